Source: an optimization exercise on an open RTL-to-GDS flow (aim: small area, a short achievable clock period and few clock cycles per item). Production flows keep margins and buffers that such runs may drop. Function was checked by simulation only, so behaviour that the tests miss may differ from the original. Runs are listed by start time; runs that overlapped did not see each other's results, and the first one shown may already differ from the original design. The series may have gaps, and a smaller design here may also do less where the tests do not look. Power is estimated from default activity; no workload was simulated.

File: design/flow/run.sh
#!/bin/bash
# synth_recipe.tcl (not shown) runs the flow's synth.tcl, then flattens the netlist and writes it again
# the make line also repeats each setting of config.mk as NAME=value (left out here)
make -C /OpenROAD-flow-scripts/flow DESIGN_CONFIG=/design/flow/config.mk WORK_HOME=/design/flow/orfs CLKGATE_MAP_FILE= SYNTH_SCRIPT=/design/flow/synth_recipe.tcl finish
File: design/flow/config.mk
export PLATFORM = sky130hd
export DESIGN_NAME = M_accelerator_wrapper
export DESIGN_NICKNAME = M_accelerator_wrapper
export VERILOG_FILES = /design/flow/design.v
export SDC_FILE = /design/flow/constraint.sdc
export NUM_CORES = 4
export LEC_CHECK = 0
export CAP_MARGIN = 20
export CORE_MARGIN = 2
export CORE_UTILIZATION = 40
export SLEW_MARGIN = 20
File: design/flow/constraint.sdc
create_clock -name core_clock -period 10.0 [get_ports {clk_i}]
set_input_delay 2.0000 -clock core_clock [delete_from_list [all_inputs] [get_ports {clk_i}]]
set_output_delay 2.0000 -clock core_clock [all_outputs]
set_load 0.01 [all_outputs]
File: design/flow/design.v
module multiplier
(
    input          clk_i,
    input          rst_i,
    input          en_pipe_i,
    input  [15:0]  A_i,
    input  [15:0]  B_i,
    input sigA_i,
    input sigB_i,
    output [32:0]  result_o
);
    wire [3:0] A3_s;
    wire [3:0] A2_s;
    wire [3:0] A1_s;
    wire [3:0] A0_s;
    wire [3:0] B3_s;
    wire [3:0] B2_s;
    wire [3:0] B1_s;
    wire [3:0] B0_s;
    wire [8:0] A3_ext_s;
    wire [8:0] A2_ext_s;
    wire [8:0] A1_ext_s;
    wire [8:0] A0_ext_s;
    wire [8:0] B3_ext_s;
    wire [8:0] B2_ext_s;
    wire [8:0] B1_ext_s;
    wire [8:0] B0_ext_s;
    wire [8:0] A0B0_s;
    wire [8:0] A0B1_s;
    wire [8:0] A0B2_s;
    wire [8:0] A0B3_s;
    wire [8:0] A1B0_s;
    wire [8:0] A1B1_s;
    wire [8:0] A1B2_s;
    wire [8:0] A1B3_s;
    wire [8:0] A2B0_s;
    wire [8:0] A2B1_s;
    wire [8:0] A2B2_s;
    wire [8:0] A2B3_s;
    wire [8:0] A3B0_s;
    wire [8:0] A3B1_s;
    wire [8:0] A3B2_s;
    wire [8:0] A3B3_s;
    wire [32:0] A0B0_ext_s;
    wire [32:0] A0B1_ext_s;
    wire [32:0] A0B2_ext_s;
    wire [32:0] A0B3_ext_s;
    wire [32:0] A1B0_ext_s;
    wire [32:0] A1B1_ext_s;
    wire [32:0] A1B2_ext_s;
    wire [32:0] A1B3_ext_s;
    wire [32:0] A2B0_ext_s;
    wire [32:0] A2B1_ext_s;
    wire [32:0] A2B2_ext_s;
    wire [32:0] A2B3_ext_s;
    wire [32:0] A3B0_ext_s;
    wire [32:0] A3B1_ext_s;
    wire [32:0] A3B2_ext_s;
    wire [32:0] A3B3_ext_s;
    wire [32:0] A0B0_sft_s;
    wire [32:0] A0B1_sft_s;
    wire [32:0] A0B2_sft_s;
    wire [32:0] A0B3_sft_s;
    wire [32:0] A1B0_sft_s;
    wire [32:0] A1B1_sft_s;
    wire [32:0] A1B2_sft_s;
    wire [32:0] A1B3_sft_s;
    wire [32:0] A2B0_sft_s;
    wire [32:0] A2B1_sft_s;
    wire [32:0] A2B2_sft_s;
    wire [32:0] A2B3_sft_s;
    wire [32:0] A3B0_sft_s;
    wire [32:0] A3B1_sft_s;
    wire [32:0] A3B2_sft_s;
    wire [32:0] A3B3_sft_s;
    assign A3_s = A_i[15:12];
    assign A2_s = A_i[11:8];
    assign A1_s = A_i[7:4];
    assign A0_s = A_i[3:0];
    assign B3_s = B_i[15:12];
    assign B2_s = B_i[11:8];
    assign B1_s = B_i[7:4];
    assign B0_s = B_i[3:0];
    assign A3_ext_s = (sigA_i) ? {{5{A3_s[3]}},A3_s} : {5'b00000, A3_s};
    assign A2_ext_s = {5'b00000, A2_s};
    assign A1_ext_s = {5'b00000, A1_s};
    assign A0_ext_s = {5'b00000, A0_s};
    assign B3_ext_s = (sigB_i) ? {{5{B3_s[3]}},B3_s} : {5'b00000, B3_s};
    assign B2_ext_s = {5'b00000, B2_s};
    assign B1_ext_s = {5'b00000, B1_s};
    assign B0_ext_s = {5'b00000, B0_s};
    assign A0B0_s = A0_ext_s*B0_ext_s;
    assign A0B1_s = A0_ext_s*B1_ext_s;
    assign A0B2_s = A0_ext_s*B2_ext_s;
    assign A0B3_s = A0_ext_s*B3_ext_s;
    assign A1B0_s = A1_ext_s*B0_ext_s;
    assign A1B1_s = A1_ext_s*B1_ext_s;
    assign A1B2_s = A1_ext_s*B2_ext_s;
    assign A1B3_s = A1_ext_s*B3_ext_s;
    assign A2B0_s = A2_ext_s*B0_ext_s;
    assign A2B1_s = A2_ext_s*B1_ext_s;
    assign A2B2_s = A2_ext_s*B2_ext_s;
    assign A2B3_s = A2_ext_s*B3_ext_s;
    assign A3B0_s = A3_ext_s*B0_ext_s;
    assign A3B1_s = A3_ext_s*B1_ext_s;
    assign A3B2_s = A3_ext_s*B2_ext_s;
    assign A3B3_s = A3_ext_s*B3_ext_s;
    reg [8:0] reg_pipe_AB_s [15:0];
    always@(posedge clk_i, posedge rst_i) begin
        if (rst_i) begin
            reg_pipe_AB_s[0] <= 9'b000000000;
            reg_pipe_AB_s[1] <= 9'b000000000;
            reg_pipe_AB_s[2] <= 9'b000000000;
            reg_pipe_AB_s[3] <= 9'b000000000;
            reg_pipe_AB_s[4] <= 9'b000000000;
            reg_pipe_AB_s[5] <= 9'b000000000;
            reg_pipe_AB_s[6] <= 9'b000000000;
            reg_pipe_AB_s[7] <= 9'b000000000;
            reg_pipe_AB_s[8] <= 9'b000000000;
            reg_pipe_AB_s[9] <= 9'b000000000;
            reg_pipe_AB_s[10] <= 9'b000000000;
            reg_pipe_AB_s[11] <= 9'b000000000;
            reg_pipe_AB_s[12] <= 9'b000000000;
            reg_pipe_AB_s[13] <= 9'b000000000;
            reg_pipe_AB_s[14] <= 9'b000000000;
            reg_pipe_AB_s[15] <= 9'b000000000;
        end
            else if(en_pipe_i) begin
                reg_pipe_AB_s[0] <= A0B0_s;
                reg_pipe_AB_s[1] <= A0B1_s;
                reg_pipe_AB_s[2] <= A0B2_s;
                reg_pipe_AB_s[3] <= A0B3_s;
                reg_pipe_AB_s[4] <= A1B0_s;
                reg_pipe_AB_s[5] <= A1B1_s;
                reg_pipe_AB_s[6] <= A1B2_s;
                reg_pipe_AB_s[7] <= A1B3_s;
                reg_pipe_AB_s[8] <= A2B0_s;
                reg_pipe_AB_s[9] <= A2B1_s;
                reg_pipe_AB_s[10] <= A2B2_s;
                reg_pipe_AB_s[11] <= A2B3_s;
                reg_pipe_AB_s[12] <= A3B0_s;
                reg_pipe_AB_s[13] <= A3B1_s;
                reg_pipe_AB_s[14] <= A3B2_s;
                reg_pipe_AB_s[15] <= A3B3_s;
            end
        end
    assign A0B0_ext_s = {{24{reg_pipe_AB_s[0][8]}}, reg_pipe_AB_s[0]};
    assign A0B1_ext_s = {{24{reg_pipe_AB_s[1][8]}}, reg_pipe_AB_s[1]};
    assign A0B2_ext_s = {{24{reg_pipe_AB_s[2][8]}}, reg_pipe_AB_s[2]};
    assign A0B3_ext_s = {{24{reg_pipe_AB_s[3][8]}}, reg_pipe_AB_s[3]};
    assign A1B0_ext_s = {{24{reg_pipe_AB_s[4][8]}}, reg_pipe_AB_s[4]};
    assign A1B1_ext_s = {{24{reg_pipe_AB_s[5][8]}}, reg_pipe_AB_s[5]};
    assign A1B2_ext_s = {{24{reg_pipe_AB_s[6][8]}}, reg_pipe_AB_s[6]};
    assign A1B3_ext_s = {{24{reg_pipe_AB_s[7][8]}}, reg_pipe_AB_s[7]};
    assign A2B0_ext_s = {{24{reg_pipe_AB_s[8][8]}}, reg_pipe_AB_s[8]};
    assign A2B1_ext_s = {{24{reg_pipe_AB_s[9][8]}}, reg_pipe_AB_s[9]};
    assign A2B2_ext_s = {{24{reg_pipe_AB_s[10][8]}}, reg_pipe_AB_s[10]};
    assign A2B3_ext_s = {{24{reg_pipe_AB_s[11][8]}}, reg_pipe_AB_s[11]};
    assign A3B0_ext_s = {{24{reg_pipe_AB_s[12][8]}}, reg_pipe_AB_s[12]};
    assign A3B1_ext_s = {{24{reg_pipe_AB_s[13][8]}}, reg_pipe_AB_s[13]};
    assign A3B2_ext_s = {{24{reg_pipe_AB_s[14][8]}}, reg_pipe_AB_s[14]};
    assign A3B3_ext_s = {{24{reg_pipe_AB_s[15][8]}}, reg_pipe_AB_s[15]};
    assign A0B0_sft_s = A0B0_ext_s;
    assign A0B1_sft_s = A0B1_ext_s<<4;
    assign A0B2_sft_s = A0B2_ext_s<<8;
    assign A0B3_sft_s = A0B3_ext_s<<12;
    assign A1B0_sft_s = A1B0_ext_s<<4;
    assign A1B1_sft_s = A1B1_ext_s<<8;
    assign A1B2_sft_s = A1B2_ext_s<<12;
    assign A1B3_sft_s = A1B3_ext_s<<16;
    assign A2B0_sft_s = A2B0_ext_s<<8;
    assign A2B1_sft_s = A2B1_ext_s<<12;
    assign A2B2_sft_s = A2B2_ext_s<<16;
    assign A2B3_sft_s = A2B3_ext_s<<20;
    assign A3B0_sft_s = A3B0_ext_s<<12;
    assign A3B1_sft_s = A3B1_ext_s<<16;
    assign A3B2_sft_s = A3B2_ext_s<<20;
    assign A3B3_sft_s = A3B3_ext_s<<24;
    assign result_o = {A0B0_sft_s[32:4] + A0B1_sft_s[32:4] + A0B2_sft_s[32:4] + A0B3_sft_s[32:4] +
                               A1B0_sft_s[32:4] + A1B1_sft_s[32:4] + A1B2_sft_s[32:4] + A1B3_sft_s[32:4] +
                               A2B0_sft_s[32:4] + A2B1_sft_s[32:4] + A2B2_sft_s[32:4] + A2B3_sft_s[32:4] +
                               A3B0_sft_s[32:4] + A3B1_sft_s[32:4] + A3B2_sft_s[32:4] + A3B3_sft_s[32:4], A0B0_sft_s[3:0]};
endmodule
module multiplier_DP ( 
    input wire        clk_i,
    input wire        rst_i,
    input wire        upper_i,
    input wire        signed_A_i,      
    input wire        signed_B_i,      
    input wire [31:0] op_A_i,
    input wire [31:0] op_B_i,
    input wire       init_i,           
    input wire       reg_B_en_i,       
    input wire       AC_en_i,          
    input wire       en_pipe_i,        
    input wire       rst_AC_i,         
    input wire       shift_amount_i,   
    output wire [31:0] result_o
);
    reg  [31:0] reg_A_s;               
    reg  [31:0] reg_B_s;               
    reg         reg_upper_s;           
    reg         reg_sigA_s;            
    reg  [1:0]  reg_sigB_s;            
    wire [31:0] mux_B_s;               
    wire [3:0]  mux_sigB_s;            
    wire [3:0] B0_s [3:0];            
    wire [3:0] B1_s [3:0];            
    reg  [32:0] pipe_S2_A0xB0_s;      
    reg  [32:0] pipe_S2_A1xB1_s;
    wire [63:0] A0_x_B0_64_s;         
    wire [63:0] A1_x_B1_64_s;         
    reg  [63:0] A0_x_B0_sft_s;         
    reg  [63:0] A1_x_B1_sft_s;         
    wire [47:0] partial_result_1_s;      
    wire [47:0] acumulated_result_s;
    wire rst_AC_s;
    reg  [47:0] pipe_S3_AC_s;                  
    reg  [15:0] pipe_S3_answr_low_s;
    wire [63:0] final_full_answer_s;
    assign mux_sigB_s = (init_i == 1'b1) ? {signed_B_i, 1'b0} : {reg_sigB_s[0], reg_sigB_s[1]};
    assign mux_B_s = (init_i == 1'b1) ? op_B_i : {reg_B_s[15:0], reg_B_s[31:16]};
    always @(posedge clk_i, posedge rst_i) begin
        if (rst_i) begin
            reg_A_s           <= 32'h00000000;
            reg_B_s           <= 32'h00000000;
            reg_upper_s       <= 1'b0;
            reg_sigA_s        <= 1'b0;
            reg_sigB_s        <= 2'b00;
        end
        else begin
            if (init_i) begin
                reg_A_s           <= op_A_i;
                reg_upper_s       <= upper_i;
                reg_sigA_s        <= signed_A_i;
            end
            if (reg_B_en_i) begin
                reg_B_s           <= mux_B_s;
                reg_sigB_s        <= mux_sigB_s; 
            end
        end
    end
    wire [32:0] temp_mult1, temp_mult2;
    multiplier mult1 (
        .clk_i     ( clk_i         ),
        .rst_i     ( rst_i         ),
        .A_i       ( reg_A_s[15:0] ),
        .B_i       ( reg_B_s[15:0] ),
        .en_pipe_i ( en_pipe_i     ),
        .sigA_i    ( 1'b0          ),
        .sigB_i    ( reg_sigB_s[0] ),
        .result_o  ( temp_mult1    )
    );
    multiplier mult2 (
        .clk_i     ( clk_i          ),
        .rst_i     ( rst_i          ),
        .A_i       ( reg_A_s[31:16] ),
        .B_i       ( reg_B_s[31:16] ),
        .en_pipe_i ( en_pipe_i      ),
        .sigA_i    ( reg_sigA_s     ),
        .sigB_i    ( reg_sigB_s[1]  ),
        .result_o  ( temp_mult2     )
    );
    always@(posedge clk_i, posedge rst_i) begin
        if (rst_i) begin
            pipe_S2_A0xB0_s   <= 33'h00000;
            pipe_S2_A1xB1_s   <= 33'h00000;
        end
        else if ( en_pipe_i ) begin
            pipe_S2_A0xB0_s   <= temp_mult1;
            pipe_S2_A1xB1_s   <= temp_mult2;
        end
    end
    assign A0_x_B0_64_s = {{31{pipe_S2_A0xB0_s[32]}}, pipe_S2_A0xB0_s};
    assign A1_x_B1_64_s = {{31{pipe_S2_A1xB1_s[32]}}, pipe_S2_A1xB1_s};
    always@* begin
        case (shift_amount_i)
            1'b1 : begin
                A0_x_B0_sft_s = A0_x_B0_64_s;
                A1_x_B1_sft_s = A1_x_B1_64_s << 32;
            end
            1'b0 : begin
                A0_x_B0_sft_s = A0_x_B0_64_s << 16;
                A1_x_B1_sft_s = A1_x_B1_64_s << 16;
            end
        endcase
    end
    assign partial_result_1_s = A0_x_B0_sft_s[63:16] + A1_x_B1_sft_s[63:16];
    assign acumulated_result_s = partial_result_1_s + pipe_S3_AC_s;
    reg pipe_S3_upper_s;
    assign rst_AC_s = rst_AC_i;
    always@(posedge clk_i, posedge rst_i) begin
        if (rst_i) begin
            pipe_S3_AC_s    <= 48'h000000000000;
            pipe_S3_upper_s <= 1'b0; 
        end
        else if (rst_AC_s) begin
            pipe_S3_AC_s    <= 48'h000000000000;
            pipe_S3_upper_s <= 1'b0; 
        end
        else if (AC_en_i) begin
            pipe_S3_AC_s    <= acumulated_result_s;
            pipe_S3_upper_s <= reg_upper_s;
        end
    end
    always@(posedge clk_i, posedge rst_i) begin
        if (rst_i) begin
            pipe_S3_answr_low_s <= 16'h0000; 
        end
        else if (rst_AC_s) begin
            pipe_S3_answr_low_s <= 16'h0000; 
        end
        else if (shift_amount_i) begin
            pipe_S3_answr_low_s <= A0_x_B0_sft_s[15:0];
        end
    end
    assign final_full_answer_s = {pipe_S3_AC_s, pipe_S3_answr_low_s};
    assign result_o = pipe_S3_upper_s ? final_full_answer_s[63:32] : final_full_answer_s[31:0];
endmodule
module multiplier_CP (
    input wire clk_i,
    input wire rst_i,
    input wire mult_en_i,              
    output reg       init_o,       
    output reg       reg_B_en_o,       
    output reg       AC_en_o,          
    output reg       en_pipe_o,        
    output reg       shift_amount_o,   
    output reg       rst_AC_o,
    output reg       stall_o       
);
    localparam INIT   = 3'b000;
    localparam MULT_1 = 3'b001;
    localparam MULT_2 = 3'b011;
    localparam WAIT   = 3'b010;
    localparam DONE   = 3'b110;
    reg [2:0] Current_State_s;
    reg [2:0] Next_State_s;
    always@* begin
        case(Current_State_s)
            INIT    : begin Next_State_s = (mult_en_i) ? MULT_1 : INIT; end
            MULT_1  : begin Next_State_s = MULT_2; end
            MULT_2  : begin Next_State_s = WAIT; end
            WAIT    : begin Next_State_s = DONE; end
            DONE    : begin Next_State_s = INIT; end
            default : begin Next_State_s = INIT; end
        endcase
    end
    always@(posedge clk_i, posedge rst_i) begin
        if (rst_i) begin
            Current_State_s <= INIT;
        end
        else begin
            Current_State_s <= Next_State_s;
        end
    end
    always@* begin
        case (Current_State_s)
            INIT : begin
                init_o         = 1'b1;
                reg_B_en_o     = 1'b1;
                en_pipe_o      = 1'b0;
                shift_amount_o = 1'b0;
                AC_en_o        = 1'b0;
                rst_AC_o       = 1'b0;
                stall_o        = 1'b0;
            end
            MULT_1 : begin
                init_o         = 1'b0;
                reg_B_en_o     = 1'b1;
                en_pipe_o      = 1'b1;
                shift_amount_o = 1'b0;
                AC_en_o        = 1'b0;
                rst_AC_o       = 1'b1;
                stall_o        = 1'b1;
            end
            MULT_2 : begin
                init_o         = 1'b0;
                reg_B_en_o     = 1'b1;
                en_pipe_o      = 1'b1;
                shift_amount_o = 1'b0;
                AC_en_o        = 1'b0;
                rst_AC_o       = 1'b0;
                stall_o        = 1'b1;
            end
            WAIT : begin
                init_o         = 1'b0;
                reg_B_en_o     = 1'b0;
                en_pipe_o      = 1'b1;
                shift_amount_o = 1'b1;
                AC_en_o        = 1'b1;
                rst_AC_o       = 1'b0;
                stall_o        = 1'b1;
            end
            DONE : begin
                init_o         = 1'b0;
                reg_B_en_o     = 1'b0;
                en_pipe_o      = 1'b1;
                shift_amount_o = 1'b0;
                AC_en_o        = 1'b1;
                rst_AC_o       = 1'b0;
                stall_o        = 1'b1;
            end
            default : begin
                init_o         = 1'b0;
                reg_B_en_o     = 1'b0;
                en_pipe_o      = 1'b0;
                shift_amount_o = 1'b0;
                AC_en_o        = 1'b0;
                rst_AC_o       = 1'b0;
                stall_o        = 1'b0;
            end
        endcase
    end
endmodule
module multiplier_top (
    input wire clk_i,
    input wire rst_i,
    input wire mult_en_i,
    input wire [31:0] op_A_i,
    input wire [31:0] op_B_i,
    input wire signed_A_i,
    input wire signed_B_i,
    input wire upper_i,
    output wire [31:0] result_o,
    output wire stall_o
);
    wire       init_s;
    wire       reg_B_en_s;
    wire       AC_en_s;
    wire       rst_AC_s;
    wire       rst_internal_s;
    wire       en_pipe_s;
    wire       mux_B_sel_s;
    wire       shift_amount_s;
    multiplier_CP MULT_CP_inst(
        .clk_i          ( clk_i          ),
        .rst_i          ( rst_i          ),
        .mult_en_i      ( mult_en_i      ),
        .init_o         ( init_s         ),
        .reg_B_en_o     ( reg_B_en_s     ),
        .AC_en_o        ( AC_en_s        ),
        .rst_AC_o       ( rst_AC_s       ),
        .en_pipe_o      ( en_pipe_s      ),
        .shift_amount_o ( shift_amount_s ),
        .stall_o        ( stall_o        )
    );
    multiplier_DP MULT_DP_inst ( 
        .clk_i          ( clk_i          ),
        .rst_i          ( rst_i          ),
        .signed_A_i     ( signed_A_i     ),
        .signed_B_i     ( signed_B_i     ),
        .upper_i        ( upper_i        ),
        .op_A_i         ( op_A_i         ),
        .op_B_i         ( op_B_i         ),
        .init_i         ( init_s         ),
        .reg_B_en_i     ( reg_B_en_s     ),
        .AC_en_i        ( AC_en_s        ),
        .rst_AC_i       ( rst_AC_s       ),
        .en_pipe_i      ( en_pipe_s      ),
        .shift_amount_i ( shift_amount_s ),
        .result_o       ( result_o       )
    );
endmodule
module divider
(
     input           clk_i
    ,input           rst_i
    ,input           div_on_i        
    ,input           signed_A_i      
    ,input           signed_B_i      
    ,input           upper_rem_i     
    ,input  [ 31:0]  operand_a_i
    ,input  [ 31:0]  operand_b_i  
    ,output          writeback_stall_o
    ,output [ 31:0]  writeback_value_o
    ,output          div_by_zero_o
);
reg          valid_q;
reg  [31:0]  wb_result_q;
reg          div_by_zero_q;
reg [31:0] dividend_q;
reg [62:0] divisor_q;
reg [31:0] quotient_q;
reg [31:0] q_mask_q;
reg        is_quotient_q;
reg        div_busy_q;
reg        invert_res_q;
reg        div_calc_clz_q; 
reg        div_prepare_q;  
reg [5:0]  saved_shift_amt_q;
reg [31:0] saved_op_b_abs_q;
wire div_start_w    =  div_on_i;
wire div_complete_w = (!(|q_mask_q) || !(|dividend_q))
                    & div_busy_q 
                    & !div_prepare_q 
                    & !div_calc_clz_q;
wire [31:0] op_a_abs_w;
wire [31:0] op_b_abs_w;
assign op_a_abs_w = (signed_A_i && operand_a_i[31])
                  ? -operand_a_i
                  : operand_a_i;
assign op_b_abs_w = (signed_B_i && operand_b_i[31])
                  ? -operand_b_i
                  : operand_b_i;
function [5:0] clz;
    input [31:0] data;
    integer i;
    begin
        clz = 32;
        for (i = 31; i >= 0; i = i - 1) begin
            if (data[i] && (clz == 32)) 
                clz = 31 - i;
        end
    end
endfunction
wire [5:0] lz_a_w;
wire [5:0] lz_b_w;
wire [5:0] diff_lz_w;
assign lz_a_w    = clz(dividend_q);       
assign lz_b_w    = clz(saved_op_b_abs_q); 
assign diff_lz_w = (lz_b_w > lz_a_w)
                 ? (lz_b_w - lz_a_w)
                 : 6'b0;
wire [32:0] sub_res_w = {1'b0, dividend_q} - {1'b0, divisor_q[31:0]};
wire divisor_high_is_zero = (divisor_q[62:32] == 31'b0);
wire can_subtract_w = divisor_high_is_zero && !sub_res_w[32];
always @(posedge clk_i or posedge rst_i)
if (rst_i)
begin
    div_busy_q        <= 1'b0;
    div_calc_clz_q    <= 1'b0; 
    div_prepare_q     <= 1'b0;
    dividend_q        <= 32'b0;
    divisor_q         <= 63'b0;
    invert_res_q      <= 1'b0;
    quotient_q        <= 32'b0;
    q_mask_q          <= 32'b0;
    is_quotient_q     <= 1'b0;
    div_by_zero_q     <= 1'b0;
    saved_shift_amt_q <= 6'b0;
    saved_op_b_abs_q  <= 32'b0;
end
else if (div_start_w && !div_busy_q && !div_prepare_q && !div_calc_clz_q)
begin
    is_quotient_q <= !upper_rem_i;
    invert_res_q <= (!upper_rem_i && signed_A_i && signed_B_i && (operand_a_i[31] != operand_b_i[31]) && |operand_b_i) || 
                    ( upper_rem_i && signed_A_i && operand_a_i[31]);
    if (op_b_abs_w == 32'b0)
    begin
        div_by_zero_q  <= 1'b1;
        dividend_q     <= operand_a_i; 
        quotient_q     <= 32'hFFFFFFFF;
        q_mask_q       <= 32'b0; 
        div_calc_clz_q <= 1'b0; 
        div_busy_q     <= 1'b1; 
    end
    else
    begin
        div_by_zero_q    <= 1'b0;
        dividend_q       <= op_a_abs_w;
        saved_op_b_abs_q <= op_b_abs_w;
        quotient_q       <= 32'b0;
        div_calc_clz_q   <= 1'b1; 
        div_busy_q       <= 1'b1; 
    end
end
else if (div_calc_clz_q) 
begin
    saved_shift_amt_q <= diff_lz_w;
    if (saved_op_b_abs_q > dividend_q)
    begin
        q_mask_q <= 32'b0;
    end
    div_calc_clz_q <= 1'b0;
    div_prepare_q  <= 1'b1;
end
else if (div_prepare_q)
begin
    if (q_mask_q != 32'b0 || (saved_op_b_abs_q <= dividend_q)) 
    begin
        q_mask_q      <= 32'h1 << saved_shift_amt_q;
        divisor_q     <= {31'b0, saved_op_b_abs_q} << saved_shift_amt_q;
        if (saved_op_b_abs_q > dividend_q) 
             q_mask_q <= 32'b0;
    end
    else
    begin
        divisor_q     <= {31'b0, saved_op_b_abs_q};
    end
    div_prepare_q <= 1'b0;
end
else if (div_complete_w)
begin
    div_busy_q <= 1'b0;
end
else if (div_busy_q)
begin
    if (can_subtract_w)
    begin
        dividend_q <= sub_res_w[31:0];
        quotient_q <= quotient_q | q_mask_q;
    end
    divisor_q <= {1'b0, divisor_q[62:1]};
    q_mask_q  <= {1'b0, q_mask_q[31:1]};
end
reg [31:0] div_result_r;
always @ *
begin
    div_result_r = 32'b0;
    if (div_by_zero_q)
    begin
        if (is_quotient_q)
            div_result_r = 32'hFFFFFFFF; 
        else
            div_result_r = dividend_q;   
    end
    else
    begin
        if (is_quotient_q)
            div_result_r = invert_res_q ? -quotient_q : quotient_q;
        else
            div_result_r = invert_res_q ? -dividend_q : dividend_q;
    end
end
always @(posedge clk_i or posedge rst_i)
if (rst_i)
    valid_q <= 1'b0;
else
    valid_q <= div_complete_w;
always @(posedge clk_i or posedge rst_i)
if (rst_i)
    wb_result_q <= 32'b0;
else if (div_complete_w)
    wb_result_q <= div_result_r;
assign writeback_stall_o = div_busy_q;
assign writeback_value_o = wb_result_q;
assign div_by_zero_o     = valid_q & div_by_zero_q;
endmodule
module decoder (
    input wire [6:0] opcode_i,
    input wire [2:0] funct3_i,
    input wire [6:0] funct7_i,
    output reg mult_on_o,
    output reg div_on_o,
    output reg signed_A_o,
    output reg signed_B_o,
    output reg upper_rem_o
);
    localparam opcode_M      = 7'b0110011;
    localparam funct7_M      = 7'b0000001;
    localparam funct3_MUL    = 3'b000;
    localparam funct3_MULH   = 3'b001;
    localparam funct3_MULHSU = 3'b010;
    localparam funct3_MULHU  = 3'b011;
    localparam funct3_DIV    = 3'b100;
    localparam funct3_DIVU   = 3'b101;
    localparam funct3_REM    = 3'b110;
    localparam funct3_REMU   = 3'b111;
    reg active_accelerator_s;
    always@* begin
        if (opcode_i == opcode_M && funct7_i == funct7_M) begin
            active_accelerator_s = 1'b1;
        end
        else begin
            active_accelerator_s = 1'b0;
        end
        if (active_accelerator_s == 1'b1 && funct3_i[2] == 1'b0) begin
            mult_on_o = 1'b1;
            div_on_o  = 1'b0;
        end
        else if (active_accelerator_s == 1'b1 && funct3_i[2] == 1'b1) begin
            mult_on_o = 1'b0;
            div_on_o  = 1'b1;
        end
        else begin
            mult_on_o = 1'b0;
            div_on_o  = 1'b0;
        end
        case (funct3_i)
            funct3_MUL : begin
                signed_A_o  = 1'b1;
                signed_B_o  = 1'b1;
                upper_rem_o = 1'b0;
            end
            funct3_MULH : begin
                signed_A_o  = 1'b1;
                signed_B_o  = 1'b1;
                upper_rem_o = 1'b1;
            end
            funct3_MULHU : begin
                signed_A_o  = 1'b0;
                signed_B_o  = 1'b0;
                upper_rem_o = 1'b1;
            end
            funct3_MULHSU : begin
                signed_A_o  = 1'b1;
                signed_B_o  = 1'b0;
                upper_rem_o = 1'b1;
            end
            funct3_DIV : begin
                signed_A_o  = 1'b1;
                signed_B_o  = 1'b1;
                upper_rem_o = 1'b0;
            end
            funct3_DIVU : begin
                signed_A_o  = 1'b0;
                signed_B_o  = 1'b0;
                upper_rem_o = 1'b0;
            end
            funct3_REM : begin
                signed_A_o  = 1'b1;
                signed_B_o  = 1'b1;
                upper_rem_o = 1'b1;
            end
            funct3_REMU : begin
                signed_A_o  = 1'b0;
                signed_B_o  = 1'b0;
                upper_rem_o = 1'b1;
            end
        endcase
    end
endmodule
module M_accelerator_wrapper (
    input  wire clk_i,
    input  wire rst_i,
    input  wire [6:0]  opcode_i,
    input  wire [2:0]  funct3_i,
    input  wire [6:0]  funct7_i,
    input  wire [31:0] op_A_i,
    input  wire [31:0] op_B_i,
    output wire  [31:0] result_o,
    output wire  stall_o,
    output wire  division_by_zero_o
);
    wire mult_on_s;
    wire div_on_s;
    wire signed_A_s;
    wire signed_B_s;
    wire upper_rem_s;
    wire [31:0] mult_result_s;
    wire        mult_stall_s;
    wire [31:0] div_result_s;
    wire        div_stall_s;
    wire mult_clk_s;
    wire div_clk_s;
    wire core_clk_s;
    reg mux_selector_s;
    wire stall_s;
    decoder DECODER_INST (
        .opcode_i    ( opcode_i    ),
        .funct3_i    ( funct3_i    ),
        .funct7_i    ( funct7_i    ),
        .mult_on_o   ( mult_on_s   ),
        .div_on_o    ( div_on_s    ),
        .signed_A_o  ( signed_A_s  ),
        .signed_B_o  ( signed_B_s  ),
        .upper_rem_o ( upper_rem_s )
    );
    multiplier_top MULTIPLIER_INST (
        .clk_i      ( clk_i    ),
        .rst_i      ( rst_i         ),
        .mult_en_i  ( mult_on_s     ),
        .op_A_i     ( op_A_i        ),
        .op_B_i     ( op_B_i        ),
        .signed_A_i ( signed_A_s    ),
        .signed_B_i ( signed_B_s    ),
        .upper_i    ( upper_rem_s   ),
        .result_o   ( mult_result_s ),
        .stall_o    ( mult_stall_s  )
    );
    divider DIVIDER_INST (
        .clk_i       ( clk_i   ),
        .rst_i       ( rst_i       ),
        .div_on_i    ( div_on_s    ),
        .signed_A_i  ( signed_A_s  ),
        .signed_B_i  ( signed_B_s  ),
        .upper_rem_i ( upper_rem_s ),
        .operand_a_i ( op_A_i      ),
        .operand_b_i ( op_B_i      ),
        .writeback_stall_o ( div_stall_s   ),
        .writeback_value_o ( div_result_s  ),
        .div_by_zero_o     ( division_by_zero_o )
    );
    always@(posedge clk_i, posedge rst_i) begin
        if (rst_i)
            mux_selector_s <= 1'b0;
        else if (!stall_s)
            mux_selector_s <= div_on_s;
    end
    assign result_o = (mux_selector_s==1'b1) ? div_result_s : mult_result_s;
    assign stall_s = div_stall_s || mult_stall_s;
    assign stall_o = stall_s;
endmodule
==> flow_metrics.env, run 1 <==
export IMPL_initial_utilization=0.403
export IMPL_end_kind="flop"
export IMPL_ys_async_sr_fraction=1.00
export IMPL_port_buffers=116
export IMPL_start_kind="flop"
export IMPL_fmax_mhz=130
export IMPL_finalSetupViolCount=0
export IMPL_critPathTopFamily="compound AO/OA/AOI/OAI gates"
export IMPL_ctsHoldBuffers=0
export IMPL_die_height_um=412
export IMPL_nets=8813
export IMPL_antenna_found_initial=9
export IMPL_cp_data_arrival_time_ns=8.31
export IMPL_first_global_vias=55078
export IMPL_slew_viol_final=0
export IMPL_status="finished clean"
export IMPL_avgRoutedWirePerCell_um=22.4
export IMPL_drtIter0Drc=5233
export IMPL_drive_above_1_share=0.0555
export IMPL_path_clk_slew_ns=0.06
export IMPL_vias=55853
export IMPL_core_area_mm2=0.165
export IMPL_final_hold_viol_count=0
export IMPL_hold_class="reg2reg"
export IMPL_synthCells=7742
export IMPL_root_buffer="clkbuf_16"
export IMPL_whs_ns=0.463
export IMPL_post_cts_buffers=0
export IMPL_place_hpwl_mm=168
export IMPL_rows=149
export IMPL_cts_tree="done"
export IMPL_rsz0062_at_grt="false"
export IMPL_synth_edf_count=0
export IMPL_first_pass_iters=7
export IMPL_maxCapViolations=0
export IMPL_grt_usage=0.262
export IMPL_finalClockSkew_ns=0.0461
export IMPL_critPathBufInv=4
export IMPL_min_period_ns=7.67
export IMPL_seq_area_frac_synth=0.265
export IMPL_post_route_period_util=0.767
export IMPL_post_cts_resized=0
export IMPL_drc_errors=0
export IMPL_crit_top_cell="buf_4"
export IMPL_synth_flop_cell="dfrtp_1"
export IMPL_grt_pass1_wl_mm=342
export IMPL_grt_overflow_total=0
export IMPL_crit_chain="nor2b_2, buf_4, nand2b_2, buf_4, buf_4, nand2_1, fa_1, inv_1, ha_1, or3_1, a211oi_1, a21boi_0, nor3_1, o21ai_0, a211o_1, a31oi_1, a2111oi_0, nor3_1, a2111oi_0, a31oi_1, or4_1, o2111ai_1"
export IMPL_synth_seq_cells=706
export IMPL_synth_nets=8901
export IMPL_die_area_mm2=0.170
export IMPL_crit_slowest_cell="a2111oi_0"
export IMPL_critPathKind="reg2reg"
export IMPL_worstSkewPairLatency_ns=0.74
export IMPL_cts_buffers=90
export IMPL_crit_path_max_incr_delay_ns=0.75
export IMPL_cts_num_sinks=706
export IMPL_clockBufferDepth=3
export IMPL_syn_avg_cell_area_um2=8.61
export IMPL_yosysUniqueCellTypes=96
export IMPL_r2r_setup_slack_ns=2.33
export IMPL_yosys_warnings=7
export IMPL_slew_headroom=0.216
export IMPL_wirelength_mm=222
export IMPL_required_ns=10.64
export IMPL_drt_antenna_violating_nets=0
export IMPL_ios=117
export IMPL_h_tree_depth=3
export IMPL_crit_fanout=34
export IMPL_routabilityCongestion=0.966
export IMPL_tightest_slew_ns=1.17
export IMPL_setup_slack_ns=2.33
export IMPL_preCtsSetupSlack_ns=2.17
export IMPL_postLayoutCoreUtil=0.443
export IMPL_syn_area_mm2=0.0667
export IMPL_fill_cells=16218
export IMPL_grt_max_degree=218
export IMPL_die_w_um=412
export IMPL_via_per_inst=5.63
export IMPL_synthToLayoutAreaGrowth_pct=9.92
==> stage by stage <==
step / cell area [µm²] / setup TNS (ns) / cells
2_1_floorplan: 66700 / -1176.13 / 7742
3_3_place_gp: 70000 / 0 / 9750
3_5_place_dp: 70000 / 0 / 9750
4_1_cts: 73300 / 0 / 9915
5_1_grt: 73300 / 0 / 9918
6_report: 73300 / 0 / 9920
==> cells in the final DEF (no fill, tap or decap), types with 42 or more instances in the layout <==
master / Yosys / routed
and3_1: 72 / 72
buf_4: 0 / 111
clkbuf_16: 0 / 92
mux2i_1: 124 / 124
or3_1: 44 / 44
nand2_1: 1248 / 1246
inv_1: 785 / 784
nor3_1: 93 / 90
xor2_1: 144 / 144
xnor2_1: 251 / 251
a21o_1: 112 / 112
o21ai_0: 486 / 486
clkdlybuf4s50_1: 0 / 116
mux2_2: 85 / 85
fa_1: 462 / 462
ha_1: 614 / 614
nand3_1: 100 / 100
a31oi_1: 43 / 42
dfrtp_1: 706 / 703
nand4_1: 73 / 73
and2_1: 269 / 269
a21oi_1: 451 / 451
o21bai_1: 59 / 59
nor2_1: 461 / 459
==> synth_stat cells (all sizes together), types with 73 or more instances <==
| cell type | number | area share |
|---|---|---|
| mux2i | 124 | 0.019 |
| ha | 614 | 0.12 |
| mux2 | 85 | 0.014 |
| nand3 | 100 | 0.0075 |
| a21oi | 451 | 0.034 |
| nand4 | 73 | 0.0068 |
| xor2 | 144 | 0.019 |
| inv | 785 | 0.044 |
| a21o | 112 | 0.013 |
| fa | 462 | 0.14 |
| nor2 | 461 | 0.026 |
| o21ai | 489 | 0.037 |
| and2 | 269 | 0.025 |
| nand2 | 1248 | 0.070 |
| nor3 | 93 | 0.0070 |
| and3 | 73 | 0.0069 |
| xnor2 | 251 | 0.033 |
| dfrtp | 706 | 0.26 |
| clkbuf | 369 | 0.021 |
==> worst reg2reg max path, stage by stage (launching register included) <==
cell	delay [ns]
dfrtp_1	0.50
nor2b_2	0.21
buf_4	0.23
nand2b_2	0.69
buf_4	0.55
buf_4	0.21
nand2_1	0.07
fa_1	0.50
inv_1	0.04
ha_1	0.24
or3_1	0.35
a211oi_1	0.20
a21boi_0	0.40
nor3_1	0.13
o21ai_0	0.45
a211o_1	0.22
a31oi_1	0.24
a2111oi_0	0.75
nor3_1	0.13
a2111oi_0	0.73
a31oi_1	0.22
or4_1	0.45
o2111ai_1	0.11
==> cell families after synthesis <==
logic type / after synthesis / share of synthesized area
and+or+nand+nor: 2528 / 0.171
AOI/OAI and AO/OA: 1613 / 0.151
buffers and inverters: 1198 / 0.0681
adders and majority gates: 1076 / 0.254
DFF: 706 / 0.265
xor gates and xnor gates: 395 / 0.0519
muxes: 226 / 0.0387
==> registers in the layout, indices dropped and copies added, names as in the netlist, 2 cells and up <==
register,cells
DIVIDER_INST.dividend_q,32
DIVIDER_INST.divisor_q,63
DIVIDER_INST.q_mask_q,32
DIVIDER_INST.quotient_q,32
DIVIDER_INST.saved_op_b_abs_q,32
DIVIDER_INST.saved_shift_amt_q,6
DIVIDER_INST.wb_result_q,32
MULTIPLIER_INST.MULT_CP_inst.Current_State_s,3
MULTIPLIER_INST.MULT_DP_inst.mult1.reg_pipe_AB_s,132
MULTIPLIER_INST.MULT_DP_inst.mult2.reg_pipe_AB_s,135
MULTIPLIER_INST.MULT_DP_inst.pipe_S2_A0xB0_s,33
MULTIPLIER_INST.MULT_DP_inst.pipe_S2_A1xB1_s,33
MULTIPLIER_INST.MULT_DP_inst.pipe_S3_AC_s,48
MULTIPLIER_INST.MULT_DP_inst.pipe_S3_answr_low_s,16
MULTIPLIER_INST.MULT_DP_inst.reg_A_s,32
MULTIPLIER_INST.MULT_DP_inst.reg_B_s,32
MULTIPLIER_INST.MULT_DP_inst.reg_sigB_s,2
==> cell type report <==
cell class / instances / area, µm² / share of cell area
Multi-Input combinational cell: 5838 / 44600 / 0.608
Sequential cell: 706 / 17700 / 0.241
Antenna cell: 4 / 10.0 / 0.000137
Tap cell: 2189 / 2740 / 0.0374
Inverter: 786 / 2950 / 0.0403
Clock inverter: 38 / 638 / 0.00870
Clock buffer: 127 / 2610 / 0.0357
Timing Repair Buffer: 232 / 2100 / 0.0287
==> layer usage <==
| layer | track usage | part of all wire | up-vias |
|---|---|---|---|
| met5 | 0 | 0 | - |
| met3 | 0.0393 | 0.074 | 321 |
| met4 | 0.0905 | 0.036 | 0 |
| met1 | 0.377 | 0.45 | 27763 |
| li1 | - | - | 25851 |
| met2 | 0.402 | 0.44 | 1918 |
==> worst paths after layout <==
| path | start | endpoint | depth (start not counted) |
|---|---|---|---|
| worst max-delay path | MULTIPLIER_INST.MULT_CP_inst.Current_State_s[1]$_DFF_PP0_ | MULTIPLIER_INST.MULT_DP_inst.pipe_S3_AC_s[46]$_DFFE_PP0P_ | 22 |
| worst min-delay path | flop | MULTIPLIER_INST.MULT_DP_inst.pipe_S2_A1xB1_s[1]$_DFFE_PP0P_ | 2 |
| worst max register to register | MULTIPLIER_INST.MULT_CP_inst.Current_State_s[1]$_DFF_PP0_ | MULTIPLIER_INST.MULT_DP_inst.pipe_S3_AC_s[46]$_DFFE_PP0P_ | 22 |
| worst min register to register | flop | MULTIPLIER_INST.MULT_DP_inst.pipe_S2_A1xB1_s[1]$_DFFE_PP0P_ | 2 |
| max in group asynchronous | rst_i | DIVIDER_INST.divisor_q[45]$_DFFE_PP0P_ | 4 |
| min in group asynchronous | rst_i | MULTIPLIER_INST.MULT_DP_inst.pipe_S2_A0xB0_s[20]$_DFFE_PP0P_ | 2 |
Testbench counts, summed over its fixed seeds: cycles 22,421, ops 3,200.
Power of run 1 is not shown: the default activity estimate is doubtful for this run.
==> run 2, diff against run 1 <==
==> design/flow/design.v (replaced) <==
module M_accelerator_wrapper (
    input  wire        clk_i,
    input  wire        rst_i,
    input  wire [6:0]  opcode_i,
    input  wire [2:0]  funct3_i,
    input  wire [6:0]  funct7_i,
    input  wire [31:0] op_A_i,
    input  wire [31:0] op_B_i,
    output wire [31:0] result_o,
    output wire        stall_o,
    output wire        division_by_zero_o
);
    localparam ST_MUL  = 2'd0;
    localparam ST_PREP = 2'd1;
    localparam ST_STEP = 2'd2;
    localparam ST_FIX  = 2'd3;
    localparam OS_LO = 2'd0;
    localparam OS_HI = 2'd1;
    localparam OS_R  = 2'd2;
    function [5:0] bitlen;
        input [31:0] x;
        integer i;
        begin
            bitlen = 6'd0;
            for (i = 0; i < 32; i = i + 1)
                if (x[i]) bitlen = i + 1;
        end
    endfunction
    reg        busy_q;
    reg [1:0]  st_q;
    reg [3:0]  cnt_q;
    reg        first_q;
    reg        msgn_q;
    reg        frem_q;
    reg        fneg_q;
    reg        dbz_q;
    reg [1:0]  osel_q;
    reg [32:0] a_q;      
    reg [32:0] b_q;      
    reg [63:0] p_q;      
    wire       is_m   = (opcode_i == 7'b0110011) && (funct7_i == 7'b0000001);
    wire       is_mul = ~funct3_i[2];
    wire       s_a    = is_mul ? (funct3_i[1:0] != 2'b11) : ~funct3_i[0];
    wire       s_b    = is_mul ? ~funct3_i[1]             : ~funct3_i[0];
    wire       a_neg  = s_a & op_A_i[31];
    wire       b_neg  = s_b & op_B_i[31];
    wire [31:0] va    = op_A_i ^ {32{a_neg}};
    wire [31:0] vb    = op_B_i ^ {32{b_neg}};
    wire [5:0] bl_a   = bitlen(va);
    wire [5:0] bl_b   = bitlen(vb);
    wire       b_zero = (op_B_i == 32'd0);
    wire [5:0] bl_a_m1 = bl_a - 6'd1;
    wire [5:0] bl_b_m1 = bl_b - 6'd1;
    wire [1:0] dig_a  = s_a ? bl_a[4:3] : ((bl_a == 6'd0) ? 2'd0 : bl_a_m1[4:3]);
    wire [1:0] dig_b  = s_b ? bl_b[4:3] : ((bl_b == 6'd0) ? 2'd0 : bl_b_m1[4:3]);
    wire       swap   = dig_b > dig_a;
    wire [5:0] bl_a_ub = bl_a + {5'd0, a_neg};
    wire       early  = b_zero | (bl_a_ub < bl_b);
    wire       fixing = busy_q & (st_q == ST_FIX);
    wire [31:0] neg_src = fixing ? (frem_q ? a_q[31:0] : p_q[31:0]) : op_A_i;
    wire [31:0] neg_val = -neg_src;
    wire [31:0] abs_a   = a_neg ? neg_val : op_A_i;
    wire [31:0] abs_b   = b_neg ? -op_B_i : op_B_i;
    wire [7:0]  digit   = b_q[cnt_q[1:0]*8 +: 8];
    wire        dtop    = first_q & msgn_q & digit[7];
    wire signed [32:0] mcand = a_q;
    wire signed [8:0]  mdig  = {dtop, digit};
    wire signed [41:0] prod  = mcand * mdig;
    wire [63:0] p_mul   = {p_q[55:0], 8'd0} + {{22{prod[41]}}, prod};
    wire        lt      = a_q[31:0] < b_q[31:0];
    wire [4:0]  dsh     = bitlen(a_q[31:0]) - bitlen(b_q[31:0]);
    wire [4:0]  dsh1    = dsh | 5'd1;
    wire [32:0] b_align = {1'b0, b_q[31:0]} << dsh1;
    wire [33:0] t1 = {2'b00, a_q[31:0]} - {1'b0, b_q};
    wire        q1 = ~t1[33];
    wire [31:0] r1 = q1 ? t1[31:0] : a_q[31:0];
    wire [32:0] t2 = {1'b0, r1} - {1'b0, b_q[32:1]};
    wire        q2 = ~t2[32];
    wire [31:0] r2 = q2 ? t2[31:0] : r1;
    always @(posedge clk_i or posedge rst_i) begin
        if (rst_i) begin
            busy_q <= 1'b0;
        end else if (!busy_q) begin
            busy_q <= is_m & (is_mul | ~early);
        end else begin
            case (st_q)
                ST_MUL:  if (cnt_q[1:0] == 2'd0) busy_q <= 1'b0;
                ST_PREP: if (lt) busy_q <= 1'b0;
                ST_STEP: if (cnt_q == 4'd0 && !fneg_q) busy_q <= 1'b0;
                default: busy_q <= 1'b0;
            endcase
        end
    end
    always @(posedge clk_i) begin
        if (!busy_q) begin
            st_q    <= is_mul ? ST_MUL : ST_PREP;
            first_q <= 1'b1;
            frem_q  <= funct3_i[1];
            fneg_q  <= funct3_i[1] ? a_neg : (a_neg ^ b_neg);
            dbz_q   <= ~is_mul & b_zero;
            if (is_mul) begin
                osel_q <= (funct3_i[1:0] == 2'b00) ? OS_LO : OS_HI;
                a_q    <= swap ? {s_b & op_B_i[31], op_B_i} : {s_a & op_A_i[31], op_A_i};
                b_q    <= {1'b0, swap ? op_A_i : op_B_i};
                msgn_q <= swap ? s_a : s_b;
                cnt_q  <= {2'b00, swap ? dig_a : dig_b};
                p_q    <= 64'd0;
            end else begin
                osel_q <= funct3_i[1] ? OS_HI : OS_LO;
                a_q    <= {1'b0, abs_a};
                b_q    <= {1'b0, abs_b};
                p_q    <= {op_A_i, {32{b_zero}}};
            end
        end else begin
            case (st_q)
                ST_MUL: begin
                    first_q <= 1'b0;
                    cnt_q   <= cnt_q - 4'd1;
                    p_q     <= p_mul;
                end
                ST_PREP: begin
                    if (!lt) begin
                        st_q   <= ST_STEP;
                        b_q    <= b_align;
                        cnt_q  <= dsh1[4:1];
                        osel_q <= frem_q ? OS_R : OS_LO;
                    end
                end
                ST_STEP: begin
                    a_q          <= {1'b0, r2};
                    b_q          <= {2'b00, b_q[32:2]};
                    p_q[31:0]    <= {p_q[29:0], q1, q2};
                    cnt_q        <= cnt_q - 4'd1;
                    if (cnt_q == 4'd0) st_q <= ST_FIX;
                end
                default: begin
                    if (frem_q) a_q[31:0] <= neg_val;
                    else        p_q[31:0] <= neg_val;
                end
            endcase
        end
    end
    assign stall_o            = busy_q;
    assign division_by_zero_o = dbz_q;
    assign result_o           = (osel_q == OS_LO) ? p_q[31:0] :
                                (osel_q == OS_HI) ? p_q[63:32] : a_q[31:0];
endmodule
==> flow_metrics.env, run 2 <==
export IMPL_hold_class="reg2reg"
export IMPL_port_buffers=116
export IMPL_h_tree_depth=4
export IMPL_routabilityCongestion=1.00
export IMPL_synth_xor_area_frac=0.0607
export IMPL_fin_setup_tns_ns=0
export IMPL_first_pass_iters=6
export IMPL_synth_edf_count=142
export IMPL_crit_fanout=14
export IMPL_post_route_period_util=0.962
export IMPL_synth_compound_area_frac=0.227
export IMPL_die_height_um=284
export IMPL_rr_startpoint="cnt_q[1]$_DFFE_PP_"
export IMPL_post_cts_buffers=0
export IMPL_maxCapViolations=0
export IMPL_vias=31086
export IMPL_min_period_ns=9.62
export IMPL_final_cell_mix="nand2_1, a21oi_1, inv_1, o21ai_0, nor2_1"
export IMPL_status="finished clean"
export IMPL_synth_area_leader_cell="fa_1"
export IMPL_synth_most_common_cell="nand2_1"
export IMPL_critPathTopFamily="compound AO/OA/AOI/OAI gates"
export IMPL_ctsHoldBuffers=0
export IMPL_clockBufferDepth=2
export IMPL_critPathBufInv=4
export IMPL_finalClockSkew_ns=0.0103
export IMPL_ys_async_sr_fraction=0.00694
export IMPL_final_common_cell="nand2_1"
export IMPL_largest_reg_flops=64
export IMPL_start_kind="flop"
export IMPL_r2r_end="p_q[62]$_DFFE_PP_"
export IMPL_via_per_inst=6.22
export IMPL_fmax_mhz=104
export IMPL_rows=102
export IMPL_busiest_layer="met2"
export IMPL_seq_area_frac_synth=0.138
export IMPL_met2_usage=0.448
export IMPL_critPathKind="reg2reg"
export IMPL_synthMuxAreaShare=0.0725
export IMPL_antenna_found_initial=0
export IMPL_yosysUniqueCellTypes=102
export IMPL_die_w_um=284
export IMPL_path_clk_slew_ns=0.07
export IMPL_root_buffer="clkbuf_16"
export IMPL_synthCells=3967
export IMPL_yosys_warnings=1
export IMPL_cts_tree="done"
export IMPL_hold_depth=2
export IMPL_required_ns=10.22
export IMPL_whs_endpoint="first_q$_SDFFE_PN1P_"
export IMPL_avgRoutedWirePerCell_um=26.1
export IMPL_first_global_vias=28851
export IMPL_synth_flop_cell="edfxtp_1"
export IMPL_r2r_cells=33
export IMPL_grt_max_degree=66
export IMPL_drive_above_1_share=0.0667
export IMPL_synthTopCellsByCount="nand2_1, a21oi_1, inv_1, o21ai_0, nor2_1"
export IMPL_crit_top_cell="fa_1"
export IMPL_synthAdderAreaFrac=0.243
export IMPL_post_cts_resized=0
export IMPL_finalSetupViolCount=0
export IMPL_tightest_slew_ns=1.16
export IMPL_synthToLayoutAreaGrowth_pct=9.23
export IMPL_synth_top_family_by_area="adder cells"
export IMPL_syn_area_mm2=0.0313
export IMPL_drc_errors=0
export IMPL_end_kind="flop"
export IMPL_nets=4492
export IMPL_reg_top3="p_q: 64 flops, a_q: 33 flops, b_q: 33 flops"
export IMPL_cts_buffers=17
export IMPL_synth_seq_cells=144
export IMPL_syn_avg_cell_area_um2=7.89
export IMPL_slew_headroom=0.215
export IMPL_place_hpwl_mm=103
export IMPL_final_hold_viol_count=0
export IMPL_ios=117
export IMPL_grt_overflow_total=0
export IMPL_worstSkewPairLatency_ns=0.50
export IMPL_r2r_setup_slack_ns=0.38
export IMPL_synth_top_cell_area_share=0.155
export IMPL_crit_path_max_incr_delay_ns=0.59
export IMPL_wirelength_mm=131
export IMPL_drt_antenna_violating_nets=0
export IMPL_initial_utilization=0.404
export IMPL_grt_pass1_wl_mm=192
export IMPL_min_from="first_q$_SDFFE_PN1P_"
export IMPL_rsz0062_at_grt="false"
export IMPL_synth_nets=4512
export IMPL_die_area_mm2=0.0805
export IMPL_slew_viol_final=0
export IMPL_drtIter0Drc=3754
export IMPL_core_area_mm2=0.0775
export IMPL_ys_top_cells_by_area="fa_1, edfxtp_1, ha_1"
export IMPL_met3_usage=0.0594
export IMPL_cp_data_arrival_time_ns=9.84
export IMPL_cts_num_sinks=144
export IMPL_crit_slowest_cell="mux4_2"
export IMPL_top_register="p_q"
export IMPL_use_met1=0.441
export IMPL_grt_usage=0.316
export IMPL_synth_simple_area_share=0.191
==> run 2: changes by cell type in the layout (fill, tap and decap cells not counted), sizes merged, moves of 142 or more <==
cell,before,now
a21oi,451,307
and2,269,118
dfrtp,706,1
edfxtp,0,142
fa,462,242
ha,614,220
inv,786,297
nand2,1248,545
nor2,461,247
o21ai,489,290
==> run 2: per-layer routing <==
| metal | vias to the layer above | share of wire |
|---|---|---|
| met5 | - | 0 |
| met4 | 0 | 0.074 |
| met3 | 295 | 0.10 |
| met2 | 1825 | 0.41 |
| met1 | 14954 | 0.42 |
| li1 | 14012 | - |
==> run 2: area by class of cell <==
type,count,area [µm²]
Sequential cell,144,4310
Multi-Input combinational cell,3278,25000
Inverter,289,1080
Antenna cell,1,2.50
Clock inverter,15,146
Timing Repair Buffer,217,1940
Clock buffer,17,425
Tap cell,1040,1300
Fill cell,7805,43300
==> run 2: how the worst max path moves through the flow <==
| stage | end | startpoint | cells past startpoint |
|---|---|---|---|
| 3_5_place_dp | p_q[62]$_DFFE_PP_ | cnt_q[1]$_DFFE_PP_ | 32 |
| 6_report | p_q[62]$_DFFE_PP_ | cnt_q[1]$_DFFE_PP_ | 33 |
| 4_1_cts | p_q[62]$_DFFE_PP_ | cnt_q[1]$_DFFE_PP_ | 32 |
| 5_1_grt | p_q[62]$_DFFE_PP_ | cnt_q[0]$_DFFE_PP_ | 33 |
| 3_3_place_gp | p_q[62]$_DFFE_PP_ | cnt_q[1]$_DFFE_PP_ | 32 |
| 2_1_floorplan | p_q[63]$_DFFE_PP_ | cnt_q[0]$_DFFE_PP_ | 32 |
==> run 2: cell families (layout without fill, tap and decap cells) <==
kind of cell / Yosys count / after routing
AOI/OAI and AO/OA: 1114 / 1114
xor gates and xnor gates: 217 / 217
adders and majority gates: 462 / 462
buffers and inverters: 545 / 538
DFF: 144 / 144
muxes: 206 / 206
other: 0 / 1
and+or+nand+nor: 1279 / 1279
==> run 2: stage by stage <==
step | hold slack, ns | cell area (µm²) | worst slack (ns) | util | instances
after global placement | 0.471 | 33500 | 0.445 | 0.433 | 4966
after CTS | 0.481 | 34100 | 0.365 | 0.441 | 4999
after detailed placement | 0.469 | 33600 | 0.415 | 0.433 | 4967
after floorplan | 0.440 | 31300 | 0.638 | - | 3967
after global routing | 0.500 | 34200 | 0.000640 | 0.441 | 5000
final | 0.493 | 34200 | 0.381 | 0.441 | 5001
==> run 2: worst register-to-register path, delay by kind of cell (launching register included) <==
kind            cells  cell delay, ns
mux                 2            0.74
simple gates        6            1.10
flops               1            0.54
fa+ha+maj           7            3.01
buf+inv             4            0.64
compound gates     13            3.09
xor+xnor            1            0.19
Testbench counts for the RTL of run 2, summed over its fixed seeds: cycles 11,772, ops 3,200.
Power of run 2 is not shown: the default activity estimate is doubtful for this run.
==> run 3, diff against run 2 <==
==> design/flow/design.v (replaced) <==
module M_accelerator_wrapper (
    input  wire        clk_i,
    input  wire        rst_i,
    input  wire [6:0]  opcode_i,
    input  wire [2:0]  funct3_i,
    input  wire [6:0]  funct7_i,
    input  wire [31:0] op_A_i,
    input  wire [31:0] op_B_i,
    output wire [31:0] result_o,
    output wire        stall_o,
    output wire        division_by_zero_o
);
    localparam ST_MUL  = 2'd0;
    localparam ST_PREP = 2'd1;
    localparam ST_STEP = 2'd2;
    localparam ST_FIX  = 2'd3;
    localparam OS_LO = 2'd0;
    localparam OS_HI = 2'd1;
    localparam OS_R  = 2'd2;
    function [5:0] bitlen;
        input [31:0] x;
        integer i;
        begin
            bitlen = 6'd0;
            for (i = 0; i < 32; i = i + 1)
                if (x[i]) bitlen = i + 1;
        end
    endfunction
    reg        busy_q;
    reg [1:0]  st_q;
    reg [7:0]  oh_q;     
    reg [3:0]  cnt_q;    
    reg [4:0]  dsh_q;    
    reg        first_q;
    reg        msgn_q;
    reg        frem_q;
    reg        fneg_q;
    reg        dbz_q;
    reg [1:0]  osel_q;
    reg [32:0] a_q;      
    reg [33:0] b_q;      
    reg [63:0] p_q;      
    wire       is_m   = (opcode_i == 7'b0110011) && (funct7_i == 7'b0000001);
    wire       is_mul = ~funct3_i[2];
    wire       s_a    = is_mul ? (funct3_i[1:0] != 2'b11) : ~funct3_i[0];
    wire       s_b    = is_mul ? ~funct3_i[1]             : ~funct3_i[0];
    wire       a_neg  = s_a & op_A_i[31];
    wire       b_neg  = s_b & op_B_i[31];
    wire [31:0] va    = op_A_i ^ {32{a_neg}};
    wire [31:0] vb    = op_B_i ^ {32{b_neg}};
    wire [5:0] bl_a   = bitlen(va);
    wire [5:0] bl_b   = bitlen(vb);
    wire       b_zero = (op_B_i == 32'd0);
    wire [5:0] bl_a_m1 = bl_a - 6'd1;
    wire [5:0] bl_b_m1 = bl_b - 6'd1;
    wire [2:0] dig_a  = s_a ? bl_a[4:2] : ((bl_a == 6'd0) ? 3'd0 : bl_a_m1[4:2]);
    wire [2:0] dig_b  = s_b ? bl_b[4:2] : ((bl_b == 6'd0) ? 3'd0 : bl_b_m1[4:2]);
    wire       swap   = dig_b > dig_a;
    wire [2:0] dig_m  = swap ? dig_a : dig_b;
    wire [6:0] ldiff  = {1'b0, bl_a} + {6'd0, a_neg} - {1'b0, bl_b};
    wire       early  = b_zero | ldiff[6];
    wire       fixing = busy_q & (st_q == ST_FIX);
    wire [31:0] neg_src = fixing ? (frem_q ? a_q[31:0] : p_q[31:0]) : op_A_i;
    wire [31:0] neg_val = -neg_src;
    wire [31:0] abs_a   = a_neg ? neg_val : op_A_i;
    wire [31:0] abs_b   = b_neg ? -op_B_i : op_B_i;
    wire [3:0] digit = ({4{oh_q[7]}} & b_q[31:28]) | ({4{oh_q[6]}} & b_q[27:24]) |
                       ({4{oh_q[5]}} & b_q[23:20]) | ({4{oh_q[4]}} & b_q[19:16]) |
                       ({4{oh_q[3]}} & b_q[15:12]) | ({4{oh_q[2]}} & b_q[11:8])  |
                       ({4{oh_q[1]}} & b_q[7:4])   | ({4{oh_q[0]}} & b_q[3:0]);
    wire        nd  = first_q & msgn_q & digit[3];
    wire [31:0] pp0 = {32{digit[0]}} & a_q[31:0];
    wire [31:0] pp1 = {32{digit[1]}} & a_q[31:0];
    wire [31:0] pp2 = {32{digit[2]}} & a_q[31:0];
    wire [31:0] pp3 = ({32{digit[3]}} & a_q[31:0]) ^ {32{nd}};
    wire        sg0 = digit[0] & a_q[32];
    wire        sg1 = digit[1] & a_q[32];
    wire        sg2 = digit[2] & a_q[32];
    wire        sg3 = digit[3] & a_q[32];
    wire [63:0] r0 = {28'hFFFFFFF, 2'b00, ~sg0, sg0, pp0};
    wire [63:0] r1 = {30'd0, ~sg1, pp1, 1'b0};
    wire [63:0] r2 = {29'd0, ~sg2, pp2, 2'b0};
    wire [63:0] r3 = {28'd0, ~sg3 ^ nd, pp3, 3'b0};
    wire [63:0] rp = {p_q[59:0], nd, 3'b0};
    wire [63:0] s1 = r0 ^ r1 ^ r2;
    wire [63:0] c1 = {((r0 & r1) | (r0 & r2) | (r1 & r2)), 1'b0};
    wire [63:0] s2 = s1 ^ c1 ^ r3;
    wire [63:0] c2 = {((s1 & c1) | (s1 & r3) | (c1 & r3)), 1'b0};
    wire [63:0] s3 = s2 ^ c2 ^ rp;
    wire [63:0] c3 = {((s2 & c2) | (s2 & rp) | (c2 & rp)), 1'b0};
    wire [63:0] p_mul = s3 + c3;
    wire [4:0]  dsh1    = dsh_q | 5'd1;
    wire [33:0] b_align = {2'b00, b_q[31:0]} << dsh1;
    wire [34:0] t1 = {3'b000, a_q[31:0]} - {1'b0, b_q};
    wire        q1 = ~t1[34];
    wire [31:0] r1d = q1 ? t1[31:0] : a_q[31:0];
    wire [33:0] t2 = {2'b00, r1d} - {1'b0, b_q[33:1]};
    wire        q2 = ~t2[33];
    wire [31:0] r2d = q2 ? t2[31:0] : r1d;
    always @(posedge clk_i or posedge rst_i) begin
        if (rst_i) begin
            busy_q <= 1'b0;
        end else if (!busy_q) begin
            busy_q <= is_m & (is_mul | ~early);
        end else begin
            case (st_q)
                ST_MUL:  if (oh_q[0]) busy_q <= 1'b0;
                ST_PREP: ;
                ST_STEP: if (cnt_q == 4'd0 && !fneg_q) busy_q <= 1'b0;
                default: busy_q <= 1'b0;
            endcase
        end
    end
    always @(posedge clk_i) begin
        if (!busy_q) begin
            st_q    <= is_mul ? ST_MUL : ST_PREP;
            first_q <= 1'b1;
            frem_q  <= funct3_i[1];
            fneg_q  <= funct3_i[1] ? a_neg : (a_neg ^ b_neg);
            dbz_q   <= ~is_mul & b_zero;
            dsh_q   <= ldiff[4:0] | {5{ldiff[5]}};
            oh_q    <= 8'd1 << dig_m;
            if (is_mul) begin
                osel_q <= (funct3_i[1:0] == 2'b00) ? OS_LO : OS_HI;
                a_q    <= swap ? {s_b & op_B_i[31], op_B_i} : {s_a & op_A_i[31], op_A_i};
                b_q    <= {2'b00, swap ? op_A_i : op_B_i};
                msgn_q <= swap ? s_a : s_b;
                p_q    <= 64'd0;
            end else begin
                osel_q <= funct3_i[1] ? OS_HI : OS_LO;
                a_q    <= {1'b0, abs_a};
                b_q    <= {2'b00, abs_b};
                p_q    <= {op_A_i, {32{b_zero}}};
            end
        end else begin
            case (st_q)
                ST_MUL: begin
                    first_q <= 1'b0;
                    oh_q    <= {1'b0, oh_q[7:1]};
                    p_q     <= p_mul;
                end
                ST_PREP: begin
                    st_q   <= ST_STEP;
                    b_q    <= b_align;
                    cnt_q  <= dsh1[4:1];
                    osel_q <= frem_q ? OS_R : OS_LO;
                end
                ST_STEP: begin
                    a_q       <= {1'b0, r2d};
                    b_q       <= {2'b00, b_q[33:2]};
                    p_q[31:0] <= {p_q[29:0], q1, q2};
                    cnt_q     <= cnt_q - 4'd1;
                    if (cnt_q == 4'd0) st_q <= ST_FIX;
                end
                default: begin
                    if (frem_q) a_q[31:0] <= neg_val;
                    else        p_q[31:0] <= neg_val;
                end
            endcase
        end
    end
    assign stall_o            = busy_q;
    assign division_by_zero_o = dbz_q;
    assign result_o           = (osel_q == OS_LO) ? p_q[31:0] :
                                (osel_q == OS_HI) ? p_q[63:32] : a_q[31:0];
endmodule
--- a/design/flow/config.mk
+++ b/design/flow/config.mk
@@ -7,5 +7,6 @@
 export LEC_CHECK = 0
 export CAP_MARGIN = 20
 export CORE_MARGIN = 2
-export CORE_UTILIZATION = 40
+export CORE_UTILIZATION = 55
+export SETUP_SLACK_MARGIN = 5
 export SLEW_MARGIN = 20
==> flow_metrics.env, run 3 <==
export IMPL_status="finished clean"
export IMPL_critPathBufInv=8
export IMPL_worstSkewPairLatency_ns=0.48
export IMPL_ir_worst_vdd_v=0.000235
export IMPL_die_area_mm2=0.0464
export IMPL_end_kind="flop"
export IMPL_post_route_period_util=0.622
export IMPL_slew_viol_final=0
export IMPL_required_ns=10.22
export IMPL_start_kind="flop"
export IMPL_reg_top3="p_q: 64 flops, b_q: 34 flops, a_q: 33 flops"
export IMPL_drive_above_1_share=0.291
export IMPL_slew_headroom=0.230
export IMPL_crit_slowest_cell="edfxtp_1"
export IMPL_drc_errors=0
export IMPL_drt_antenna_violating_nets=0
export IMPL_grt_usage=0.510
export IMPL_ys_async_sr_fraction=0.00637
export IMPL_min_period_ns=6.22
export IMPL_antenna_found_initial=3
export IMPL_crit_path_max_incr_delay_ns=0.52
export IMPL_seq_power_share=0.137
export IMPL_syn_avg_cell_area_um2=7.86
export IMPL_fin_setup_tns_ns=0
export IMPL_final_cell_mix="nand2_1, buf_4, nor2_1, o21ai_0, a21oi_1"
export IMPL_avgRoutedWirePerCell_um=30.6
export IMPL_yosys_warnings=1
export IMPL_grt_max_degree=65
export IMPL_synth_edf_count=155
export IMPL_place_hpwl_mm=80.0
export IMPL_synth_nets=3461
export IMPL_synthCells=3130
export IMPL_clockBufferDepth=2
export IMPL_wirelength_mm=125
export IMPL_seq_area_frac_synth=0.191
export IMPL_power_internal_mw=3.37
export IMPL_hold_class="reg2reg"
export IMPL_h_tree_depth=4
export IMPL_drtIter0Drc=5492
export IMPL_rr_startpoint="b_q[8]$_DFFE_PP_"
export IMPL_grt_overflow_total=0
export IMPL_routabilityCongestion=1.07
export IMPL_final_cell_area_mm2=0.0333
export IMPL_synthToLayoutAreaGrowth_pct=35.5
export IMPL_yosysUniqueCellTypes=104
export IMPL_via_per_inst=7.24
export IMPL_vias=29595
export IMPL_clkPwrFrac=0.112
export IMPL_cp_data_arrival_time_ns=6.45
export IMPL_setup_slack_ns=3.78
export IMPL_cp_depth=29
export IMPL_place_inst=3683
export IMPL_synth_most_common_cell="nand2_1"
export IMPL_synthAdderAreaFrac=0.157
export IMPL_synth_compound_area_frac=0.253
export IMPL_cts_tree="done"
export IMPL_synth_simple_area_share=0.198
export IMPL_preCtsSetupSlack_ns=1.98
export IMPL_synth_top_cell_area_share=0.189
export IMPL_synthMuxAreaShare=0.0730
export IMPL_synth_flop_cell="edfxtp_1"
export IMPL_critPathKind="reg2reg"
export IMPL_postLayoutCoreUtil=0.754
export IMPL_nets=3807
export IMPL_min_from="first_q$_SDFFE_PN1P_"
export IMPL_final_hold_viol_count=0
export IMPL_switching_share=0.488
export IMPL_synth_xor_area_frac=0.0722
export IMPL_grt_pass1_wl_mm=177
export IMPL_die_height_um=216
export IMPL_syn_area_mm2=0.0246
export IMPL_tightest_slew_ns=1.15
export IMPL_r2r_setup_slack_ns=3.78
export IMPL_cts_buffers=17
export IMPL_r2r_cells=29
export IMPL_path_clk_slew_ns=0.07
export IMPL_root_buffer="clkbuf_16"
export IMPL_critPathTopFamily="compound AO/OA/AOI/OAI gates"
export IMPL_power_leakage_nw=14.1
export IMPL_switchingPower_mw=3.21
export IMPL_synth_seq_cells=157
export IMPL_synth_top_family_by_area="compound AO/OA/AOI/OAI gates"
export IMPL_rows=77
export IMPL_first_global_vias=27788
export IMPL_hold_depth=2
export IMPL_largest_reg_flops=64
export IMPL_fmax_mhz=161
export IMPL_crit_end="a_q[2]$_DFFE_PP_"
export IMPL_placed_area_mm2=0.0266
export IMPL_port_buffers=116
export IMPL_die_w_um=216
export IMPL_r2r_end="a_q[2]$_DFFE_PP_"
export IMPL_final_common_cell="nand2_1"
export IMPL_cts_num_sinks=157
export IMPL_finalClockSkew_ns=0.0174
export IMPL_ios=117
export IMPL_pwr_share_comb=0.750
export IMPL_rsz0062_at_grt="true"
export IMPL_crit_fanout=4
export IMPL_fin_cells=4088
export IMPL_first_pass_iters=14
export IMPL_core_area_mm2=0.0442
export IMPL_synthTopCellsByCount="nand2_1, o21ai_0, nor2_1"
export IMPL_synth_area_leader_cell="edfxtp_1"
export IMPL_finalSetupViolCount=0
export IMPL_top_register="p_q"
export IMPL_ys_top_cells_by_area="edfxtp_1, fa_1, ha_1"
export IMPL_startpoint="b_q[8]$_DFFE_PP_"
export IMPL_initial_utilization=0.556
export IMPL_p_per_area_mw_per_mm2=198
export IMPL_maxCapViolations=0
run 3: cell count changes after synthesis, moves of 26 or more:
cell	change
clkbuf_1	-56
xnor2_1	-26
mux2i_1	-36
fa_1	-141
nand2_1	-134
ha_1	-73
a21oi_1	-79
inv_1	-146
run 3: final cells by class:
| type | count | area (µm²) |
|---|---|---|
| inverter | 144 | 583 |
| clock inverter | 15 | 185 |
| tap | 592 | 741 |
| multi-input combinational | 2625 | 21300 |
| sequential | 157 | 4700 |
| clock buffer | 17 | 425 |
| fill | 3096 | 10900 |
| timing repair buffer | 531 | 5400 |
| antenna | 7 | 17.5 |
run 3: worst min-delay path by stage:
| stage | to | slack, ns |
|---|---|---|
| 3_3_place_gp | first_q$_SDFFE_PN1P_ | 0.48 |
| 2_1_floorplan | first_q$_SDFFE_PN1P_ | 0.44 |
| 4_1_cts | first_q$_SDFFE_PN1P_ | 0.50 |
| 3_5_place_dp | first_q$_SDFFE_PN1P_ | 0.49 |
| 5_1_grt | first_q$_SDFFE_PN1P_ | 0.56 |
| 6_report | first_q$_SDFFE_PN1P_ | 0.50 |
run 3: stage by stage:
stage | total power [mW] | hold slack, ns
2_1_floorplan | 3.33 | 0.444
3_3_place_gp | 4.21 | 0.479
3_5_place_dp | 4.25 | 0.486
4_1_cts | 5.95 | 0.499
5_1_grt | 6.81 | 0.557
6_report | 6.58 | 0.502
run 3: kinds of logic (layout without fill, tap and decap cells):
kind of cell | Yosys count | count (layout)
multiplexers | 167 | 167
AO/OA/AOI/OAI | 955 | 956
buffers and inverters | 352 | 707
adder cells (fa/ha/maj) | 248 | 248
flip-flops | 157 | 157
XOR/XNOR | 202 | 202
other | 0 | 7
AND/OR/NAND/NOR | 1049 | 1052
run 3: power by group through the flow:
stage	Clock [mW]	Sequential, mW	Combinational, mW
floorplan	0	0.846	2.49
global placement	0	0.931	3.27
detailed placement	0	0.932	3.32
CTS	0.714	0.894	4.34
global route	0.743	0.901	5.16
finish	0.740	0.905	4.94
run 3: timing repair:
action,in CTS,in global routing
pin swaps,220,133
setup buffers,258,87
setup endpoints to repair,143,142
gates cloned,21,0
hold buffers,0,0
resized for setup,654,240
run 3: routing by layer:
metal	vias to the layer above	global-route usage	share of wire
met2	2759	0.745	0.41
met4	6	0.372	0.099
met3	921	0.196	0.16
li1	12064	-	-
met1	13845	0.610	0.33
met5	-	0.00729	0.0014
run 3: tightest hold or removal path, stage by stage (launching register included):
cell and delay [ns]:
dfxtp_1 0.32, inv_1 0.06, o21ai_0 0.07
Testbench counts for the RTL of run 3, summed over its fixed seeds: cycles 14,551, ops 3,200.
==> run 4, diff against run 3 <==
==> design/flow/design.v (replaced) <==
module m_booth_enc (
    input  wire [8:0] chunk,
    output wire [3:0] one,
    output wire [3:0] two,
    output wire [3:0] neg
);
    genvar gt;
    generate
        for (gt = 0; gt < 4; gt = gt + 1) begin : g_dig
            wire b0 = chunk[2*gt];
            wire b1 = chunk[2*gt+1];
            wire b2 = chunk[2*gt+2];
            assign one[gt] = b1 ^ b0;
            assign two[gt] = (b2 & ~b1 & ~b0) | (~b2 & b1 & b0);
            assign neg[gt] = b2;
        end
    endgenerate
endmodule
module m_mul_step (
    input  wire [32:0] mc,         
    input  wire [3:0]  one,
    input  wire [3:0]  two,
    input  wire [3:0]  neg,
    input  wire [63:0] p_q,
    output wire [63:0] p_mul
);
    wire [33:0] mc1 = {mc[32], mc};
    wire [33:0] mc2 = {mc, 1'b0};
    wire [33:0] bpp [0:3];
    genvar gt;
    generate
        for (gt = 0; gt < 4; gt = gt + 1) begin : g_pp
            assign bpp[gt] = (({34{one[gt]}} & mc1) | ({34{two[gt]}} & mc2)) ^ {34{neg[gt]}};
        end
    endgenerate
    wire [63:0] r0 = {30'd0, ~bpp[0][33], bpp[0][32:0]};
    wire [63:0] r1 = {28'd0, ~bpp[1][33], bpp[1][32:0], 2'b00};
    wire [63:0] r2 = {26'd0, ~bpp[2][33], bpp[2][32:0], 4'b0000};
    wire [63:0] r3 = {24'd0, ~bpp[3][33], bpp[3][32:0], 6'b000000};
    wire [63:0] rp = {p_q[55:0], 1'b0, neg[3], 1'b0, neg[2], 1'b0, neg[1], 1'b0, neg[0]};
    wire [63:0] rk = 64'hFFFFFF5600000000;
    wire [63:0] s1 = r0 ^ r1 ^ r2;
    wire [63:0] c1 = {((r0[62:0] & r1[62:0]) | (r0[62:0] & r2[62:0]) | (r1[62:0] & r2[62:0])), 1'b0};
    wire [63:0] s2 = r3 ^ rp ^ rk;
    wire [63:0] c2 = {((r3[62:0] & rp[62:0]) | (r3[62:0] & rk[62:0]) | (rp[62:0] & rk[62:0])), 1'b0};
    wire [63:0] s3 = s1 ^ c1 ^ s2;
    wire [63:0] c3 = {((s1[62:0] & c1[62:0]) | (s1[62:0] & s2[62:0]) | (c1[62:0] & s2[62:0])), 1'b0};
    wire [63:0] s4 = s3 ^ c3 ^ c2;
    wire [63:0] c4 = {((s3[62:0] & c3[62:0]) | (s3[62:0] & c2[62:0]) | (c3[62:0] & c2[62:0])), 1'b0};
    assign p_mul = s4 + c4;
endmodule
module m_div_align (
    input  wire [31:0] abs_a,
    input  wire [33:0] b_q,        
    output wire [34:0] d_align,
    output wire [3:0]  cnt         
);
    function [5:0] bitlen;
        input [31:0] x;
        integer i;
        begin
            bitlen = 6'd0;
            for (i = 0; i < 32; i = i + 1)
                if (x[i]) bitlen = i + 1;
        end
    endfunction
    wire [6:0] ldiff = {1'b0, bitlen(abs_a)} - {1'b0, bitlen(b_q[31:0] ^ {32{b_q[32]}})};
    wire [4:0] dsh1  = (ldiff[4:0] | 5'd1 | {5{ldiff[5]}}) & {5{~ldiff[6]}} | {4'd0, ldiff[6]};
    assign d_align = {{3{b_q[32]}}, b_q[31:0]} << dsh1;
    assign cnt     = dsh1[4:1];
endmodule
module m_div_step (
    input  wire [31:0] r,
    input  wire [34:0] d,
    output wire [31:0] r_next,
    output wire        q1,
    output wire        q2
);
    wire        dneg = d[34];
    wire [35:0] d1   = {d[34], d} ^ {36{~dneg}};
    wire [35:0] d2   = {d[34], d[34], d[34:1]} ^ {36{~dneg}};
    wire [35:0] t1   = {4'b0000, r} + d1 + {35'd0, ~dneg};
    assign      q1   = ~t1[35];
    wire [31:0] r1   = q1 ? t1[31:0] : r;
    wire [35:0] t2   = {4'b0000, r1} + d2 + {35'd0, ~dneg};
    assign      q2   = ~t2[35];
    assign r_next    = q2 ? t2[31:0] : r1;
endmodule
module m_issue (
    input  wire [6:0]  opcode_i,
    input  wire [2:0]  funct3_i,
    input  wire [6:0]  funct7_i,
    input  wire [31:0] op_A_i,
    input  wire [31:0] op_B_i,
    output wire        is_m,       
    output wire        is_mul,
    output wire        a_neg,      
    output wire        b_neg,
    output wire        b_zero,
    output wire        early,      
    output wire        swap,       
    output wire [4:0]  top_a,      
    output wire [4:0]  top_b
);
    function [31:0] sfx_or;
        input [31:0] x;
        integer i, k;
        reg [31:0] t;
        begin
            t = x;
            for (k = 1; k < 32; k = k * 2)
                for (i = 0; i + k < 32; i = i + 1)
                    t[i] = t[i] | t[i + k];
            sfx_or = t;
        end
    endfunction
    assign is_m   = (opcode_i == 7'b0110011) && (funct7_i == 7'b0000001);
    assign is_mul = ~funct3_i[2];
    wire   s_a    = is_mul ? (funct3_i[1:0] != 2'b11) : ~funct3_i[0];
    wire   s_b    = is_mul ? ~funct3_i[1]             : ~funct3_i[0];
    assign a_neg  = s_a & op_A_i[31];
    assign b_neg  = s_b & op_B_i[31];
    wire [31:0] va = op_A_i ^ {32{a_neg}};
    wire [31:0] vb = op_B_i ^ {32{b_neg}};
    wire [31:0] ta = sfx_or(va);
    wire [31:0] tb = sfx_or(vb);
    assign b_zero = ~tb[0] & ~b_neg;
    wire [4:0] th_a = {ta[31], ta[23], ta[15], ta[7], 1'b1};
    wire [4:0] th_b = {tb[31], tb[23], tb[15], tb[7], 1'b1};
    assign top_a = th_a & ~{1'b0, th_a[4:1]};
    assign top_b = th_b & ~{1'b0, th_b[4:1]};
    assign swap  = |(th_b & ~th_a);
    wire [31:0] ta_ub = a_neg ? {ta[30:0], 1'b1} : ta;
    assign early = b_zero | (|(tb & ~ta_ub));
endmodule
module M_accelerator_wrapper (
    input  wire        clk_i,
    input  wire        rst_i,
    input  wire [6:0]  opcode_i,
    input  wire [2:0]  funct3_i,
    input  wire [6:0]  funct7_i,
    input  wire [31:0] op_A_i,
    input  wire [31:0] op_B_i,
    output wire [31:0] result_o,
    output wire        stall_o,
    output wire        division_by_zero_o
);
    localparam ST_MUL  = 2'd0;
    localparam ST_PREP = 2'd1;
    localparam ST_STEP = 2'd2;
    localparam ST_FIX  = 2'd3;
    localparam OS_LO = 2'd0;
    localparam OS_HI = 2'd1;
    localparam OS_R  = 2'd2;
    reg        busy_q;
    reg [1:0]  st_q;
    reg [4:0]  oh_q;     
    reg [3:0]  bo_q;     
    reg [3:0]  bt_q;
    reg [3:0]  bn_q;
    reg [3:0]  cnt_q;    
    reg        frem_q;
    reg        fneg_q;
    reg        dbz_q;
    reg [1:0]  osel_q;
    reg [32:0] a_q;      
    reg [34:0] b_q;      
    reg [63:0] p_q;      
    wire       is_m, is_mul, a_neg, b_neg, b_zero, early, swap;
    wire [4:0] top_a, top_b;
    m_issue ISSUE (
        .opcode_i (opcode_i),
        .funct3_i (funct3_i),
        .funct7_i (funct7_i),
        .op_A_i   (op_A_i),
        .op_B_i   (op_B_i),
        .is_m     (is_m),
        .is_mul   (is_mul),
        .a_neg    (a_neg),
        .b_neg    (b_neg),
        .b_zero   (b_zero),
        .early    (early),
        .swap     (swap),
        .top_a    (top_a),
        .top_b    (top_b)
    );
    wire [40:0] ax = {{8{a_neg}}, op_A_i, 1'b0};
    wire [40:0] bx = {{8{b_neg}}, op_B_i, 1'b0};
    wire [40:0] mx = {{8{b_q[32]}}, b_q[31:0], 1'b0};
    wire [8:0]  chunk_issue = swap ?
        (({9{top_a[4]}} & ax[40:32]) | ({9{top_a[3]}} & ax[32:24]) | ({9{top_a[2]}} & ax[24:16]) |
         ({9{top_a[1]}} & ax[16:8])  | ({9{top_a[0]}} & ax[8:0])) :
        (({9{top_b[4]}} & bx[40:32]) | ({9{top_b[3]}} & bx[32:24]) | ({9{top_b[2]}} & bx[24:16]) |
         ({9{top_b[1]}} & bx[16:8])  | ({9{top_b[0]}} & bx[8:0]));
    wire [8:0]  chunk_next = ({9{oh_q[4]}} & mx[32:24]) | ({9{oh_q[3]}} & mx[24:16]) |
                             ({9{oh_q[2]}} & mx[16:8])  | ({9{oh_q[1]}} & mx[8:0]);
    wire [8:0]  chunk = busy_q ? chunk_next : chunk_issue;
    wire [3:0]  one, two, neg;
    m_booth_enc BOOTH (
        .chunk (chunk),
        .one   (one),
        .two   (two),
        .neg   (neg)
    );
    wire [63:0] p_mul;
    m_mul_step MUL (
        .mc    (a_q),
        .one   (bo_q),
        .two   (bt_q),
        .neg   (bn_q),
        .p_q   (p_q),
        .p_mul (p_mul)
    );
    wire        fixing  = busy_q & (st_q == ST_FIX);
    wire [31:0] neg_src = fixing ? (frem_q ? a_q[31:0] : p_q[31:0]) : op_A_i;
    wire [31:0] neg_val = -neg_src;
    wire [31:0] abs_a   = a_neg ? neg_val : op_A_i;
    wire [34:0] d_align;
    wire [3:0]  cnt_init;
    m_div_align ALIGN (
        .abs_a   (a_q[31:0]),
        .b_q     (b_q[33:0]),
        .d_align (d_align),
        .cnt     (cnt_init)
    );
    wire [31:0] r2d;
    wire        q1, q2;
    m_div_step STEP (
        .r      (a_q[31:0]),
        .d      (b_q),
        .r_next (r2d),
        .q1     (q1),
        .q2     (q2)
    );
    always @(posedge clk_i or posedge rst_i) begin
        if (rst_i) begin
            busy_q <= 1'b0;
        end else if (!busy_q) begin
            busy_q <= is_m & (is_mul | ~early);
        end else begin
            case (st_q)
                ST_MUL:  if (oh_q[0]) busy_q <= 1'b0;
                ST_PREP: ;
                ST_STEP: if (cnt_q == 4'd0 && !fneg_q) busy_q <= 1'b0;
                default: busy_q <= 1'b0;
            endcase
        end
    end
    always @(posedge clk_i) begin
        if (!busy_q) begin
            st_q    <= is_mul ? ST_MUL : ST_PREP;
            frem_q  <= funct3_i[1];
            fneg_q  <= funct3_i[1] ? a_neg : (a_neg ^ b_neg);
            dbz_q   <= ~is_mul & b_zero;
            oh_q    <= swap ? top_a : top_b;
            bo_q    <= one;
            bt_q    <= two;
            bn_q    <= neg;
            if (is_mul) begin
                osel_q <= (funct3_i[1:0] == 2'b00) ? OS_LO : OS_HI;
                a_q    <= swap ? {b_neg, op_B_i} : {a_neg, op_A_i};
                b_q    <= swap ? {2'b00, a_neg, op_A_i} : {2'b00, b_neg, op_B_i};
                p_q    <= 64'd0;
            end else begin
                osel_q <= funct3_i[1] ? (early ? OS_HI : OS_R) : OS_LO;
                a_q    <= {1'b0, abs_a};
                b_q    <= {2'b00, b_neg, op_B_i};
                p_q    <= {op_A_i, {32{b_zero}}};
            end
        end else begin
            case (st_q)
                ST_MUL: begin
                    oh_q    <= {1'b0, oh_q[4:1]};
                    bo_q    <= one;
                    bt_q    <= two;
                    bn_q    <= neg;
                    p_q     <= p_mul;
                end
                ST_PREP: begin
                    st_q    <= ST_STEP;
                    b_q     <= d_align;
                    cnt_q   <= cnt_init;
                end
                ST_STEP: begin
                    a_q       <= {1'b0, r2d};
                    b_q       <= {b_q[34], b_q[34], b_q[34:2]};
                    p_q[31:0] <= {p_q[29:0], q1, q2};
                    cnt_q     <= cnt_q - 4'd1;
                    if (cnt_q == 4'd0) st_q <= ST_FIX;
                end
                default: begin
                    if (frem_q) a_q[31:0] <= neg_val;
                    else        p_q[31:0] <= neg_val;
                end
            endcase
        end
    end
    assign stall_o            = busy_q;
    assign division_by_zero_o = dbz_q;
    assign result_o           = (osel_q == OS_LO) ? p_q[31:0] :
                                (osel_q == OS_HI) ? p_q[63:32] : a_q[31:0];
endmodule
--- a/design/flow/config.mk
+++ b/design/flow/config.mk
@@ -7,6 +7,6 @@
 export LEC_CHECK = 0
 export CAP_MARGIN = 20
 export CORE_MARGIN = 2
-export CORE_UTILIZATION = 55
+export CORE_UTILIZATION = 45
 export SETUP_SLACK_MARGIN = 5
 export SLEW_MARGIN = 20
==> flow_metrics.env, run 4 <==
export IMPL_yosysUniqueCellTypes=106
export IMPL_syn_avg_cell_area_um2=7.86
export IMPL_die_w_um=257
export IMPL_rows=92
export IMPL_vias=32343
export IMPL_ctsHoldBuffers=0
export IMPL_busiest_layer="met2"
export IMPL_die_area_mm2=0.0660
export IMPL_crit_path_max_incr_delay_ns=0.46
export IMPL_syn_area_mm2=0.0288
export IMPL_critPathTopFamily="compound AO/OA/AOI/OAI gates"
export IMPL_cp_data_arrival_time_ns=6.36
export IMPL_use_met1=0.519
export IMPL_synth_top_cell_area_share=0.167
export IMPL_critPathKind="reg2reg"
export IMPL_reg_top3="p_q: 64 flops, b_q: 35 flops, a_q: 33 flops"
export IMPL_h_tree_depth=4
export IMPL_synth_flop_cell="edfxtp_1"
export IMPL_drtIter0Drc=4842
export IMPL_drc_errors=0
export IMPL_ys_async_sr_fraction=0.00621
export IMPL_tightest_slew_ns=1.29
export IMPL_final_hold_viol_count=0
export IMPL_path_clk_slew_ns=0.08
export IMPL_postLayoutCoreUtil=0.613
export IMPL_slew_headroom=0.142
export IMPL_ios=117
export IMPL_required_ns=10.23
export IMPL_slew_viol_final=0
export IMPL_finalSetupViolCount=0
export IMPL_place_hpwl_mm=92.6
export IMPL_ys_top_cells_by_area="edfxtp_1, ha_1, xnor2_1"
export IMPL_port_buffers=116
export IMPL_end_kind="flop"
export IMPL_cts_buffers=17
export IMPL_start_kind="flop"
export IMPL_r2r_setup_slack_ns=3.87
export IMPL_post_route_period_util=0.613
export IMPL_first_pass_iters=8
export IMPL_rsz0062_at_grt="true"
export IMPL_met3_usage=0.115
export IMPL_r2r_cells=26
export IMPL_hold_class="reg2reg"
export IMPL_fin_cells=4806
export IMPL_crit_fanout=7
export IMPL_synthTopCellsByCount="nand2_1, inv_1, o21ai_0"
export IMPL_top_register="p_q"
export IMPL_fmax_mhz=163
export IMPL_whs_endpoint="cnt_q[0]$_DFFE_PP_"
export IMPL_maxCapViolations=0
export IMPL_avgRoutedWirePerCell_um=29.3
export IMPL_grt_pass1_wl_mm=200
export IMPL_place_inst=4429
export IMPL_seq_area_frac_synth=0.168
export IMPL_hold_depth=1
export IMPL_antenna_found_initial=6
export IMPL_die_height_um=257
export IMPL_cts_tree="done"
export IMPL_clockBufferDepth=2
export IMPL_yosys_warnings=4
export IMPL_grt_overflow_total=0
export IMPL_nets=4330
export IMPL_synthToLayoutAreaGrowth_pct=34.6
export IMPL_final_common_cell="nand2_1"
export IMPL_grt_usage=0.404
export IMPL_register_area_mm2=0.00483
export IMPL_cp_depth=26
export IMPL_multi_input_comb_area_mm2=0.0258
export IMPL_initial_utilization=0.456
export IMPL_largest_reg_flops=64
export IMPL_min_period_ns=6.13
export IMPL_worstSkewPairLatency_ns=0.48
export IMPL_final_cell_mix="nand2_1, buf_4, inv_1, nor2_1, xnor2_1"
export IMPL_first_global_vias=29799
export IMPL_grt_max_degree=74
export IMPL_critPathBufInv=5
export IMPL_routabilityCongestion=1.02
export IMPL_crit_slowest_cell="edfxtp_1"
export IMPL_r2r_end="a_q[28]$_DFFE_PP_"
export IMPL_min_from="cnt_q[0]$_DFFE_PP_"
export IMPL_root_buffer="clkbuf_16"
export IMPL_fin_setup_tns_ns=0
export IMPL_drive_above_1_share=0.273
export IMPL_synth_nets=4051
export IMPL_met2_usage=0.597
export IMPL_wirelength_mm=141
export IMPL_fill_cells=5432
export IMPL_synth_area_leader_cell="edfxtp_1"
export IMPL_finalClockSkew_ns=0.0186
export IMPL_synthCells=3665
export IMPL_synth_most_common_cell="nand2_1"
export IMPL_status="finished clean"
export IMPL_synth_edf_count=160
export IMPL_drt_antenna_violating_nets=0
export IMPL_cts_num_sinks=161
export IMPL_core_area_mm2=0.0632
export IMPL_via_per_inst=6.73
export IMPL_synth_seq_cells=161
export IMPL_rr_startpoint="b_q[34]$_SDFFCE_PN0P_"
[run 4: cell count changes after synthesis, moves of 43 or more]
cell      delta
ha_1        +60
nand2_1     -64
and2_1      -88
nor2_1      -43
mux2i_1     +65
xnor2_1    +138
inv_1      +123
a22oi_1    +117
clkbuf_1    +55
[run 4: logic make-up after synthesis]
| family | after synthesis | share of synthesized area |
|---|---|---|
| flops | 161 | 0.168 |
| fa+ha+maj | 303 | 0.157 |
| mux | 213 | 0.0753 |
| xor+xnor | 326 | 0.0994 |
| buf+inv | 566 | 0.0775 |
| simple gates | 932 | 0.152 |
| compound gates | 1164 | 0.272 |
[run 4: worst max-delay path by stage]
stage,startpoint,end
after floorplan,b_q[34]$_SDFFCE_PN0P_,a_q[30]$_DFFE_PP_
after global placement,op_A_i[31],a_q[5]$_DFFE_PP_
after detailed placement,op_A_i[31],a_q[5]$_DFFE_PP_
after CTS,b_q[34]$_SDFFCE_PN0P_,a_q[30]$_DFFE_PP_
after global routing,b_q[34]$_SDFFCE_PN0P_,a_q[30]$_DFFE_PP_
final,b_q[34]$_SDFFCE_PN0P_,a_q[28]$_DFFE_PP_
[run 4: area by class of cell]
class                      count  share of cell area
multi-input combinational   2946               0.665
timing repair buffer         548               0.140
sequential                   161               0.125
inverter                     270              0.0273
tap                          846              0.0273
clock buffer                  17              0.0110
clock inverter                15             0.00442
antenna                        3            0.000194
[run 4: what timing repair did]
action | 4_1_cts | 5_1_grt
resized for setup | 590 | 350
setup endpoints to repair | 155 | 141
cloned | 19 | 7
pin swaps | 189 | 201
buffers inserted | 210 | 106
[run 4: per-stage QoR]
step | cell area [µm²] | setup slack [ns] | hold slack, ns
global placement | 31100 | 2.53 | 0.611
detailed placement | 31100 | 2.56 | 0.612
global route | 38800 | 3.62 | 0.668
floorplan | 29600 | 4.33 | 0.531
CTS | 36300 | 3.79 | 0.623
finish | 38800 | 3.87 | 0.615
[run 4: layer usage]
layer	part of all wire	wire, µm	up-vias
met5	0.0014	196	-
met4	0.078	11000	10
met1	0.37	52700	15342
met2	0.42	58900	2429
met3	0.13	18100	615
li1	-	-	13947
Testbench counts for the RTL of run 4, summed over its fixed seeds: cycles 11,867, ops 3,200.
Power of run 4 is not shown: the default activity estimate is doubtful for this run.
==> run 5, diff against run 4 <==
--- a/design/flow/config.mk
+++ b/design/flow/config.mk
@@ -5,8 +5,10 @@
 export SDC_FILE = /design/flow/constraint.sdc
 export NUM_CORES = 4
 export LEC_CHECK = 0
+export ABC_AREA = 1
 export CAP_MARGIN = 20
 export CORE_MARGIN = 2
 export CORE_UTILIZATION = 45
 export SETUP_SLACK_MARGIN = 5
 export SLEW_MARGIN = 20
+export TNS_END_PERCENT = 0
==> flow_metrics.env, run 5 <==
export IMPL_vias=32218
export IMPL_port_buffers=116
export IMPL_hold_class="reg2reg"
export IMPL_seq_area_frac_synth=0.173
export IMPL_synthCells=4103
export IMPL_fin_cells=5050
export IMPL_grt_overflow_total=0
export IMPL_power_leakage_nw=14.6
export IMPL_slew_headroom=0.263
export IMPL_crit_path_max_incr_delay_ns=0.55
export IMPL_final_common_cell="nand2_1"
export IMPL_top_register="p_q"
export IMPL_synthToLayoutAreaGrowth_pct=17.4
export IMPL_clockBufferDepth=2
export IMPL_ys_async_sr_fraction=0.00621
export IMPL_reg_top3="p_q: 64 flops, b_q: 35 flops, a_q: 33 flops"
export IMPL_first_pass_iters=8
export IMPL_end_kind="flop"
export IMPL_h_tree_depth=4
export IMPL_p_per_area_mw_per_mm2=314
export IMPL_root_buffer="clkbuf_16"
export IMPL_synthTopCellsByCount="nand2_1, inv_1, a21oi_1"
export IMPL_nets=4632
export IMPL_drive_above_1_share=0.118
export IMPL_worstSkewPairLatency_ns=0.51
export IMPL_synth_seq_cells=161
export IMPL_synth_nets=4489
export IMPL_cts_num_sinks=161
export IMPL_finalClockSkew_ns=0.0231
export IMPL_grt_max_degree=66
export IMPL_required_ns=10.33
export IMPL_crit_top_cell="nor2_1"
export IMPL_syn_area_mm2=0.0279
export IMPL_grt_usage=0.410
export IMPL_yosys_warnings=4
export IMPL_yosysUniqueCellTypes=67
export IMPL_routabilityCongestion=1.04
export IMPL_die_height_um=253
export IMPL_post_route_period_util=0.617
export IMPL_min_period_ns=6.17
export IMPL_cts_buffers=17
export IMPL_synth_top_cell_area_share=0.172
export IMPL_preCtsSetupSlack_ns=2.33
export IMPL_syn_avg_cell_area_um2=6.81
export IMPL_start_kind="primary input"
export IMPL_crit_slowest_cell="clkdlybuf4s50_1"
export IMPL_drtIter0Drc=4858
export IMPL_ir_worst_vdd_v=0.000336
export IMPL_fill_cells=6171
export IMPL_wirelength_mm=136
export IMPL_die_w_um=253
export IMPL_maxCapViolations=0
export IMPL_synth_edf_count=160
export IMPL_avgRoutedWirePerCell_um=26.9
export IMPL_initial_utilization=0.454
export IMPL_synth_flop_cell="edfxtp_1"
export IMPL_ctsHoldBuffers=0
export IMPL_place_inst=4856
export IMPL_final_cell_mix="nand2_1, inv_1, a21oi_1, o21ai_0, nand3_1"
export IMPL_synth_area_leader_cell="edfxtp_1"
export IMPL_crit_fanout=58
export IMPL_slew_viol_final=0
export IMPL_r2r_cells=30
export IMPL_crit_chain="clkdlybuf4s50_1, inv_1, nor2_4, inv_2, buf_6, nor2_1, or2_2, nor2_1, nand4_1, nor2_2, inv_1, nor2_4, nand2_1, nand3_2, buf_12, inv_8, o211ai_1, nand3_1, o21ai_1, nor2_1, a211oi_2"
export IMPL_rsz0062_at_grt="true"
export IMPL_grt_pass1_wl_mm=193
export IMPL_final_hold_viol_count=0
export IMPL_place_hpwl_mm=101
export IMPL_cts_tree="done"
export IMPL_synth_most_common_cell="nand2_1"
export IMPL_die_area_mm2=0.0641
export IMPL_ios=117
export IMPL_hold_depth=3
export IMPL_antenna_found_initial=3
export IMPL_ys_top_cells_by_area="edfxtp_1, ha_1, nand2_1"
export IMPL_status="finished clean"
export IMPL_core_area_mm2=0.0615
export IMPL_setup_slack_ns=3.83
export IMPL_drc_errors=0
export IMPL_fmax_mhz=162
export IMPL_fin_setup_tns_ns=0
export IMPL_postLayoutCoreUtil=0.533
export IMPL_largest_reg_flops=64
export IMPL_path_clk_slew_ns=0.08
export IMPL_critPathKind="in2reg"
export IMPL_finalSetupViolCount=0
export IMPL_tightest_slew_ns=1.10
export IMPL_via_per_inst=6.38
export IMPL_drt_antenna_violating_nets=0
export IMPL_rows=91
export IMPL_first_global_vias=29099
export IMPL_cp_data_arrival_time_ns=6.50
run 5: cell count changes after synthesis, moves of 84 or more:
cell / delta
o21ai_0: +97
a22oi_1: -139
a21oi_1: +130
inv_1: +296
a21o_1: -84
nand2_1: +324
o22ai_1: +158
mux2i_1: -189
xnor2_1: -135
xor2_1: +143
clkbuf_1: -84
nand3_1: +194
run 5: cells by family (layout without fill, tap and decap cells):
| family | Yosys count | count (layout) | share of synthesized area |
|---|---|---|---|
| xor+xnor | 333 | 333 | 0.104 |
| fa+ha+maj | 303 | 303 | 0.162 |
| other cells | 0 | 1 | 0 |
| simple gates | 1335 | 1340 | 0.206 |
| compound gates | 1160 | 1160 | 0.242 |
| buf+inv | 811 | 962 | 0.113 |
| flops | 161 | 161 | 0.173 |
run 5: stage by stage:
| stage | total power, mW | cell area, µm² | hold slack, ns |
|---|---|---|---|
| detailed placement | 8.17 | 29600 | 0.693 |
| global route | 11.1 | 32800 | 0.744 |
| finish | 10.3 | 32800 | 0.699 |
| CTS | 9.49 | 31600 | 0.706 |
| global placement | 8.16 | 29600 | 0.656 |
| floorplan | 6.23 | 28000 | 0.567 |
run 5: metal layers:
metal	global-route usage	wire length, µm
met1	0.548	52600
met2	0.599	55900
met3	0.0944	17500
met4	0.243	9900
met5	0	0
run 5: worst max-delay path, delay by kind of cell:
family | cells | cell delay [ns]
buf+inv | 7 | 2.03
simple gates | 11 | 1.76
compound gates | 3 | 0.66
run 5: cell type report:
| cell class | count | area (µm²) | share of cell area |
|---|---|---|---|
| multi-input cells | 3136 | 20800 | 0.635 |
| repair buffers | 324 | 3150 | 0.0962 |
| repair inverters | 1 | 8.76 | 0.000267 |
| clock inverters | 15 | 170 | 0.00519 |
| clock buffers | 17 | 425 | 0.0130 |
| well taps | 790 | 988 | 0.0301 |
| flip-flops and latches | 161 | 4830 | 0.147 |
| diodes | 1 | 2.50 | 0.0000763 |
| inverters | 605 | 2370 | 0.0723 |
run 5: what timing repair did:
item	CTS	global route
gates cloned	11	7
pin swaps	28	55
endpoints found under the setup margin	157	169
buffers inserted	82	61
gates resized for setup	152	118
run 5: path summary, 6_finish.rpt:
kind	slack (ns)	from	to
hold / removal	0.70	cnt_q[0]$_DFFE_PP_	cnt_q[0]$_DFFE_PP_
setup reg to reg	3.85	a_q[7]$_DFFE_PP_	p_q[31]$_DFFE_PP_
hold reg to reg	0.70	cnt_q[0]$_DFFE_PP_	cnt_q[0]$_DFFE_PP_
min in group asynchronous	1.62	rst_i	busy_q$_DFF_PP0_
setup / recovery	3.83	op_A_i[31]	bt_q[3]$_DFFE_PP_
max in group asynchronous	8.28	rst_i	busy_q$_DFF_PP0_
run 5: power by group:
| group | total [mW] | switching [mW] | internal, mW |
|---|---|---|---|
| Combinational | 8.68 | 5.41 | 3.27 |
| Sequential | 0.884 | 0.0902 | 0.794 |
| Clock | 0.714 | 0.360 | 0.354 |
| Total | 10.3 | 5.86 | 4.42 |
==> run 6, diff against run 5 <==
--- a/design/flow/config.mk
+++ b/design/flow/config.mk
@@ -8,7 +8,8 @@
 export ABC_AREA = 1
 export CAP_MARGIN = 20
 export CORE_MARGIN = 2
-export CORE_UTILIZATION = 45
+export CORE_UTILIZATION = 50
+export PLACE_DENSITY = 0.7
 export SETUP_SLACK_MARGIN = 5
 export SLEW_MARGIN = 20
 export TNS_END_PERCENT = 0
==> flow_metrics.env, run 6 <==
export IMPL_place_hpwl_mm=95.6
export IMPL_synth_seq_cells=161
export IMPL_antenna_found_initial=2
export IMPL_vias=32378
export IMPL_synth_area_leader_cell="edfxtp_1"
export IMPL_critPathTopFamily="compound AO/OA/AOI/OAI gates"
export IMPL_end_kind="flop"
export IMPL_root_buffer="clkbuf_16"
export IMPL_ys_async_sr_fraction=0.00621
export IMPL_p_per_area_mw_per_mm2=314
export IMPL_required_ns=10.23
export IMPL_rsz0062_at_grt="true"
export IMPL_die_height_um=240
export IMPL_cts_num_sinks=161
export IMPL_final_hold_viol_count=0
export IMPL_drive_above_1_share=0.0968
export IMPL_crit_fanout=16
export IMPL_post_route_period_util=0.651
export IMPL_via_per_inst=6.52
export IMPL_rows=86
export IMPL_synthCells=4103
export IMPL_finalSetupViolCount=0
export IMPL_port_buffers=116
export IMPL_fin_setup_tns_ns=0
export IMPL_nets=4587
export IMPL_cts_tree="done"
export IMPL_cts_buffers=17
export IMPL_synthToLayoutAreaGrowth_pct=15.0
export IMPL_seq_area_frac_synth=0.173
export IMPL_avgRoutedWirePerCell_um=25.9
export IMPL_die_w_um=240
export IMPL_cp_data_arrival_time_ns=6.74
export IMPL_grt_overflow_total=0
export IMPL_status="finished clean"
export IMPL_slew_viol_final=0
export IMPL_wirelength_mm=129
export IMPL_synth_edf_count=160
export IMPL_slew_headroom=0.258
export IMPL_reg_top3="p_q: 64 flops, b_q: 35 flops, a_q: 33 flops"
export IMPL_hold_class="reg2reg"
export IMPL_final_cell_mix="nand2_1, inv_1, a21oi_1, o21ai_0, nand3_1"
export IMPL_first_pass_iters=9
export IMPL_crit_path_max_incr_delay_ns=0.65
export IMPL_syn_area_mm2=0.0279
export IMPL_core_area_mm2=0.0552
export IMPL_grt_max_degree=65
export IMPL_critPathBufInv=6
export IMPL_grt_usage=0.438
export IMPL_drc_errors=0
export IMPL_clockBufferDepth=2
export IMPL_routabilityCongestion=1.10
export IMPL_first_global_vias=29450
export IMPL_yosysUniqueCellTypes=67
export IMPL_critPathKind="reg2reg"
export IMPL_power_leakage_nw=14.4
export IMPL_drt_antenna_violating_nets=0
export IMPL_crit_slowest_cell="clkinvlp_2"
export IMPL_whs_ns=0.681
export IMPL_syn_avg_cell_area_um2=6.81
export IMPL_ios=117
export IMPL_die_area_mm2=0.0578
export IMPL_final_common_cell="nand2_1"
export IMPL_h_tree_depth=4
export IMPL_start_kind="flop"
export IMPL_synth_nets=4489
export IMPL_synthTopCellsByCount="nand2_1, inv_1, a21oi_1"
export IMPL_ir_worst_vdd_v=0.000466
export IMPL_crit_top_cell="nand2_1"
export IMPL_ys_top_cells_by_area="edfxtp_1, ha_1, nand2_1"
export IMPL_min_period_ns=6.51
export IMPL_power_mw=10.1
export IMPL_finalClockSkew_ns=0.0178
export IMPL_drtIter0Drc=5660
export IMPL_top_register="p_q"
export IMPL_tightest_slew_ns=1.11
export IMPL_worstSkewPairLatency_ns=0.50
export IMPL_largest_reg_flops=64
export IMPL_initial_utilization=0.506
export IMPL_maxCapViolations=0
export IMPL_grt_pass1_wl_mm=187
export IMPL_fmax_mhz=154
export IMPL_synth_flop_cell="edfxtp_1"
export IMPL_yosys_warnings=4
export IMPL_synth_top_cell_area_share=0.172
export IMPL_path_clk_slew_ns=0.07
export IMPL_synth_most_common_cell="nand2_1"
[run 6: final timing paths]
kind,start,to,slack (ns),cells past startpoint
worst min-delay path,cnt_q[0]$_DFFE_PP_,cnt_q[0]$_DFFE_PP_,0.68,3
min in group asynchronous,rst_i,busy_q$_DFF_PP0_,1.64,2
max in group asynchronous,rst_i,busy_q$_DFF_PP0_,8.26,2
worst max-delay path,bt_q[0]$_DFFE_PP_,p_q[60]$_DFFE_PP_,3.49,28
worst min register to register,cnt_q[0]$_DFFE_PP_,cnt_q[0]$_DFFE_PP_,0.68,3
worst max register to register,bt_q[0]$_DFFE_PP_,p_q[60]$_DFFE_PP_,3.49,28
[run 6: final cells by class]
| class | count | area [µm²] |
|---|---|---|
| Fill cell | 5359 | 23100 |
| Multi-Input combinational cell | 3134 | 20600 |
| Sequential cell | 161 | 4830 |
| Timing Repair Buffer | 279 | 2820 |
| Inverter | 605 | 2360 |
| Tap cell | 748 | 936 |
| Clock buffer | 19 | 433 |
| Clock inverter | 13 | 153 |
| Timing Repair inverter | 3 | 18.8 |
| Antenna cell | 2 | 5.00 |
[run 6: repair_timing]
item	CTS	global route
hold buffers	0	0
pin swaps	35	32
buffers inserted	79	26
cloned	14	1
resized for setup	142	40
setup endpoints to repair	157	157
[run 6: kinds of logic after synthesis]
group                      count (synthesis)  share of synthesized area
AOI/OAI and AO/OA                       1160                      0.242
xor gates and xnor gates                 333                      0.104
adders and majority gates                303                      0.162
buffers and inverters                    811                      0.113
DFF                                      161                      0.173
and+or+nand+nor                         1335                      0.206
[run 6: where the power goes]
part | switching [mW] | total [mW] | leakage, nW | internal [mW]
clock | 0.335 | 0.708 | 0.276 | 0.372
sequential | 0.0897 | 0.884 | 1.81 | 0.794
combinational | 5.36 | 8.49 | 12.3 | 3.13
[run 6: worst register-to-register path: cells and delay by family (launching register included)]
family          cells  cell delay [ns]
compound gates      9             1.77
xor+xnor            1             0.21
fa+ha+maj           4             1.72
buf+inv             6             1.16
flops               1             0.51
simple gates        8             0.89
[run 6: metrics by stage]
step / utilization / setup WS [ns] / cells / area [µm²]
global placement: 0.535 / 2.44 / 4810 / 29500
finish: 0.582 / 3.49 / 4964 / 32100
detailed placement: 0.535 / 2.31 / 4810 / 29500
global route: 0.582 / 3.34 / 4962 / 32100
floorplan: - / 4.48 / 4103 / 28000
CTS: 0.574 / 3.78 / 4935 / 31700
[run 6: metal layers]
layer,routed length [µm],GRT usage
met2,51400,0.626
met3,18400,0.132
met4,10700,0.282
met5,25,0
met1,48000,0.571
==> run 7, diff against run 6 <==
--- a/design/flow/config.mk
+++ b/design/flow/config.mk
@@ -8,8 +8,7 @@
 export ABC_AREA = 1
 export CAP_MARGIN = 20
 export CORE_MARGIN = 2
-export CORE_UTILIZATION = 50
-export PLACE_DENSITY = 0.7
-export SETUP_SLACK_MARGIN = 5
+export CORE_UTILIZATION = 45
+export SETUP_SLACK_MARGIN = 4
 export SLEW_MARGIN = 20
 export TNS_END_PERCENT = 0
==> flow_metrics.env, run 7 <==
export IMPL_status="finished clean"
export IMPL_syn_avg_cell_area_um2=6.81
export IMPL_final_common_cell="nand2_1"
export IMPL_die_height_um=253
export IMPL_final_cell_mix="nand2_1, inv_1, a21oi_1, o21ai_0, nand3_1"
export IMPL_largest_reg_flops=64
export IMPL_wirelength_mm=134
export IMPL_r2r_cells=39
export IMPL_root_buffer="clkbuf_16"
export IMPL_diodes=0
export IMPL_routabilityCongestion=1.09
export IMPL_synth_xor_area_frac=0.104
export IMPL_vias=32059
export IMPL_cts_num_sinks=161
export IMPL_synth_compound_area_frac=0.242
export IMPL_nets=4614
export IMPL_synth_flop_cell="edfxtp_1"
export IMPL_synth_nets=4489
export IMPL_hold_depth=2
export IMPL_via_per_inst=6.37
export IMPL_synthCells=4103
export IMPL_avgRoutedWirePerCell_um=26.6
export IMPL_tightest_slew_ns=1.12
export IMPL_slew_viol_final=0
export IMPL_crit_fanout=5
export IMPL_synthToLayoutAreaGrowth_pct=17.0
export IMPL_antenna_found_initial=0
export IMPL_seq_area_frac_synth=0.173
export IMPL_fin_setup_tns_ns=0
export IMPL_grt_pass1_wl_mm=190
export IMPL_drtIter0Drc=5065
export IMPL_synth_seq_cells=161
export IMPL_setup_slack_ns=3.85
export IMPL_core_area_mm2=0.0615
export IMPL_drive_above_1_share=0.114
export IMPL_yosysUniqueCellTypes=67
export IMPL_p_per_area_mw_per_mm2=332
export IMPL_rsz0062_at_grt="true"
export IMPL_min_from="b_q[33]$_SDFFCE_PN0P_"
export IMPL_end_kind="flop"
export IMPL_ios=117
export IMPL_ys_top_cells_by_area="edfxtp_1, ha_1, nand2_1"
export IMPL_synth_simple_area_share=0.206
export IMPL_worstSkewPairLatency_ns=0.50
export IMPL_drt_antenna_violating_nets=0
export IMPL_cts_buffers=17
export IMPL_synth_area_leader_cell="edfxtp_1"
export IMPL_r2r_setup_slack_ns=3.86
export IMPL_preCtsSetupSlack_ns=2.10
export IMPL_power_mw=10.8
export IMPL_slew_headroom=0.250
export IMPL_critPathKind="in2reg"
export IMPL_drc_errors=0
export IMPL_start_kind="primary input"
export IMPL_hold_class="reg2reg"
export IMPL_final_hold_viol_count=0
export IMPL_port_buffers=116
export IMPL_grt_max_degree=66
export IMPL_ys_async_sr_fraction=0.00621
export IMPL_clockBufferDepth=2
export IMPL_required_ns=10.32
export IMPL_cp_data_arrival_time_ns=6.47
export IMPL_reg_top3="p_q: 64 flops, b_q: 35 flops, a_q: 33 flops"
export IMPL_syn_area_mm2=0.0279
export IMPL_rr_startpoint="a_q[4]$_DFFE_PP_"
export IMPL_whs_endpoint="b_q[31]$_DFFE_PP_"
export IMPL_yosys_warnings=4
export IMPL_postLayoutCoreUtil=0.532
export IMPL_post_route_period_util=0.615
export IMPL_path_clk_slew_ns=0.07
export IMPL_ir_worst_vdd_v=0.000314
export IMPL_synth_most_common_cell="nand2_1"
export IMPL_h_tree_depth=4
export IMPL_die_w_um=253
export IMPL_synthAdderAreaFrac=0.162
export IMPL_place_hpwl_mm=101
export IMPL_r2r_end="p_q[57]$_DFFE_PP_"
export IMPL_top_register="p_q"
export IMPL_power_leakage_nw=14.6
export IMPL_maxCapViolations=0
export IMPL_fmax_mhz=163
export IMPL_initial_utilization=0.454
export IMPL_first_global_vias=28855
export IMPL_min_period_ns=6.15
export IMPL_synth_edf_count=160
export IMPL_first_pass_iters=7
export IMPL_finalSetupViolCount=0
export IMPL_rows=91
export IMPL_synthTopCellsByCount="nand2_1, inv_1, a21oi_1"
export IMPL_synthMuxAreaShare=0
export IMPL_synth_top_cell_area_share=0.172
export IMPL_grt_usage=0.403
export IMPL_die_area_mm2=0.0641
export IMPL_finalClockSkew_ns=0.0214
export IMPL_synth_top_family_by_area="compound AO/OA/AOI/OAI gates"
export IMPL_grt_overflow_total=0
export IMPL_cts_tree="done"
## run 7: cell counts after synthesis
No cell type changed its count.
## run 7: worst max-delay path: stages
cell and delay [ns]:
clkdlybuf4s50_1 0.56, inv_1 0.39, o21ai_1 0.19, inv_1 0.10
nand2_1 0.06, nor2_1 0.17, inv_1 0.07, nor2_2 0.14
inv_2 0.05, or4_1 0.44, nor4_2 0.29, nand2_1 0.11
nor4_2 0.30, nand2_1 0.18, nor3_2 0.20, nand3b_1 0.15
xor2_1 0.48, a21boi_0 0.33, o2111ai_1 0.26
## run 7: what timing repair did
action,CTS,global route
buffers inserted,76,52
gates resized for setup,133,148
gates cloned,10,5
hold buffers,0,0
pin swaps,33,65
endpoints found under the setup margin,153,125
## run 7: how the worst max path moves through the flow
stage / from / cells after the start / end / slack [ns]
2_1_floorplan: b_q[34]$_SDFFCE_PN0P_ / 33 / a_q[18]$_DFFE_PP_ / 4.26
3_3_place_gp: op_A_i[31] / 18 / b_q[27]$_DFFE_PP_ / 2.11
3_5_place_dp: op_A_i[31] / 18 / b_q[27]$_DFFE_PP_ / 2.10
4_1_cts: bo_q[0]$_DFFE_PP_ / 41 / p_q[62]$_DFFE_PP_ / 3.74
5_1_grt: a_q[4]$_DFFE_PP_ / 41 / p_q[61]$_DFFE_PP_ / 3.63
6_report: op_A_i[2] / 19 / a_q[28]$_DFFE_PP_ / 3.85
## run 7: kinds of logic (layout without fill, tap and decap cells)
family,Yosys count,count (layout)
buffers and inverters,811,943
AND/OR/NAND/NOR,1335,1340
XOR/XNOR,333,333
flip-flops,161,161
AO/OA/AOI/OAI,1160,1160
adder cells (fa/ha/maj),303,303
## run 7: layout make-up
| class | instances | area [µm²] |
|---|---|---|
| Tap cell | 790 | 988 |
| Fill cell | 6235 | 28800 |
| Timing Repair inverter | 1 | 5.00 |
| Clock inverter | 14 | 209 |
| Inverter | 605 | 2330 |
| Sequential cell | 161 | 4830 |
| Multi-Input combinational cell | 3136 | 20900 |
| Clock buffer | 17 | 425 |
| Timing Repair Buffer | 306 | 3020 |
## run 7: report_power, final
| part | total, mW | leakage (nW) | internal [mW] | switching, mW |
|---|---|---|---|---|
| Clock | 0.771 | 0.305 | 0.422 | 0.350 |
| Sequential | 0.882 | 1.81 | 0.794 | 0.0884 |
| Combinational | 9.19 | 12.5 | 3.45 | 5.74 |
| Total | 10.8 | 14.6 | 4.67 | 6.17 |
## run 7: per-layer routing
layer	GRT usage	share of wire
met4	0.223	0.070
met1	0.538	0.38
met2	0.604	0.42
met3	0.0889	0.13
met5	0	0.00040
## run 7: per-stage QoR
step	cell area (µm²)	hold WS, ns	cells
2_1_floorplan	27900	0.567	4103
3_3_place_gp	29600	0.653	4855
3_5_place_dp	29600	0.682	4856
4_1_cts	31600	0.696	4973
5_1_grt	32700	0.745	5030
6_report	32700	0.701	5030
==> run 8, diff against run 7 <==
--- a/design/flow/design.v
+++ b/design/flow/design.v
@@ -33,26 +33,34 @@
             assign bpp[gt] = (({34{one[gt]}} & mc1) | ({34{two[gt]}} & mc2)) ^ {34{neg[gt]}};
         end
     endgenerate
-    wire [63:0] r0 = {30'd0, ~bpp[0][33], bpp[0][32:0]};
-    wire [63:0] r1 = {28'd0, ~bpp[1][33], bpp[1][32:0], 2'b00};
-    wire [63:0] r2 = {26'd0, ~bpp[2][33], bpp[2][32:0], 4'b0000};
-    wire [63:0] r3 = {24'd0, ~bpp[3][33], bpp[3][32:0], 6'b000000};
-    wire [63:0] rp = {p_q[55:0], 1'b0, neg[3], 1'b0, neg[2], 1'b0, neg[1], 1'b0, neg[0]};
-    wire [63:0] rk = 64'hFFFFFF5600000000;
-    wire [63:0] s1 = r0 ^ r1 ^ r2;
-    wire [63:0] c1 = {((r0[62:0] & r1[62:0]) | (r0[62:0] & r2[62:0]) | (r1[62:0] & r2[62:0])), 1'b0};
-    wire [63:0] s2 = r3 ^ rp ^ rk;
-    wire [63:0] c2 = {((r3[62:0] & rp[62:0]) | (r3[62:0] & rk[62:0]) | (rp[62:0] & rk[62:0])), 1'b0};
-    wire [63:0] s3 = s1 ^ c1 ^ s2;
-    wire [63:0] c3 = {((s1[62:0] & c1[62:0]) | (s1[62:0] & s2[62:0]) | (c1[62:0] & s2[62:0])), 1'b0};
-    wire [63:0] s4 = s3 ^ c3 ^ c2;
-    wire [63:0] c4 = {((s3[62:0] & c3[62:0]) | (s3[62:0] & c2[62:0]) | (c3[62:0] & c2[62:0])), 1'b0};
-    assign p_mul = s4 + c4;
+    wire [39:0] r0 = {6'd0, ~bpp[0][33], bpp[0][32:0]};
+    wire [39:0] r1 = {4'd0, ~bpp[1][33], bpp[1][32:0], 2'b00};
+    wire [39:0] r2 = {2'd0, ~bpp[2][33], bpp[2][32:0], 4'b0000};
+    wire [39:0] r3 = {~bpp[3][33], bpp[3][32:0], 6'b000000};
+    wire [39:0] rp = {p_q[31:0], 1'b0, neg[3], 1'b0, neg[2], 1'b0, neg[1], 1'b0, neg[0]};
+    wire [39:0] rk = 40'h5600000000;
+    wire [39:0] s1 = r0 ^ r1 ^ r2;
+    wire [40:0] c1 = {((r0 & r1) | (r0 & r2) | (r1 & r2)), 1'b0};
+    wire [39:0] s2 = r3 ^ rp ^ rk;
+    wire [40:0] c2 = {((r3 & rp) | (r3 & rk) | (rp & rk)), 1'b0};
+    wire [39:0] s3 = s1 ^ c1[39:0] ^ s2;
+    wire [40:0] c3 = {((s1 & c1[39:0]) | (s1 & s2) | (c1[39:0] & s2)), 1'b0};
+    wire [39:0] s4 = s3 ^ c3[39:0] ^ c2[39:0];
+    wire [40:0] c4 = {((s3 & c3[39:0]) | (s3 & c2[39:0]) | (c3[39:0] & c2[39:0])), 1'b0};
+    wire [40:0] lo = {1'b0, s4} + {1'b0, c4[39:0]};
+    wire [1:0]  ne  = {1'b0, c2[40]} + {1'b0, c4[40]};
+    wire [23:0] pu  = p_q[55:32];
+    wire [23:0] um1 = pu - 24'd1;
+    wire [23:0] up1 = pu + 24'd1;
+    wire [23:0] up2 = pu + 24'd2;
+    wire [23:0] hi0 = (ne == 2'd0) ? um1 : (ne == 2'd1) ? pu  : up1;
+    wire [23:0] hi1 = (ne == 2'd0) ? pu  : (ne == 2'd1) ? up1 : up2;
+    assign p_mul = {lo[40] ? hi1 : hi0, lo[39:0]};
 endmodule
 module m_div_align (
     input  wire [31:0] abs_a,
     input  wire [33:0] b_q,        
-    output wire [34:0] d_align,
+    output wire [34:0] d_align,    
     output wire [3:0]  cnt         
 );
     function [5:0] bitlen;
@@ -66,23 +74,24 @@
     endfunction
     wire [6:0] ldiff = {1'b0, bitlen(abs_a)} - {1'b0, bitlen(b_q[31:0] ^ {32{b_q[32]}})};
     wire [4:0] dsh1  = (ldiff[4:0] | 5'd1 | {5{ldiff[5]}}) & {5{~ldiff[6]}} | {4'd0, ldiff[6]};
-    assign d_align = {{3{b_q[32]}}, b_q[31:0]} << dsh1;
+    wire [34:0] d_sh = {{3{b_q[32]}}, b_q[31:0]} << dsh1;
+    assign d_align = d_sh ^ {35{~b_q[32]}};
     assign cnt     = dsh1[4:1];
 endmodule
 module m_div_step (
     input  wire [31:0] r,
-    input  wire [34:0] d,
+    input  wire [34:0] dc,
+    input  wire        cin,        
     output wire [31:0] r_next,
     output wire        q1,
     output wire        q2
 );
-    wire        dneg = d[34];
-    wire [35:0] d1   = {d[34], d} ^ {36{~dneg}};
-    wire [35:0] d2   = {d[34], d[34], d[34:1]} ^ {36{~dneg}};
-    wire [35:0] t1   = {4'b0000, r} + d1 + {35'd0, ~dneg};
+    wire [35:0] d1   = {dc[34], dc};
+    wire [35:0] d2   = {dc[34], dc[34], dc[34:1]};
+    wire [35:0] t1   = {4'b0000, r} + d1 + {35'd0, cin};
     assign      q1   = ~t1[35];
     wire [31:0] r1   = q1 ? t1[31:0] : r;
-    wire [35:0] t2   = {4'b0000, r1} + d2 + {35'd0, ~dneg};
+    wire [35:0] t2   = {4'b0000, r1} + d2 + {35'd0, cin};
     assign      q2   = ~t2[35];
     assign r_next    = q2 ? t2[31:0] : r1;
 endmodule
@@ -162,6 +171,7 @@
     reg        frem_q;
     reg        fneg_q;
     reg        dbz_q;
+    reg        dpos_q;   
     reg [1:0]  osel_q;
     reg [32:0] a_q;      
     reg [34:0] b_q;      
@@ -227,7 +237,8 @@
     wire        q1, q2;
     m_div_step STEP (
         .r      (a_q[31:0]),
-        .d      (b_q),
+        .dc     (b_q),
+        .cin    (dpos_q),
         .r_next (r2d),
         .q1     (q1),
         .q2     (q2)
@@ -252,6 +263,7 @@
             frem_q  <= funct3_i[1];
             fneg_q  <= funct3_i[1] ? a_neg : (a_neg ^ b_neg);
             dbz_q   <= ~is_mul & b_zero;
+            dpos_q  <= ~b_neg;
             oh_q    <= swap ? top_a : top_b;
             bo_q    <= one;
             bt_q    <= two;
--- a/design/flow/config.mk
+++ b/design/flow/config.mk
@@ -9,6 +9,6 @@
 export CAP_MARGIN = 20
 export CORE_MARGIN = 2
 export CORE_UTILIZATION = 45
-export SETUP_SLACK_MARGIN = 4
+export SETUP_SLACK_MARGIN = 5
 export SLEW_MARGIN = 20
 export TNS_END_PERCENT = 0
==> flow_metrics.env, run 8 <==
export IMPL_grt_usage=0.426
export IMPL_cts_buffers=17
export IMPL_synth_simple_area_share=0.236
export IMPL_synth_seq_cells=162
export IMPL_critPathKind="reg2reg"
export IMPL_final_common_cell="nand2_1"
export IMPL_die_height_um=254
export IMPL_final_cell_area_mm2=0.0330
export IMPL_cts_num_sinks=162
export IMPL_largest_reg_flops=64
export IMPL_h_tree_depth=4
export IMPL_finalClockSkew_ns=0.0149
export IMPL_power_mw=9.91
export IMPL_tightest_slew_ns=1.09
export IMPL_synth_top_family_by_area="simple AND/OR/NAND/NOR gates"
export IMPL_postLayoutCoreUtil=0.534
export IMPL_ctsHoldBuffers=0
export IMPL_synth_nets=4561
export IMPL_rsz0062_at_grt="true"
export IMPL_routabilityCongestion=1.07
export IMPL_first_global_vias=29648
export IMPL_maxCapViolations=0
export IMPL_hold_class="reg2reg"
export IMPL_top_register="p_q"
export IMPL_nets=4736
export IMPL_initial_utilization=0.455
export IMPL_synth_top_cell_area_share=0.172
export IMPL_grt_max_degree=66
export IMPL_core_area_mm2=0.0617
export IMPL_min_period_ns=6.84
export IMPL_cts_tree="done"
export IMPL_drtIter0Drc=5230
export IMPL_ys_top_cells_by_area="edfxtp_1, nand2_1, inv_1"
export IMPL_synth_compound_area_frac=0.233
export IMPL_synthTopCellsByCount="nand2_1, inv_1, o21ai_0"
export IMPL_place_hpwl_mm=101
export IMPL_grt_pass1_wl_mm=200
export IMPL_slew_viol_final=0
export IMPL_rows=91
export IMPL_synthToLayoutAreaGrowth_pct=17.4
export IMPL_fmax_mhz=146
export IMPL_worstSkewPairLatency_ns=0.48
export IMPL_start_kind="flop"
export IMPL_synthAdderAreaFrac=0.144
export IMPL_synthMuxAreaShare=0
export IMPL_post_route_period_util=0.684
export IMPL_synth_area_leader_cell="edfxtp_1"
export IMPL_final_cell_mix="nand2_1, inv_1, o21ai_0, a21oi_1, nand3_1"
export IMPL_port_buffers=116
export IMPL_reg_top3="p_q: 64 flops, b_q: 35 flops, a_q: 33 flops"
export IMPL_synth_edf_count=161
export IMPL_drive_above_1_share=0.120
export IMPL_clockBufferDepth=2
export IMPL_placed_area_mm2=0.0301
export IMPL_yosysUniqueCellTypes=72
export IMPL_die_w_um=254
export IMPL_vias=33006
export IMPL_avgRoutedWirePerCell_um=26.7
export IMPL_synth_most_common_cell="nand2_1"
export IMPL_power_leakage_nw=14.9
export IMPL_fin_cells=5241
export IMPL_p_per_area_mw_per_mm2=300
export IMPL_path_clk_slew_ns=0.07
export IMPL_synthCells=4213
export IMPL_crit_slowest_cell="edfxtp_1"
export IMPL_ir_worst_vdd_v=0.000262
export IMPL_end_kind="flop"
export IMPL_ios=117
export IMPL_synth_flop_cell="edfxtp_1"
export IMPL_fin_setup_tns_ns=0
export IMPL_syn_area_mm2=0.0281
export IMPL_final_hold_viol_count=0
export IMPL_die_area_mm2=0.0644
export IMPL_cp_data_arrival_time_ns=7.04
export IMPL_ys_async_sr_fraction=0.00617
export IMPL_fill_cells=6308
export IMPL_drt_antenna_violating_nets=0
export IMPL_antenna_found_initial=3
export IMPL_place_inst=5025
export IMPL_wirelength_mm=140
export IMPL_first_pass_iters=7
export IMPL_finalSetupViolCount=0
export IMPL_seq_area_frac_synth=0.173
export IMPL_crit_fanout=7
export IMPL_via_per_inst=6.30
export IMPL_drc_errors=0
export IMPL_crit_path_max_incr_delay_ns=0.56
export IMPL_slew_headroom=0.269
export IMPL_synth_xor_area_frac=0.0981
export IMPL_root_buffer="clkbuf_16"
export IMPL_syn_avg_cell_area_um2=6.67
export IMPL_grt_overflow_total=0
export IMPL_crit_top_cell="o21ai_4"
export IMPL_required_ns=10.20
export IMPL_yosys_warnings=4
export IMPL_status="finished clean"
run 8: cell count changes in the layout (fill, tap and decap cells not counted), moves of 26 or more:
cell     delta
a21oi_1    -68
buf_4      +65
ha_1       -53
inv_2      -26
nand2_1   +197
o21ai_0    +61
o21ai_1    -35
xnor2_1    -34
run 8: worst max-delay path: cells and delay by family (launching register included):
family	cells	cell delay, ns
compound gates	18	2.91
fa+ha+maj	3	0.84
flops	1	0.56
buf+inv	3	0.36
simple gates	14	1.87
run 8: final timing paths:
| path | from | end | slack [ns] | cells past startpoint |
|---|---|---|---|---|
| min in group asynchronous | rst_i | busy_q$_DFF_PP0_ | 1.65 | 2 |
| setup / recovery | b_q[4]$_DFFE_PP_ | a_q[1]$_DFFE_PP_ | 3.16 | 38 |
| max in group asynchronous | rst_i | busy_q$_DFF_PP0_ | 8.22 | 2 |
| hold reg to reg | p_q[55]$_DFFE_PP_ | p_q[63]$_DFFE_PP_ | 0.61 | 2 |
| hold / removal | p_q[55]$_DFFE_PP_ | p_q[63]$_DFFE_PP_ | 0.61 | 2 |
| setup reg to reg | b_q[4]$_DFFE_PP_ | a_q[1]$_DFFE_PP_ | 3.16 | 38 |
run 8: final cells by class:
| cell class | instances | area [µm²] | share of cell area |
|---|---|---|---|
| Antenna cell | 3 | 7.51 | 0.000228 |
| Clock buffer | 18 | 429 | 0.0130 |
| Clock inverter | 14 | 158 | 0.00478 |
| Inverter | 618 | 2440 | 0.0739 |
| Multi-Input combinational cell | 3226 | 20800 | 0.630 |
| Sequential cell | 162 | 4860 | 0.147 |
| Tap cell | 837 | 1050 | 0.0318 |
| Timing Repair Buffer | 357 | 3200 | 0.0969 |
| Timing Repair inverter | 6 | 48.8 | 0.00148 |
run 8: cells by family (layout without fill, tap and decap cells):
| kind of cell | count (synthesis) | after routing |
|---|---|---|
| AOI/OAI and AO/OA | 1101 | 1101 |
| xor gates and xnor gates | 312 | 312 |
| adders and majority gates | 265 | 265 |
| buffers and inverters | 829 | 1013 |
| DFF | 162 | 162 |
| other | 0 | 3 |
| and+or+nand+nor | 1544 | 1548 |
run 8: per-stage QoR:
step	hold WS, ns	setup slack [ns]
floorplan	0.549	4.12
global placement	0.590	2.27
detailed placement	0.603	2.11
CTS	0.626	3.37
global route	0.682	2.90
finish	0.612	3.16
run 8: layer usage:
layer	wire length (µm)	vias to the layer above	global-route usage
li1	-	14592	-
met4	10200	4	0.261
met2	55000	2542	0.583
met1	55300	15327	0.580
met3	19500	541	0.130
met5	23	-	0.00541
run 8: repair_timing:
item,4_1_cts,5_1_grt
gates resized for setup,102,86
setup buffers,119,48
endpoints found under the setup margin,171,183
pin swaps,30,49
gates cloned,12,1
run 8: where the power goes:
group | leakage [nW] | internal, mW | total (mW) | switching, mW
Clock | 0.278 | 0.372 | 0.715 | 0.343
Sequential | 1.82 | 0.800 | 0.882 | 0.0821
Combinational | 12.8 | 2.91 | 8.31 | 5.40
Total | 14.9 | 4.08 | 9.91 | 5.83
Testbench counts for the RTL of run 8, summed over its fixed seeds: cycles 11,867, ops 3,200.
==> run 9, diff against run 8 <==
==> design/flow/flow/run.sh (new file) <==
#!/bin/bash
# The standard layout, with the port buffers made from buf_2 instead of the
# cell buffer_ports picks by default (a slow delay buffer on sky130hd).
set -euo pipefail
bash standard.sh "BUFFER_PORTS_ARGS=-buffer_cell sky130_fd_sc_hd__buf_2" finish > flow_standard.log 2>&1
==> design/flow/standard.sh (new file) <==
#!/bin/bash
# synth_recipe.tcl (not shown) runs the flow's synth.tcl, then flattens the netlist and writes it again
# the make line also repeats each setting of config.mk as NAME=value (left out here)
make -C /OpenROAD-flow-scripts/flow DESIGN_CONFIG=/design/flow/config.mk WORK_HOME=/design/flow/orfs CLKGATE_MAP_FILE= SYNTH_SCRIPT=/design/flow/synth_recipe.tcl "${@:-finish}"
removed: design/flow/run.sh
==> flow_metrics.env, run 9 <==
export IMPL_synth_simple_area_share=0.236
export IMPL_die_area_mm2=0.0644
export IMPL_place_hpwl_mm=105
export IMPL_maxCapViolations=0
export IMPL_path_clk_slew_ns=0.08
export IMPL_required_ns=10.28
export IMPL_initial_utilization=0.455
export IMPL_synth_area_leader_cell="edfxtp_1"
export IMPL_nets=4729
export IMPL_start_kind="flop"
export IMPL_grt_max_degree=52
export IMPL_clockBufferDepth=2
export IMPL_rows=91
export IMPL_worstSkewPairLatency_ns=0.52
export IMPL_synth_top_family_by_area="simple AND/OR/NAND/NOR gates"
export IMPL_crit_path_max_incr_delay_ns=0.57
export IMPL_synth_edf_count=161
export IMPL_synth_nets=4561
export IMPL_seq_area_frac_synth=0.173
export IMPL_finalClockSkew_ns=0.0165
export IMPL_syn_avg_cell_area_um2=6.67
export IMPL_crit_slowest_cell="nor4_2"
export IMPL_ir_worst_vdd_v=0.000296
export IMPL_synth_seq_cells=162
export IMPL_crit_fanout=6
export IMPL_grt_pass1_wl_mm=199
export IMPL_ios=117
export IMPL_routabilityCongestion=1.08
export IMPL_synthTopCellsByCount="nand2_1, inv_1, o21ai_0"
export IMPL_yosys_warnings=4
export IMPL_preCtsSetupSlack_ns=2.18
export IMPL_final_cell_area_mm2=0.0322
export IMPL_end_kind="flop"
export IMPL_first_global_vias=29786
export IMPL_synth_compound_area_frac=0.233
export IMPL_synthAdderAreaFrac=0.144
export IMPL_synthToLayoutAreaGrowth_pct=14.8
export IMPL_root_buffer="clkbuf_16"
export IMPL_cts_tree="done"
export IMPL_min_period_ns=6.90
export IMPL_post_route_period_util=0.690
export IMPL_cts_buffers=17
export IMPL_drtIter0Drc=4984
export IMPL_setup_slack_ns=3.10
export IMPL_power_leakage_nw=14.9
export IMPL_yosysUniqueCellTypes=72
export IMPL_synth_flop_cell="edfxtp_1"
export IMPL_postLayoutCoreUtil=0.523
export IMPL_rsz0062_at_grt="true"
export IMPL_ys_top_cells_by_area="edfxtp_1, nand2_1, inv_1"
export IMPL_core_area_mm2=0.0617
export IMPL_port_buffers=116
export IMPL_cts_num_sinks=162
export IMPL_tightest_slew_ns=1.26
export IMPL_reg_top3="p_q: 64 flops, b_q: 35 flops, a_q: 33 flops"
export IMPL_fin_setup_tns_ns=0
export IMPL_via_per_inst=6.25
export IMPL_syn_area_mm2=0.0281
export IMPL_grt_usage=0.424
export IMPL_drive_above_1_share=0.144
export IMPL_synthCells=4213
export IMPL_fin_cells=5233
export IMPL_place_inst=5002
export IMPL_p_per_area_mw_per_mm2=313
export IMPL_finalSetupViolCount=0
export IMPL_first_pass_iters=9
export IMPL_hold_class="reg2reg"
export IMPL_antenna_found_initial=3
export IMPL_final_hold_viol_count=0
export IMPL_grt_overflow_total=0
export IMPL_ctsHoldBuffers=0
export IMPL_h_tree_depth=4
export IMPL_final_common_cell="nand2_1"
export IMPL_slew_viol_final=0
export IMPL_vias=32725
export IMPL_wirelength_mm=139
export IMPL_placed_area_mm2=0.0294
export IMPL_synth_most_common_cell="nand2_1"
export IMPL_die_w_um=254
export IMPL_synth_xor_area_frac=0.0981
export IMPL_final_cell_mix="nand2_1, inv_1, o21ai_0, a21oi_1, nand3_1"
export IMPL_slew_headroom=0.154
export IMPL_avgRoutedWirePerCell_um=26.6
export IMPL_largest_reg_flops=64
export IMPL_cp_data_arrival_time_ns=7.18
export IMPL_ys_async_sr_fraction=0.00617
export IMPL_synth_top_cell_area_share=0.172
export IMPL_synthMuxAreaShare=0
export IMPL_fmax_mhz=145
export IMPL_drc_errors=0
export IMPL_status="finished clean"
export IMPL_critPathKind="reg2reg"
export IMPL_top_register="p_q"
export IMPL_drt_antenna_violating_nets=0
export IMPL_die_height_um=254
-- run 9: cell counts after synthesis --
No cell type changed its count.
-- run 9: worst max-delay path: cells and delay by family, from the launching register on --
kind | cells | cell delay [ns]
buf+inv | 6 | 0.74
flops | 1 | 0.48
fa+ha+maj | 3 | 0.81
xor+xnor | 1 | 0.35
compound gates | 15 | 2.32
simple gates | 10 | 1.94
-- run 9: cell families (layout without fill, tap and decap cells) --
logic type	Yosys count	after routing
AO/OA/AOI/OAI	1101	1101
flip-flops	162	162
AND/OR/NAND/NOR	1544	1547
XOR/XNOR	312	312
buffers and inverters	829	1007
adder cells (fa/ha/maj)	265	265
other	0	2
-- run 9: worst paths after layout --
| path | endpoint | cells after the start | slack (ns) | from |
|---|---|---|---|---|
| worst max register to register | a_q[3]$_DFFE_PP_ | 35 | 3.10 | a_q[8]$_DFFE_PP_ |
| min in group asynchronous | busy_q$_DFF_PP0_ | 2 | 1.29 | rst_i |
| worst min register to register | cnt_q[0]$_DFFE_PP_ | 3 | 0.68 | cnt_q[0]$_DFFE_PP_ |
| worst max-delay path | a_q[3]$_DFFE_PP_ | 35 | 3.10 | a_q[8]$_DFFE_PP_ |
| worst min-delay path | cnt_q[0]$_DFFE_PP_ | 3 | 0.68 | cnt_q[0]$_DFFE_PP_ |
| max in group asynchronous | busy_q$_DFF_PP0_ | 2 | 8.61 | rst_i |
-- run 9: stage by stage --
| stage | power, mW | hold slack, ns |
|---|---|---|
| after global routing | 11.0 | 0.733 |
| final | 10.1 | 0.675 |
| after CTS | 9.76 | 0.681 |
| after floorplan | 6.44 | 0.549 |
| after detailed placement | 8.65 | 0.670 |
| after global placement | 8.64 | 0.654 |
-- run 9: layout make-up --
type / instances / area, µm²
Fill cell: 6355 / 29500
Clock buffer: 17 / 425
Clock inverter: 15 / 149
Timing Repair Buffer: 353 / 2480
Antenna cell: 2 / 5.00
Multi-Input combinational cell: 3225 / 20800
Inverter: 618 / 2430
Tap cell: 837 / 1050
Timing Repair inverter: 4 / 35.0
Sequential cell: 162 / 4860
-- run 9: where the power goes --
part | switching [mW] | internal (mW) | total, mW
clock | 0.362 | 0.350 | 0.711
sequential | 0.0743 | 0.800 | 0.874
combinational | 5.62 | 2.88 | 8.50
total | 6.06 | 4.03 | 10.1
-- run 9: repair_timing --
| item | in CTS | in global routing |
|---|---|---|
| gates resized for setup | 133 | 48 |
| endpoints found under the setup margin | 168 | 183 |
| setup buffers | 125 | 65 |
| pin swaps | 39 | 42 |
| gates cloned | 6 | 1 |
-- run 9: per-layer routing --
| layer | vias to the layer above | track usage | part of all wire |
|---|---|---|---|
| met1 | 15156 | 0.577 | 0.39 |
| li1 | 14588 | - | - |
| met3 | 467 | 0.137 | 0.15 |
| met5 | - | 0 | 0.00018 |
| met2 | 2510 | 0.588 | 0.39 |
| met4 | 4 | 0.234 | 0.066 |
==> run 10, diff against run 9 <==
==> design/flow/design.v: back to that of run 4 <==
==> flow_metrics.env, run 10 <==
export IMPL_status="finished clean"
export IMPL_syn_avg_cell_area_um2=6.81
export IMPL_fin_cells=5012
export IMPL_synthTopCellsByCount="nand2_1, inv_1, a21oi_1"
export IMPL_min_period_ns=6.29
export IMPL_cts_tree="done"
export IMPL_synth_flop_cell="edfxtp_1"
export IMPL_ios=117
export IMPL_h_tree_depth=4
export IMPL_seq_area_frac_synth=0.173
export IMPL_crit_top_cell="nand2_1"
export IMPL_tightest_slew_ns=1.19
export IMPL_rsz0062_at_grt="true"
export IMPL_initial_utilization=0.454
export IMPL_drc_errors=0
export IMPL_cp_data_arrival_time_ns=6.49
export IMPL_ir_worst_vdd_v=0.000300
export IMPL_grt_overflow_total=0
export IMPL_crit_fanout=18
export IMPL_crit_path_max_incr_delay_ns=0.39
export IMPL_synth_top_cell_area_share=0.172
export IMPL_place_inst=4850
export IMPL_final_hold_viol_count=0
export IMPL_ys_top_cells_by_area="edfxtp_1, ha_1, nand2_1"
export IMPL_synth_most_common_cell="nand2_1"
export IMPL_power_leakage_nw=14.4
export IMPL_path_clk_slew_ns=0.08
export IMPL_die_w_um=253
export IMPL_via_per_inst=6.34
export IMPL_root_buffer="clkbuf_16"
export IMPL_crit_slowest_cell="ha_2"
export IMPL_reg_top3="p_q: 64 flops, b_q: 35 flops, a_q: 33 flops"
export IMPL_finalClockSkew_ns=0.0187
export IMPL_first_global_vias=28507
export IMPL_drt_antenna_violating_nets=0
export IMPL_synth_edf_count=160
export IMPL_critPathKind="reg2reg"
export IMPL_die_height_um=253
export IMPL_end_kind="flop"
export IMPL_synth_seq_cells=161
export IMPL_final_common_cell="nand2_1"
export IMPL_nets=4593
export IMPL_fin_setup_tns_ns=0
export IMPL_yosys_warnings=4
export IMPL_yosysUniqueCellTypes=67
export IMPL_drive_above_1_share=0.132
export IMPL_die_area_mm2=0.0641
export IMPL_finalSetupViolCount=0
export IMPL_top_register="p_q"
export IMPL_drtIter0Drc=4676
export IMPL_synthToLayoutAreaGrowth_pct=14.0
export IMPL_place_hpwl_mm=101
export IMPL_slew_headroom=0.203
export IMPL_required_ns=10.20
export IMPL_ys_async_sr_fraction=0.00621
export IMPL_syn_area_mm2=0.0279
export IMPL_port_buffers=116
export IMPL_fmax_mhz=159
export IMPL_grt_max_degree=66
export IMPL_start_kind="flop"
export IMPL_routabilityCongestion=1.08
export IMPL_worstSkewPairLatency_ns=0.47
export IMPL_final_cell_mix="nand2_1, inv_1, a21oi_1, o21ai_0, nand3_1"
export IMPL_p_per_area_mw_per_mm2=338
export IMPL_fill_cells=6248
export IMPL_first_pass_iters=8
export IMPL_antenna_found_initial=2
export IMPL_synthCells=4103
export IMPL_largest_reg_flops=64
export IMPL_maxCapViolations=0
export IMPL_avgRoutedWirePerCell_um=26.6
export IMPL_cts_buffers=17
export IMPL_post_route_period_util=0.629
export IMPL_grt_usage=0.400
export IMPL_hold_class="reg2reg"
export IMPL_synth_area_leader_cell="edfxtp_1"
export IMPL_synth_nets=4489
export IMPL_vias=31790
export IMPL_grt_pass1_wl_mm=189
export IMPL_clockBufferDepth=2
export IMPL_slew_viol_final=0
export IMPL_rows=91
export IMPL_cts_num_sinks=161
export IMPL_core_area_mm2=0.0615
export IMPL_wirelength_mm=133
[run 10: cell types whose count changed in the layout (fill, tap and decap cells not counted), sizes merged, moves of 13 or more]
| cell | delta |
|---|---|
| buf | -80 |
| xnor2 | +45 |
| xor2 | -24 |
| nor2 | +26 |
| nor3 | -17 |
| nand2 | -167 |
| nand4 | -13 |
| or2 | -19 |
| a21oi | +70 |
| o21ai | -25 |
| ha | +40 |
[run 10: power breakdown]
part,internal [mW],total (mW),switching [mW]
combinational,3.32,9.15,5.83
clock,0.396,0.728,0.332
sequential,0.794,0.882,0.0882
[run 10: worst paths after layout]
kind	start	endpoint	slack, ns	depth (start not counted)
max in group asynchronous	rst_i	busy_q$_DFF_PP0_	8.55	2
max	b_q[34]$_SDFFCE_PN0P_	a_q[28]$_DFFE_PP_	3.71	37
min in group asynchronous	rst_i	busy_q$_DFF_PP0_	1.34	2
min reg2reg	b_q[12]$_DFFE_PP_	b_q[10]$_DFFE_PP_	0.60	2
max reg2reg	b_q[34]$_SDFFCE_PN0P_	a_q[28]$_DFFE_PP_	3.71	37
min	b_q[12]$_DFFE_PP_	b_q[10]$_DFFE_PP_	0.60	2
[run 10: logic make-up after synthesis]
group                      synth area share
and+or+nand+nor                       0.206
AOI/OAI and AO/OA                     0.242
buffers and inverters                 0.113
xor gates and xnor gates              0.104
adders and majority gates             0.162
DFF                                   0.173
[run 10: timing repair]
item,4_1_cts,5_1_grt
pin swaps,29,61
setup buffers,64,47
resized for setup,111,117
hold buffers,0,0
endpoints found under the setup margin,156,156
cloned,9,8
[run 10: stage by stage]
step	setup WS [ns]	hold slack, ns	power (mW)	util	area (µm²)
finish	3.71	0.600	10.8	0.518	31800
global placement	2.48	0.610	8.45	0.472	29000
detailed placement	2.57	0.612	8.48	0.472	29000
floorplan	4.48	0.567	6.23	-	28000
global route	3.49	0.621	11.6	0.518	31800
CTS	3.70	0.667	9.69	0.500	30700
[run 10: critical path: cells and delay by family (launching register included)]
kind                       cells  cell delay [ns]
AOI/OAI and AO/OA             14             2.29
and+or+nand+nor               13             1.38
buffers and inverters          6             0.85
adders and majority gates      2             0.78
DFF                            1             0.36
xor gates and xnor gates       2             0.35
[run 10: layout make-up]
| type | instances | area, µm² | share of cell area |
|---|---|---|---|
| antenna | 2 | 5.00 | 0.000157 |
| clock buffer | 17 | 425 | 0.0134 |
| clock inverter | 15 | 181 | 0.00570 |
| inverter | 605 | 2360 | 0.0741 |
| multi-input combinational | 3135 | 20800 | 0.653 |
| sequential | 161 | 4830 | 0.152 |
| tap | 790 | 988 | 0.0310 |
| timing repair buffer | 284 | 2230 | 0.0699 |
| timing repair inverter | 3 | 18.8 | 0.000589 |
[run 10: metal layers]
metal / wire length [µm] / global-route usage
met5: 9 / 0
met4: 10000 / 0.251
met3: 16400 / 0.0752
met2: 54400 / 0.581
met1: 52400 / 0.544
Testbench counts for the RTL of run 10, summed over its fixed seeds: cycles 11,867, ops 3,200.
==> run 11, diff against run 10 <==
--- a/design/flow/design.v
+++ b/design/flow/design.v
@@ -33,26 +33,34 @@
             assign bpp[gt] = (({34{one[gt]}} & mc1) | ({34{two[gt]}} & mc2)) ^ {34{neg[gt]}};
         end
     endgenerate
-    wire [63:0] r0 = {30'd0, ~bpp[0][33], bpp[0][32:0]};
-    wire [63:0] r1 = {28'd0, ~bpp[1][33], bpp[1][32:0], 2'b00};
-    wire [63:0] r2 = {26'd0, ~bpp[2][33], bpp[2][32:0], 4'b0000};
-    wire [63:0] r3 = {24'd0, ~bpp[3][33], bpp[3][32:0], 6'b000000};
-    wire [63:0] rp = {p_q[55:0], 1'b0, neg[3], 1'b0, neg[2], 1'b0, neg[1], 1'b0, neg[0]};
-    wire [63:0] rk = 64'hFFFFFF5600000000;
-    wire [63:0] s1 = r0 ^ r1 ^ r2;
-    wire [63:0] c1 = {((r0[62:0] & r1[62:0]) | (r0[62:0] & r2[62:0]) | (r1[62:0] & r2[62:0])), 1'b0};
-    wire [63:0] s2 = r3 ^ rp ^ rk;
-    wire [63:0] c2 = {((r3[62:0] & rp[62:0]) | (r3[62:0] & rk[62:0]) | (rp[62:0] & rk[62:0])), 1'b0};
-    wire [63:0] s3 = s1 ^ c1 ^ s2;
-    wire [63:0] c3 = {((s1[62:0] & c1[62:0]) | (s1[62:0] & s2[62:0]) | (c1[62:0] & s2[62:0])), 1'b0};
-    wire [63:0] s4 = s3 ^ c3 ^ c2;
-    wire [63:0] c4 = {((s3[62:0] & c3[62:0]) | (s3[62:0] & c2[62:0]) | (c3[62:0] & c2[62:0])), 1'b0};
-    assign p_mul = s4 + c4;
+    wire [39:0] r0 = {6'd0, ~bpp[0][33], bpp[0][32:0]};
+    wire [39:0] r1 = {4'd0, ~bpp[1][33], bpp[1][32:0], 2'b00};
+    wire [39:0] r2 = {2'd0, ~bpp[2][33], bpp[2][32:0], 4'b0000};
+    wire [39:0] r3 = {~bpp[3][33], bpp[3][32:0], 6'b000000};
+    wire [39:0] rp = {p_q[31:0], 1'b0, neg[3], 1'b0, neg[2], 1'b0, neg[1], 1'b0, neg[0]};
+    wire [39:0] rk = 40'h5600000000;
+    wire [39:0] s1 = r0 ^ r1 ^ r2;
+    wire [40:0] c1 = {((r0 & r1) | (r0 & r2) | (r1 & r2)), 1'b0};
+    wire [39:0] s2 = r3 ^ rp ^ rk;
+    wire [40:0] c2 = {((r3 & rp) | (r3 & rk) | (rp & rk)), 1'b0};
+    wire [39:0] s3 = s1 ^ c1[39:0] ^ s2;
+    wire [40:0] c3 = {((s1 & c1[39:0]) | (s1 & s2) | (c1[39:0] & s2)), 1'b0};
+    wire [39:0] s4 = s3 ^ c3[39:0] ^ c2[39:0];
+    wire [40:0] c4 = {((s3 & c3[39:0]) | (s3 & c2[39:0]) | (c3[39:0] & c2[39:0])), 1'b0};
+    wire [40:0] lo = {1'b0, s4} + {1'b0, c4[39:0]};
+    wire [1:0]  ne  = {1'b0, c2[40]} + {1'b0, c4[40]};
+    wire [23:0] pu  = p_q[55:32];
+    wire [23:0] um1 = pu - 24'd1;
+    wire [23:0] up1 = pu + 24'd1;
+    wire [23:0] up2 = pu + 24'd2;
+    wire [23:0] hi0 = (ne == 2'd0) ? um1 : (ne == 2'd1) ? pu  : up1;
+    wire [23:0] hi1 = (ne == 2'd0) ? pu  : (ne == 2'd1) ? up1 : up2;
+    assign p_mul = {lo[40] ? hi1 : hi0, lo[39:0]};
 endmodule
 module m_div_align (
     input  wire [31:0] abs_a,
     input  wire [33:0] b_q,        
-    output wire [34:0] d_align,
+    output wire [34:0] d_align,    
     output wire [3:0]  cnt         
 );
     function [5:0] bitlen;
@@ -66,25 +74,31 @@
     endfunction
     wire [6:0] ldiff = {1'b0, bitlen(abs_a)} - {1'b0, bitlen(b_q[31:0] ^ {32{b_q[32]}})};
     wire [4:0] dsh1  = (ldiff[4:0] | 5'd1 | {5{ldiff[5]}}) & {5{~ldiff[6]}} | {4'd0, ldiff[6]};
-    assign d_align = {{3{b_q[32]}}, b_q[31:0]} << dsh1;
+    wire [34:0] d_sh = {{3{b_q[32]}}, b_q[31:0]} << dsh1;
+    assign d_align = d_sh ^ {35{~b_q[32]}};
     assign cnt     = dsh1[4:1];
 endmodule
 module m_div_step (
     input  wire [31:0] r,
-    input  wire [34:0] d,
+    input  wire [34:0] dc,
+    input  wire        cin,        
     output wire [31:0] r_next,
     output wire        q1,
     output wire        q2
 );
-    wire        dneg = d[34];
-    wire [35:0] d1   = {d[34], d} ^ {36{~dneg}};
-    wire [35:0] d2   = {d[34], d[34], d[34:1]} ^ {36{~dneg}};
-    wire [35:0] t1   = {4'b0000, r} + d1 + {35'd0, ~dneg};
-    assign      q1   = ~t1[35];
-    wire [31:0] r1   = q1 ? t1[31:0] : r;
-    wire [35:0] t2   = {4'b0000, r1} + d2 + {35'd0, ~dneg};
-    assign      q2   = ~t2[35];
-    assign r_next    = q2 ? t2[31:0] : r1;
+    wire [35:0] x   = {4'b0000, r};
+    wire [35:0] d1  = {dc[34], dc};
+    wire [35:0] d2  = {dc[34], dc[34], dc[34:1]};
+    wire [35:0] t1  = x + d1 + {35'd0, cin};
+    wire [35:0] t2a = x + d2 + {35'd0, cin};
+    wire [35:0] cs  = x ^ d1 ^ d2;
+    wire [35:0] cc  = {((x[34:0] & d1[34:0]) | (x[34:0] & d2[34:0]) | (d1[34:0] & d2[34:0])), cin};
+    wire [35:0] t2b = cs + cc + {35'd0, cin};
+    assign q1       = ~t1[35];
+    wire   q2a      = ~t2a[35];
+    wire   q2b      = ~t2b[35];
+    assign q2       = q1 ? q2b : q2a;
+    assign r_next   = q1 ? (q2b ? t2b[31:0] : t1[31:0]) : (q2a ? t2a[31:0] : r);
 endmodule
 module m_issue (
     input  wire [6:0]  opcode_i,
@@ -162,6 +176,7 @@
     reg        frem_q;
     reg        fneg_q;
     reg        dbz_q;
+    reg        dpos_q;   
     reg [1:0]  osel_q;
     reg [32:0] a_q;      
     reg [34:0] b_q;      
@@ -227,7 +242,8 @@
     wire        q1, q2;
     m_div_step STEP (
         .r      (a_q[31:0]),
-        .d      (b_q),
+        .dc     (b_q),
+        .cin    (dpos_q),
         .r_next (r2d),
         .q1     (q1),
         .q2     (q2)
@@ -252,6 +268,7 @@
             frem_q  <= funct3_i[1];
             fneg_q  <= funct3_i[1] ? a_neg : (a_neg ^ b_neg);
             dbz_q   <= ~is_mul & b_zero;
+            dpos_q  <= ~b_neg;
             oh_q    <= swap ? top_a : top_b;
             bo_q    <= one;
             bt_q    <= two;
==> flow_metrics.env, run 11 <==
export IMPL_synthTopCellsByCount="nand2_1, inv_1, o21ai_0"
export IMPL_worstSkewPairLatency_ns=0.51
export IMPL_finalSetupViolCount=0
export IMPL_clockBufferDepth=2
export IMPL_synth_most_common_cell="nand2_1"
export IMPL_ys_async_sr_fraction=0.00617
export IMPL_place_hpwl_mm=105
export IMPL_wirelength_mm=140
export IMPL_crit_slowest_cell="edfxtp_1"
export IMPL_register_area_mm2=0.00486
export IMPL_core_area_mm2=0.0659
export IMPL_synth_top_cell_area_share=0.161
export IMPL_ys_top_cells_by_area="edfxtp_1, nand2_1, fa_1"
export IMPL_slew_viol_final=0
export IMPL_synth_seq_cells=162
export IMPL_crit_fanout=16
export IMPL_crit_end="p_q[7]$_DFFE_PP_"
export IMPL_grt_max_degree=64
export IMPL_seq_area_frac_synth=0.162
export IMPL_crit_path_max_incr_delay_ns=0.49
export IMPL_ir_worst_vdd_v=0.000373
export IMPL_nets=5015
export IMPL_die_w_um=262
export IMPL_syn_avg_cell_area_um2=6.69
export IMPL_synth_area_leader_cell="edfxtp_1"
export IMPL_synth_edf_count=161
export IMPL_final_common_cell="nand2_1"
export IMPL_drive_above_1_share=0.107
export IMPL_rows=94
export IMPL_min_from="oh_q[0]$_DFFE_PP_"
export IMPL_drt_antenna_violating_nets=0
export IMPL_die_height_um=262
export IMPL_yosys_warnings=4
export IMPL_r2r_setup_slack_ns=4.00
export IMPL_via_per_inst=6.20
export IMPL_h_tree_depth=4
export IMPL_min_period_ns=6.00
export IMPL_avgRoutedWirePerCell_um=25.6
export IMPL_reg_top3="p_q: 64 flops, b_q: 35 flops, a_q: 33 flops"
export IMPL_syn_area_mm2=0.0300
export IMPL_first_pass_iters=9
export IMPL_final_hold_viol_count=0
export IMPL_power_internal_mw=4.56
export IMPL_rr_startpoint="bo_q[2]$_DFFE_PP_"
export IMPL_preCtsSetupSlack_ns=2.26
export IMPL_switchingPower_mw=6.05
export IMPL_die_area_mm2=0.0687
export IMPL_root_buffer="clkbuf_16"
export IMPL_slew_headroom=0.281
export IMPL_r2r_cells=31
export IMPL_largest_reg_flops=64
export IMPL_yosysUniqueCellTypes=70
export IMPL_fmax_mhz=167
export IMPL_seq_power_share=0.085
export IMPL_vias=33908
export IMPL_crit_top_cell="buf_4"
export IMPL_rsz0062_at_grt="true"
export IMPL_post_route_period_util=0.600
export IMPL_synth_nets=4902
export IMPL_maxCapViolations=0
export IMPL_top_register="p_q"
export IMPL_tightest_slew_ns=1.07
export IMPL_r2r_end="p_q[7]$_DFFE_PP_"
export IMPL_synthToLayoutAreaGrowth_pct=12.5
export IMPL_start_kind="flop"
export IMPL_setup_slack_ns=4.00
export IMPL_path_clk_slew_ns=0.07
export IMPL_end_kind="flop"
export IMPL_fill_cells=6754
export IMPL_fin_setup_tns_ns=0
export IMPL_hold_class="reg2reg"
export IMPL_cts_num_sinks=162
export IMPL_antenna_found_initial=9
export IMPL_clkPwrFrac=0.064
export IMPL_grt_usage=0.400
export IMPL_finalClockSkew_ns=0.0189
export IMPL_switching_share=0.570
export IMPL_routabilityCongestion=1.01
export IMPL_first_global_vias=30954
export IMPL_multi_input_comb_area_mm2=0.0222
export IMPL_required_ns=10.25
export IMPL_port_buffers=116
export IMPL_startpoint="bo_q[2]$_DFFE_PP_"
export IMPL_cts_buffers=17
export IMPL_initial_utilization=0.455
export IMPL_cp_data_arrival_time_ns=6.25
export IMPL_final_cell_mix="nand2_1, inv_1, o21ai_0, a21oi_1, nor2_1"
export IMPL_p_per_area_mw_per_mm2=315
export IMPL_drtIter0Drc=5178
export IMPL_synth_flop_cell="edfxtp_1"
export IMPL_grt_pass1_wl_mm=202
export IMPL_status="finished clean"
export IMPL_synthCells=4482
export IMPL_pwr_share_comb=0.850
export IMPL_drc_errors=0
export IMPL_ios=117
export IMPL_power_leakage_nw=15.9
export IMPL_grt_overflow_total=0
export IMPL_critPathKind="reg2reg"
export IMPL_cts_tree="done"
[run 11: cell families after synthesis]
| family | after synthesis | share of synthesized area |
|---|---|---|
| mux | 1 | 0.000334 |
| simple gates | 1583 | 0.223 |
| xor+xnor | 344 | 0.100 |
| buf+inv | 880 | 0.114 |
| flops | 162 | 0.162 |
| fa+ha+maj | 337 | 0.173 |
| compound gates | 1175 | 0.227 |
[run 11: layout make-up]
cell class                      instances  share of cell area
Timing Repair Buffer                  304              0.0701
Inverter                              663              0.0774
Timing Repair inverter                  4            0.000853
Antenna cell                            2            0.000148
Multi-Input combinational cell       3443               0.659
Sequential cell                       162               0.144
Tap cell                              864              0.0320
Clock buffer                           20              0.0129
Clock inverter                         11             0.00341
[run 11: critical path, delay by kind of cell, from the launching register on]
kind            cells  cell delay (ns)
fa+ha+maj           4             1.38
buf+inv            18             2.34
compound gates      4             0.95
simple gates        4             0.41
flops               1             0.49
xor+xnor            1             0.18
[run 11: metal layers]
metal / global-route usage / up-vias / routed length (µm)
li1: - / 15418 / -
met1: 0.553 / 15784 / 56600
met2: 0.571 / 2298 / 56700
met3: 0.106 / 400 / 18300
met4: 0.201 / 8 / 8190
met5: 0 / - / 48
[run 11: what timing repair did]
action / CTS / global route
hold buffers: 0 / 0
setup endpoints to repair: 189 / 189
buffers inserted: 120 / 7
gates cloned: 9 / 2
resized for setup: 141 / 24
pin swaps: 30 / 6
[run 11: worst min-delay path by stage]
| stage | end | depth (start not counted) | slack, ns |
|---|---|---|---|
| after global routing | busy_q$_DFF_PP0_ | 2 | 0.58 |
| final | busy_q$_DFF_PP0_ | 2 | 0.56 |
| after global placement | busy_q$_DFF_PP0_ | 2 | 0.54 |
| after floorplan | st_q[1]$_SDFFCE_PN0P_ | 0 | 0.51 |
| after detailed placement | busy_q$_DFF_PP0_ | 2 | 0.55 |
| after CTS | busy_q$_DFF_PP0_ | 2 | 0.56 |
[run 11: through the flow]
| stage | util | hold WS (ns) | cells | power, mW | instance area (µm²) |
|---|---|---|---|---|---|
| final | 0.512 | 0.558 | 5473 | 10.6 | 33700 |
| after CTS | 0.509 | 0.557 | 5461 | 10.3 | 33500 |
| after global routing | 0.512 | 0.580 | 5471 | 11.6 | 33700 |
| after detailed placement | 0.474 | 0.555 | 5301 | 8.53 | 31200 |
| after global placement | 0.474 | 0.539 | 5300 | 8.50 | 31200 |
| after floorplan | - | 0.508 | 4482 | 6.46 | 30100 |
[run 11: power by group through the flow]
stage / clock network (mW) / logic (mW) / registers (mW)
CTS: 0.672 / 8.69 / 0.899
global placement: 0 / 7.56 / 0.941
detailed placement: 0 / 7.59 / 0.941
finish: 0.683 / 9.02 / 0.903
global route: 0.697 / 10.0 / 0.904
floorplan: 0 / 5.59 / 0.872
Testbench counts for the RTL of run 11, summed over its fixed seeds: cycles 11,867, ops 3,200.
==> run 12, diff against run 11 <==
==> design/flow/flow/run.sh (replaced) <==
#!/bin/bash
# The standard layout with two changes to how it is made: the port buffers
# are buf_2 instead of the slow delay buffer buffer_ports picks by default,
# and synthesis leaves adders to abc instead of mapping them to the
# library's full/half-adder cells (registers are untouched by either).
set -euo pipefail
bash standard.sh "BUFFER_PORTS_ARGS=-buffer_cell sky130_fd_sc_hd__buf_2" "ADDER_MAP_FILE=" finish > flow_standard.log 2>&1
==> flow_metrics.env, run 12 <==
export IMPL_slew_headroom=0.306
export IMPL_ir_worst_vdd_v=0.000237
export IMPL_place_inst=6213
export IMPL_synth_flop_cell="edfxtp_1"
export IMPL_first_pass_iters=9
export IMPL_grt_max_degree=67
export IMPL_drc_errors=0
export IMPL_vias=39625
export IMPL_power_mw=9.16
export IMPL_die_height_um=265
export IMPL_start_kind="primary input"
export IMPL_synth_top_family_by_area="simple AND/OR/NAND/NOR gates"
export IMPL_reg_top3="p_q: 64 flops, b_q: 35 flops, a_q: 33 flops"
export IMPL_top_register="p_q"
export IMPL_largest_reg_flops=64
export IMPL_initial_utilization=0.455
export IMPL_first_global_vias=33956
export IMPL_fin_cells=6452
export IMPL_r2r_cells=27
export IMPL_crit_fanout=5
export IMPL_crit_slowest_cell="buf_2"
export IMPL_rsz0062_at_grt="true"
export IMPL_grt_pass1_wl_mm=233
export IMPL_synth_nets=5491
export IMPL_drt_antenna_violating_nets=0
export IMPL_finalSetupViolCount=0
export IMPL_synthAdderAreaFrac=0
export IMPL_final_hold_viol_count=0
export IMPL_place_hpwl_mm=127
export IMPL_fmax_mhz=175
export IMPL_critPathKind="in2reg"
export IMPL_drive_above_1_share=0.115
export IMPL_rows=95
export IMPL_end_kind="flop"
export IMPL_maxCapViolations=0
export IMPL_synth_simple_area_share=0.349
export IMPL_hold_class="reg2reg"
export IMPL_cts_num_sinks=162
export IMPL_via_per_inst=6.14
export IMPL_fill_cells=7341
export IMPL_status="finished clean"
export IMPL_synth_most_common_cell="nand2_1"
export IMPL_final_cell_area_mm2=0.0346
export IMPL_synth_seq_cells=162
export IMPL_avgRoutedWirePerCell_um=25.7
export IMPL_post_route_period_util=0.572
export IMPL_crit_end="a_q[3]$_DFFE_PP_"
export IMPL_syn_avg_cell_area_um2=5.66
export IMPL_ys_top_cells_by_area="nand2_1, edfxtp_1, xor2_1"
export IMPL_placed_area_mm2=0.0317
export IMPL_power_leakage_nw=17.1
export IMPL_syn_area_mm2=0.0306
export IMPL_die_w_um=265
export IMPL_drtIter0Drc=5875
export IMPL_yosys_warnings=4
export IMPL_rr_startpoint="b_q[0]$_DFFE_PP_"
export IMPL_grt_overflow_total=0
export IMPL_crit_top_cell="buf_4"
export IMPL_wirelength_mm=166
export IMPL_synthToLayoutAreaGrowth_pct=13.2
export IMPL_seq_area_frac_synth=0.159
export IMPL_synth_area_leader_cell="nand2_1"
export IMPL_synthMuxAreaShare=0.000327
export IMPL_grt_usage=0.453
export IMPL_fin_setup_tns_ns=0
export IMPL_crit_path_max_incr_delay_ns=0.23
export IMPL_finalClockSkew_ns=0.0161
export IMPL_synth_compound_area_frac=0.240
export IMPL_die_area_mm2=0.0701
export IMPL_cts_tree="done"
export IMPL_root_buffer="clkbuf_16"
export IMPL_final_common_cell="nand2_1"
export IMPL_port_buffers=116
export IMPL_synth_xor_area_frac=0.130
export IMPL_p_per_area_mw_per_mm2=265
export IMPL_synthCells=5408
export IMPL_synthTopCellsByCount="nand2_1, inv_1, nor2_1"
export IMPL_r2r_end="a_q[6]$_DFFE_PP_"
export IMPL_yosysUniqueCellTypes=68
export IMPL_worstSkewPairLatency_ns=0.48
export IMPL_ys_async_sr_fraction=0.00617
export IMPL_nets=5642
export IMPL_ios=117
export IMPL_routabilityCongestion=1.05
export IMPL_r2r_setup_slack_ns=4.31
export IMPL_min_period_ns=5.72
export IMPL_final_cell_mix="nand2_1, inv_1, nor2_1, o21ai_0, xor2_1"
export IMPL_antenna_found_initial=2
export IMPL_required_ns=10.22
export IMPL_startpoint="op_A_i[3]"
export IMPL_h_tree_depth=4
export IMPL_path_clk_slew_ns=0.08
export IMPL_cp_data_arrival_time_ns=5.93
export IMPL_slew_viol_final=0
export IMPL_core_area_mm2=0.0673
export IMPL_tightest_slew_ns=1.04
export IMPL_synth_top_cell_area_share=0.185
export IMPL_cts_buffers=17
export IMPL_clockBufferDepth=2
export IMPL_synth_edf_count=161
run 12: kinds of logic (layout without fill, tap and decap cells):
logic type,after synthesis,count (layout)
and+or+nand+nor,2563,2564
AOI/OAI and AO/OA,1262,1262
other,0,7
xor gates and xnor gates,453,453
DFF,162,162
buffers and inverters,967,1130
muxes,1,1
run 12: through the flow:
step           setup slack [ns]   util  hold slack (ns)
4_1_cts                    4.19  0.492            0.641
5_1_grt                    4.16  0.515            0.671
2_1_floorplan              4.52      -            0.508
3_5_place_dp               1.67  0.471            0.623
3_3_place_gp               1.81  0.471            0.621
6_report                   4.28  0.515            0.650
run 12: repair_timing:
action,in CTS,in global routing
hold buffers,0,0
endpoints found under the setup margin,187,187
buffers inserted,60,131
cloned,5,2
pin swaps,24,33
resized for setup,80,129
run 12: critical path: cells and delay by family:
kind,cells,cell delay (ns)
buffers and inverters,26,3.25
AO/OA/AOI/OAI,4,0.42
AND/OR/NAND/NOR,3,0.29
run 12: worst min path at each step:
| stage | startpoint | end | slack [ns] | cells past startpoint |
|---|---|---|---|---|
| 2_1_floorplan | busy_q$_DFF_PP0_ | st_q[1]$_SDFFCE_PN0P_ | 0.51 | 0 |
| 3_3_place_gp | cnt_q[0]$_DFFE_PP_ | cnt_q[0]$_DFFE_PP_ | 0.62 | 1 |
| 3_5_place_dp | p_q[0]$_DFFE_PP_ | p_q[2]$_DFFE_PP_ | 0.62 | 2 |
| 4_1_cts | p_q[0]$_DFFE_PP_ | p_q[2]$_DFFE_PP_ | 0.64 | 2 |
| 5_1_grt | cnt_q[0]$_DFFE_PP_ | cnt_q[0]$_DFFE_PP_ | 0.67 | 1 |
| 6_report | cnt_q[0]$_DFFE_PP_ | cnt_q[0]$_DFFE_PP_ | 0.65 | 1 |
run 12: per-layer routing:
metal  vias up  global-route usage  part of all wire
met5         -             0.00347           0.00022
met4         4               0.239             0.068
met3       581               0.120              0.14
met2      2804               0.641              0.39
met1     18080               0.625              0.40
li1      18156                   -                 -
run 12: layout make-up:
cell class	instances	area, µm²	share of cell area
diodes	7	17.5	0.000506
clock buffers	17	425	0.0123
clock inverters	15	135	0.00390
inverters	734	2930	0.0846
multi-input cells	4280	22500	0.649
flip-flops and latches	162	4860	0.140
well taps	873	1090	0.0315
repair buffers	360	2670	0.0770
repair inverters	4	32.5	0.000939
run 12: report_power, final:
group | internal, mW | total (mW) | switching (mW)
Clock | 0.346 | 0.689 | 0.343
Sequential | 0.801 | 0.917 | 0.116
Combinational | 2.40 | 7.56 | 5.16
Total | 3.55 | 9.16 | 5.62
==> run 13, diff against run 12 <==
==> design/flow/design.v: back to that of run 4 <==
==> flow_metrics.env, run 13 <==
export IMPL_clockBufferDepth=2
export IMPL_end_kind="flop"
export IMPL_path_clk_slew_ns=0.07
export IMPL_final_common_cell="nand2_1"
export IMPL_synth_most_common_cell="nand2_1"
export IMPL_maxCapViolations=0
export IMPL_cts_num_sinks=161
export IMPL_post_route_period_util=0.555
export IMPL_die_height_um=269
export IMPL_drive_above_1_share=0.151
export IMPL_postLayoutCoreUtil=0.534
export IMPL_die_w_um=269
export IMPL_crit_slowest_cell="o21bai_1"
export IMPL_final_cell_mix="nand2_1, inv_1, nor2_1, o21ai_0, nand3_1"
export IMPL_wirelength_mm=177
export IMPL_synthTopCellsByCount="nand2_1, inv_1, nor2_1"
export IMPL_synth_edf_count=160
export IMPL_finalClockSkew_ns=0.0240
export IMPL_h_tree_depth=4
export IMPL_setup_slack_ns=4.45
export IMPL_crit_path_max_incr_delay_ns=0.17
export IMPL_yosysUniqueCellTypes=76
export IMPL_top_register="p_q"
export IMPL_synth_area_leader_cell="nand2_1"
export IMPL_slew_viol_final=0
export IMPL_rows=97
export IMPL_hold_class="reg2reg"
export IMPL_min_period_ns=5.55
export IMPL_status="finished clean"
export IMPL_seq_area_frac_synth=0.153
export IMPL_grt_usage=0.469
export IMPL_initial_utilization=0.453
export IMPL_start_kind="primary input"
export IMPL_root_buffer="clkbuf_16"
export IMPL_finalSetupViolCount=0
export IMPL_first_global_vias=36220
export IMPL_synth_top_cell_area_share=0.192
export IMPL_antenna_found_initial=4
export IMPL_die_area_mm2=0.0723
export IMPL_largest_reg_flops=64
export IMPL_syn_area_mm2=0.0316
export IMPL_synth_seq_cells=161
export IMPL_crit_fanout=3
export IMPL_nets=5891
export IMPL_synthToLayoutAreaGrowth_pct=18.0
export IMPL_reg_top3="p_q: 64 flops, b_q: 35 flops, a_q: 33 flops"
export IMPL_ctsHoldBuffers=0
export IMPL_core_area_mm2=0.0698
export IMPL_routabilityCongestion=1.10
export IMPL_p_per_area_mw_per_mm2=295
export IMPL_cts_tree="done"
export IMPL_synthCells=5582
export IMPL_critPathBufInv=26
export IMPL_syn_avg_cell_area_um2=5.66
export IMPL_drc_errors=0
export IMPL_via_per_inst=6.19
export IMPL_drt_antenna_violating_nets=0
export IMPL_critPathTopFamily="buffers and inverters"
export IMPL_grt_overflow_total=0
export IMPL_cp_data_arrival_time_ns=5.82
export IMPL_rsz0062_at_grt="true"
export IMPL_crit_top_cell="buf_4"
export IMPL_ys_top_cells_by_area="nand2_1, edfxtp_1, xor2_1"
export IMPL_synth_flop_cell="edfxtp_1"
export IMPL_worstSkewPairLatency_ns=0.53
export IMPL_tightest_slew_ns=1.16
export IMPL_grt_pass1_wl_mm=246
export IMPL_required_ns=10.27
export IMPL_ys_async_sr_fraction=0.00621
export IMPL_drtIter0Drc=6749
export IMPL_final_hold_viol_count=0
export IMPL_slew_headroom=0.225
export IMPL_ios=117
export IMPL_synth_nets=5665
export IMPL_fin_setup_tns_ns=0
export IMPL_vias=41853
export IMPL_critPathKind="in2reg"
export IMPL_cts_buffers=17
export IMPL_avgRoutedWirePerCell_um=26.1
export IMPL_grt_max_degree=67
export IMPL_preCtsSetupSlack_ns=2.18
export IMPL_yosys_warnings=4
export IMPL_first_pass_iters=7
export IMPL_power_leakage_nw=17.9
export IMPL_place_hpwl_mm=133
export IMPL_port_buffers=116
export IMPL_fmax_mhz=180
export IMPL_ir_worst_vdd_v=0.000257
run 13: changes by cell type after synthesis, moves of 24 or more:
cell      change
xor2_1       -50
clkbuf_1     -49
nor2_1       -28
o21ai_1      +42
a21oi_1      -24
o21ai_0      -55
nand2_1     +112
xnor2_1      +28
nand3_1     +156
run 13: per-layer routing:
layer | share of wire | GRT usage
met2 | 0.39 | 0.646
met1 | 0.39 | 0.627
met5 | 0.00043 | 0.00473
met3 | 0.15 | 0.162
met4 | 0.070 | 0.277
run 13: cells by family after synthesis:
kind of cell    count (synthesis)  share of synthesized area
buf+inv                       954                      0.121
xor+xnor                      444                      0.126
flops                         161                      0.153
mux                             1                   0.000317
compound gates               1212                      0.224
simple gates                 2810                      0.376
run 13: power by group:
group / switching [mW] / total (mW) / leakage [nW] / internal [mW]
combinational: 6.69 / 9.38 / 15.8 / 2.69
sequential: 0.121 / 0.916 / 1.82 / 0.796
clock: 0.356 / 0.705 / 0.277 / 0.349
total: 7.17 / 11.0 / 17.9 / 3.84
run 13: worst paths after layout:
| path | depth (start not counted) | startpoint | end | slack [ns] |
|---|---|---|---|---|
| hold reg to reg | 1 | cnt_q[0]$_DFFE_PP_ | cnt_q[0]$_DFFE_PP_ | 0.63 |
| setup reg to reg | 30 | b_q[34]$_SDFFCE_PN0P_ | a_q[28]$_DFFE_PP_ | 4.52 |
| min in group asynchronous | 2 | rst_i | busy_q$_DFF_PP0_ | 1.30 |
| max in group asynchronous | 2 | rst_i | busy_q$_DFF_PP0_ | 8.59 |
| setup / recovery | 34 | op_A_i[1] | a_q[1]$_DFFE_PP_ | 4.45 |
| hold / removal | 1 | cnt_q[0]$_DFFE_PP_ | cnt_q[0]$_DFFE_PP_ | 0.63 |
run 13: per-stage QoR:
stage | power [mW] | instances | hold slack, ns | area [µm²]
floorplan | 6.75 | 5582 | 0.531 | 31600
global placement | 9.30 | 6448 | 0.615 | 32600
detailed placement | 9.29 | 6448 | 0.630 | 32600
CTS | 10.2 | 6627 | 0.643 | 35100
global route | 11.6 | 6761 | 0.674 | 37300
finish | 11.0 | 6763 | 0.630 | 37300
run 13: what timing repair did:
item	in CTS	in global routing
pin swaps	36	56
setup buffers	136	125
cloned	11	7
endpoints found under the setup margin	151	151
gates resized for setup	155	243
run 13: area by class of cell:
| type | instances | area [µm²] |
|---|---|---|
| fillers | 7469 | 32500 |
| multi-input cells | 4473 | 24200 |
| flip-flops and latches | 161 | 4830 |
| repair buffers | 437 | 3580 |
| inverters | 717 | 2860 |
| well taps | 940 | 1180 |
| clock buffers | 17 | 425 |
| clock inverters | 15 | 146 |
| repair inverters | 1 | 7.51 |
| diodes | 2 | 5.00 |
run 13: worst register-to-register path: cells and delay by family (launching register included):
| kind | cells | cell delay (ns) |
|---|---|---|
| xor+xnor | 2 | 0.41 |
| simple gates | 16 | 2.17 |
| buf+inv | 7 | 0.98 |
| compound gates | 5 | 1.01 |
| flops | 1 | 0.64 |
Testbench counts for the RTL of run 13, summed over its fixed seeds: cycles 11,867, ops 3,200.
==> run 14, diff against run 13 <==
==> design/flow/design.v: back to that of run 11 <==
--- a/design/flow/config.mk
+++ b/design/flow/config.mk
@@ -9,6 +9,7 @@
 export CAP_MARGIN = 20
 export CORE_MARGIN = 2
 export CORE_UTILIZATION = 45
+export GPL_ROUTABILITY_DRIVEN = 0
 export SETUP_SLACK_MARGIN = 5
 export SLEW_MARGIN = 20
 export TNS_END_PERCENT = 0
==> flow_metrics.env, run 14 <==
export IMPL_status="finished clean"
export IMPL_wl_met2_mm=60.2
export IMPL_path_clk_slew_ns=0.07
export IMPL_port_buffers=116
export IMPL_finalClockSkew_ns=0.0196
export IMPL_ys_async_sr_fraction=0.00617
export IMPL_post_route_period_util=0.573
export IMPL_rows=95
export IMPL_nets=5623
export IMPL_ios=117
export IMPL_cts_num_sinks=162
export IMPL_synth_area_leader_cell="nand2_1"
export IMPL_die_area_mm2=0.0701
export IMPL_synthToLayoutAreaGrowth_pct=13.1
export IMPL_synth_most_common_cell="nand2_1"
export IMPL_synth_compound_area_frac=0.240
export IMPL_p_per_area_mw_per_mm2=270
export IMPL_initial_utilization=0.455
export IMPL_synthAdderAreaFrac=0
export IMPL_rsz0062_at_grt="true"
export IMPL_synth_seq_cells=162
export IMPL_critPathKind="in2reg"
export IMPL_cts_tree="done"
export IMPL_tightest_slew_ns=1.19
export IMPL_syn_area_mm2=0.0306
export IMPL_placed_area_mm2=0.0318
export IMPL_synth_nets=5491
export IMPL_crit_fanout=2
export IMPL_fmax_mhz=174
export IMPL_synth_xor_area_frac=0.130
export IMPL_wirelength_mm=157
export IMPL_fin_setup_tns_ns=0
export IMPL_power_mw=9.33
export IMPL_hold_class="reg2reg"
export IMPL_dr_wl_met3_mm=25.2
export IMPL_synthCells=5408
export IMPL_final_hold_viol_count=0
export IMPL_whs_ns=0.643
export IMPL_reg_top3="p_q: 64 flops, b_q: 35 flops, a_q: 33 flops"
export IMPL_first_pass_iters=11
export IMPL_drtIter0Drc=6723
export IMPL_fill_cells=7144
export IMPL_end_kind="flop"
export IMPL_min_period_ns=5.73
export IMPL_yosysUniqueCellTypes=68
export IMPL_grt_max_degree=67
export IMPL_crit_top_cell="buf_4"
export IMPL_vias=39880
export IMPL_synthMuxAreaShare=0.000327
export IMPL_root_buffer="clkbuf_16"
export IMPL_syn_avg_cell_area_um2=5.66
export IMPL_worstSkewPairLatency_ns=0.48
export IMPL_drc_errors=0
export IMPL_crit_path_max_incr_delay_ns=0.16
export IMPL_synth_top_family_by_area="simple AND/OR/NAND/NOR gates"
export IMPL_die_height_um=265
export IMPL_cp_data_arrival_time_ns=5.95
export IMPL_required_ns=10.22
export IMPL_drt_antenna_violating_nets=0
export IMPL_clockBufferDepth=2
export IMPL_core_area_mm2=0.0673
export IMPL_synth_top_cell_area_share=0.185
export IMPL_synth_simple_area_share=0.349
export IMPL_maxCapViolations=0
export IMPL_final_common_cell="nand2_1"
export IMPL_grt_usage=0.420
export IMPL_postLayoutCoreUtil=0.514
export IMPL_slew_viol_final=0
export IMPL_start_kind="primary input"
export IMPL_final_cell_mix="nand2_1, inv_1, nor2_1, o21ai_0, xor2_1"
export IMPL_cts_buffers=17
export IMPL_slew_headroom=0.204
export IMPL_finalSetupViolCount=0
export IMPL_first_global_vias=34030
export IMPL_yosys_warnings=4
export IMPL_avgRoutedWirePerCell_um=24.4
export IMPL_grt_overflow_total=0
export IMPL_synth_edf_count=161
export IMPL_antenna_found_initial=8
export IMPL_met1_length_mm=58.7
export IMPL_synthTopCellsByCount="nand2_1, inv_1, nor2_1"
export IMPL_grt_pass1_wl_mm=220
export IMPL_ys_top_cells_by_area="nand2_1, edfxtp_1, xor2_1"
export IMPL_top_register="p_q"
export IMPL_via_per_inst=6.20
export IMPL_die_w_um=265
export IMPL_final_cell_area_mm2=0.0346
export IMPL_synth_flop_cell="edfxtp_1"
export IMPL_drive_above_1_share=0.110
export IMPL_crit_slowest_cell="o21ai_4"
export IMPL_largest_reg_flops=64
export IMPL_register_area_mm2=0.00486
export IMPL_multi_input_comb_area_mm2=0.0224
export IMPL_seq_area_frac_synth=0.159
export IMPL_top_layer_used="met5"
export IMPL_place_hpwl_mm=115
export IMPL_ir_worst_vdd_v=0.000219
export IMPL_h_tree_depth=4
export IMPL_ctsHoldBuffers=0
export IMPL_power_leakage_nw=17.1
-- run 14: cell types whose count changed after synthesis, sizes merged, moves of 15 or more --
cell,previous run,this run
o221ai,48,63
clkbuf,107,155
xnor2,116,88
a21oi,314,332
nand3,399,240
nand2,1637,1519
xor2,328,365
o21bai,33,10
buf,130,78
-- run 14: area by class of cell --
cell class,instances,share of cell area
antenna,6,0.000434
inverter,734,0.0839
tap,873,0.0316
clock inverter,14,0.00452
multi-input combinational,4281,0.649
clock buffer,18,0.0124
timing repair inverter,5,0.00109
sequential,162,0.141
timing repair buffer,339,0.0767
-- run 14: layer usage --
layer  vias to the layer above  GRT usage
li1                      18089          -
met2                      3274      0.584
met3                       746      0.134
met5                         -          0
met4                         8      0.271
met1                     17763      0.555
-- run 14: cell families (layout without fill, tap and decap cells) --
| family | after synthesis | count (layout) |
|---|---|---|
| and+or+nand+nor | 2563 | 2565 |
| AOI/OAI and AO/OA | 1262 | 1262 |
| buffers and inverters | 967 | 1110 |
| xor gates and xnor gates | 453 | 453 |
| DFF | 162 | 162 |
| muxes | 1 | 1 |
| other | 0 | 6 |
-- run 14: stage by stage --
step | setup slack [ns] | instances
after global routing | 4.16 | 6427
after floorplan | 4.52 | 5408
after global placement | 2.36 | 6221
after detailed placement | 2.17 | 6222
final | 4.27 | 6432
after CTS | 4.29 | 6324
-- run 14: critical path, delay by kind of cell --
family	cells	cell delay (ns)
compound gates	2	0.25
buf+inv	31	3.55
simple gates	2	0.10
-- run 14: worst paths after layout --
kind,endpoint,startpoint,cells after the start,slack [ns]
worst max-delay path,p_q[0]$_DFFE_PP_,op_A_i[0],35,4.27
worst min-delay path,cnt_q[0]$_DFFE_PP_,cnt_q[0]$_DFFE_PP_,1,0.64
worst max register to register,p_q[31]$_DFFE_PP_,busy_q$_DFF_PP0_,39,4.46
worst min register to register,cnt_q[0]$_DFFE_PP_,cnt_q[0]$_DFFE_PP_,1,0.64
max in group asynchronous,busy_q$_DFF_PP0_,rst_i,2,8.52
min in group asynchronous,busy_q$_DFF_PP0_,rst_i,2,1.36
-- run 14: repair_timing --
action	CTS	global route
endpoints found under the setup margin	187	187
pin swaps	24	43
cloned	7	6
resized for setup	77	140
buffers inserted	63	94
-- run 14: where the power goes --
group | internal [mW] | leakage (nW) | switching [mW]
combinational | 2.44 | 15.0 | 5.26
clock | 0.372 | 0.274 | 0.343
sequential | 0.801 | 1.83 | 0.120
Testbench counts for the RTL of run 14, summed over its fixed seeds: cycles 11,867, ops 3,200.
==> run 15, diff against run 14 <==
--- a/design/flow/config.mk
+++ b/design/flow/config.mk
@@ -8,8 +8,7 @@
 export ABC_AREA = 1
 export CAP_MARGIN = 20
 export CORE_MARGIN = 2
-export CORE_UTILIZATION = 45
-export GPL_ROUTABILITY_DRIVEN = 0
+export CORE_UTILIZATION = 38
 export SETUP_SLACK_MARGIN = 5
 export SLEW_MARGIN = 20
 export TNS_END_PERCENT = 0
==> flow_metrics.env, run 15 <==
export IMPL_crit_chain="buf_2, inv_1, nand2_1, o21ai_0, inv_1, nor2_4, nand2_2, nor2_4, nand2_2, nor2_4, nand3_2, nor2_4, nand2_2, nor2_4, nand2_2, nor2_4, nand2_2, nor2_4, nand2_2, buf_4, xor2_1, o21ai_0, a21oi_1, nand2_1"
export IMPL_r2r_setup_slack_ns=4.51
export IMPL_slew_headroom=0.171
export IMPL_via_per_inst=5.90
export IMPL_core_area_mm2=0.0802
export IMPL_cts_tree="done"
export IMPL_top_register="p_q"
export IMPL_switching_share=0.608
export IMPL_drive_above_1_share=0.103
export IMPL_ys_top_cells_by_area="nand2_1, edfxtp_1, xor2_1"
export IMPL_grt_usage=0.376
export IMPL_syn_avg_cell_area_um2=5.66
export IMPL_synthCells=5408
export IMPL_synth_most_common_cell="nand2_1"
export IMPL_synthAdderAreaFrac=0
export IMPL_clkPwrFrac=0.077
export IMPL_cp_data_arrival_time_ns=5.85
export IMPL_place_hpwl_mm=122
export IMPL_crit_path_max_incr_delay_ns=0.94
export IMPL_grt_overflow_total=0
export IMPL_cts_num_sinks=162
export IMPL_path_clk_slew_ns=0.08
export IMPL_grt_max_degree=67
export IMPL_reg_top3="p_q: 64 flops, b_q: 35 flops, a_q: 33 flops"
export IMPL_switchingPower_mw=5.51
export IMPL_end_kind="flop"
export IMPL_antenna_found_initial=9
export IMPL_rsz0062_at_grt="true"
export IMPL_routabilityCongestion=1.05
export IMPL_seq_area_frac_synth=0.159
export IMPL_min_period_ns=5.65
export IMPL_drt_antenna_violating_nets=0
export IMPL_largest_reg_flops=64
export IMPL_multi_input_comb_area_mm2=0.0225
export IMPL_grt_pass1_wl_mm=229
export IMPL_yosysUniqueCellTypes=68
export IMPL_register_area_mm2=0.00486
export IMPL_post_route_period_util=0.565
export IMPL_drtIter0Drc=5330
export IMPL_synthToLayoutAreaGrowth_pct=11.9
export IMPL_die_height_um=288
export IMPL_die_area_mm2=0.0828
export IMPL_syn_area_mm2=0.0306
export IMPL_crit_slowest_cell="xor2_1"
export IMPL_yosys_warnings=4
export IMPL_die_w_um=288
export IMPL_pwr_share_comb=0.823
export IMPL_finalClockSkew_ns=0.0149
export IMPL_placed_area_mm2=0.0321
export IMPL_power_internal_mw=3.56
export IMPL_avgRoutedWirePerCell_um=24.8
export IMPL_synth_compound_area_frac=0.240
export IMPL_first_pass_iters=7
export IMPL_synth_nets=5491
export IMPL_rows=104
export IMPL_drc_errors=0
export IMPL_fin_setup_tns_ns=0
export IMPL_tightest_slew_ns=1.24
export IMPL_ys_async_sr_fraction=0.00617
export IMPL_initial_utilization=0.382
export IMPL_synth_xor_area_frac=0.130
export IMPL_crit_top_cell="nor2_4"
export IMPL_p_per_area_mw_per_mm2=265
export IMPL_cts_buffers=17
export IMPL_port_buffers=116
export IMPL_crit_fanout=5
export IMPL_final_common_cell="nand2_1"
export IMPL_h_tree_depth=4
export IMPL_final_cell_mix="nand2_1, inv_1, nor2_1, o21ai_0, xor2_1"
export IMPL_critPathTopFamily="simple AND/OR/NAND/NOR gates"
export IMPL_first_global_vias=33789
export IMPL_critPathKind="in2reg"
export IMPL_status="finished clean"
export IMPL_ctsHoldBuffers=0
export IMPL_wirelength_mm=163
export IMPL_clockBufferDepth=2
export IMPL_synthMuxAreaShare=0.000327
export IMPL_fill_cells=8800
export IMPL_synth_simple_area_share=0.349
export IMPL_required_ns=10.20
export IMPL_fmax_mhz=177
export IMPL_synth_seq_cells=162
export IMPL_seq_power_share=0.100
export IMPL_synth_top_family_by_area="simple AND/OR/NAND/NOR gates"
export IMPL_root_buffer="clkbuf_16"
export IMPL_slew_viol_final=0
export IMPL_maxCapViolations=0
export IMPL_ir_worst_vdd_v=0.000161
export IMPL_final_hold_viol_count=0
export IMPL_finalSetupViolCount=0
export IMPL_worstSkewPairLatency_ns=0.48
export IMPL_power_leakage_nw=16.8
export IMPL_vias=38721
export IMPL_synthTopCellsByCount="nand2_1, inv_1, nor2_1"
export IMPL_critPathBufInv=4
export IMPL_ios=117
export IMPL_start_kind="primary input"
export IMPL_hold_class="reg2reg"
export IMPL_synth_area_leader_cell="nand2_1"
export IMPL_final_cell_area_mm2=0.0342
export IMPL_synth_flop_cell="edfxtp_1"
export IMPL_synth_edf_count=161
export IMPL_synth_top_cell_area_share=0.185
export IMPL_nets=5574
[run 15: cell count changes in the layout (fill, tap and decap cells not counted), moves of 8 or more]
cell	before	now
buf_6	19	9
buf_4	185	160
o21ai_0	439	431
o21ai_1	33	43
[run 15: worst paths after layout]
| check | start | end | cells past startpoint |
|---|---|---|---|
| max | op_A_i[4] | a_q[20]$_DFFE_PP_ | 24 |
| min | cnt_q[0]$_DFFE_PP_ | cnt_q[0]$_DFFE_PP_ | 1 |
| max reg2reg | b_q[7]$_DFFE_PP_ | a_q[31]$_DFFE_PP_ | 23 |
| min reg2reg | cnt_q[0]$_DFFE_PP_ | cnt_q[0]$_DFFE_PP_ | 1 |
| max in group asynchronous | rst_i | busy_q$_DFF_PP0_ | 2 |
| min in group asynchronous | rst_i | busy_q$_DFF_PP0_ | 2 |
[run 15: cell type report]
class,count,share of cell area
antenna,3,0.000219
tap,1060,0.0387
timing repair inverter,1,0.000219
clock buffer,18,0.0125
clock inverter,14,0.00373
multi-input combinational,4282,0.656
sequential,162,0.142
inverter,734,0.0842
timing repair buffer,293,0.0622
[run 15: timing repair]
action | CTS | global route
resized for setup | 91 | 110
endpoints found under the setup margin | 187 | 187
setup buffers | 52 | 53
pin swaps | 26 | 32
gates cloned | 5 | 3
[run 15: cell families (layout without fill, tap and decap cells)]
| family | after synthesis | count (layout) |
|---|---|---|
| other | 0 | 3 |
| multiplexers | 1 | 1 |
| AND/OR/NAND/NOR | 2563 | 2566 |
| flip-flops | 162 | 162 |
| buffers and inverters | 967 | 1060 |
| AO/OA/AOI/OAI | 1262 | 1262 |
| XOR/XNOR | 453 | 453 |
[run 15: layer usage]
metal | track usage | vias to the layer above | part of all wire
met5 | 0.0174 | - | 0.0015
met4 | 0.237 | 12 | 0.078
met3 | 0.109 | 541 | 0.13
met2 | 0.558 | 2408 | 0.41
met1 | 0.474 | 17743 | 0.38
li1 | - | 18017 | -
[run 15: stage by stage]
stage	hold WS, ns	utilization	std cells	power, mW	worst slack (ns)
finish	0.638	0.427	6567	9.07	4.35
global route	0.639	0.427	6564	9.89	4.22
CTS	0.627	0.417	6506	8.73	4.35
detailed placement	0.617	0.400	6417	7.91	1.96
global placement	0.616	0.400	6417	7.89	2.12
floorplan	0.508	-	5408	6.19	4.52
[run 15: power by group through the flow]
stage | combinational, mW | clock, mW | sequential [mW]
finish | 7.47 | 0.699 | 0.903
global route | 8.29 | 0.705 | 0.901
CTS | 7.15 | 0.681 | 0.901
global placement | 6.95 | 0 | 0.934
floorplan | 5.34 | 0 | 0.847
detailed placement | 6.98 | 0 | 0.934
==> run 16, diff against run 15 <==
--- a/design/flow/config.mk
+++ b/design/flow/config.mk
@@ -8,7 +8,7 @@
 export ABC_AREA = 1
 export CAP_MARGIN = 20
 export CORE_MARGIN = 2
-export CORE_UTILIZATION = 38
+export CORE_UTILIZATION = 30
 export SETUP_SLACK_MARGIN = 5
 export SLEW_MARGIN = 20
 export TNS_END_PERCENT = 0
==> flow_metrics.env, run 16 <==
export IMPL_pwr_share_comb=0.820
export IMPL_seq_area_frac_synth=0.159
export IMPL_crit_slowest_cell="xor2_1"
export IMPL_ir_worst_vdd_v=0.000156
export IMPL_placed_area_mm2=0.0325
export IMPL_grt_max_degree=67
export IMPL_worstSkewPairLatency_ns=0.49
export IMPL_hold_class="reg2reg"
export IMPL_root_buffer="clkbuf_16"
export IMPL_top_register="p_q"
export IMPL_cts_num_sinks=162
export IMPL_vias=39416
export IMPL_syn_avg_cell_area_um2=5.66
export IMPL_ys_async_sr_fraction=0.00617
export IMPL_required_ns=10.22
export IMPL_status="finished clean"
export IMPL_whs_ns=0.631
export IMPL_ios=117
export IMPL_die_area_mm2=0.105
export IMPL_core_area_mm2=0.101
export IMPL_synth_flop_cell="edfxtp_1"
export IMPL_critPathTopFamily="simple AND/OR/NAND/NOR gates"
export IMPL_seq_power_share=0.098
export IMPL_clockBufferDepth=2
export IMPL_synthTopCellsByCount="nand2_1, inv_1, nor2_1"
export IMPL_via_per_inst=5.69
export IMPL_start_kind="primary input"
export IMPL_cts_buffers=17
export IMPL_clkPwrFrac=0.082
export IMPL_path_clk_slew_ns=0.07
export IMPL_port_buffers=116
export IMPL_synth_seq_cells=162
export IMPL_reg_top3="p_q: 64 flops, b_q: 35 flops, a_q: 33 flops"
export IMPL_power_mw=9.21
export IMPL_switchingPower_mw=5.54
export IMPL_preCtsSetupSlack_ns=1.29
export IMPL_die_w_um=323
export IMPL_yosys_warnings=4
export IMPL_rsz0062_at_grt="true"
export IMPL_antenna_found_initial=16
export IMPL_grt_usage=0.298
export IMPL_crit_path_max_incr_delay_ns=0.80
export IMPL_synthToLayoutAreaGrowth_pct=14.8
export IMPL_final_common_cell="nand2_1"
export IMPL_place_hpwl_mm=123
export IMPL_finalClockSkew_ns=0.0152
export IMPL_drtIter0Drc=5257
export IMPL_synth_top_cell_area_share=0.185
export IMPL_cp_data_arrival_time_ns=5.82
export IMPL_die_height_um=323
export IMPL_ctsHoldBuffers=0
export IMPL_slew_headroom=0.0783
export IMPL_critPathKind="in2reg"
export IMPL_wirelength_mm=163
export IMPL_post_route_period_util=0.560
export IMPL_ys_top_cells_by_area="nand2_1, edfxtp_1, xor2_1"
export IMPL_slew_viol_final=0
export IMPL_maxCapViolations=0
export IMPL_crit_top_cell="nor2_4"
export IMPL_yosysUniqueCellTypes=68
export IMPL_synth_edf_count=161
export IMPL_synthCells=5408
export IMPL_fmax_mhz=178
export IMPL_synth_nets=5491
export IMPL_end_kind="flop"
export IMPL_drive_above_1_share=0.113
export IMPL_synth_most_common_cell="nand2_1"
export IMPL_fin_cells=6925
export IMPL_grt_overflow_total=0
export IMPL_nets=5620
export IMPL_p_per_area_mw_per_mm2=262
export IMPL_initial_utilization=0.302
export IMPL_power_leakage_nw=17.0
export IMPL_setup_slack_ns=4.40
export IMPL_first_global_vias=34461
export IMPL_final_cell_area_mm2=0.0351
export IMPL_first_pass_iters=10
export IMPL_synth_area_leader_cell="nand2_1"
export IMPL_power_internal_mw=3.67
export IMPL_fin_setup_tns_ns=0
export IMPL_switching_share=0.601
export IMPL_finalSetupViolCount=0
export IMPL_final_hold_viol_count=0
export IMPL_h_tree_depth=4
export IMPL_postLayoutCoreUtil=0.346
export IMPL_avgRoutedWirePerCell_um=23.6
export IMPL_routabilityCongestion=1.06
export IMPL_tightest_slew_ns=1.37
export IMPL_crit_fanout=4
export IMPL_grt_pass1_wl_mm=230
export IMPL_critPathBufInv=7
export IMPL_rows=117
export IMPL_largest_reg_flops=64
export IMPL_place_inst=6723
export IMPL_cts_tree="done"
export IMPL_final_cell_mix="nand2_1, inv_1, nor2_1, o21ai_0, xor2_1"
export IMPL_drt_antenna_violating_nets=0
export IMPL_syn_area_mm2=0.0306
export IMPL_min_period_ns=5.60
export IMPL_drc_errors=0
==> run 16: cell counts after synthesis <==
Identical to the previous run, type by type.
==> run 16: worst register-to-register path, stage by stage, from the launching register on <==
cell and delay [ns]:
edfxtp_1 0.48, clkinv_1 0.50, o22ai_1 0.34, xor2_1 0.11, or2_2 0.30, nand2_1 0.08, xor2_1 0.08, or2_2 0.29
nand2_1 0.08, xor2_1 0.18, inv_1 0.06, nand2_1 0.07, inv_1 0.04, o21ai_0 0.22, nand2_1 0.14, nand2_1 0.17
o21ai_1 0.12, a21oi_1 0.17, o21ai_0 0.21, a221oi_4 0.30, buf_4 0.20, nand3_4 0.17, nand3_1 0.12, o21ai_0 0.10
or2_1 0.22, nand3_1 0.21, o21ai_0 0.21
==> run 16: timing repair <==
item | CTS | global route
pin swaps | 26 | 46
resized for setup | 93 | 117
endpoints found under the setup margin | 187 | 186
cloned | 7 | 4
hold endpoints to repair | 0 | 0
setup buffers | 61 | 91
==> run 16: routing by layer <==
layer / vias up / global-route usage / wire length, µm
met2: 2690 / 0.441 / 66700
met4: 14 / 0.175 / 11600
met5: - / 0 / 132
met3: 604 / 0.0870 / 21500
li1: 18100 / - / -
met1: 18008 / 0.382 / 63500
==> run 16: area by class of cell <==
class	count	area (µm²)
multi-input combinational	4285	22600
sequential	162	4860
timing repair inverter	5	37.5
fill	11326	66300
tap	1368	1710
antenna	7	17.5
clock inverter	13	175
timing repair buffer	332	2390
inverter	734	2910
clock buffer	19	443
==> run 16: logic make-up after synthesis <==
family / after synthesis / synth area share
AND/OR/NAND/NOR: 2563 / 0.349
AO/OA/AOI/OAI: 1262 / 0.240
buffers and inverters: 967 / 0.122
XOR/XNOR: 453 / 0.130
flip-flops: 162 / 0.159
multiplexers: 1 / 0.000327
==> run 16: worst paths after layout <==
check                                   start                  to  slack, ns  depth (start not counted)
max in group asynchronous               rst_i    busy_q$_DFF_PP0_       8.33                          2
min in group asynchronous               rst_i    busy_q$_DFF_PP0_       1.43                          2
hold / removal             cnt_q[0]$_DFFE_PP_  cnt_q[0]$_DFFE_PP_       0.63                          1
setup / recovery                    op_A_i[1]   a_q[20]$_DFFE_PP_       4.40                         30
setup reg to reg            a_q[24]$_DFFE_PP_   p_q[57]$_DFFE_PP_       4.53                         26
hold reg to reg            cnt_q[0]$_DFFE_PP_  cnt_q[0]$_DFFE_PP_       0.63                          1
==> run 16: power groups by stage <==
stage	logic, mW	registers (mW)	clock network, mW
after floorplan	5.34	0.847	0
after global placement	6.90	0.942	0
after detailed placement	6.93	0.942	0
after CTS	7.09	0.909	0.742
after global routing	8.30	0.901	0.766
final	7.55	0.903	0.757
==> run 17, diff against run 16 <==
--- a/design/flow/config.mk
+++ b/design/flow/config.mk
@@ -8,7 +8,8 @@
 export ABC_AREA = 1
 export CAP_MARGIN = 20
 export CORE_MARGIN = 2
-export CORE_UTILIZATION = 30
+export CORE_UTILIZATION = 38
+export GPL_ROUTABILITY_DRIVEN = 0
 export SETUP_SLACK_MARGIN = 5
 export SLEW_MARGIN = 20
 export TNS_END_PERCENT = 0
==> flow_metrics.env, run 17 <==
export IMPL_min_period_ns=5.61
export IMPL_yosysUniqueCellTypes=68
export IMPL_largest_reg_flops=64
export IMPL_nets=5606
export IMPL_final_cell_mix="nand2_1, inv_1, nor2_1, o21ai_0, xor2_1"
export IMPL_die_height_um=288
export IMPL_cp_data_arrival_time_ns=5.82
export IMPL_syn_avg_cell_area_um2=5.66
export IMPL_cp_depth=34
export IMPL_top_register="p_q"
export IMPL_ys_async_sr_fraction=0.00617
export IMPL_power_leakage_nw=16.9
export IMPL_first_pass_iters=13
export IMPL_synthToLayoutAreaGrowth_pct=13.1
export IMPL_port_buffers=116
export IMPL_fmax_mhz=178
export IMPL_worstSkewPairLatency_ns=0.48
export IMPL_final_hold_viol_count=0
export IMPL_preCtsSetupSlack_ns=1.59
export IMPL_synthCells=5408
export IMPL_power_mw=9.16
export IMPL_syn_area_mm2=0.0306
export IMPL_crit_fanout=5
export IMPL_postLayoutCoreUtil=0.432
export IMPL_grt_overflow_total=0
export IMPL_drtIter0Drc=6041
export IMPL_h_tree_depth=4
export IMPL_grt_max_degree=69
export IMPL_rows=104
export IMPL_ios=117
export IMPL_setup_slack_ns=4.39
export IMPL_synth_edf_count=161
export IMPL_tightest_slew_ns=1.19
export IMPL_rsz0062_at_grt="true"
export IMPL_r2r_setup_slack_ns=4.56
export IMPL_drive_above_1_share=0.112
export IMPL_avgRoutedWirePerCell_um=23.3
export IMPL_root_buffer="clkbuf_16"
export IMPL_path_clk_slew_ns=0.08
export IMPL_required_ns=10.21
export IMPL_maxCapViolations=0
export IMPL_ys_top_cells_by_area="nand2_1, edfxtp_1, xor2_1"
export IMPL_cts_num_sinks=162
export IMPL_synth_flop_cell="edfxtp_1"
export IMPL_via_per_inst=5.95
export IMPL_initial_utilization=0.382
export IMPL_place_hpwl_mm=114
export IMPL_synthTopCellsByCount="nand2_1, inv_1, nor2_1"
export IMPL_status="finished clean"
export IMPL_ir_worst_vdd_v=0.000160
export IMPL_crit_slowest_cell="or2_1"
export IMPL_drc_errors=0
export IMPL_cts_tree="done"
export IMPL_critPathTopFamily="simple AND/OR/NAND/NOR gates"
export IMPL_grt_pass1_wl_mm=219
export IMPL_crit_path_max_incr_delay_ns=0.26
export IMPL_die_area_mm2=0.0828
export IMPL_die_w_um=288
export IMPL_slew_headroom=0.199
export IMPL_hold_depth=3
export IMPL_first_global_vias=34161
export IMPL_cts_buffers=17
export IMPL_synth_top_cell_area_share=0.185
export IMPL_crit_top_cell="nor2_4"
export IMPL_fin_setup_tns_ns=0
export IMPL_finalSetupViolCount=0
export IMPL_final_common_cell="nand2_1"
export IMPL_hold_class="reg2reg"
export IMPL_grt_usage=0.353
export IMPL_synth_nets=5491
export IMPL_start_kind="primary input"
export IMPL_wirelength_mm=154
export IMPL_synth_area_leader_cell="nand2_1"
export IMPL_r2r_cells=24
export IMPL_seq_area_frac_synth=0.159
export IMPL_synth_most_common_cell="nand2_1"
export IMPL_post_route_period_util=0.561
export IMPL_finalClockSkew_ns=0.0186
export IMPL_drt_antenna_violating_nets=0
export IMPL_synth_seq_cells=162
export IMPL_p_per_area_mw_per_mm2=265
export IMPL_yosys_warnings=4
export IMPL_core_area_mm2=0.0802
export IMPL_antenna_found_initial=12
export IMPL_critPathKind="in2reg"
export IMPL_clockBufferDepth=2
export IMPL_end_kind="flop"
export IMPL_reg_top3="p_q: 64 flops, b_q: 35 flops, a_q: 33 flops"
export IMPL_critPathBufInv=6
export IMPL_vias=39301
export IMPL_slew_viol_final=0
[run 17: cell count changes in the layout (fill, tap and decap cells not counted), moves of 4 or more]
cell / delta
nor2_2: +8
buf_6: -4
o21ai_0: -8
buf_4: -13
nor2_1: -9
nand3_2: +4
clkinvlp_4: -4
inv_1: +7
o21ai_1: +6
[run 17: final cells by class]
type | instances | area (µm²)
Multi-Input combinational cell | 4284 | 22600
Antenna cell | 7 | 17.5
Timing Repair Buffer | 316 | 2260
Inverter | 734 | 2900
Timing Repair inverter | 8 | 56.3
Clock inverter | 12 | 134
Fill cell | 8851 | 45600
Clock buffer | 20 | 437
Sequential cell | 162 | 4860
Tap cell | 1060 | 1330
[run 17: layer usage]
| layer | track usage | up-vias | wire [µm] |
|---|---|---|---|
| li1 | - | 18094 | - |
| met1 | 0.427 | 17795 | 56500 |
| met2 | 0.515 | 2664 | 61700 |
| met3 | 0.133 | 734 | 22300 |
| met4 | 0.242 | 14 | 13500 |
| met5 | 0.00465 | - | 171 |
[run 17: kinds of logic (layout without fill, tap and decap cells)]
group,Yosys count,count (layout),share of synthesized area
and+or+nand+nor,2563,2568,0.349
muxes,1,1,0.000327
xor gates and xnor gates,453,453,0.130
AOI/OAI and AO/OA,1262,1262,0.240
DFF,162,162,0.159
other,0,7,0
buffers and inverters,967,1090,0.122
[run 17: worst reg2reg max path: stages, from the launching register on]
cell and delay, ns:
edfxtp_1 0.51, buf_4 0.19, nand2_1 0.10, o21ai_2 0.20
a21oi_1 0.15, o21bai_1 0.26, a21oi_1 0.15, o21ai_1 0.21
nand2_1 0.10, a31oi_2 0.26, nand2_1 0.09, a31oi_1 0.25
nand2_1 0.09, a31oi_1 0.24, xor2_1 0.21, nand4_1 0.19
nor3_2 0.27, nand2_1 0.09, nor2_2 0.14, nand3_2 0.12
nor2_2 0.15, nand3_1 0.08, o21a_1 0.12, o211ai_1 0.91
nand2_1 0.09
[run 17: stage by stage]
step,cell area (µm²),cells,hold WS [ns]
global route,34600,6597,0.672
floorplan,30600,5408,0.508
CTS,33300,6498,0.633
detailed placement,32000,6412,0.622
global placement,32000,6412,0.617
finish,34600,6603,0.643
[run 17: final timing paths]
kind,from,end
worst min register to register,oh_q[0]$_DFFE_PP_,busy_q$_DFF_PP0_
min in group asynchronous,rst_i,busy_q$_DFF_PP0_
worst max-delay path,op_A_i[2],a_q[25]$_DFFE_PP_
max in group asynchronous,rst_i,busy_q$_DFF_PP0_
worst max register to register,a_q[0]$_DFFE_PP_,a_q[24]$_DFFE_PP_
worst min-delay path,oh_q[0]$_DFFE_PP_,busy_q$_DFF_PP0_
[run 17: report_power, final]
group          switching [mW]  internal (mW)  leakage (nW)  total, mW
logic                    5.11           2.45          14.8       7.55
clock network           0.336          0.369         0.272      0.706
registers               0.101          0.801          1.83      0.902
[run 17: what timing repair did]
action | CTS | global route
pin swaps | 21 | 39
gates cloned | 6 | 8
resized for setup | 70 | 157
setup buffers | 48 | 89
setup endpoints to repair | 187 | 186
hold buffers | 0 | 0
endpoints found under the hold margin | 0 | 0
==> run 18, diff against run 17 <==
--- a/design/flow/design.v
+++ b/design/flow/design.v
@@ -263,52 +263,52 @@
         end
     end
     always @(posedge clk_i) begin
+        bo_q <= one;
+        bt_q <= two;
+        bn_q <= neg;
+        oh_q <= busy_q ? {1'b0, oh_q[4:1]} : (swap ? top_a : top_b);
+        cnt_q <= (st_q == ST_PREP) ? cnt_init : cnt_q - 4'd1;
+        p_q[63:32] <= busy_q ? p_mul[63:32] : (is_mul ? 32'd0 : op_A_i);
+        if (!busy_q)
+            p_q[31:0] <= {32{~is_mul & b_zero}};
+        else begin
+            case (st_q)
+                ST_MUL:  p_q[31:0] <= p_mul[31:0];
+                ST_PREP: p_q[31:0] <= 32'd0;
+                ST_STEP: p_q[31:0] <= {p_q[29:0], q1, q2};
+                default: p_q[31:0] <= neg_val;
+            endcase
+        end
+    end
+    always @(posedge clk_i) begin
         if (!busy_q) begin
             st_q    <= is_mul ? ST_MUL : ST_PREP;
             frem_q  <= funct3_i[1];
             fneg_q  <= funct3_i[1] ? a_neg : (a_neg ^ b_neg);
             dbz_q   <= ~is_mul & b_zero;
             dpos_q  <= ~b_neg;
-            oh_q    <= swap ? top_a : top_b;
-            bo_q    <= one;
-            bt_q    <= two;
-            bn_q    <= neg;
             if (is_mul) begin
                 osel_q <= (funct3_i[1:0] == 2'b00) ? OS_LO : OS_HI;
                 a_q    <= swap ? {b_neg, op_B_i} : {a_neg, op_A_i};
                 b_q    <= swap ? {2'b00, a_neg, op_A_i} : {2'b00, b_neg, op_B_i};
-                p_q    <= 64'd0;
             end else begin
                 osel_q <= funct3_i[1] ? (early ? OS_HI : OS_R) : OS_LO;
                 a_q    <= {1'b0, abs_a};
                 b_q    <= {2'b00, b_neg, op_B_i};
-                p_q    <= {op_A_i, {32{b_zero}}};
             end
         end else begin
             case (st_q)
-                ST_MUL: begin
-                    oh_q    <= {1'b0, oh_q[4:1]};
-                    bo_q    <= one;
-                    bt_q    <= two;
-                    bn_q    <= neg;
-                    p_q     <= p_mul;
-                end
+                ST_MUL: ;
                 ST_PREP: begin
                     st_q    <= ST_STEP;
                     b_q     <= d_align;
-                    cnt_q   <= cnt_init;
                 end
                 ST_STEP: begin
                     a_q       <= {1'b0, r2d};
                     b_q       <= {b_q[34], b_q[34], b_q[34:2]};
-                    p_q[31:0] <= {p_q[29:0], q1, q2};
-                    cnt_q     <= cnt_q - 4'd1;
                     if (cnt_q == 4'd0) st_q <= ST_FIX;
                 end
-                default: begin
-                    if (frem_q) a_q[31:0] <= neg_val;
-                    else        p_q[31:0] <= neg_val;
-                end
+                default: a_q[31:0] <= neg_val;
             endcase
         end
     end
--- a/design/flow/config.mk
+++ b/design/flow/config.mk
@@ -9,7 +9,6 @@
 export CAP_MARGIN = 20
 export CORE_MARGIN = 2
 export CORE_UTILIZATION = 38
-export GPL_ROUTABILITY_DRIVEN = 0
 export SETUP_SLACK_MARGIN = 5
 export SLEW_MARGIN = 20
 export TNS_END_PERCENT = 0
==> flow_metrics.env, run 18 <==
export IMPL_drc_errors=0
export IMPL_vias=38217
export IMPL_preCtsSetupSlack_ns=2.53
export IMPL_r2r_end="p_q[61]$_DFF_P_"
export IMPL_setup_slack_ns=4.28
export IMPL_finalSetupViolCount=0
export IMPL_reg_top3="p_q: 64 flops, b_q: 35 flops, a_q: 33 flops"
export IMPL_synth_flop_cell="dfxtp_1"
export IMPL_syn_area_mm2=0.0298
export IMPL_grt_usage=0.359
export IMPL_cts_tree="done"
export IMPL_startpoint="funct3_i[2]"
export IMPL_place_inst=6438
export IMPL_grt_pass1_wl_mm=219
export IMPL_slew_viol_final=0
export IMPL_port_buffers=116
export IMPL_wirelength_mm=152
export IMPL_die_w_um=284
export IMPL_postLayoutCoreUtil=0.419
export IMPL_fill_cells=8813
export IMPL_power_leakage_nw=16.1
export IMPL_h_tree_depth=4
export IMPL_grt_max_degree=73
export IMPL_top_register="p_q"
export IMPL_die_area_mm2=0.0807
export IMPL_worstSkewPairLatency_ns=0.48
export IMPL_seq_area_frac_synth=0.135
export IMPL_crit_fanout=36
export IMPL_cts_buffers=17
export IMPL_grt_overflow_total=0
export IMPL_required_ns=10.22
export IMPL_synth_top_cell_area_share=0.197
export IMPL_synth_area_leader_cell="nand2_1"
export IMPL_rsz0062_at_grt="true"
export IMPL_via_per_inst=5.86
export IMPL_hold_class="reg2reg"
export IMPL_ys_top_cells_by_area="nand2_1, xor2_1, inv_1"
export IMPL_slew_headroom=0.332
export IMPL_first_global_vias=33692
export IMPL_ir_worst_vdd_v=0.000161
export IMPL_start_kind="primary input"
export IMPL_r2r_cells=25
export IMPL_critPathKind="in2reg"
export IMPL_ctsHoldBuffers=0
export IMPL_root_buffer="clkbuf_16"
export IMPL_fin_cells=6523
export IMPL_synth_most_common_cell="nand2_1"
export IMPL_antenna_found_initial=6
export IMPL_drive_above_1_share=0.0823
export IMPL_r2r_setup_slack_ns=4.29
export IMPL_avgRoutedWirePerCell_um=23.2
export IMPL_ios=117
export IMPL_largest_reg_flops=64
export IMPL_fin_setup_tns_ns=0
export IMPL_first_pass_iters=8
export IMPL_nets=5551
export IMPL_status="finished clean"
export IMPL_synthCells=5475
export IMPL_finalClockSkew_ns=0.00953
export IMPL_synth_seq_cells=162
export IMPL_routabilityCongestion=1.08
export IMPL_final_common_cell="nand2_1"
export IMPL_tightest_slew_ns=0.998
export IMPL_drt_antenna_violating_nets=0
export IMPL_yosysUniqueCellTypes=61
export IMPL_die_height_um=284
export IMPL_fmax_mhz=175
export IMPL_syn_avg_cell_area_um2=5.44
export IMPL_p_per_area_mw_per_mm2=271
export IMPL_crit_end="b_q[5]$_DFFE_PP_"
export IMPL_ys_async_sr_fraction=0.00617
export IMPL_rr_startpoint="a_q[24]$_DFFE_PP_"
export IMPL_synthTopCellsByCount="nand2_1, inv_1, nor2_1"
export IMPL_final_hold_viol_count=0
export IMPL_cp_data_arrival_time_ns=5.94
export IMPL_post_route_period_util=0.572
export IMPL_final_cell_mix="nand2_1, inv_1, nor2_1, o21ai_0, xor2_1"
export IMPL_yosys_warnings=4
export IMPL_clockBufferDepth=2
export IMPL_cts_num_sinks=162
export IMPL_path_clk_slew_ns=0.07
export IMPL_initial_utilization=0.384
export IMPL_synthToLayoutAreaGrowth_pct=9.01
export IMPL_place_hpwl_mm=117
export IMPL_rows=102
export IMPL_synth_nets=5558
export IMPL_end_kind="flop"
export IMPL_synth_edf_count=76
export IMPL_core_area_mm2=0.0776
export IMPL_power_mw=8.79
export IMPL_min_period_ns=5.72
export IMPL_drtIter0Drc=5327
export IMPL_maxCapViolations=0
-- run 18: area by class of cell --
type	count	area, µm²	area share
antenna	2	5.00	0.000154
clock buffer	19	443	0.0136
clock inverter	13	108	0.00331
inverter	751	2860	0.0880
multi-input combinational	4321	22200	0.684
sequential	162	4010	0.124
tap	1040	1300	0.0401
timing repair buffer	214	1510	0.0466
timing repair inverter	1	7.51	0.000231
-- run 18: layer usage --
metal / GRT usage / share of wire / routed length (µm) / vias to the layer above
met4: 0.224 / 0.071 / 10800 / 6
met3: 0.0973 / 0.13 / 20200 / 414
met1: 0.495 / 0.41 / 62700 / 17330
li1: - / - / - / 17921
met5: 0 / 0.00029 / 44 / -
met2: 0.490 / 0.38 / 57800 / 2546
-- run 18: per-stage QoR --
stage               cell area (µm²)  hold slack (ns)
floorplan                     29800            0.450
global placement              31100            0.463
detailed placement            31100            0.468
CTS                           32200            0.481
global route                  32500            0.508
finish                        32500            0.483
-- run 18: worst max-delay path, stage by stage --
cell and delay, ns:
buf_2 0.15, o21ai_4 0.25, nand2_8 0.15, buf_8 0.22, nand2_1 0.14, nand3_1 0.17, nor2_2 0.22, nand2_2 0.11
nor2_4 0.14, inv_1 0.11, nor3_4 0.16, nand2_1 0.13, nor2_2 0.13, nand2_2 0.13, nor2_2 0.14, nand2_1 0.12
nor2_4 0.17, a21oi_4 0.07, inv_2 0.12, buf_12 0.17, nand2_2 0.10, bufbuf_16 0.34, o21ai_0 0.14, o21ai_0 0.10
a21oi_1 0.15, o21ai_0 0.10
-- run 18: report_power, final --
group          leakage [nW]  internal, mW  switching [mW]  total [mW]
clock network         0.270         0.349           0.324       0.673
registers              1.53         0.751           0.132       0.883
logic                  14.3          2.29            4.95        7.24
total                  16.1          3.39            5.40        8.79
-- run 18: logic make-up after synthesis --
family	synth area share
AOI/OAI and AO/OA	0.245
xor gates and xnor gates	0.124
buffers and inverters	0.127
DFF	0.135
and+or+nand+nor	0.369
-- run 18: what timing repair did --
item / CTS / global route
cloned: 7 / 0
gates resized for setup: 74 / 28
setup endpoints to repair: 185 / 186
pin swaps: 6 / 5
setup buffers: 27 / 17
-- run 18: how the worst min path moves through the flow --
stage	start	endpoint	slack, ns	depth (start not counted)
global placement	cnt_q[1]$_DFF_P_	cnt_q[1]$_DFF_P_	0.46	2
finish	cnt_q[1]$_DFF_P_	cnt_q[1]$_DFF_P_	0.48	2
global route	cnt_q[1]$_DFF_P_	cnt_q[1]$_DFF_P_	0.51	2
CTS	cnt_q[1]$_DFF_P_	cnt_q[1]$_DFF_P_	0.48	2
detailed placement	cnt_q[1]$_DFF_P_	cnt_q[1]$_DFF_P_	0.47	2
floorplan	cnt_q[0]$_DFF_P_	cnt_q[0]$_DFF_P_	0.45	1
Testbench counts for the RTL of run 18, summed over its fixed seeds: cycles 11,867, ops 3,200.
==> run 19, diff against run 18 <==
--- a/design/flow/config.mk
+++ b/design/flow/config.mk
@@ -8,7 +8,7 @@
 export ABC_AREA = 1
 export CAP_MARGIN = 20
 export CORE_MARGIN = 2
-export CORE_UTILIZATION = 38
+export CORE_UTILIZATION = 32
 export SETUP_SLACK_MARGIN = 5
 export SLEW_MARGIN = 20
 export TNS_END_PERCENT = 0
==> flow_metrics.env, run 19 <==
export IMPL_status="finished clean"
export IMPL_synth_area_leader_cell="nand2_1"
export IMPL_path_clk_slew_ns=0.07
export IMPL_synth_top_cell_area_share=0.197
export IMPL_fin_setup_tns_ns=0
export IMPL_startpoint="b_q[9]$_DFFE_PP_"
export IMPL_worstSkewPairLatency_ns=0.48
export IMPL_postLayoutCoreUtil=0.361
export IMPL_drt_antenna_violating_nets=0
export IMPL_slew_headroom=0.228
export IMPL_routabilityCongestion=1.02
export IMPL_setup_slack_ns=4.14
export IMPL_ys_async_sr_fraction=0.00617
export IMPL_fill_cells=10463
export IMPL_die_w_um=309
export IMPL_post_route_period_util=0.586
export IMPL_seq_area_frac_synth=0.135
export IMPL_root_buffer="clkbuf_16"
export IMPL_synth_edf_count=76
export IMPL_crit_path_max_incr_delay_ns=0.69
export IMPL_grt_pass1_wl_mm=224
export IMPL_syn_avg_cell_area_um2=5.44
export IMPL_crit_chain="inv_1, xor2_1, xor2_1, o21ai_0, a21oi_1, a21boi_0, o21ai_0, a221oi_1, nand3_1, buf_4, inv_1, buf_4, o22ai_1, o211ai_1, nand2_1"
export IMPL_drive_above_1_share=0.0927
export IMPL_min_from="cnt_q[1]$_DFF_P_"
export IMPL_yosys_warnings=4
export IMPL_ir_worst_vdd_v=0.000198
export IMPL_hold_class="reg2reg"
export IMPL_cts_tree="done"
export IMPL_pwr_share_comb=0.823
export IMPL_cp_data_arrival_time_ns=6.06
export IMPL_syn_area_mm2=0.0298
export IMPL_slew_viol_final=0
export IMPL_h_tree_depth=4
export IMPL_crit_fanout=27
export IMPL_synthCells=5475
export IMPL_yosysUniqueCellTypes=61
export IMPL_tightest_slew_ns=1.15
export IMPL_power_leakage_nw=16.3
export IMPL_synth_most_common_cell="nand2_1"
export IMPL_fin_cells=6768
export IMPL_drc_errors=0
export IMPL_final_cell_mix="nand2_1, inv_1, nor2_1, o21ai_0, xor2_1"
export IMPL_vias=38244
export IMPL_grt_max_degree=69
export IMPL_min_period_ns=5.86
export IMPL_finalSetupViolCount=0
export IMPL_via_per_inst=5.65
export IMPL_final_hold_viol_count=0
export IMPL_initial_utilization=0.324
export IMPL_rr_startpoint="b_q[9]$_DFFE_PP_"
export IMPL_maxCapViolations=0
export IMPL_switchingPower_mw=5.46
export IMPL_end_kind="flop"
export IMPL_grt_usage=0.318
export IMPL_synthToLayoutAreaGrowth_pct=11.4
export IMPL_antenna_found_initial=9
export IMPL_die_area_mm2=0.0956
export IMPL_place_inst=6640
export IMPL_finalClockSkew_ns=0.0191
export IMPL_switching_share=0.615
export IMPL_top_register="p_q"
export IMPL_largest_reg_flops=64
export IMPL_synth_flop_cell="dfxtp_1"
export IMPL_port_buffers=116
export IMPL_seq_power_share=0.098
export IMPL_fmax_mhz=171
export IMPL_die_height_um=309
export IMPL_crit_slowest_cell="edfxtp_1"
export IMPL_final_common_cell="nand2_1"
export IMPL_synth_nets=5558
export IMPL_first_global_vias=33086
export IMPL_drtIter0Drc=5259
export IMPL_synth_seq_cells=162
export IMPL_required_ns=10.20
export IMPL_whs_ns=0.477
export IMPL_core_area_mm2=0.0919
export IMPL_wirelength_mm=158
export IMPL_cts_num_sinks=162
export IMPL_critPathKind="reg2reg"
export IMPL_power_internal_mw=3.42
export IMPL_clockBufferDepth=2
export IMPL_cts_buffers=17
export IMPL_avgRoutedWirePerCell_um=23.4
export IMPL_preCtsSetupSlack_ns=2.62
export IMPL_critPathTopFamily="compound AO/OA/AOI/OAI gates"
export IMPL_ctsHoldBuffers=0
export IMPL_rsz0062_at_grt="true"
export IMPL_synthTopCellsByCount="nand2_1, inv_1, nor2_1"
export IMPL_start_kind="flop"
export IMPL_ys_top_cells_by_area="nand2_1, xor2_1, inv_1"
export IMPL_p_per_area_mw_per_mm2=268
export IMPL_reg_top3="p_q: 64 flops, b_q: 35 flops, a_q: 33 flops"
export IMPL_r2r_setup_slack_ns=4.14
export IMPL_rows=111
export IMPL_nets=5593
export IMPL_critPathBufInv=4
export IMPL_grt_overflow_total=0
export IMPL_first_pass_iters=8
export IMPL_ios=117
export IMPL_place_hpwl_mm=122
export IMPL_clkPwrFrac=0.079
==> run 19: cell types whose count changed in the layout (fill, tap and decap cells not counted), sizes merged <==
cell      previous run  this run
buf                210       252
inv                744       734
clkinvlp            10        18
clkbuf              19        26
bufbuf               4         1
clkinv              10         8
==> run 19: stage by stage <==
step           instance area, µm²  total power, mW
2_1_floorplan               29800             6.10
3_3_place_gp                31400             7.81
3_5_place_dp                31400             7.82
4_1_cts                     32600             8.61
5_1_grt                     33200             9.72
6_report                    33200             8.88
==> run 19: what timing repair did <==
action,in CTS,in global routing
resized for setup,74,68
endpoints found under the setup margin,184,186
setup buffers,44,44
gates cloned,4,2
pin swaps,12,16
==> run 19: metal layers <==
layer | vias up | GRT usage | routed length [µm]
li1 | 18008 | - | -
met1 | 17447 | 0.445 | 67100
met2 | 2353 | 0.449 | 62100
met3 | 422 | 0.0593 | 17600
met4 | 14 | 0.186 | 11100
met5 | - | 0 | 94
==> run 19: cell type report <==
class | instances | area, µm² | area share
clock buffer | 23 | 489 | 0.0147
antenna | 2 | 5.00 | 0.000151
clock inverter | 9 | 92.6 | 0.00279
sequential | 162 | 4010 | 0.121
timing repair buffer | 256 | 1810 | 0.0547
tap | 1243 | 1560 | 0.0468
inverter | 751 | 2900 | 0.0875
multi-input combinational | 4321 | 22300 | 0.672
timing repair inverter | 1 | 7.51 | 0.000226
==> run 19: power by group through the flow <==
stage,clock network [mW],registers [mW],logic (mW)
2_1_floorplan,0,0.797,5.31
3_3_place_gp,0,0.904,6.91
3_5_place_dp,0,0.903,6.92
4_1_cts,0.697,0.877,7.04
5_1_grt,0.723,0.865,8.13
6_report,0.704,0.867,7.31
==> run 19: logic make-up (layout without fill, tap and decap cells) <==
group / count (synthesis) / in the layout / synth area share
AO/OA/AOI/OAI: 1248 / 1248 / 0.245
XOR/XNOR: 422 / 422 / 0.124
buffers and inverters: 994 / 1040 / 0.127
flip-flops: 162 / 162 / 0.135
other: 0 / 2 / 0
AND/OR/NAND/NOR: 2649 / 2651 / 0.369
==> run 19: tightest hold or removal path, cell delays in order (launching register included) <==
cell and delay, ns:
dfxtp_1 0.31, nand2_1 0.05, a31oi_1 0.07
==> run 19: worst paths after layout <==
| kind | end | cells past startpoint |
|---|---|---|
| max in group asynchronous | busy_q$_DFF_PP0_ | 2 |
| min reg2reg | cnt_q[1]$_DFF_P_ | 2 |
| max reg2reg | a_q[29]$_DFFE_PP_ | 15 |
| max | a_q[29]$_DFFE_PP_ | 15 |
| min | cnt_q[1]$_DFF_P_ | 2 |
| min in group asynchronous | busy_q$_DFF_PP0_ | 2 |
==> run 20, diff against run 19 <==
--- a/design/flow/config.mk
+++ b/design/flow/config.mk
@@ -8,7 +8,7 @@
 export ABC_AREA = 1
 export CAP_MARGIN = 20
 export CORE_MARGIN = 2
-export CORE_UTILIZATION = 32
+export CORE_UTILIZATION = 26
 export SETUP_SLACK_MARGIN = 5
 export SLEW_MARGIN = 20
 export TNS_END_PERCENT = 0
==> flow_metrics.env, run 20 <==
export IMPL_r2r_setup_slack_ns=4.44
export IMPL_grt_usage=0.253
export IMPL_tightest_slew_ns=1.00
export IMPL_synth_top_cell_area_share=0.197
export IMPL_syn_area_mm2=0.0298
export IMPL_drc_errors=0
export IMPL_h_tree_depth=4
export IMPL_synth_most_common_cell="nand2_1"
export IMPL_ys_top_cells_by_area="nand2_1, xor2_1, inv_1"
export IMPL_synthCells=5475
export IMPL_via_per_inst=5.50
export IMPL_setup_slack_ns=4.25
export IMPL_cts_buffers=17
export IMPL_vias=38967
export IMPL_start_kind="primary input"
export IMPL_worstSkewPairLatency_ns=0.48
export IMPL_final_cell_mix="nand2_1, inv_1, nor2_1, o21ai_0, xor2_1"
export IMPL_status="finished clean"
export IMPL_finalClockSkew_ns=0.0174
export IMPL_ir_worst_vdd_v=0.000172
export IMPL_synthTopCellsByCount="nand2_1, inv_1, nor2_1"
export IMPL_first_pass_iters=6
export IMPL_p_per_area_mw_per_mm2=261
export IMPL_hold_class="reg2reg"
export IMPL_whs_endpoint="cnt_q[1]$_DFF_P_"
export IMPL_synth_nets=5558
export IMPL_reg_top3="p_q: 64 flops, b_q: 35 flops, a_q: 33 flops"
export IMPL_slew_headroom=0.330
export IMPL_die_w_um=343
export IMPL_syn_avg_cell_area_um2=5.44
export IMPL_post_route_period_util=0.575
export IMPL_rows=124
export IMPL_final_cell_area_mm2=0.0340
export IMPL_core_area_mm2=0.114
export IMPL_r2r_end="a_q[30]$_DFFE_PP_"
export IMPL_final_common_cell="nand2_1"
export IMPL_fin_setup_tns_ns=0
export IMPL_finalSetupViolCount=0
export IMPL_rr_startpoint="b_q[4]$_DFFE_PP_"
export IMPL_wirelength_mm=156
export IMPL_r2r_cells=27
export IMPL_die_height_um=343
export IMPL_path_clk_slew_ns=0.08
export IMPL_first_global_vias=33937
export IMPL_synth_flop_cell="dfxtp_1"
export IMPL_largest_reg_flops=64
export IMPL_crit_fanout=13
export IMPL_fill_cells=12899
export IMPL_final_hold_viol_count=0
export IMPL_clockBufferDepth=2
export IMPL_rsz0062_at_grt="true"
export IMPL_cts_tree="done"
export IMPL_power_leakage_nw=16.5
export IMPL_die_area_mm2=0.117
export IMPL_end_kind="flop"
export IMPL_grt_pass1_wl_mm=223
export IMPL_synth_area_leader_cell="nand2_1"
export IMPL_preCtsSetupSlack_ns=2.35
export IMPL_place_inst=6912
export IMPL_nets=5635
export IMPL_drtIter0Drc=5601
export IMPL_yosys_warnings=4
export IMPL_synthToLayoutAreaGrowth_pct=14.1
export IMPL_drive_above_1_share=0.101
export IMPL_yosysUniqueCellTypes=61
export IMPL_seq_area_frac_synth=0.135
export IMPL_maxCapViolations=0
export IMPL_drt_antenna_violating_nets=0
export IMPL_power_mw=8.86
export IMPL_postLayoutCoreUtil=0.298
export IMPL_root_buffer="clkbuf_16"
export IMPL_ios=117
export IMPL_initial_utilization=0.261
export IMPL_cp_data_arrival_time_ns=5.93
export IMPL_fmax_mhz=174
export IMPL_fin_cells=7079
export IMPL_hold_depth=2
export IMPL_whs_ns=0.487
export IMPL_synth_edf_count=76
export IMPL_port_buffers=116
export IMPL_min_period_ns=5.75
export IMPL_place_hpwl_mm=119
export IMPL_routabilityCongestion=1.07
export IMPL_top_register="p_q"
export IMPL_avgRoutedWirePerCell_um=22.1
export IMPL_ys_async_sr_fraction=0.00617
export IMPL_grt_overflow_total=0
export IMPL_slew_viol_final=0
export IMPL_critPathKind="in2reg"
export IMPL_placed_area_mm2=0.0317
export IMPL_required_ns=10.18
export IMPL_synth_seq_cells=162
export IMPL_cts_num_sinks=162
export IMPL_antenna_found_initial=4
export IMPL_grt_max_degree=65
export IMPL_min_from="cnt_q[1]$_DFF_P_"
## run 20: where the power goes
part	internal, mW	total (mW)	switching [mW]
Clock	0.363	0.683	0.321
Sequential	0.751	0.865	0.114
Combinational	2.32	7.31	5.00
## run 20: critical path, cell delays in order
cell        delay [ns]
buf_2             0.17
o21ai_4           0.23
buf_12            0.14
nand2_8           0.07
buf_4             0.20
nand2_1           0.20
nand3_1           0.15
nor2_1            0.24
nand2_2           0.13
nor2_4            0.13
inv_1             0.10
nor3_4            0.15
nand2_2           0.11
nor2_4            0.16
nand2_4           0.10
nor2_4            0.16
nand2_2           0.08
nor2_4            0.15
a21oi_4           0.08
buf_12            0.15
clkinvlp_4        0.13
buf_4             0.14
buf_12            0.14
a21oi_1           0.08
o21ai_0           0.11
o221ai_1          0.15
a31oi_1           0.16
o21ai_0           0.11
## run 20: cell families after synthesis
logic type / Yosys count / synth area share
simple gates: 2649 / 0.369
compound gates: 1248 / 0.245
buf+inv: 994 / 0.127
xor+xnor: 422 / 0.124
flops: 162 / 0.135
## run 20: routing by layer
layer / part of all wire / up-vias / track usage
li1: - / 18121 / -
met1: 0.40 / 17756 / 0.340
met2: 0.40 / 2622 / 0.363
met3: 0.13 / 464 / 0.0575
met4: 0.074 / 4 / 0.157
met5: 0.00015 / - / 0
## run 20: how the worst max path moves through the flow
stage / from / end / slack, ns / cells after the start
finish: funct3_i[2] / a_q[24]$_DFFE_PP_ / 4.25 / 28
detailed placement: funct3_i[2] / a_q[24]$_DFFE_PP_ / 2.35 / 29
CTS: op_A_i[0] / a_q[30]$_DFFE_PP_ / 4.35 / 38
floorplan: op_A_i[0] / a_q[30]$_DFFE_PP_ / 4.42 / 37
global route: op_A_i[0] / a_q[30]$_DFFE_PP_ / 4.11 / 38
global placement: funct3_i[2] / b_q[22]$_DFFE_PP_ / 2.51 / 26
## run 20: area by class of cell
class	count	area, µm²	area share
Clock inverter	10	70.1	0.00206
Multi-Input combinational cell	4322	22300	0.657
Sequential cell	162	4010	0.118
Tap cell	1512	1890	0.0556
Timing Repair inverter	3	21.3	0.000626
Antenna cell	2	5.00	0.000147
Timing Repair Buffer	295	2210	0.0651
Clock buffer	22	508	0.0149
Inverter	751	2940	0.0865
## run 20: what timing repair did
item                                    4_1_cts  5_1_grt
buffers inserted                             30       90
endpoints found under the setup margin      183      186
cloned                                       10        3
hold buffers                                  0        0
pin swaps                                    17       29
gates resized for setup                      69       83

port drivers added, routing unchanged:
The flow's constraints put no driver on any port. The routed layouts listed below were extracted and timed again, unchanged, in two steps.
Step 1 (the two cells are an assumption about what drives the block):
set clk [get_ports {clk_i}]
set_driving_cell -lib_cell sky130_fd_sc_hd__clkbuf_16 $clk
set_driving_cell -lib_cell sky130_fd_sc_hd__buf_2 [delete_from_list [all_inputs] $clk]
Step 2 also shifts input and output timing later by t, the mid clock arrival at the registers, as if the neighbouring blocks saw the same clock.
Three values: no drivers, after step 1, after step 2; two values: the first two.
| run | shift t [ns] | setup slack, ns | worst setup path at the end |
|---|---|---|---|
| run 1 | 0.794 | 2.331 / 2.331 / 2.107 | input to register |
| run 2 | 0.556 | 0.381 / 0.381 / 0.381 | register to register |
| run 3 | 0.532 | 3.776 / 3.776 / 3.447 | input to register |
| run 4 | 0.536 | 3.869 / 3.869 / 3.869 | register to register |
| run 5 | 0.559 | 3.833 / 3.849 / 3.312 | input to register |
| run 6 | 0.548 | 3.492 / 3.492 / 3.100 | input to register |
| run 7 | 0.555 | 3.848 / 3.863 / 3.326 | input to register |
| run 8 | 0.540 | 3.157 / 3.157 / 2.720 | input to register |
| run 9 | 0.575 | 3.097 / 3.097 / 2.754 | input to register |
| run 10 | 0.524 | 3.712 / 3.712 / 3.320 | input to register |
| run 11 | 0.564 | 3.999 / 3.999 / 3.503 | input to register |
| run 12 | 0.530 | 4.283 / 4.295 / 3.765 | input to register |
| run 13 | 0.582 | 4.454 / 4.472 / 3.890 | input to register |
| run 14 | 0.532 | 4.269 / 4.282 / 3.750 | input to register |
| run 15 | 0.543 | 4.355 / 4.398 / 3.855 | input to register |
| run 16 | 0.548 | 4.397 / 4.413 / 3.865 | input to register |
| run 17 | 0.545 | 4.391 / 4.439 / 3.894 | input to register |
| run 18 | 0.529 | 4.275 / 4.295 / 3.783 | input to register |
| run 19 | 0.530 | 4.138 / 4.138 / 3.718 | input to register |
| run 20 | 0.521 | 4.247 / 4.282 / 3.761 | input to register |
After both steps setup and hold are still met in every run listed. The setup slack of run 13, which loses most, moves by +0.018 ns with the drivers and by -0.564 ns with both steps.
